This is an optimization exercise on Yosys and OpenROAD, whose aim is small area, a short achievable clock period and few clock cycles, not a production implementation.
At most, simulation tests tie the RTL to the original design; equivalence was not proved.
Order is by start time. A run may have started before the one above it ended, and the first run may already hold edits.
The series may have gaps, and a smaller design here may also do less where the tests do not look.
No functional check of the RTL was part of runs 2 to 10 and 19.
Power is estimated from default activity; no workload was simulated.

### flow/run.sh
#!/bin/bash
# synth_recipe.tcl (not shown) runs the flow's synth.tcl, then flattens the netlist and writes it again
# the make line also repeats each setting of config.mk as NAME=value (left out here)
make -C /OpenROAD-flow-scripts/flow DESIGN_CONFIG=/design/flow/config.mk WORK_HOME=/design/flow/orfs CLKGATE_MAP_FILE= SYNTH_SCRIPT=/design/flow/synth_recipe.tcl finish
### flow/constraint.sdc
create_clock -name core_clock -period 9.0 [get_ports {clk}]
set_input_delay 1.8000 -clock core_clock [delete_from_list [all_inputs] [get_ports {clk}]]
set_output_delay 1.8000 -clock core_clock [all_outputs]
set_load 0.01 [all_outputs]
### flow/design.v
module huffman(clk, reset, gray_data, gray_valid, CNT_valid, CNT1, CNT2, CNT3, CNT4, CNT5, CNT6,
    code_valid, HC1, HC2, HC3, HC4, HC5, HC6, M1, M2, M3, M4, M5, M6);
input clk;
input reset;
input gray_valid;
input [2:0] gray_data;
output reg CNT_valid;
output reg [7:0] CNT1, CNT2, CNT3, CNT4, CNT5, CNT6;
output reg code_valid;
output reg [7:0] HC1, HC2, HC3, HC4, HC5, HC6;
output reg [7:0] M1, M2, M3, M4, M5, M6;
parameter idle           = 3'd0;    
parameter rec            = 3'd1;    
parameter CNT_OUT        = 3'd2;    
parameter merge          = 3'd3;    
parameter split_1        = 3'd4;    
parameter code_valid_OUT = 3'd5;    
reg [2:0] cs, ns;
reg [6:0] node_cnt [1:6];
reg [5:0] node_idx [1:6];
reg [2:0] merge_count;
function smaller;
	input [6:0] cnt_a;
	input [5:0] idx_a;
	input [6:0] cnt_b;
	input [5:0] idx_b;
	begin
		if (idx_b == 6'd0)
			smaller = 1'b1;
		else if (idx_a == 6'd0)
			smaller = 1'b0;
		else if (cnt_a != cnt_b)
			smaller = (cnt_a < cnt_b);
		else
			smaller = (idx_a > idx_b);
	end
endfunction
reg [2:0] rank [1:6];
reg [5:0] first_sel, second_sel;    
reg [6:0] first_cnt, second_cnt;
reg [5:0] first_idx, second_idx;
integer i, j;
always @(*) begin
	for (i = 1; i <= 6; i = i + 1) begin
		rank[i] = 3'd0;
		for (j = 1; j <= 6; j = j + 1)
			if (j != i && smaller(node_cnt[j], node_idx[j], node_cnt[i], node_idx[i]))
				rank[i] = rank[i] + 3'd1;
	end
	first_cnt  = 7'd0;
	first_idx  = 6'd0;
	second_cnt = 7'd0;
	second_idx = 6'd0;
	for (i = 1; i <= 6; i = i + 1) begin
		first_sel[i-1]  = (rank[i] == 3'd0);
		second_sel[i-1] = (rank[i] == 3'd1);
		if (rank[i] == 3'd0) begin
			first_cnt = first_cnt | node_cnt[i];
			first_idx = first_idx | node_idx[i];
		end
		if (rank[i] == 3'd1) begin
			second_cnt = second_cnt | node_cnt[i];
			second_idx = second_idx | node_idx[i];
		end
	end
end
wire [6:0] merge_cnt   = first_cnt + second_cnt;
wire [5:0] merge_index = first_idx | second_idx;
wire split_finish = M1[0] & M2[0] & M3[0] & M4[0] & M5[0] & M6[0];
always @(*) begin
	case (cs)
		idle :
			if (gray_valid)
				ns = rec;
			else
				ns = idle;
		rec :
			if (!gray_valid)
				ns = CNT_OUT;
			else
				ns = rec;
		CNT_OUT :
			ns = merge;
		merge :
			if (merge_count == 3'd4)
				ns = split_1;
			else
				ns = merge;
		split_1 :
			if (split_finish)
				ns = code_valid_OUT;
			else
				ns = split_1;
		code_valid_OUT :
			ns = code_valid_OUT;
		default :
			ns = idle;
	endcase
end
always @(posedge clk) begin
	if (reset) cs <= idle;
	else cs <= ns;
end
always @(*) begin
	CNT_valid = (cs == CNT_OUT);
end
always @(posedge clk) begin
	if (reset) begin
		CNT1 <= 8'd0;
		CNT2 <= 8'd0;
		CNT3 <= 8'd0;
		CNT4 <= 8'd0;
		CNT5 <= 8'd0;
		CNT6 <= 8'd0;
	end
	else if (gray_valid && (cs == idle || cs == rec)) begin
		case (gray_data)
			3'd1 : CNT1 <= CNT1 + 8'd1;
			3'd2 : CNT2 <= CNT2 + 8'd1;
			3'd3 : CNT3 <= CNT3 + 8'd1;
			3'd4 : CNT4 <= CNT4 + 8'd1;
			3'd5 : CNT5 <= CNT5 + 8'd1;
			3'd6 : CNT6 <= CNT6 + 8'd1;
			default : ;
		endcase
	end
end
always @(posedge clk) begin
	if (reset) begin
		for (i = 1; i <= 6; i = i + 1) begin
			node_cnt[i] <= 7'd0;
			node_idx[i] <= 6'd0;
		end
		merge_count <= 3'd0;
	end
	else if (cs == CNT_OUT) begin
		node_cnt[1] <= CNT1[6:0];
		node_cnt[2] <= CNT2[6:0];
		node_cnt[3] <= CNT3[6:0];
		node_cnt[4] <= CNT4[6:0];
		node_cnt[5] <= CNT5[6:0];
		node_cnt[6] <= CNT6[6:0];
		for (i = 1; i <= 6; i = i + 1)
			node_idx[i] <= 6'd1 << (i - 1);
		merge_count <= 3'd0;
	end
	else if (cs == merge) begin
		for (i = 1; i <= 6; i = i + 1) begin
			if (second_sel[i-1]) begin
				node_cnt[i] <= merge_cnt;
				node_idx[i] <= merge_index;
			end
			else if (first_sel[i-1]) begin
				node_cnt[i] <= 7'd0;
				node_idx[i] <= 6'd0;
			end
		end
		merge_count <= merge_count + 3'd1;
	end
end
always @(posedge clk) begin
	if (reset)
		code_valid <= 1'b0;
	else if (cs == split_1 && split_finish)
		code_valid <= 1'b1;
end
always @(posedge clk) begin
	if (reset) begin
		HC1 <= 8'd0;  M1 <= 8'd0;
		HC2 <= 8'd0;  M2 <= 8'd0;
		HC3 <= 8'd0;  M3 <= 8'd0;
		HC4 <= 8'd0;  M4 <= 8'd0;
		HC5 <= 8'd0;  M5 <= 8'd0;
		HC6 <= 8'd0;  M6 <= 8'd0;
	end
	else if (cs == merge) begin
		if (merge_index[0]) begin HC1 <= {first_idx[0], HC1[7:1]}; M1 <= {1'b1, M1[7:1]}; end
		if (merge_index[1]) begin HC2 <= {first_idx[1], HC2[7:1]}; M2 <= {1'b1, M2[7:1]}; end
		if (merge_index[2]) begin HC3 <= {first_idx[2], HC3[7:1]}; M3 <= {1'b1, M3[7:1]}; end
		if (merge_index[3]) begin HC4 <= {first_idx[3], HC4[7:1]}; M4 <= {1'b1, M4[7:1]}; end
		if (merge_index[4]) begin HC5 <= {first_idx[4], HC5[7:1]}; M5 <= {1'b1, M5[7:1]}; end
		if (merge_index[5]) begin HC6 <= {first_idx[5], HC6[7:1]}; M6 <= {1'b1, M6[7:1]}; end
	end
	else if (cs == split_1) begin
		if (!M1[0]) begin HC1 <= {1'b0, HC1[7:1]}; M1 <= {1'b0, M1[7:1]}; end
		if (!M2[0]) begin HC2 <= {1'b0, HC2[7:1]}; M2 <= {1'b0, M2[7:1]}; end
		if (!M3[0]) begin HC3 <= {1'b0, HC3[7:1]}; M3 <= {1'b0, M3[7:1]}; end
		if (!M4[0]) begin HC4 <= {1'b0, HC4[7:1]}; M4 <= {1'b0, M4[7:1]}; end
		if (!M5[0]) begin HC5 <= {1'b0, HC5[7:1]}; M5 <= {1'b0, M5[7:1]}; end
		if (!M6[0]) begin HC6 <= {1'b0, HC6[7:1]}; M6 <= {1'b0, M6[7:1]}; end
	end
end
endmodule
### flow/config.mk
export PLATFORM = sky130hd
export DESIGN_NAME = huffman
export DESIGN_NICKNAME = huffman
export VERILOG_FILES = /design/flow/design.v
export SDC_FILE = /design/flow/constraint.sdc
export NUM_CORES = 4
export LEC_CHECK = 0
export CAP_MARGIN = 20
export CORE_MARGIN = 2
export CORE_UTILIZATION = 40
export SLEW_MARGIN = 20
==> results of run 1 <==
==> placed cells by master, fill, tap and decap left out, types with 47 or more instances in the layout <==
cell type | netlist | routed
nand2_1 | 241 | 240
ha_1 | 235 | 235
dfxtp_1 | 229 | 229
nor2_1 | 192 | 190
clkdlybuf4s50_1 | 0 | 150
o21ai_0 | 108 | 108
a21oi_1 | 108 | 108
inv_1 | 103 | 103
nand3_1 | 88 | 88
mux2i_1 | 53 | 53
nor3_1 | 48 | 48
nand4_1 | 47 | 47
==> worst paths after layout <==
| path | startpoint | end | slack [ns] |
|---|---|---|---|
| worst min register to register | HC2[0]$_SDFFE_PP0P_ | HC2[0]$_SDFFE_PP0P_ | 0.47 |
| worst max register to register | node_cnt[3][1]$_SDFFE_PP0P_ | node_cnt[6][6]$_SDFFE_PP0P_ | 1.17 |
| worst max-delay path | node_cnt[3][1]$_SDFFE_PP0P_ | node_cnt[6][6]$_SDFFE_PP0P_ | 1.17 |
| worst min-delay path | HC2[0]$_SDFFE_PP0P_ | HC2[0]$_SDFFE_PP0P_ | 0.47 |
==> metrics by stage <==
stage,setup slack (ns),cells,instance area (sq um)
final,1.17,2846,20300
after global placement,1.37,2799,19400
after detailed placement,1.23,2801,19400
after floorplan,2.47,2149,17400
after CTS,1.21,2844,20300
after global routing,0.587,2846,20300
==> power breakdown <==
part / total (mW) / switching (mW) / internal, mW
logic: 0.747 / 0.505 / 0.242
clock network: 1.11 / 0.438 / 0.670
registers: 1.05 / 0.0299 / 1.02
==> layout make-up <==
| class | instances | area (sq um) |
|---|---|---|
| clock buffer | 33 | 716 |
| clock inverter | 10 | 159 |
| fill | 4203 | 22800 |
| inverter | 105 | 397 |
| multi-input combinational | 1711 | 12000 |
| sequential | 229 | 4580 |
| tap | 585 | 732 |
| timing repair buffer | 173 | 1700 |
==> logic make-up (layout without fill, tap and decap cells) <==
family | after synthesis | count (layout) | synth area share
buffers and inverters | 209 | 321 | 0.0480
XOR/XNOR | 74 | 74 | 0.0425
AND/OR/NAND/NOR | 810 | 810 | 0.229
multiplexers | 63 | 63 | 0.0369
adder cells (fa/ha/maj) | 236 | 236 | 0.170
flip-flops | 229 | 229 | 0.263
AO/OA/AOI/OAI | 528 | 528 | 0.210
==> worst max-delay path: cells and delay by family, from the launching register on <==
family	cells	cell delay (ns)
XOR/XNOR	1	0.21
AND/OR/NAND/NOR	7	1.14
buffers and inverters	2	0.21
multiplexers	1	0.40
adder cells (fa/ha/maj)	6	1.93
AO/OA/AOI/OAI	18	3.29
flip-flops	1	0.53
==> routing by layer <==
metal / routed length [um] / vias up / part of all wire / GRT usage
met5: 0 / - / 0 / 0
met4: 2520 / 0 / 0.040 / 0.107
met3: 5080 / 147 / 0.080 / 0.0403
li1: - / 8164 / - / -
met2: 28000 / 786 / 0.44 / 0.441
met1: 27700 / 8334 / 0.44 / 0.374
==> run_results.csv, run 1 <==
group,metric,value,unit
finish,final_util,0.472,
finish,diodes,0,
setup_path,cp_slowest_stage_delay,0.53,ns
detailed_routing,detail-route-antenna-nets,0,
finish,area_growth_syn_to_layout,16.6,%
pwr,leakagePower,8.20,nW
finish,layout-drive-gt1-share,0.0522,
clock_network,cts_resized,0,
clock_network,cts-root-buf,"clkbuf_16",
detailed_routing,drt_iter0_drc,1760,
clock_network,htree_levels,1,
sta,fmax,128,MHz
hold_path,holdPathStages,2,
setup_path,critical_path_class,"reg -> reg",
place,dp_hpwl,47.3,mm
detailed_routing,drc_errors,0,
grt,grt_pass1_wl,97.2,mm
place,io_buffers,151,
floorplanning,die_y,213,um
floorplanning,core,43100,sq um
floorplanning,die_width,213,um
finish,largest_register,"node_cnt",
setup_path,worst-path-max-fanout,12,
sta,drv_slew,0,
job,maxCapViolCount,0,
run_status,status,"timing/DRC/antenna clean",
clock_network,cts-hold-fix-buffers,0,
sta,hold_viol_final,0,
sta,fin_worst_skew,0.0158,ns
clock_network,path_clk_slew,0.06,ns
logic_synthesis,synth_common_cells,"241 x nand2_1, 235 x ha_1, 229 x dfxtp_1",
sta,setup_tns,0,ns
grt,grtUsageTotal,0.275,
sta,period_needed,7.83,ns
logic_synthesis,synthFlopType,"dfxtp_1",
grt,grt_max_degree,98,
setup_path,crit_path_end_kind,"flip-flop",
detailed_routing,dr_total_vias,17431,
logic_synthesis,yosys.area.top_type,"dfxtp_1",
logic_synthesis,synth_most_common_cell,"nand2_1",
sta,post-route-period-util,0.869,
detailed_routing,drt-wirelength-per-cell,22.2,um
detailed_routing,first_pass_iters,10,
grt,grt_overflow,0,
sta,tightest_slew,1.13,ns
detailed_routing,wl,63.3,mm
sta,rsz0062_at_grt,"false",
hold_path,min_path_type,"reg -> reg",
logic_synthesis,synth_edf_count,0,
grt,grt_pass1_vias,16696,
clock_network,cts_setup_buffers,0,
clock_network,insertion_delay,0.54,ns
place,gp_congestion,0.968,
setup_path,cp_slowest_cell,"dfxtp_1",
finish,top_regs,"node_cnt x42, node_idx x36",
logic_synthesis,async_reset_ff_frac,0,
grt,antenna_found_initial,0,
floorplanning,boundaryPins,152,
clock_network,numCtsBuffers,24,
pwr,power,2.91,mW
logic_synthesis,synth_top_area_frac,0.263,
logic_synthesis,synth_cells,2149,
logic_synthesis,seq_area_frac_synth,0.263,
logic_synthesis,synth_seq_cells,229,
finish,largest_reg_flops,42,
logic_synthesis,syn_avg_cell_area,8.11,sq um
setup_path,crit_required,9.45,ns
detailed_routing,vias_per_cell,6.12,
clock_network,clkSinkCount,229,
setup_path,arrival,8.27,ns
finish,nets,2486,
pwr,p_per_area,143,nW/um^2
sta,hold_ws,0.474,ns
logic_synthesis,synth_cell_types,89,
setup_path,r2r_cells,35,
logic_synthesis,synth.cell_area,17400,sq um
floorplanning,die_area,45300,sq um
pwr,vdd_drop_max,159,uV
floorplanning,row_count,76,
clock_network,cts_tree,"yes",
sta,slew_headroom,0.237,
clock_network,clockBufferDepth,3,
logic_synthesis,synthTopCellsByArea,"dfxtp_1 26%, ha_1 17%, nand2_1 5.2%, nor2_1 4.1%, a21oi_1 3.1%",
setup_path,cp-start-kind,"flip-flop",
sta,finalSetupViolations,0,
floorplanning,start_util,0.405,
logic_synthesis,ys_warn_count,4,
Testbench counts, summed over its fixed seeds: cycles 28,006.
==> run 2, diff against run 1 <==
==> flow/design.v (replaced) <==
module huffman(clk, reset, gray_data, gray_valid, CNT_valid, CNT1, CNT2, CNT3, CNT4, CNT5, CNT6,
    code_valid, HC1, HC2, HC3, HC4, HC5, HC6, M1, M2, M3, M4, M5, M6);
input clk;
input reset;
input gray_valid;
input [2:0] gray_data;
output CNT_valid;
output [7:0] CNT1, CNT2, CNT3, CNT4, CNT5, CNT6;
output code_valid;
output [7:0] HC1, HC2, HC3, HC4, HC5, HC6;
output [7:0] M1, M2, M3, M4, M5, M6;
reg        seen;                 
reg [6:0]  w   [1:6];            
reg [6:1]  v;                    
reg [6:1]  mem [1:6];            
reg [4:0]  hc  [1:6];            
reg [4:0]  m   [1:6];            
integer i, j;
reg [6:1] sm [1:6];
always @(*) begin
	for (i = 1; i <= 6; i = i + 1)
		for (j = 1; j <= 6; j = j + 1)
			if (j == i)
				sm[i][j] = 1'b0;
			else if (i < j)
				sm[i][j] = !(v[i] && (!v[j] || w[i] < w[j]));
			else
				sm[i][j] = v[j] && (!v[i] || w[j] < w[i]);
end
reg [6:1] sel_a, sel_ab, sel_b;
always @(*) begin
	for (i = 1; i <= 6; i = i + 1) begin
		sel_a[i]  = (sm[i] == 6'd0);
		sel_ab[i] = ((sm[i] & (sm[i] - 6'd1)) == 6'd0);    
	end
	sel_b = sel_ab & ~sel_a;
end
reg [6:0] wa, wb;
reg [6:1] in_a, in_ab;
always @(*) begin
	wa = 7'd0;
	wb = 7'd0;
	for (i = 1; i <= 6; i = i + 1) begin
		if (sel_a[i]) wa = wa | w[i];
		if (sel_b[i]) wb = wb | w[i];
	end
	for (j = 1; j <= 6; j = j + 1) begin
		in_a[j]  = sel_a[j];
		in_ab[j] = sel_ab[j];
		for (i = j + 1; i <= 6; i = i + 1) begin
			in_a[j]  = in_a[j]  | (sel_a[i]  & mem[i][j]);
			in_ab[j] = in_ab[j] | (sel_ab[i] & mem[i][j]);
		end
	end
end
wire [6:0] wsum = wa + wb;
wire done = (v[5:1] == 5'd0);
wire merge = seen && !gray_valid && !done;
assign CNT_valid = seen && !gray_valid && (v == 6'b111111);
assign code_valid = done;
assign CNT1 = {1'b0, w[1]};
assign CNT2 = {1'b0, w[2]};
assign CNT3 = {1'b0, w[3]};
assign CNT4 = {1'b0, w[4]};
assign CNT5 = {1'b0, w[5]};
assign CNT6 = {1'b0, w[6]};
assign HC1 = {3'd0, hc[1]};
assign HC2 = {3'd0, hc[2]};
assign HC3 = {3'd0, hc[3]};
assign HC4 = {3'd0, hc[4]};
assign HC5 = {3'd0, hc[5]};
assign HC6 = {3'd0, hc[6]};
assign M1 = {3'd0, m[1]};
assign M2 = {3'd0, m[2]};
assign M3 = {3'd0, m[3]};
assign M4 = {3'd0, m[4]};
assign M5 = {3'd0, m[5]};
assign M6 = {3'd0, m[6]};
always @(posedge clk) begin
	if (reset)
		seen <= 1'b0;
	else if (gray_valid)
		seen <= 1'b1;
end
always @(posedge clk) begin
	for (i = 1; i <= 6; i = i + 1) begin
		if (reset) begin
			w[i]   <= 7'd0;
			v[i]   <= 1'b1;
			mem[i] <= 6'd0;
			hc[i]  <= 5'd0;
			m[i]   <= 5'd0;
		end else if (merge) begin
			if (sel_ab[i]) w[i] <= wsum;
			for (j = i + 1; j <= 6; j = j + 1)
				if (sel_ab[i] && sel_ab[j]) v[i] <= 1'b0;
			if (sel_ab[i]) mem[i] <= mem[i] | in_ab;
			if (in_ab[i]) begin
				m[i]  <= {m[i][3:0], 1'b1};
				hc[i] <= hc[i] | ({5{in_a[i]}} & ~m[i] & {m[i][3:0], 1'b1});
			end
		end else if (gray_valid && gray_data == i)
			w[i] <= w[i] + 7'd1;
	end
end
endmodule
==> run 2 against run 1 <==
Net effect: still clean; global-route usage fell by 1.1 points; sequential cell count fell by 106; non-clock buffer count fell by 57; register-to-register slack improved by 2.2 ns; final cell count fell by 44%; wire length fell by 48%; cell area fell by 45%; critical path depth fell by 13; via count fell by 46%; synthesized area fell by 46%; combinational power rose by 54%; synthesized cell count fell by 45%; critical endpoint is now w[6][6]$_SDFFE_PP0P_; largest power group is now combinational logic.
==> run_results.csv, run 2 <==
group,metric,value,unit
detailed_routing,vias_per_cell,5.84,
place,dp_hpwl,23.9,mm
sta,slew_headroom,0.277,
clock_network,htree_levels,4,
logic_synthesis,synth_cells,1176,
clock_network,cts-hold-fix-buffers,0,
place,gp_congestion,0.928,
clock_network,cts_resized,0,
finish,final_common_cell,"dfxtp_1",
pwr,power,2.49,mW
place,io_buffers,109,
logic_synthesis,syn_avg_cell_area,8.07,sq um
detailed_routing,dr_total_vias,9335,
floorplanning,die_width,158,um
finish,final_cell_mix,"123 x dfxtp_1, 116 x nand2_1, 113 x nor2_1, 111 x a21oi_1, 108 x clkdlybuf4s50_1",
logic_synthesis,synth_edf_count,0,
logic_synthesis,synth_cell_types,94,
pwr,leakagePower,4.54,nW
sta,drv_slew,0,
logic_synthesis,async_reset_ff_frac,0,
detailed_routing,first_pass_iters,9,
finish,nets,1375,
finish,largest_reg_flops,42,
finish,top_regs,"w x42, hc x30, m x30",
logic_synthesis,synth_top_area_frac,0.259,
detailed_routing,drt-wirelength-per-cell,20.5,um
finish,diodes,0,
sta,finalSetupViolations,0,
floorplanning,start_util,0.406,
sta,fin_worst_skew,0.0135,ns
clock_network,cts_tree,"yes",
pwr,vdd_drop_max,128,uV
grt,antenna_found_initial,0,
logic_synthesis,synthFlopType,"dfxtp_1",
clock_network,cts_setup_buffers,0,
clock_network,cts-root-buf,"clkbuf_16",
floorplanning,die_area,25000,sq um
detailed_routing,drt_iter0_drc,1033,
finish,largest_register,"w",
sta,tightest_slew,1.08,ns
floorplanning,core,23400,sq um
finish,final_cells,1598,
job,maxCapViolCount,0,
logic_synthesis,synth_most_common_cell,"dfxtp_1",
clock_network,numCtsBuffers,17,
grt,grt_max_degree,65,
logic_synthesis,synth_seq_cells,123,
grt,grtUsageTotal,0.265,
sta,setup_tns,0,ns
finish,layout-drive-gt1-share,0.0758,
clock_network,insertion_delay,0.44,ns
detailed_routing,drc_errors,0,
clock_network,clockBufferDepth,2,
finish,multi_input_area,6430,sq um
grt,grt_pass1_vias,8776,
finish,fill_cells,2307,
clock_network,clkSinkCount,123,
logic_synthesis,yosys.area.top_type,"dfxtp_1",
floorplanning,row_count,56,
logic_synthesis,ys_warn_count,6,
setup_path,cp-start-kind,"flip-flop",
setup_path,arrival,5.94,ns
run_status,status,"timing/DRC/antenna clean",
grt,grt_pass1_wl,50.6,mm
floorplanning,boundaryPins,152,
hold_path,min_path_type,"reg -> reg",
sta,hold_viol_final,0,
pwr,p_per_area,221,nW/um^2
clock_network,path_clk_slew,0.07,ns
logic_synthesis,synth_common_cells,"123 x dfxtp_1, 116 x nand2_1, 114 x nor2_1",
setup_path,crit_required,9.35,ns
setup_path,crit_path_end_kind,"flip-flop",
logic_synthesis,synthTopCellsByArea,"dfxtp_1 26%, ha_1 13%, a21oi_1 5.9%, nand2_1 4.6%, nor2_1 4.5%",
sta,post-route-period-util,0.620,
place,dp.cells,1566,
sta,fmax,179,MHz
finish,area_growth_syn_to_layout,18.7,%
detailed_routing,wl,32.7,mm
floorplanning,die_y,158,um
setup_path,critical_path_class,"reg -> reg",
detailed_routing,detail-route-antenna-nets,0,
sta,rsz0062_at_grt,"false",
setup_path,worst-path-max-fanout,12,
logic_synthesis,synth.cell_area,9490,sq um
sta,period_needed,5.58,ns
grt,grt_overflow,0,
finish,regArea,2460,sq um
logic_synthesis,seq_area_frac_synth,0.259,
-- run 2: cell types whose count changed in the layout (fill, tap and decap cells not counted), sizes merged, moves of 37 or more --
cell,change
clkdlybuf4s50,-42
conb,+42
dfxtp,-106
ha,-133
nand2,-122
nand4,-37
nor2,-78
nor3,-37
o21ai,-62
xor2,-44
-- run 2: through the flow --
stage	hold WS (ns)	setup WS, ns	util	area (sq um)
after floorplan	0.438	4.39	-	9650
after global placement	0.445	3.62	0.456	10700
after detailed placement	0.446	3.55	0.456	10700
after CTS	0.468	3.53	0.482	11300
after global routing	0.474	3.05	0.482	11300
final	0.464	3.42	0.482	11300
-- run 2: critical path, cell delays in order, from the launching register on --
cell	delay (ns)
dfxtp_1	0.53
inv_1	0.19
ha_1	0.37
and3_1	0.18
nand3_1	0.14
o221a_2	0.39
nor3_2	0.24
and2_1	0.59
nor2b_1	0.28
a222oi_1	0.42
nand2_1	0.10
ha_1	0.21
inv_1	0.07
fa_1	0.20
inv_1	0.05
a21oi_1	0.16
o21bai_1	0.12
a21o_1	0.19
a21o_1	0.21
or3b_4	0.28
nand2_4	0.09
or4_1	0.41
o211ai_1	0.08
-- run 2: kinds of logic (layout without fill, tap and decap cells) --
group | count (synthesis) | in the layout | share of synthesized area
AO/OA/AOI/OAI | 370 | 370 | 0.287
multiplexers | 22 | 22 | 0.0232
XOR/XNOR | 10 | 10 | 0.00923
adder cells (fa/ha/maj) | 107 | 107 | 0.141
AND/OR/NAND/NOR | 393 | 393 | 0.200
buffers and inverters | 150 | 212 | 0.0799
flip-flops | 123 | 123 | 0.259
other | 1 | 42 | 0.000395
-- run 2: final timing paths --
path	start	endpoint	slack [ns]	cells after the start
min	hc[4][3]$_SDFFE_PP0P_	hc[4][3]$_SDFFE_PP0P_	0.46	1
max reg2reg	w[5][6]$_SDFFE_PP0P_	w[6][6]$_SDFFE_PP0P_	3.42	22
max	w[5][6]$_SDFFE_PP0P_	w[6][6]$_SDFFE_PP0P_	3.42	22
min reg2reg	hc[4][3]$_SDFFE_PP0P_	hc[4][3]$_SDFFE_PP0P_	0.46	1
-- run 2: where the power goes --
part           internal (mW)  leakage [nW]  switching [mW]  total, mW
clock network          0.395         0.286           0.315      0.710
logic                  0.390          3.26           0.757       1.15
registers              0.570         0.993          0.0615      0.631
total                   1.36          4.54            1.13       2.49
-- run 2: routing by layer --
layer	share of wire	track usage	vias to the layer above
met5	0	0	-
met4	0.042	0.123	0
met3	0.088	0.0610	90
met2	0.44	0.411	452
met1	0.43	0.348	4362
li1	-	-	4431
-- run 2: final cells by class --
type | instances | area share
Multi-Input combinational cell | 944 | 0.571
Clock buffer | 17 | 0.0378
Timing Repair Buffer | 116 | 0.101
Tap cell | 319 | 0.0354
Sequential cell | 123 | 0.219
Inverter | 64 | 0.0213
Clock inverter | 15 | 0.0149
==> run 3, diff against run 2 <==
==> flow/design.v (replaced) <==
module huffman(clk, reset, gray_data, gray_valid, CNT_valid, CNT1, CNT2, CNT3, CNT4, CNT5, CNT6,
    code_valid, HC1, HC2, HC3, HC4, HC5, HC6, M1, M2, M3, M4, M5, M6);
input clk;
input reset;
input gray_valid;
input [2:0] gray_data;
output CNT_valid;
output [7:0] CNT1, CNT2, CNT3, CNT4, CNT5, CNT6;
output code_valid;
output [7:0] HC1, HC2, HC3, HC4, HC5, HC6;
output [7:0] M1, M2, M3, M4, M5, M6;
reg        mg;                   
reg        ph;                   
reg [6:1]  sa, sb;               
reg [6:0]  w   [1:6];            
reg [6:1]  v;                    
reg [6:1]  mem [1:6];            
reg [4:0]  hc  [1:6];            
reg [4:1]  m   [1:6];            
reg [6:1]  m0;                   
integer i, j;
function lt7;
	input [6:0] a, b;
	integer n;
	reg br;
	begin
		br = 1'b0;
		for (n = 0; n < 7; n = n + 1)
			br = (~a[n] & b[n]) | (~a[n] & br) | (b[n] & br);
		lt7 = br;
	end
endfunction
reg [6:1] sm [1:6];
always @(*) begin
	for (i = 1; i <= 6; i = i + 1)
		sm[i][i] = 1'b0;
	for (i = 1; i <= 6; i = i + 1)
		for (j = i + 1; j <= 6; j = j + 1) begin
			sm[j][i] = v[i] && (!v[j] || lt7(w[i], w[j]));
			sm[i][j] = !sm[j][i];
		end
end
reg [6:1] r0, r1, dec;
always @(*) begin
	for (i = 1; i <= 6; i = i + 1) begin
		r0[i] = (sm[i] == 6'd0);
		r1[i] = (sm[i] != 6'd0) && ((sm[i] & (sm[i] - 6'd1)) == 6'd0);
		dec[i] = gray_valid && !reset && (gray_data == i);
	end
end
reg [6:0] wa, wb;
reg [6:1] sab, lo, in_a, in_ab;
always @(*) begin
	wa = 7'd0;
	wb = 7'd0;
	sab = sa | sb;
	for (i = 1; i <= 6; i = i + 1) begin
		if (sa[i]) wa = wa | w[i];
		if (sb[i]) wb = wb | w[i];
		lo[i] = 1'b0;
		for (j = i + 1; j <= 6; j = j + 1)
			lo[i] = lo[i] | (sab[i] & sab[j]);
	end
	for (j = 1; j <= 6; j = j + 1) begin
		in_a[j]  = sa[j];
		in_ab[j] = sab[j];
		for (i = j + 1; i <= 6; i = i + 1) begin
			in_a[j]  = in_a[j]  | (sa[i]  & mem[i][j]);
			in_ab[j] = in_ab[j] | (sab[i] & mem[i][j]);
		end
	end
	for (i = 1; i <= 6; i = i + 1)
		m0[i] = !v[i] || (mem[i] != 6'd0);
end
wire [6:0] wsum = wa + wb + {6'd0, !mg};
wire wen = !mg || ph;
wire done = (v[5:1] == 5'd0);
assign CNT_valid = ph && (v == 6'b111111);
assign code_valid = done;
assign CNT1 = {1'b0, w[1]};
assign CNT2 = {1'b0, w[2]};
assign CNT3 = {1'b0, w[3]};
assign CNT4 = {1'b0, w[4]};
assign CNT5 = {1'b0, w[5]};
assign CNT6 = {1'b0, w[6]};
assign HC1 = {3'd0, hc[1]};
assign HC2 = {3'd0, hc[2]};
assign HC3 = {3'd0, hc[3]};
assign HC4 = {3'd0, hc[4]};
assign HC5 = {3'd0, hc[5]};
assign HC6 = {3'd0, hc[6]};
assign M1 = {3'd0, m[1], m0[1]};
assign M2 = {3'd0, m[2], m0[2]};
assign M3 = {3'd0, m[3], m0[3]};
assign M4 = {3'd0, m[4], m0[4]};
assign M5 = {3'd0, m[5], m0[5]};
assign M6 = {3'd0, m[6], m0[6]};
always @(posedge clk) begin
	if (reset) begin
		mg <= 1'b0;
		ph <= 1'b0;
	end else begin
		mg <= mg || (!gray_valid && sa != 6'd0);
		ph <= mg && !ph && !done;
	end
	sa <= (mg && !reset) ? r0 : dec;
	sb <= (mg && !reset) ? r1 : 6'd0;
end
always @(posedge clk) begin
	for (i = 1; i <= 6; i = i + 1) begin
		if (reset) begin
			w[i]   <= 7'd0;
			v[i]   <= 1'b1;
			mem[i] <= 6'd0;
		end else begin
			if (wen && sab[i]) w[i] <= wsum;
			if (ph && lo[i]) v[i] <= 1'b0;
			if (ph && sab[i]) mem[i] <= mem[i] | in_ab;
		end
		if (ph && in_ab[i]) begin
			m[i]  <= {m[i][3:1] & {3{m0[i]}}, m0[i]};
			hc[i] <= m0[i] ? hc[i] | ({5{in_a[i]}} & {m[i][3:1], 2'b11} & ~{m[i], 1'b1})
			               : {4'd0, in_a[i]};
		end
	end
end
endmodule
==> run 3 against run 2 <==
Net effect: die area fell by 8.6%; count of clock-buffer cells in the layout stayed put; first-iteration DRC count decreased by 18%; sequential power is 16% higher; critical path type is now reg -> out; largest power group is now sequential cells.
==> run_results.csv, run 3 <==
group,metric,value,unit
run_status,status,"timing/DRC/antenna clean",
sta,finalSetupViolations,0,
logic_synthesis,synth_top_area_frac,0.224,
detailed_routing,drc_errors,0,
clock_network,numCtsBuffers,17,
logic_synthesis,synth_cells,1013,
logic_synthesis,ys_warn_count,6,
pwr,pwr-share-comb,0.120,
finish,final_cell_mix,"153 x nor2_1, 108 x clkdlybuf4s50_1, 97 x dfxtp_1, 55 x inv_1, 54 x edfxtp_1",
logic_synthesis,async_reset_ff_frac,0,
hold_path,min_path_type,"reg -> reg",
grt,grt_pass1_vias,7334,
finish,multi_input_area,4470,sq um
logic_synthesis,yosys.area.top_type,"dfxtp_1",
hold_path,holdPathEnd,"mem[4][6]$_SDFFE_PP0P_",
detailed_routing,dr_total_vias,7894,
setup_path,worst-path-max-fanout,13,
grt,grtUsageTotal,0.239,
hold_path,holdPathStages,2,
finish,diodes,0,
finish,largest_reg_flops,42,
clock_network,path_clk_slew,0.06,ns
sta,post-route-period-util,0.469,
clock_network,cts_tree,"yes",
pwr,swShare,0.286,
pwr,clockPowerShare,0.421,
logic_synthesis,synth_most_common_cell,"nor2_1",
pwr,vdd_drop_max,122,uV
logic_synthesis,synthTopCellsByArea,"dfxtp_1 22%, edfxtp_1 19%, nor2_1 6.8%, a22oi_1 4.6%, buf_4 3.6%",
pwr,leakagePower,3.75,nW
floorplanning,die_y,151,um
setup_path,r2r-start,"sa[1]$_DFF_P_",
logic_synthesis,syn_avg_cell_area,8.55,sq um
clock_network,cts-hold-fix-buffers,0,
finish,postLayoutCellArea,10300,sq um
finish,layout-drive-gt1-share,0.0503,
pwr,p_per_area,155,nW/um^2
pwr,pwr-share-seq,0.459,
detailed_routing,first_pass_iters,5,
sta,hold_ws,0.469,ns
pwr,switching_power,0.457,mW
logic_synthesis,synth_cell_types,69,
place,gp_congestion,0.907,
job,maxCapViolCount,0,
clock_network,insertion_delay,0.43,ns
sta,tightest_slew,1.12,ns
setup_path,crit_required,7.20,ns
setup_path,timing.rr.end,"w[5][6]$_SDFFE_PP0P_",
logic_synthesis,synth_edf_count,54,
logic_synthesis,synth_common_cells,"156 x nor2_1, 97 x dfxtp_1, 61 x clkbuf_1",
detailed_routing,vias_per_cell,5.77,
sta,drv_slew,0,
sta,fin_worst_skew,0.00621,ns
setup_path,arrival,2.42,ns
finish,nets,1094,
sta,slew_headroom,0.244,
detailed_routing,drt-wirelength-per-cell,19.9,um
floorplanning,start_util,0.409,
clock_network,htree_levels,4,
finish,regArea,3560,sq um
hold_path,min-delay-start,"mem[4][6]$_SDFFE_PP0P_",
pwr,internal_power,1.14,mW
grt,grt_overflow,0,
detailed_routing,drt_iter0_drc,848,
detailed_routing,detail-route-antenna-nets,0,
sta,fmax,237,MHz
floorplanning,die_width,151,um
clock_network,cts-root-buf,"clkbuf_16",
place,dp_hpwl,18.9,mm
logic_synthesis,synth.cell_area,8660,sq um
finish,final_common_cell,"nor2_1",
finish,fill_cells,2073,
sta,period_needed,4.22,ns
grt,grt_pass1_wl,41.3,mm
setup_path,r2r_slack,5.65,ns
logic_synthesis,synthFlopType,"dfxtp_1",
floorplanning,boundaryPins,152,
finish,area_growth_syn_to_layout,18.8,%
finish,top_regs,"w x42, mem x36, hc x30",
clock_network,cts_resized,0,
clock_network,cts_setup_buffers,0,
sta,hold_viol_final,0,
setup_path,critical_path_class,"reg -> out",
floorplanning,core,21200,sq um
grt,antenna_found_initial,0,
setup_path,r2r_cells,12,
floorplanning,die_area,22800,sq um
floorplanning,row_count,53,
clock_network,clockBufferDepth,2,
detailed_routing,wl,27.3,mm
sta,rsz0062_at_grt,"false",
sta,setup_tns,0,ns
place,io_buffers,109,
logic_synthesis,synth_seq_cells,151,
setup_path,crit_path_end_kind,"output port",
grt,grt_max_degree,88,
finish,largest_register,"w",
clock_network,clkSinkCount,151,
logic_synthesis,seq_area_frac_synth,0.412,
setup_path,cp-start-kind,"flip-flop",
place,placed_area,9730,sq um
[run 3: changes by cell type after synthesis, moves of 14 or more]
cell | before | now
nor2b_1 | 11 | 36
a22oi_1 | 15 | 53
a21oi_1 | 111 | 50
dfxtp_1 | 123 | 97
edfxtp_1 | 0 | 54
o2bb2ai_1 | 18 | 0
ha_1 | 102 | 5
nand2b_1 | 17 | 31
nand2_1 | 116 | 43
nor2_1 | 114 | 156
maj3_1 | 1 | 17
nand3_1 | 52 | 21
and3_1 | 18 | 4
clkbuf_1 | 27 | 61
[run 3: kinds of logic after synthesis]
group           count (synthesis)  share of synthesized area
simple gates                  376                      0.215
flops                         151                      0.412
fa+ha+maj                      27                     0.0354
xor+xnor                       10                     0.0101
mux                            25                     0.0289
buf+inv                       166                     0.0905
other cells                     1                   0.000433
compound gates                257                      0.208
[run 3: worst max-delay path, stage by stage (launching register included)]
cell and delay [ns]:
dfxtp_1 0.71, nor4b_1 0.43, nand2_1 0.30, clkdlybuf4s50_1 0.55
[run 3: how the worst max path moves through the flow]
| stage | cells after the start | slack [ns] | end | from |
|---|---|---|---|---|
| 2_1_floorplan | 6 | 5.83 | M5[0] | v[4]$_SDFFE_PP1P_ |
| 3_3_place_gp | 7 | 5.27 | sb[4]$_SDFF_PN0_ | reset |
| 3_5_place_dp | 7 | 5.23 | sb[4]$_SDFF_PN0_ | reset |
| 4_1_cts | 4 | 4.82 | M1[0] | v[0]$_SDFFE_PP1P_ |
| 5_1_grt | 3 | 4.69 | M3[0] | v[2]$_SDFFE_PP1P_ |
| 6_report | 3 | 4.78 | M3[0] | v[2]$_SDFFE_PP1P_ |
[run 3: final cells by class]
cell class | instances | share of cell area
multi-input combinational | 737 | 0.435
clock inverter | 15 | 0.0117
timing repair buffer | 117 | 0.112
clock buffer | 17 | 0.0413
tap | 275 | 0.0334
inverter | 57 | 0.0208
sequential | 151 | 0.346
[run 3: power groups by stage]
stage / sequential (mW) / combinational [mW] / clock, mW
after floorplan: 0.734 / 0.152 / 0
after global placement: 0.748 / 0.189 / 0
after detailed placement: 0.748 / 0.189 / 0
after CTS: 0.732 / 0.189 / 0.684
after global routing: 0.734 / 0.208 / 0.713
final: 0.734 / 0.192 / 0.674
[run 3: per-layer routing]
| metal | track usage | vias up | part of all wire |
|---|---|---|---|
| met5 | 0 | - | 0 |
| met4 | 0.0902 | 0 | 0.035 |
| met3 | 0.0485 | 66 | 0.073 |
| met2 | 0.393 | 380 | 0.47 |
| met1 | 0.310 | 3746 | 0.42 |
| li1 | - | 3702 | - |
[run 3: through the flow]
step | util | std cells | total power, mW | setup WS, ns
finish | 0.486 | 1369 | 1.60 | 4.78
global route | 0.486 | 1369 | 1.65 | 4.69
CTS | 0.486 | 1368 | 1.61 | 4.82
detailed placement | 0.460 | 1336 | 0.936 | 5.23
global placement | 0.460 | 1336 | 0.937 | 5.27
floorplan | - | 1054 | 0.886 | 5.83
==> run 4, diff against run 3 <==
--- a/flow/config.mk
+++ b/flow/config.mk
@@ -5,7 +5,9 @@
 export SDC_FILE = /design/flow/constraint.sdc
 export NUM_CORES = 4
 export LEC_CHECK = 0
+export ABC_CLOCK_PERIOD_IN_PS = 2800
 export CAP_MARGIN = 20
 export CORE_MARGIN = 2
 export CORE_UTILIZATION = 40
+export SETUP_SLACK_MARGIN = 5.0
 export SLEW_MARGIN = 20
==> run 4 against run 3 <==
Net effect: synthesized area unchanged; final cell count hardly changed; clock skew increased by 0.0012 ns; worst hold slack barely moved; sequential share of layout area fell by 0.068 points; non-clock buffer count up 1; still clean; count of clock-buffer cells in the layout stayed put; via count decreased by 0.13%; fmax grew 7.9%; largest power group unchanged.
==> run_results.csv, run 4 <==
group,metric,value,unit
logic_synthesis,synth_cells,1013,
grt,grt_max_degree,88,
logic_synthesis,synth_xor_area_frac,0.0101,
detailed_routing,first_pass_iters,6,
grt,grt_pass1_vias,7350,
logic_synthesis,synth.cell_area,8660,sq um
sta,drv_slew,0,
sta,tightest_slew,1.09,ns
logic_synthesis,syn_avg_cell_area,8.55,sq um
job,maxCapViolCount,0,
run_status,status,"timing/DRC/antenna clean",
detailed_routing,vias_per_cell,5.75,
finish,largest_register,"w",
grt,antenna_found_initial,0,
setup_path,worst-path-max-fanout,10,
detailed_routing,wl,27.4,mm
floorplanning,die_y,151,um
place,io_buffers,109,
logic_synthesis,synth_most_common_cell,"nor2_1",
pwr,switching_power,0.455,mW
pwr,internal_power,1.14,mW
detailed_routing,drc_errors,0,
floorplanning,core,21200,sq um
sta,slew_headroom,0.265,
finish,final_cell_mix,"153 x nor2_1, 107 x clkdlybuf4s50_1, 94 x dfxtp_1, 55 x inv_1, 54 x edfxtp_1",
finish,area_growth_syn_to_layout,19.2,%
clock_network,clkSinkCount,151,
pwr,leakagePower,3.78,nW
setup_path,crit_required,7.20,ns
setup_path,startpoint,"v[0]$_SDFFE_PP1P_",
clock_network,htree_levels,4,
floorplanning,start_util,0.409,
clock_network,cts_tree,"yes",
pwr,vdd_drop_max,122,uV
floorplanning,die_width,151,um
clock_network,cts-hold-fix-buffers,0,
setup_path,timing.rr.end,"w[5][6]$_SDFFE_PP0P_",
pwr,swShare,0.285,
logic_synthesis,yosys.area.top_type,"dfxtp_1",
grt,grt_pass1_wl,41.5,mm
clock_network,insertion_delay,0.43,ns
hold_path,min_path_type,"reg -> reg",
grt,grtUsageTotal,0.240,
setup_path,arrival,2.11,ns
logic_synthesis,synth_edf_count,54,
pwr,pwr-share-comb,0.120,
finish,nets,1095,
logic_synthesis,yosys.area_share.simple,0.215,
sta,fin_worst_skew,0.00744,ns
sta,post-route-period-util,0.435,
grt,grt_overflow,0,
place,dp_hpwl,18.9,mm
clock_network,path_clk_slew,0.06,ns
setup_path,cp_slowest_stage_delay,0.53,ns
floorplanning,boundaryPins,152,
finish,top_regs,"w x42, mem x36, hc x30",
pwr,clockPowerShare,0.421,
logic_synthesis,synthAdderAreaFrac,0.0354,
floorplanning,die_area,22800,sq um
detailed_routing,drt_iter0_drc,880,
pwr,p_per_area,155,nW/um^2
detailed_routing,detail-route-antenna-nets,0,
finish,largest_reg_flops,42,
pwr,power,1.60,mW
logic_synthesis,synth_top_area_frac,0.224,
finish,regArea,3570,sq um
logic_synthesis,synthTopCellsByArea,"dfxtp_1 22%, edfxtp_1 19%, nor2_1 6.8%, a22oi_1 4.6%, buf_4 3.6%",
detailed_routing,drt-wirelength-per-cell,20.0,um
sta,finalSetupViolations,0,
setup_path,cp-start-kind,"flip-flop",
sta,setup_tns,0,ns
finish,fill_cells,2072,
logic_synthesis,muxShareOfSynthArea,0.0289,
logic_synthesis,synth_compound_area_frac,0.208,
detailed_routing,dr_total_vias,7884,
logic_synthesis,synthFlopType,"dfxtp_1",
sta,period_needed,3.91,ns
finish,layout-drive-gt1-share,0.0584,
setup_path,cp_slowest_cell,"clkdlybuf4s50_1",
logic_synthesis,seq_area_frac_synth,0.412,
clock_network,numCtsBuffers,17,
logic_synthesis,ys_warn_count,6,
pwr,pwr-share-seq,0.459,
logic_synthesis,synth_seq_cells,151,
logic_synthesis,synth_cell_types,69,
finish,final_common_cell,"nor2_1",
setup_path,critical_path_class,"reg -> out",
place,gp_congestion,0.907,
finish,multi_input_area,4490,sq um
setup_path,timing.critical_path.to,"M1[0]",
clock_network,clockBufferDepth,2,
logic_synthesis,synth_top_family_by_area,"simple AND/OR/NAND/NOR gates",
logic_synthesis,synth_common_cells,"156 x nor2_1, 97 x dfxtp_1, 61 x clkbuf_1",
finish,diodes,0,
setup_path,r2r_slack,5.67,ns
sta,fmax,255,MHz
setup_path,crit_path_end_kind,"output port",
setup_path,r2r-start,"sa[1]$_DFF_P_",
sta,hold_viol_final,0,
sta,rsz0062_at_grt,"true",
setup_path,r2r_cells,12,
logic_synthesis,async_reset_ff_frac,0,
setup_path,path_cells,"inv_1 -> nor4_2 -> nand2_2 -> clkdlybuf4s50_1",
floorplanning,row_count,53,
clock_network,cts-root-buf,"clkbuf_16",
hold_path,holdPathStages,2,
==> run 4: cell counts after synthesis <==
Identical to the previous run, type by type.
==> run 4: per-layer routing <==
metal  track usage  up-vias  routed length [um]
li1              -     3698                   -
met1         0.310     3726               11500
met2         0.395      392               13000
met3        0.0485       68                1970
met4        0.0897        0                 955
met5             0        -                   0
==> run 4: cell type report <==
type                            instances  area share
Multi-Input combinational cell        737       0.435
Timing Repair Buffer                  118       0.112
Clock buffer                           17      0.0412
Tap cell                              275      0.0333
Inverter                               57      0.0207
Sequential cell                       151       0.346
Clock inverter                         15      0.0116
==> run 4: how the worst min path moves through the flow <==
stage,startpoint,end,slack [ns]
6_report,mem[4][6]$_SDFFE_PP0P_,mem[4][6]$_SDFFE_PP0P_,0.47
5_1_grt,mem[2][6]$_SDFFE_PP0P_,mem[2][6]$_SDFFE_PP0P_,0.49
4_1_cts,mem[1][3]$_SDFFE_PP0P_,mem[1][3]$_SDFFE_PP0P_,0.47
3_5_place_dp,mem[1][3]$_SDFFE_PP0P_,mem[1][3]$_SDFFE_PP0P_,0.46
3_3_place_gp,mem[1][3]$_SDFFE_PP0P_,mem[1][3]$_SDFFE_PP0P_,0.45
2_1_floorplan,sa[6]$_DFF_P_,hc[6][0]$_DFFE_PP_,0.41
==> run 4: per-stage QoR <==
step	util	area, sq um	std cells	worst slack, ns	hold slack, ns
floorplan	-	8810	1054	5.83	0.406
global placement	0.460	9730	1336	5.27	0.449
CTS	0.486	10300	1369	4.98	0.472
finish	0.488	10300	1370	5.09	0.469
global route	0.488	10300	1370	4.90	0.493
detailed placement	0.460	9730	1336	5.23	0.455
==> run 4: cell families after synthesis <==
| logic type | Yosys count |
|---|---|
| buffers and inverters | 166 |
| flip-flops | 151 |
| AO/OA/AOI/OAI | 257 |
| adder cells (fa/ha/maj) | 27 |
| other | 1 |
| AND/OR/NAND/NOR | 376 |
| XOR/XNOR | 10 |
| multiplexers | 25 |
==> run 4: timing repair <==
item,CTS,global route
setup endpoints to repair,5,5
resized for setup,4,5
gates cloned,0,0
pin swaps,1,0
setup buffers,1,0
==> run 4: worst max-delay path, delay by kind of cell, from the launching register on <==
| family | cells | cell delay (ns) |
|---|---|---|
| flip-flops | 1 | 0.42 |
| AND/OR/NAND/NOR | 2 | 0.56 |
| buffers and inverters | 2 | 0.71 |
==> run 4: power by group through the flow <==
| stage | registers (mW) | logic (mW) | clock network [mW] |
|---|---|---|---|
| floorplan | 0.734 | 0.152 | 0 |
| global placement | 0.748 | 0.189 | 0 |
| detailed placement | 0.748 | 0.189 | 0 |
| CTS | 0.732 | 0.189 | 0.684 |
| global route | 0.734 | 0.208 | 0.713 |
| finish | 0.733 | 0.191 | 0.672 |
==> run 5, diff against run 4 <==
--- a/flow/design.v
+++ b/flow/design.v
@@ -4,9 +4,9 @@
 input reset;
 input gray_valid;
 input [2:0] gray_data;
-output CNT_valid;
+output reg CNT_valid;
 output [7:0] CNT1, CNT2, CNT3, CNT4, CNT5, CNT6;
-output code_valid;
+output reg code_valid;
 output [7:0] HC1, HC2, HC3, HC4, HC5, HC6;
 output [7:0] M1, M2, M3, M4, M5, M6;
 reg        mg;                   
@@ -75,8 +75,6 @@
 wire [6:0] wsum = wa + wb + {6'd0, !mg};
 wire wen = !mg || ph;
 wire done = (v[5:1] == 5'd0);
-assign CNT_valid = ph && (v == 6'b111111);
-assign code_valid = done;
 assign CNT1 = {1'b0, w[1]};
 assign CNT2 = {1'b0, w[2]};
 assign CNT3 = {1'b0, w[3]};
@@ -89,12 +87,12 @@
 assign HC4 = {3'd0, hc[4]};
 assign HC5 = {3'd0, hc[5]};
 assign HC6 = {3'd0, hc[6]};
-assign M1 = {3'd0, m[1], m0[1]};
-assign M2 = {3'd0, m[2], m0[2]};
-assign M3 = {3'd0, m[3], m0[3]};
-assign M4 = {3'd0, m[4], m0[4]};
-assign M5 = {3'd0, m[5], m0[5]};
-assign M6 = {3'd0, m[6], m0[6]};
+assign M1 = {3'd0, m[1], 1'b1};    
+assign M2 = {3'd0, m[2], 1'b1};    
+assign M3 = {3'd0, m[3], 1'b1};    
+assign M4 = {3'd0, m[4], 1'b1};    
+assign M5 = {3'd0, m[5], 1'b1};    
+assign M6 = {3'd0, m[6], 1'b1};    
 always @(posedge clk) begin
 	if (reset) begin
 		mg <= 1'b0;
@@ -103,6 +101,8 @@
 		mg <= mg || (!gray_valid && sa != 6'd0);
 		ph <= mg && !ph && !done;
 	end
+	CNT_valid <= !reset && !mg && !gray_valid && sa != 6'd0;
+	code_valid <= !reset && mg && (done || (ph && v[5:1] == lo[5:1]));
 	sa <= (mg && !reset) ? r0 : dec;
 	sb <= (mg && !reset) ? r1 : 6'd0;
 end
@@ -115,7 +115,7 @@
 		end else begin
 			if (wen && sab[i]) w[i] <= wsum;
 			if (ph && lo[i]) v[i] <= 1'b0;
-			if (ph && sab[i]) mem[i] <= mem[i] | in_ab;
+			if (ph && sab[i]) mem[i] <= (mem[i] | in_ab) & ((6'd1 << (i - 1)) - 6'd1);
 		end
 		if (ph && in_ab[i]) begin
 			m[i]  <= {m[i][3:1] & {3{m0[i]}}, m0[i]};
==> run 5 against run 4 <==
Net effect: critical path type unchanged; critical path depth down 3; worst setup slack improved by 0.30 ns; wire length is 3.0% lower; largest power group is now clock; highest routed layer unchanged; sequential share of layout area decreased by 2.1 points; combinational power up 17%; final cell count is 1.4% lower.
==> run_results.csv, run 5 <==
group,metric,value,unit
logic_synthesis,synth.cell_area,8240,sq um
clock_network,cts_setup_buffers,0,
sta,slew_headroom,0.290,
finish,nets,1081,
logic_synthesis,ys_warn_count,6,
clock_network,cts-root-buf,"clkbuf_16",
grt,antenna_found_initial,0,
job,maxCapViolCount,0,
logic_synthesis,synth_common_cells,"107 x nand2_1, 101 x nor2_1, 78 x dfxtp_1",
sta,finalSetupViolations,0,
logic_synthesis,synth_cell_types,71,
floorplanning,row_count,52,
setup_path,cp_slowest_cell,"dfxtp_1",
sta,fin_worst_skew,0.00728,ns
setup_path,r2r_slack,5.83,ns
detailed_routing,wl,26.6,mm
finish,regArea,3180,sq um
setup_path,critical_path_class,"reg -> out",
sta,fmax,277,MHz
place,dp_hpwl,18.4,mm
finish,diodes,0,
detailed_routing,vias_per_cell,5.68,
clock_network,insertion_delay,0.42,ns
setup_path,cp.buffers_inverters,1,
place,placed_area,9220,sq um
finish,top_regs,"w x42, hc x30, m x24",
pwr,power,1.57,mW
clock_network,htree_levels,4,
clock_network,cts_tree,"yes",
logic_synthesis,synth_top_area_frac,0.197,
sta,hold_viol_final,0,
grt,grt_overflow,0,
sta,period_needed,3.61,ns
finish,final_common_cell,"nand2_1",
floorplanning,boundaryPins,152,
clock_network,numCtsBuffers,17,
logic_synthesis,yosys.area.top_type,"edfxtp_1",
logic_synthesis,synthFlopType,"dfxtp_1",
finish,largest_reg_flops,42,
detailed_routing,first_pass_iters,5,
finish,multi_input_area,4330,sq um
finish,final_util,0.485,
setup_path,arrival,1.81,ns
setup_path,crit_required,7.20,ns
finish,largest_register,"w",
sta,rsz0062_at_grt,"false",
floorplanning,die_width,148,um
finish,layout-drive-gt1-share,0.0500,
logic_synthesis,synth_cells,1007,
detailed_routing,drt-wirelength-per-cell,19.7,um
setup_path,cp_slowest_stage_delay,0.73,ns
place,dp.cells,1319,
logic_synthesis,syn_avg_cell_area,8.19,sq um
floorplanning,die_y,148,um
grt,grt_pass1_vias,7058,
clock_network,path_clk_slew,0.06,ns
logic_synthesis,synth_edf_count,54,
clock_network,cts-hold-fix-buffers,0,
setup_path,path_cells,"clkdlybuf4s50_1",
clock_network,cts_resized,0,
place,io_buffers,103,
clock_network,clockBufferDepth,2,
setup_path,crit_path_end_kind,"output port",
finish,final_cells,1351,
sta,tightest_slew,1.06,ns
grt,grt_pass1_wl,41.3,mm
sta,setup_tns,0,ns
logic_synthesis,async_reset_ff_frac,0,
finish,fill_cells,1962,
logic_synthesis,synthTopCellsByArea,"edfxtp_1 20%, dfxtp_1 19%, nand2_1 4.9%, a22oi_1 4.6%, nor2_1 4.6%",
finish,postLayoutCellArea,9800,sq um
pwr,vdd_drop_max,128,uV
floorplanning,start_util,0.407,
finish,final_cell_mix,"107 x nand2_1, 102 x clkdlybuf4s50_1, 101 x nor2_1, 78 x dfxtp_1, 73 x inv_1",
hold_path,min_path_type,"reg -> reg",
detailed_routing,detail-route-antenna-nets,0,
pwr,leakagePower,3.66,nW
pwr,p_per_area,160,nW/um^2
logic_synthesis,seq_area_frac_synth,0.386,
place,gp_congestion,0.949,
run_status,status,"timing/DRC/antenna clean",
detailed_routing,drc_errors,0,
sta,drv_slew,0,
logic_synthesis,synth_most_common_cell,"nand2_1",
grt,grt_max_degree,64,
setup_path,crit_family,"flip-flops",
floorplanning,core,20200,sq um
setup_path,cp-start-kind,"flip-flop",
clock_network,clkSinkCount,132,
setup_path,worst-path-max-fanout,13,
detailed_routing,dr_total_vias,7677,
finish,area_growth_syn_to_layout,18.9,%
floorplanning,die_area,21800,sq um
grt,grtUsageTotal,0.243,
sta,post-route-period-util,0.401,
logic_synthesis,synth_seq_cells,132,
detailed_routing,drt_iter0_drc,692,
## run 5: cell count changes after synthesis, sizes merged, moves of 18 or more
cell   delta
a21oi    +20
dfxtp    -19
inv      +18
mux2i    -25
nand2    +64
nor2     -55
## run 5: final cells by class
type                            count  area share
Multi-Input combinational cell    731       0.442
Sequential cell                   132       0.325
Timing Repair Buffer              111       0.111
Clock buffer                       21      0.0459
Tap cell                          270      0.0345
Inverter                           75      0.0287
Clock inverter                     11      0.0137
## run 5: where the power goes
group          switching [mW]  internal [mW]
logic                   0.140         0.0836
clock network           0.253          0.439
registers              0.0237          0.627
## run 5: final timing paths
check	startpoint	to	depth (start not counted)
max	w[6][4]$_SDFFE_PP0P_	CNT6[4]	1
min	mg$_SDFF_PP0_	CNT_valid$_DFF_P_	1
max reg2reg	sa[3]$_DFF_P_	w[3][6]$_SDFFE_PP0P_	12
min reg2reg	mg$_SDFF_PP0_	CNT_valid$_DFF_P_	1
## run 5: kinds of logic (layout without fill, tap and decap cells)
logic type      after synthesis  in the layout  synth area share
simple gates                359            359             0.210
compound gates              271            271             0.227
buf+inv                     190            218             0.109
flops                       132            132             0.386
fa+ha+maj                    37             37            0.0495
xor+xnor                     15             15            0.0159
other cells                   2             48          0.000911
mux                           1              1           0.00137
## run 5: metrics by stage
stage	worst slack [ns]	hold WS [ns]
final	5.39	0.512
after global routing	5.38	0.531
after CTS	5.42	0.504
after detailed placement	5.60	0.489
after global placement	5.60	0.472
after floorplan	6.15	0.406
## run 5: layer usage
metal / vias to the layer above / track usage / part of all wire
met5: - / 0 / 0
met4: 0 / 0.0620 / 0.019
met3: 42 / 0.0565 / 0.098
met2: 406 / 0.360 / 0.44
met1: 3612 / 0.355 / 0.45
li1: 3617 / - / -
==> run 6, diff against run 5 <==
==> flow/flow/run.sh (new file) <==
#!/bin/bash
# The standard layout, with each port buffered by a plain buffer (buf_2) instead of the
# delay-cell buffer buffer_ports picks by default. Full make output goes to flow.log here;
# each ORFS step's log is under orfs/logs/.
set -euo pipefail
export BUFFER_PORTS_ARGS="-buffer_cell sky130_fd_sc_hd__buf_2"
bash standard.sh > flow.log 2>&1
==> flow/standard.sh (new file) <==
#!/bin/bash
# synth_recipe.tcl (not shown) runs the flow's synth.tcl, then flattens the netlist and writes it again
# the make line also repeats each setting of config.mk as NAME=value (left out here)
make -C /OpenROAD-flow-scripts/flow DESIGN_CONFIG=/design/flow/config.mk WORK_HOME=/design/flow/orfs CLKGATE_MAP_FILE= SYNTH_SCRIPT=/design/flow/synth_recipe.tcl "${@:-finish}"
removed: flow/run.sh
==> run 6 against run 5 <==
Net effect: synthesized cell count did not move; die area stayed put; sequential share of layout area increased by 1.6 points; clock power grew 14%; via count shrank 0.20%; register-to-register slack about the same.
==> run_results.csv, run 6 <==
group,metric,value,unit
detailed_routing,vias_per_cell,5.68,
floorplanning,die_y,148,um
grt,grt_pass1_vias,6899,
floorplanning,die_width,148,um
floorplanning,die_area,21800,sq um
logic_synthesis,async_reset_ff_frac,0,
grt,grt_max_degree,64,
sta,setup_tns,0,ns
detailed_routing,wl,26.1,mm
clock_network,numCtsBuffers,17,
setup_path,r2r-start,"sa[5]$_DFF_P_",
setup_path,crit_path_end_kind,"output port",
hold_path,min-delay-start,"mg$_SDFF_PP0_",
finish,final_cell_mix,"107 x nand2_1, 103 x buf_2, 101 x nor2_1, 78 x dfxtp_1, 73 x inv_1",
logic_synthesis,yosys.area.top_type,"edfxtp_1",
setup_path,r2r_slack,5.82,ns
place,gp_congestion,0.922,
logic_synthesis,synthFlopType,"dfxtp_1",
sta,post-route-period-util,0.358,
setup_path,cp_slowest_stage_delay,0.75,ns
place,io_buffers,103,
job,maxCapViolCount,0,
logic_synthesis,synth_cell_types,71,
grt,grt_pass1_wl,40.7,mm
clock_network,cts-root-buf,"clkbuf_16",
clock_network,htree_levels,4,
clock_network,cts-hold-fix-buffers,0,
setup_path,path_cells,"buf_2",
sta,drv_slew,0,
finish,largest_register,"w",
clock_network,clockBufferDepth,2,
sta,fmax,310,MHz
floorplanning,core,20200,sq um
floorplanning,row_count,52,
setup_path,crit_required,7.20,ns
place,post-place-ws,5.56,ns
sta,fin_worst_skew,0.00904,ns
pwr,p_per_area,177,nW/um^2
logic_synthesis,synth.cell_area,8240,sq um
grt,grtUsageTotal,0.239,
sta,period_needed,3.22,ns
sta,hold_viol_final,0,
sta,rsz0062_at_grt,"false",
logic_synthesis,seq_area_frac_synth,0.386,
detailed_routing,dr_total_vias,7662,
detailed_routing,drc_errors,0,
clock_network,cts_tree,"yes",
pwr,power,1.65,mW
sta,hold_ws,0.522,ns
floorplanning,boundaryPins,152,
finish,area_growth_syn_to_layout,13.5,%
clock_network,cts_setup_buffers,0,
hold_path,min_path_type,"reg -> reg",
sta,finalSetupViolations,0,
clock_network,path_clk_slew,0.06,ns
setup_path,cp_slowest_cell,"dfxtp_1",
detailed_routing,drt-wirelength-per-cell,19.4,um
sta,slew_headroom,0.342,
run_status,status,"timing/DRC/antenna clean",
logic_synthesis,syn_avg_cell_area,8.19,sq um
finish,largest_reg_flops,42,
place,dp_hpwl,18.3,mm
grt,grt_overflow,0,
setup_path,critical_path_class,"reg -> out",
setup_path,crit_family,"flip-flops",
finish,layout-drive-gt1-share,0.145,
setup_path,cp-start-kind,"flip-flop",
finish,final_common_cell,"nand2_1",
logic_synthesis,synth_seq_cells,132,
clock_network,insertion_delay,0.43,ns
floorplanning,start_util,0.407,
logic_synthesis,ys_warn_count,6,
pwr,leakagePower,3.77,nW
grt,antenna_found_initial,0,
detailed_routing,first_pass_iters,7,
logic_synthesis,synthTopCellsByArea,"edfxtp_1 20%, dfxtp_1 19%, nand2_1 4.9%, a22oi_1 4.6%, nor2_1 4.6%",
setup_path,worst-path-max-fanout,13,
clock_network,clkSinkCount,132,
logic_synthesis,synth_cells,1007,
sta,fin_ws,5.78,ns
pwr,vdd_drop_max,140,uV
finish,nets,1079,
setup_path,startpoint,"w[2][4]$_SDFFE_PP0P_",
setup_path,arrival,1.42,ns
logic_synthesis,synth_most_common_cell,"nand2_1",
logic_synthesis,synth_common_cells,"107 x nand2_1, 101 x nor2_1, 78 x dfxtp_1",
finish,top_regs,"w x42, hc x30, m x24",
logic_synthesis,synth_top_area_frac,0.197,
detailed_routing,drt_iter0_drc,882,
detailed_routing,detail-route-antenna-nets,0,
finish,diodes,0,
logic_synthesis,synth_edf_count,54,
clock_network,cts_resized,0,
setup_path,cp.buffers_inverters,1,
sta,tightest_slew,0.984,ns
run 6: cell counts after synthesis:
Identical to the previous run, type by type.
run 6: final timing paths:
check	to	cells after the start
setup reg to reg	w[3][6]$_SDFFE_PP0P_	12
hold reg to reg	CNT_valid$_DFF_P_	1
hold / removal	CNT_valid$_DFF_P_	1
setup / recovery	CNT2[4]	1
run 6: where the power goes:
| group | internal, mW | switching [mW] | leakage (nW) |
|---|---|---|---|
| sequential | 0.627 | 0.0253 | 1.13 |
| combinational | 0.0771 | 0.137 | 2.32 |
| clock | 0.519 | 0.266 | 0.319 |
run 6: cell type report:
| type | instances | area, sq um |
|---|---|---|
| Clock buffer | 19 | 433 |
| Clock inverter | 13 | 228 |
| Fill cell | 2036 | 10900 |
| Inverter | 75 | 282 |
| Multi-Input combinational cell | 731 | 4330 |
| Sequential cell | 132 | 3180 |
| Tap cell | 270 | 338 |
| Timing Repair Buffer | 109 | 561 |
run 6: logic make-up after synthesis:
family,after synthesis,share of synthesized area
buffers and inverters,190,0.109
other,2,0.000911
AND/OR/NAND/NOR,359,0.210
adder cells (fa/ha/maj),37,0.0495
AO/OA/AOI/OAI,271,0.227
flip-flops,132,0.386
XOR/XNOR,15,0.0159
multiplexers,1,0.00137
run 6: metrics by stage:
stage                     utilization  cells  area [sq um]
after floorplan                     -   1053          8420
after global placement          0.430   1317          8690
after detailed placement        0.430   1317          8690
after CTS                       0.462   1349          9360
after global routing            0.462   1349          9360
final                           0.462   1349          9360
run 6: routing by layer:
metal	global-route usage	vias up	part of all wire
met3	0.0660	59	0.098
met2	0.349	407	0.43
met4	0.0769	0	0.025
met1	0.341	3583	0.45
met5	0	-	0
li1	-	3613	-
==> run 7, diff against run 6 <==
--- a/flow/design.v
+++ b/flow/design.v
@@ -9,16 +9,23 @@
 output reg code_valid;
 output [7:0] HC1, HC2, HC3, HC4, HC5, HC6;
 output [7:0] M1, M2, M3, M4, M5, M6;
+reg        rq;                   
 reg        mg;                   
 reg        ph;                   
 reg [6:1]  sa, sb;               
 reg [6:0]  w   [1:6];            
-reg [6:1]  v;                    
-reg [6:1]  mem [1:6];            
+reg [5:1]  vr;                   
+reg [5:1]  mem [2:6];            
 reg [4:0]  hc  [1:6];            
 reg [4:1]  m   [1:6];            
-reg [6:1]  m0;                   
 integer i, j;
+wire [6:1] v = {1'b1, vr};
+function inset;
+	input integer i, s;
+	begin
+		inset = (s < i) ? mem[i][s] : 1'b0;
+	end
+endfunction
 function lt7;
 	input [6:0] a, b;
 	integer n;
@@ -49,7 +56,7 @@
 	end
 end
 reg [6:0] wa, wb;
-reg [6:1] sab, lo, in_a, in_ab;
+reg [6:1] sab, lo, in_a, in_ab, m0;
 always @(*) begin
 	wa = 7'd0;
 	wb = 7'd0;
@@ -65,16 +72,19 @@
 		in_a[j]  = sa[j];
 		in_ab[j] = sab[j];
 		for (i = j + 1; i <= 6; i = i + 1) begin
-			in_a[j]  = in_a[j]  | (sa[i]  & mem[i][j]);
-			in_ab[j] = in_ab[j] | (sab[i] & mem[i][j]);
+			in_a[j]  = in_a[j]  | (sa[i]  & inset(i, j));
+			in_ab[j] = in_ab[j] | (sab[i] & inset(i, j));
 		end
 	end
-	for (i = 1; i <= 6; i = i + 1)
-		m0[i] = !v[i] || (mem[i] != 6'd0);
+	for (i = 1; i <= 6; i = i + 1) begin
+		m0[i] = !v[i];
+		for (j = 1; j < i; j = j + 1)
+			m0[i] = m0[i] | inset(i, j);
+	end
 end
 wire [6:0] wsum = wa + wb + {6'd0, !mg};
 wire wen = !mg || ph;
-wire done = (v[5:1] == 5'd0);
+wire done = (vr == 5'd0);
 assign CNT1 = {1'b0, w[1]};
 assign CNT2 = {1'b0, w[2]};
 assign CNT3 = {1'b0, w[3]};
@@ -87,13 +97,14 @@
 assign HC4 = {3'd0, hc[4]};
 assign HC5 = {3'd0, hc[5]};
 assign HC6 = {3'd0, hc[6]};
-assign M1 = {3'd0, m[1], 1'b1};    
-assign M2 = {3'd0, m[2], 1'b1};    
-assign M3 = {3'd0, m[3], 1'b1};    
-assign M4 = {3'd0, m[4], 1'b1};    
-assign M5 = {3'd0, m[5], 1'b1};    
-assign M6 = {3'd0, m[6], 1'b1};    
+assign M1 = {3'd0, m[1], 1'b1};
+assign M2 = {3'd0, m[2], 1'b1};
+assign M3 = {3'd0, m[3], 1'b1};
+assign M4 = {3'd0, m[4], 1'b1};
+assign M5 = {3'd0, m[5], 1'b1};
+assign M6 = {3'd0, m[6], 1'b1};
 always @(posedge clk) begin
+	rq <= reset;
 	if (reset) begin
 		mg <= 1'b0;
 		ph <= 1'b0;
@@ -102,25 +113,33 @@
 		ph <= mg && !ph && !done;
 	end
 	CNT_valid <= !reset && !mg && !gray_valid && sa != 6'd0;
-	code_valid <= !reset && mg && (done || (ph && v[5:1] == lo[5:1]));
+	code_valid <= !reset && mg && (done || (ph && vr == lo[5:1]));
 	sa <= (mg && !reset) ? r0 : dec;
 	sb <= (mg && !reset) ? r1 : 6'd0;
 end
 always @(posedge clk) begin
 	for (i = 1; i <= 6; i = i + 1) begin
-		if (reset) begin
-			w[i]   <= 7'd0;
-			v[i]   <= 1'b1;
-			mem[i] <= 6'd0;
-		end else begin
-			if (wen && sab[i]) w[i] <= wsum;
-			if (ph && lo[i]) v[i] <= 1'b0;
-			if (ph && sab[i]) mem[i] <= (mem[i] | in_ab) & ((6'd1 << (i - 1)) - 6'd1);
+		if (rq)
+			w[i] <= 7'd0;
+		else if (wen && sab[i])
+			w[i] <= wsum;
+		if (i <= 5) begin
+			if (rq)
+				vr[i] <= 1'b1;
+			else if (ph && lo[i])
+				vr[i] <= 1'b0;
 		end
-		if (ph && in_ab[i]) begin
-			m[i]  <= {m[i][3:1] & {3{m0[i]}}, m0[i]};
-			hc[i] <= m0[i] ? hc[i] | ({5{in_a[i]}} & {m[i][3:1], 2'b11} & ~{m[i], 1'b1})
-			               : {4'd0, in_a[i]};
+		for (j = 1; j < i; j = j + 1)
+			if (rq)
+				mem[i][j] <= 1'b0;
+			else if (ph && sab[i] && in_ab[j])
+				mem[i][j] <= 1'b1;
+		if (rq) begin
+			m[i]  <= 4'd0;
+			hc[i] <= 5'd0;
+		end else if (ph && in_ab[i]) begin
+			m[i]  <= m[i] | {m[i][3:1], m0[i]};
+			hc[i] <= hc[i] | ({5{in_a[i]}} & {m[i][3:1], m0[i], 1'b1} & ~{m[i], m0[i]});
 		end
 	end
 end
==> flow/flow/run.sh (replaced) <==
#!/bin/bash
# The standard layout, with each port buffered by a plain buffer (buf_2) instead of the
# delay-cell buffer buffer_ports picks by default, and timing repair aimed at a 4 ns period.
# Full make output goes to flow.log here; each ORFS step's log is under orfs/logs/.
set -euo pipefail
export BUFFER_PORTS_ARGS="-buffer_cell sky130_fd_sc_hd__buf_2"
bash standard.sh SETUP_SLACK_MARGIN=5.0 finish > flow.log 2>&1
--- a/flow/config.mk
+++ b/flow/config.mk
@@ -9,5 +9,4 @@
 export CAP_MARGIN = 20
 export CORE_MARGIN = 2
 export CORE_UTILIZATION = 40
-export SETUP_SLACK_MARGIN = 5.0
 export SLEW_MARGIN = 20
==> run 7 against run 6 <==
Net effect: cell area down 6.5%; die area down 5.8%; register-to-register slack worse by 0.06 ns; combinational power down 4%; utilization up 0.057 points; wire length down 5.1%; worst hold slack worse by 0.056 ns; synthesized cell count down 0.20%.
==> run_results.csv, run 7 <==
group,metric,value,unit
run_status,status,"timing/DRC/antenna clean",
sta,finalSetupViolations,0,
setup_path,startpoint,"w[1][6]$_SDFFE_PP0P_",
finish,area_growth_syn_to_layout,12.8,%
pwr,clockPowerShare,0.449,
finish,nets,1073,
grt,grt_pass1_wl,38.3,mm
sta,rsz0062_at_grt,"false",
pwr,pwr-share-seq,0.415,
logic_synthesis,synth.cell_area,7750,sq um
logic_synthesis,synth_cells,1005,
logic_synthesis,synth_seq_cells,133,
setup_path,cp_slowest_cell,"dfxtp_1",
sta,drv_slew,0,
setup_path,crit_path_end_kind,"output port",
floorplanning,die_width,143,um
finish,final_cell_mix,"164 x nor2_1, 132 x dfxtp_1, 103 x buf_2, 67 x a21oi_1, 55 x inv_1",
setup_path,timing.critical_path.to,"CNT1[6]",
sta,fmax,307,MHz
detailed_routing,wl,24.8,mm
clock_network,clockBufferDepth,2,
setup_path,cp-start-kind,"flip-flop",
detailed_routing,drt-wirelength-per-cell,18.6,um
setup_path,worst-path-max-fanout,15,
setup_path,cp.buffers_inverters,1,
logic_synthesis,ys_warn_count,6,
clock_network,cts-hold-fix-buffers,0,
finish,layout-drive-gt1-share,0.140,
finish,diodes,0,
finish,final_cells,1333,
grt,grt_pass1_vias,6718,
detailed_routing,drt_iter0_drc,785,
place,dp.cells,1301,
floorplanning,row_count,50,
setup_path,critical_path_class,"reg -> out",
detailed_routing,vias_per_cell,5.63,
setup_path,crit_required,7.20,ns
pwr,internal_power,1.09,mW
sta,tightest_slew,1.12,ns
finish,final_common_cell,"nor2_1",
logic_synthesis,seq_area_frac_synth,0.343,
logic_synthesis,syn_avg_cell_area,7.72,sq um
logic_synthesis,synth_top_area_frac,0.343,
sta,period_needed,3.26,ns
clock_network,path_clk_slew,0.06,ns
clock_network,cts-root-buf,"clkbuf_16",
place,dp_hpwl,17.7,mm
clock_network,clkSinkCount,133,
setup_path,arrival,1.46,ns
finish,largest_reg_flops,42,
setup_path,path_cells,"buf_2",
clock_network,cts_resized,0,
grt,grtUsageTotal,0.240,
clock_network,htree_levels,4,
sta,setup_tns,0,ns
pwr,switching_power,0.413,mW
setup_path,crit_family,"flip-flops",
floorplanning,start_util,0.410,
sta,hold_viol_final,0,
sta,fin_worst_skew,0.0115,ns
detailed_routing,dr_total_vias,7505,
floorplanning,core,18900,sq um
pwr,power,1.51,mW
floorplanning,die_y,143,um
logic_synthesis,synth_common_cells,"164 x nor2_1, 133 x dfxtp_1, 67 x a21oi_1",
logic_synthesis,yosys.area.top_type,"dfxtp_1",
grt,grt_max_degree,87,
place,io_buffers,103,
clock_network,cts_tree,"yes",
logic_synthesis,synth_cell_types,67,
logic_synthesis,synth_edf_count,0,
setup_path,r2r_slack,5.76,ns
hold_path,holdPathStages,2,
clock_network,numCtsBuffers,17,
pwr,swShare,0.275,
setup_path,cp_slowest_stage_delay,0.78,ns
detailed_routing,detail-route-antenna-nets,0,
pwr,pwr-share-comb,0.136,
sta,slew_headroom,0.247,
floorplanning,die_area,20500,sq um
setup_path,timing.rr.end,"w[6][6]$_SDFFE_PP0P_",
pwr,vdd_drop_max,92.9,uV
logic_synthesis,synthTopCellsByArea,"dfxtp_1 34%, nor2_1 7.9%, a22oi_1 4.8%, buf_4 4.6%, a21oi_1 4.3%",
detailed_routing,drc_errors,0,
grt,antenna_found_initial,0,
hold_path,min_path_type,"reg -> reg",
floorplanning,boundaryPins,152,
logic_synthesis,synth_most_common_cell,"nor2_1",
finish,largest_register,"w",
logic_synthesis,synthFlopType,"dfxtp_1",
finish,fill_cells,1894,
grt,grt_overflow,0,
sta,post-route-period-util,0.362,
clock_network,cts_setup_buffers,0,
detailed_routing,first_pass_iters,7,
setup_path,r2r-start,"sa[6]$_DFF_P_",
clock_network,insertion_delay,0.41,ns
place,gp_congestion,0.929,
setup_path,worst-path-stages,1,
pwr,leakagePower,3.51,nW
logic_synthesis,async_reset_ff_frac,0,
setup_path,r2r_cells,12,
finish,top_regs,"w x42, hc x30, m x24",
pwr,p_per_area,172,nW/um^2
job,maxCapViolCount,0,
finish,final_util,0.463,
## run 7: cell types whose count changed in the layout (fill, tap and decap cells not counted), moves of 7 or more
cell	delta
a31oi_1	+7
mux2i_1	+26
a211oi_1	+7
nand2_1	-58
nor2_1	+63
nor2b_1	+10
edfxtp_1	-54
dfxtp_1	+54
and2_1	-10
inv_1	-18
## run 7: kinds of logic after synthesis
family / synth area share
AND/OR/NAND/NOR: 0.206
AO/OA/AOI/OAI: 0.250
multiplexers: 0.0336
flip-flops: 0.343
XOR/XNOR: 0.0136
adder cells (fa/ha/maj): 0.0460
other: 0.000968
buffers and inverters: 0.107
## run 7: layout make-up
class / instances / area, sq um / share of cell area
multi-input cells: 747 / 4440 / 0.507
flip-flops and latches: 133 / 2670 / 0.305
repair buffers: 105 / 531 / 0.0607
clock buffers: 21 / 450 / 0.0515
well taps: 260 / 325 / 0.0372
inverters: 56 / 210 / 0.0240
clock inverters: 11 / 128 / 0.0146
## run 7: stage by stage
step / hold WS [ns] / cell area [sq um] / setup WS, ns
2_1_floorplan: 0.469 / 7930 / 6.18
3_3_place_gp: 0.445 / 8170 / 5.86
3_5_place_dp: 0.453 / 8170 / 5.81
4_1_cts: 0.468 / 8750 / 5.76
5_1_grt: 0.480 / 8750 / 5.49
6_report: 0.465 / 8750 / 5.74
## run 7: layer usage
layer  vias to the layer above  global-route usage  wire length (um)
met5                         -                   0                 0
met4                         0              0.0918               671
met3                        46              0.0526              2050
met2                       339               0.344             10500
met1                      3548               0.348             11500
li1                       3572                   -                 -
## run 7: worst min-delay path by stage
stage	startpoint	slack [ns]	to
final	hc[4][2]$_SDFFE_PP0P_	0.47	hc[4][2]$_SDFFE_PP0P_
after CTS	hc[4][2]$_SDFFE_PP0P_	0.47	hc[4][2]$_SDFFE_PP0P_
after detailed placement	hc[6][3]$_SDFFE_PP0P_	0.45	hc[6][3]$_SDFFE_PP0P_
after global placement	hc[4][4]$_SDFFE_PP0P_	0.44	hc[4][4]$_SDFFE_PP0P_
after floorplan	mg$_SDFF_PP0_	0.47	CNT_valid$_DFF_P_
after global routing	hc[4][2]$_SDFFE_PP0P_	0.48	hc[4][2]$_SDFFE_PP0P_
## run 7: power by group through the flow
stage / Clock, mW / Sequential [mW] / Combinational [mW]
final: 0.676 / 0.625 / 0.205
after global routing: 0.713 / 0.627 / 0.226
after CTS: 0.689 / 0.624 / 0.202
after detailed placement: 0 / 0.637 / 0.201
after global placement: 0 / 0.636 / 0.201
after floorplan: 0 / 0.619 / 0.184
==> run 8, diff against run 7 <==
==> flow/flow/run.sh (replaced) <==
#!/bin/bash
# The standard layout, with each port buffered by a plain buffer (buf_2) instead of the
# delay-cell buffer buffer_ports picks by default, and timing repair aimed at a 2.8 ns period.
# Full make output goes to flow.log here; each ORFS step's log is under orfs/logs/.
set -euo pipefail
export BUFFER_PORTS_ARGS="-buffer_cell sky130_fd_sc_hd__buf_2"
bash standard.sh SETUP_SLACK_MARGIN=6.2 finish > flow.log 2>&1
==> run 8 against run 7 <==
Net effect: clock skew up 0.0049 ns; global-route usage is 1.8 points higher; sequential share of layout area up 0.33 points; count of clock-buffer cells in the layout up 3; register-to-register slack better by 0.47 ns; critical path depth stayed put; utilization grew 3.2 points; fmax increased by 17%.
==> run_results.csv, run 8 <==
group,metric,value,unit
run_status,status,"timing/DRC/antenna clean",
floorplanning,core,18900,sq um
logic_synthesis,synthFlopType,"dfxtp_1",
clock_network,numCtsBuffers,17,
place,gp_congestion,0.961,
setup_path,critical_path_class,"reg -> out",
grt,grt_pass1_wl,40.4,mm
logic_synthesis,async_reset_ff_frac,0,
detailed_routing,wl,26.6,mm
logic_synthesis,synthTopCellsByArea,"dfxtp_1 34%, nor2_1 7.9%, a22oi_1 4.8%, buf_4 4.6%, a21oi_1 4.3%",
hold_path,holdPathStages,2,
setup_path,cp_slowest_cell,"dfxtp_4",
finish,top_regs,"w x42, hc x30, m x24",
setup_path,cp.buffers_inverters,1,
sta,rsz0062_at_grt,"true",
pwr,pwr-share-comb,0.147,
finish,largest_reg_flops,42,
pwr,leakagePower,3.81,nW
detailed_routing,dr_total_vias,7767,
floorplanning,row_count,50,
pwr,vdd_drop_max,124,uV
sta,tightest_slew,1.08,ns
finish,diodes,0,
sta,setup_tns,0,ns
pwr,clockPowerShare,0.457,
logic_synthesis,yosys.area.top_type,"dfxtp_1",
floorplanning,start_util,0.410,
finish,final_common_cell,"nor2_1",
floorplanning,die_y,143,um
logic_synthesis,synth_top_area_frac,0.343,
finish,regArea,2880,sq um
floorplanning,die_area,20500,sq um
sta,slew_headroom,0.274,
clock_network,clkSinkCount,133,
grt,antenna_found_initial,1,
hold_path,holdPathEnd,"hc[4][4]$_SDFFE_PP0P_",
pwr,swShare,0.267,
sta,drv_slew,0,
floorplanning,die_width,143,um
grt,grt_pass1_vias,6969,
finish,largest_register,"w",
setup_path,worst-path-max-fanout,7,
clock_network,htree_levels,4,
finish,fill_cells,1891,
finish,final_cells,1372,
sta,fin_ws,6.21,ns
finish,layout-drive-gt1-share,0.239,
sta,hold_viol_final,0,
logic_synthesis,ys_warn_count,6,
setup_path,cp-start-kind,"flip-flop",
setup_path,arrival,0.99,ns
setup_path,crit_required,7.20,ns
sta,hold_ws,0.461,ns
detailed_routing,drc_errors,0,
place,io_buffers,103,
setup_path,r2r_cells,12,
job,maxCapViolCount,0,
finish,nets,1112,
detailed_routing,drt_iter0_drc,872,
logic_synthesis,synth_edf_count,0,
detailed_routing,first_pass_iters,8,
pwr,internal_power,1.12,mW
grt,grtUsageTotal,0.258,
floorplanning,boundaryPins,152,
sta,fin_worst_skew,0.0164,ns
hold_path,min_path_type,"reg -> reg",
hold_path,min-delay-start,"hc[4][4]$_SDFFE_PP0P_",
finish,multi_input_area,4480,sq um
sta,fmax,358,MHz
logic_synthesis,seq_area_frac_synth,0.343,
clock_network,clockBufferDepth,2,
logic_synthesis,syn_avg_cell_area,7.72,sq um
setup_path,cp_slowest_stage_delay,0.42,ns
logic_synthesis,synth_seq_cells,133,
detailed_routing,drt-wirelength-per-cell,19.4,um
detailed_routing,detail-route-antenna-nets,0,
setup_path,r2r-start,"sa[4]$_DFF_P_",
place,post-place-ws,6.00,ns
pwr,p_per_area,164,nW/um^2
place,dp.cells,1302,
sta,period_needed,2.79,ns
sta,post-route-period-util,0.310,
grt,grt_overflow,0,
setup_path,worst-path-stages,1,
pwr,pwr-share-seq,0.396,
clock_network,cts_tree,"yes",
pwr,power,1.53,mW
setup_path,path_cells,"buf_2",
clock_network,path_clk_slew,0.05,ns
logic_synthesis,synth_cells,1005,
detailed_routing,vias_per_cell,5.66,
finish,area_growth_syn_to_layout,20.5,%
finish,final_cell_mix,"164 x nor2_1, 101 x buf_2, 65 x a21oi_1, 61 x dfxtp_1, 55 x inv_1",
setup_path,r2r_slack,6.23,ns
place,dp_hpwl,17.5,mm
sta,finalSetupViolations,0,
logic_synthesis,synth_common_cells,"164 x nor2_1, 133 x dfxtp_1, 67 x a21oi_1",
pwr,switching_power,0.408,mW
logic_synthesis,synth_cell_types,67,
logic_synthesis,synth.cell_area,7750,sq um
logic_synthesis,synth_most_common_cell,"nor2_1",
clock_network,cts-hold-fix-buffers,0,
clock_network,insertion_delay,0.42,ns
clock_network,cts-root-buf,"clkbuf_16",
grt,grt_max_degree,108,
setup_path,timing.rr.end,"w[4][6]$_SDFFE_PP0P_",
setup_path,crit_path_end_kind,"output port",
setup_path,crit_family,"flip-flops",
[run 8: cell counts after synthesis]
No cell type changed its count.
[run 8: kinds of logic after synthesis]
| group | after synthesis | share of synthesized area |
|---|---|---|
| buffers and inverters | 171 | 0.107 |
| other | 2 | 0.000968 |
| DFF | 133 | 0.343 |
| xor gates and xnor gates | 12 | 0.0136 |
| AOI/OAI and AO/OA | 286 | 0.250 |
| and+or+nand+nor | 343 | 0.206 |
| adders and majority gates | 32 | 0.0460 |
| muxes | 26 | 0.0336 |
[run 8: area by class of cell]
class,instances,area share
Clock buffer,24,0.0505
Multi-Input combinational cell,747,0.479
Inverter,56,0.0225
Tap cell,260,0.0348
Timing Repair Buffer,144,0.0916
Clock inverter,8,0.0134
Sequential cell,133,0.308
[run 8: stage by stage]
step | util | cell area, sq um
2_1_floorplan | - | 7940
3_3_place_gp | 0.433 | 8180
3_5_place_dp | 0.433 | 8180
4_1_cts | 0.485 | 9170
5_1_grt | 0.495 | 9350
6_report | 0.495 | 9350
[run 8: power groups by stage]
| stage | logic [mW] | clock network, mW | registers [mW] |
|---|---|---|---|
| CTS | 0.217 | 0.710 | 0.607 |
| floorplan | 0.184 | 0 | 0.619 |
| detailed placement | 0.203 | 0 | 0.634 |
| global placement | 0.202 | 0 | 0.634 |
| finish | 0.226 | 0.699 | 0.606 |
| global route | 0.247 | 0.738 | 0.606 |
[run 8: what timing repair did]
item,CTS,global route
buffers inserted,28,10
pin swaps,0,2
gates resized for setup,97,35
gates cloned,0,0
setup endpoints to repair,63,45
[run 8: per-layer routing]
| metal | wire, um | track usage | vias up |
|---|---|---|---|
| li1 | - | - | 3656 |
| met1 | 11700 | 0.366 | 3630 |
| met2 | 11200 | 0.363 | 408 |
| met3 | 2930 | 0.0795 | 73 |
| met4 | 866 | 0.0991 | 0 |
| met5 | 0 | 0 | - |
[run 8: how the worst max path moves through the flow]
stage,startpoint,endpoint
detailed placement,sa[6]$_DFF_P_,w[2][6]$_SDFFE_PP0P_
finish,w[4][2]$_SDFFE_PP0P_,CNT4[2]
global route,sb[1]$_SDFF_PN0_,w[4][6]$_SDFFE_PP0P_
floorplan,sa[6]$_DFF_P_,w[1][6]$_SDFFE_PP0P_
CTS,w[2][5]$_SDFFE_PP0P_,CNT2[5]
global placement,sa[6]$_DFF_P_,w[4][6]$_SDFFE_PP0P_
==> run 9, diff against run 8 <==
==> flow/flow/run.sh (replaced) <==
#!/bin/bash
# The standard layout, with each port buffered by a plain buffer (buf_2) instead of the
# delay-cell buffer buffer_ports picks by default, a clock tree of fewer, larger clusters
# without dummy loads, and timing repair aimed at a 2.8 ns period.
# Full make output goes to flow.log here; each ORFS step's log is under orfs/logs/.
set -euo pipefail
export BUFFER_PORTS_ARGS="-buffer_cell sky130_fd_sc_hd__buf_2"
export CTS_ARGS="-sink_clustering_enable -repair_clock_nets -sink_clustering_size 30 -sink_clustering_max_diameter 100 -buf_list sky130_fd_sc_hd__clkbuf_8 -dont_use_dummy_load"
bash standard.sh SETUP_SLACK_MARGIN=6.2 finish > flow.log 2>&1
==> run 9 against run 8 <==
Net effect: synthesized cell count is the same; clock skew grew 0.0079 ns; count of clock-buffer cells in the layout fell by 7; cell area shrank 2.4%; register-to-register slack gained 0.07 ns; clock power fell by 48%; utilization shrank 1.2 points; critical path type unchanged.
==> run_results.csv, run 9 <==
group,metric,value,unit
logic_synthesis,synth_cells,1005,
run_status,status,"timing/DRC/antenna clean",
sta,drv_slew,0,
grt,antenna_found_initial,3,
pwr,pwr-share-comb,0.198,
sta,setup_tns,0,ns
setup_path,critical_path_class,"reg -> out",
detailed_routing,vias_per_cell,5.71,
clock_network,cts_tree,"yes",
place,gp_congestion,0.961,
logic_synthesis,syn_avg_cell_area,7.72,sq um
floorplanning,row_count,50,
detailed_routing,detail-route-antenna-nets,0,
floorplanning,core,18900,sq um
place,post-place-ws,6.00,ns
sta,fin_ws,6.21,ns
pwr,leakagePower,3.72,nW
finish,largest_register,"w",
hold_path,min_path_type,"reg -> reg",
finish,layout-drive-gt1-share,0.250,
finish,final_cell_mix,"164 x nor2_1, 97 x buf_2, 64 x a21oi_1, 57 x dfxtp_1, 55 x inv_1",
clock_network,htree_levels,4,
logic_synthesis,synthTopCellsByArea,"dfxtp_1 34%, nor2_1 7.9%, a22oi_1 4.8%, buf_4 4.6%, a21oi_1 4.3%",
logic_synthesis,synth_edf_count,0,
setup_path,worst-path-max-fanout,2,
logic_synthesis,yosys.area.top_type,"dfxtp_1",
pwr,p_per_area,132,nW/um^2
logic_synthesis,ys_warn_count,6,
logic_synthesis,synth.cell_area,7750,sq um
setup_path,crit_required,7.20,ns
sta,tightest_slew,1.09,ns
finish,final_common_cell,"nor2_1",
pwr,vdd_drop_max,98.6,uV
logic_synthesis,synth_top_area_frac,0.343,
detailed_routing,drt-wirelength-per-cell,19.6,um
pwr,pwr-share-seq,0.502,
clock_network,insertion_delay,0.45,ns
place,dp_hpwl,17.5,mm
floorplanning,boundaryPins,152,
pwr,switching_power,0.356,mW
floorplanning,die_width,143,um
setup_path,arrival,0.99,ns
finish,largest_reg_flops,42,
sta,rsz0062_at_grt,"true",
job,maxCapViolCount,0,
finish,final_cells,1369,
logic_synthesis,seq_area_frac_synth,0.343,
floorplanning,die_area,20500,sq um
floorplanning,start_util,0.410,
finish,area_growth_syn_to_layout,17.7,%
sta,fmax,358,MHz
clock_network,numCtsBuffers,17,
setup_path,cp-start-kind,"flip-flop",
logic_synthesis,synth_common_cells,"164 x nor2_1, 133 x dfxtp_1, 67 x a21oi_1",
grt,grt_max_degree,108,
setup_path,crit_path_end_kind,"output port",
logic_synthesis,synth_seq_cells,133,
clock_network,clkSinkCount,133,
logic_synthesis,synthFlopType,"dfxtp_1",
place,dp.cells,1302,
clock_network,path_clk_slew,0.07,ns
sta,post-route-period-util,0.310,
grt,grt_overflow,0,
logic_synthesis,synth_cell_types,67,
pwr,internal_power,0.844,mW
logic_synthesis,synth_most_common_cell,"nor2_1",
sta,period_needed,2.79,ns
grt,grt_pass1_wl,40.8,mm
detailed_routing,wl,26.8,mm
pwr,clockPowerShare,0.300,
grt,grt_pass1_vias,7031,
finish,nets,1123,
detailed_routing,drc_errors,0,
detailed_routing,drt_iter0_drc,1005,
sta,fin_worst_skew,0.0243,ns
clock_network,cts-root-buf,"clkbuf_8",
sta,slew_headroom,0.272,
place,io_buffers,103,
pwr,swShare,0.297,
clock_network,clockBufferDepth,2,
finish,top_regs,"w x42, hc x30, m x24",
floorplanning,die_y,143,um
pwr,power,1.20,mW
sta,hold_viol_final,0,
grt,grtUsageTotal,0.262,
detailed_routing,first_pass_iters,6,
detailed_routing,dr_total_vias,7822,
logic_synthesis,async_reset_ff_frac,0,
sta,finalSetupViolations,0,
==> run 9: final cells by class <==
class	count	area, sq um
multi-input combinational	747	4510
clock buffer	17	234
tap	260	325
inverter	56	210
antenna	1	2.50
fill	1935	9770
timing repair buffer	155	960
sequential	133	2890
==> run 9: worst max-delay path, stage by stage, from the launching register on <==
cell and delay [ns]:
dfxtp_2 0.32, buf_6 0.13, buf_6 0.11
==> run 9: cells by family after synthesis <==
family,Yosys count,synth area share
AND/OR/NAND/NOR,343,0.206
AO/OA/AOI/OAI,286,0.250
buffers and inverters,171,0.107
flip-flops,133,0.343
adder cells (fa/ha/maj),32,0.0460
multiplexers,26,0.0336
XOR/XNOR,12,0.0136
other,2,0.000968
==> run 9: what timing repair did <==
item                                    in CTS  in global routing
pin swaps                                    0                  4
setup buffers                               45                  4
hold buffers                                 0                  0
endpoints found under the setup margin      79                 43
resized for setup                          115                 32
==> run 9: power groups by stage <==
stage / Sequential [mW] / Clock [mW] / Combinational, mW
floorplan: 0.619 / 0 / 0.184
finish: 0.602 / 0.361 / 0.238
detailed placement: 0.634 / 0 / 0.203
global route: 0.603 / 0.392 / 0.259
global placement: 0.634 / 0 / 0.202
CTS: 0.603 / 0.373 / 0.226
==> run 9: final timing paths <==
| check | depth (start not counted) | slack, ns | startpoint | endpoint |
|---|---|---|---|---|
| setup / recovery | 2 | 6.21 | w[6][3]$_SDFFE_PP0P_ | CNT6[3] |
| hold / removal | 2 | 0.46 | hc[4][4]$_SDFFE_PP0P_ | hc[4][4]$_SDFFE_PP0P_ |
| setup reg to reg | 9 | 6.30 | w[4][0]$_SDFFE_PP0P_ | sb[6]$_SDFF_PN0_ |
| hold reg to reg | 2 | 0.46 | hc[4][4]$_SDFFE_PP0P_ | hc[4][4]$_SDFFE_PP0P_ |
==> run 9: metal layers <==
layer,track usage,vias up,part of all wire
li1,-,3671,-
met1,0.363,3675,0.43
met2,0.362,402,0.42
met3,0.0902,74,0.11
met4,0.119,0,0.035
met5,0,-,0
==> run 9: metrics by stage <==
stage | area [sq um] | hold WS, ns | util
floorplan | 7940 | 0.469 | -
global placement | 8180 | 0.445 | 0.433
detailed placement | 8180 | 0.449 | 0.433
CTS | 8970 | 0.468 | 0.475
global route | 9120 | 0.492 | 0.483
finish | 9130 | 0.464 | 0.483
==> run 10, diff against run 9 <==
--- a/flow/flow/run.sh
+++ b/flow/flow/run.sh
@@ -5,5 +5,5 @@
 # Full make output goes to flow.log here; each ORFS step's log is under orfs/logs/.
 set -euo pipefail
 export BUFFER_PORTS_ARGS="-buffer_cell sky130_fd_sc_hd__buf_2"
-export CTS_ARGS="-sink_clustering_enable -repair_clock_nets -sink_clustering_size 30 -sink_clustering_max_diameter 100 -buf_list sky130_fd_sc_hd__clkbuf_8 -dont_use_dummy_load"
+export CTS_ARGS="-sink_clustering_enable -repair_clock_nets -sink_clustering_size 40 -sink_clustering_max_diameter 150 -buf_list sky130_fd_sc_hd__clkbuf_16 -dont_use_dummy_load"
 bash standard.sh SETUP_SLACK_MARGIN=6.2 finish > flow.log 2>&1
==> run 10 against run 9 <==
Net effect: worst setup slack gained 0.020 ns; worst hold slack lost 0.0034 ns; global-route usage shrank 0.67 points; via count shrank 0.59%; synthesized area is the same; utilization grew 0.38 points; largest power group unchanged; sequential power grew 0.8%; synthesized cell count is the same; first-iteration DRC count shrank 11%; final cell count shrank 0.73%.
==> run_results.csv, run 10 <==
group,metric,value,unit
place,io_buffers,103,
place,gp_congestion,0.961,
sta,drv_slew,0,
finish,layout-drive-gt1-share,0.235,
place,post-place-ws,6.00,ns
logic_synthesis,syn_avg_cell_area,7.72,sq um
setup_path,path_cells,"buf_2",
logic_synthesis,synth_edf_count,0,
sta,finalSetupViolations,0,
grt,grtUsageTotal,0.255,
floorplanning,core,18900,sq um
finish,final_cells,1359,
finish,nets,1113,
logic_synthesis,synthTopCellsByArea,"dfxtp_1 34%, nor2_1 7.9%, a22oi_1 4.8%, buf_4 4.6%, a21oi_1 4.3%",
logic_synthesis,async_reset_ff_frac,0,
sta,setup_tns,0,ns
finish,largest_register,"w",
floorplanning,boundaryPins,152,
floorplanning,row_count,50,
finish,regArea,2880,sq um
place,dp_hpwl,17.5,mm
finish,area_growth_syn_to_layout,18.6,%
sta,rsz0062_at_grt,"false",
pwr,leakagePower,3.74,nW
floorplanning,die_area,20500,sq um
detailed_routing,dr_total_vias,7776,
floorplanning,start_util,0.410,
job,maxCapViolCount,0,
logic_synthesis,synth_top_area_frac,0.343,
sta,period_needed,2.77,ns
finish,largest_reg_flops,42,
logic_synthesis,synth_seq_cells,133,
sta,fin_ws,6.23,ns
clock_network,path_clk_slew,0.05,ns
setup_path,crit_family,"flip-flops",
logic_synthesis,synth_most_common_cell,"nor2_1",
setup_path,worst-path-stages,1,
floorplanning,die_width,143,um
setup_path,timing.critical_path.to,"CNT4[2]",
grt,antenna_found_initial,2,
finish,top_regs,"w x42, hc x30, m x24",
clock_network,clkSinkCount,133,
grt,grt_pass1_vias,6945,
detailed_routing,drt_iter0_drc,893,
detailed_routing,detail-route-antenna-nets,0,
clock_network,clockBufferDepth,2,
setup_path,cp_slowest_stage_delay,0.42,ns
grt,grt_overflow,0,
setup_path,cp_slowest_cell,"dfxtp_4",
setup_path,critical_path_class,"reg -> out",
setup_path,worst-path-max-fanout,7,
detailed_routing,drt-wirelength-per-cell,19.3,um
sta,slew_headroom,0.285,
place,dp.cells,1302,
setup_path,cp-start-kind,"flip-flop",
sta,hold_viol_final,0,
detailed_routing,vias_per_cell,5.72,
logic_synthesis,yosys.area.top_type,"dfxtp_1",
setup_path,crit_required,7.20,ns
floorplanning,die_y,143,um
grt,grt_max_degree,108,
detailed_routing,drc_errors,0,
logic_synthesis,synth_common_cells,"164 x nor2_1, 133 x dfxtp_1, 67 x a21oi_1",
logic_synthesis,synthFlopType,"dfxtp_1",
clock_network,insertion_delay,0.42,ns
grt,grt_pass1_wl,40.1,mm
finish,final_cell_mix,"164 x nor2_1, 100 x buf_2, 64 x a21oi_1, 61 x dfxtp_1, 55 x inv_1",
pwr,vdd_drop_max,124,uV
finish,multi_input_area,4500,sq um
hold_path,min_path_type,"reg -> reg",
setup_path,timing.rr.end,"w[2][6]$_SDFFE_PP0P_",
clock_network,cts-root-buf,"clkbuf_16",
setup_path,crit_path_end_kind,"output port",
clock_network,cts_tree,"yes",
logic_synthesis,ys_warn_count,6,
finish,final_common_cell,"nor2_1",
setup_path,r2r_slack,6.27,ns
setup_path,cp.buffers_inverters,1,
setup_path,r2r-start,"sa[5]$_DFF_P_",
clock_network,numCtsBuffers,17,
detailed_routing,first_pass_iters,6,
logic_synthesis,synth_cell_types,67,
finish,fill_cells,1908,
detailed_routing,wl,26.3,mm
setup_path,r2r_cells,10,
setup_path,arrival,0.97,ns
logic_synthesis,synth.cell_area,7750,sq um
setup_path,startpoint,"w[4][2]$_SDFFE_PP0P_",
sta,fmax,361,MHz
sta,tightest_slew,1.07,ns
sta,post-route-period-util,0.308,
finish,final_util,0.487,
pwr,p_per_area,149,nW/um^2
run_status,status,"timing/DRC/antenna clean",
logic_synthesis,seq_area_frac_synth,0.343,
clock_network,cts-hold-fix-buffers,0,
logic_synthesis,synth_cells,1005,
sta,fin_worst_skew,0.0277,ns
clock_network,htree_levels,4,
run 10: cell count changes in the layout (fill, tap and decap cells not counted), sizes merged:
cell,delta
buf,-10
run 10: repair_timing:
action	in CTS	in global routing
resized for setup	94	41
endpoints found under the setup margin	61	51
pin swaps	0	2
setup buffers	25	14
run 10: layout make-up:
type	instances	share of cell area
inverter	56	0.0229
antenna	1	0.000272
tap	260	0.0354
multi-input combinational	747	0.489
timing repair buffer	145	0.0932
clock buffer	17	0.0462
sequential	133	0.313
run 10: cells by family (layout without fill, tap and decap cells):
family,Yosys count,in the layout,synth area share
buf+inv,171,218,0.107
mux,26,26,0.0336
fa+ha+maj,32,32,0.0460
other cells,2,49,0.000968
xor+xnor,12,12,0.0136
simple gates,343,343,0.206
flops,133,133,0.343
compound gates,286,286,0.250
run 10: worst min-delay path by stage:
stage / startpoint / end / slack [ns] / cells after the start
after floorplan: mg$_SDFF_PP0_ / CNT_valid$_DFF_P_ / 0.47 / 1
after global placement: hc[4][4]$_SDFFE_PP0P_ / hc[4][4]$_SDFFE_PP0P_ / 0.44 / 2
after detailed placement: hc[6][3]$_SDFFE_PP0P_ / hc[6][3]$_SDFFE_PP0P_ / 0.45 / 2
after CTS: hc[4][4]$_SDFFE_PP0P_ / hc[4][4]$_SDFFE_PP0P_ / 0.46 / 2
after global routing: hc[4][4]$_SDFFE_PP0P_ / hc[4][4]$_SDFFE_PP0P_ / 0.49 / 2
final: hc[4][4]$_SDFFE_PP0P_ / hc[4][4]$_SDFFE_PP0P_ / 0.46 / 2
run 10: through the flow:
stage | hold WS, ns | power, mW | area, sq um
after floorplan | 0.469 | 0.803 | 7940
after global placement | 0.445 | 0.836 | 8180
after detailed placement | 0.449 | 0.837 | 8180
after CTS | 0.464 | 1.38 | 8970
after global routing | 0.487 | 1.43 | 9200
final | 0.461 | 1.37 | 9200
run 10: routing by layer:
layer / track usage / wire length (um) / share of wire / up-vias
met1: 0.363 / 11600 / 0.44 / 3621
met3: 0.0724 / 2730 / 0.10 / 78
li1: - / - / - / 3646
met2: 0.359 / 11000 / 0.42 / 431
met4: 0.103 / 957 / 0.036 / 0
met5: 0 / 0 / 0 / -
run 10: power breakdown:
group	switching, mW	internal, mW	total, mW
logic	0.139	0.0862	0.225
clock network	0.217	0.325	0.542
registers	0.0193	0.587	0.607
run 10: worst min-delay path, delay by kind of cell (launching register included):
kind	cells	cell delay, ns
AOI/OAI and AO/OA	1	0.04
DFF	1	0.32
and+or+nand+nor	1	0.07
==> run 11, diff against run 10 <==
--- a/flow/design.v
+++ b/flow/design.v
@@ -14,12 +14,19 @@
 reg        ph;                   
 reg [6:1]  sa, sb;               
 reg [6:0]  w   [1:6];            
-reg [5:1]  vr;                   
 reg [5:1]  mem [2:6];            
 reg [4:0]  hc  [1:6];            
 reg [4:1]  m   [1:6];            
 integer i, j;
-wire [6:1] v = {1'b1, vr};
+reg  [6:1] v;                    
+always @(*) begin
+	v[6] = 1'b1;
+	for (i = 1; i <= 5; i = i + 1) begin
+		v[i] = 1'b1;
+		for (j = i + 1; j <= 6; j = j + 1)
+			v[i] = v[i] & !mem[j][i];
+	end
+end
 function inset;
 	input integer i, s;
 	begin
@@ -84,7 +91,7 @@
 end
 wire [6:0] wsum = wa + wb + {6'd0, !mg};
 wire wen = !mg || ph;
-wire done = (vr == 5'd0);
+wire done = (v[5:1] == 5'd0);
 assign CNT1 = {1'b0, w[1]};
 assign CNT2 = {1'b0, w[2]};
 assign CNT3 = {1'b0, w[3]};
@@ -113,7 +120,7 @@
 		ph <= mg && !ph && !done;
 	end
 	CNT_valid <= !reset && !mg && !gray_valid && sa != 6'd0;
-	code_valid <= !reset && mg && (done || (ph && vr == lo[5:1]));
+	code_valid <= !reset && mg && (done || (ph && v[5:1] == lo[5:1]));
 	sa <= (mg && !reset) ? r0 : dec;
 	sb <= (mg && !reset) ? r1 : 6'd0;
 end
@@ -123,12 +130,6 @@
 			w[i] <= 7'd0;
 		else if (wen && sab[i])
 			w[i] <= wsum;
-		if (i <= 5) begin
-			if (rq)
-				vr[i] <= 1'b1;
-			else if (ph && lo[i])
-				vr[i] <= 1'b0;
-		end
 		for (j = 1; j < i; j = j + 1)
 			if (rq)
 				mem[i][j] <= 1'b0;
--- a/flow/flow/run.sh
+++ b/flow/flow/run.sh
@@ -5,5 +5,5 @@
 # Full make output goes to flow.log here; each ORFS step's log is under orfs/logs/.
 set -euo pipefail
 export BUFFER_PORTS_ARGS="-buffer_cell sky130_fd_sc_hd__buf_2"
-export CTS_ARGS="-sink_clustering_enable -repair_clock_nets -sink_clustering_size 40 -sink_clustering_max_diameter 150 -buf_list sky130_fd_sc_hd__clkbuf_16 -dont_use_dummy_load"
+export CTS_ARGS="-sink_clustering_enable -repair_clock_nets -sink_clustering_size 30 -sink_clustering_max_diameter 100 -buf_list sky130_fd_sc_hd__clkbuf_8 -dont_use_dummy_load"
 bash standard.sh SETUP_SLACK_MARGIN=6.2 finish > flow.log 2>&1
==> run 11 against run 10 <==
Net effect: still clean; sequential power decreased by 4.6%; fmax about the same; critical path depth unchanged; clock power decreased by 34%; via count increased by 1.2%; sequential cell count decreased by 5; utilization increased by 0.054 points; cell area decreased by 0.88%; first-iteration DRC count decreased by 10%; worst setup slack improved by 0.00093 ns; global-route usage increased by 0.44 points; largest power group unchanged.
==> run_results.csv, run 11 <==
group,metric,value,unit
run_status,status,"timing/DRC/antenna clean",
pwr,p_per_area,130,nW/um^2
place,dp.cells,1268,
logic_synthesis,synth_top_family_by_area,"compound AO/OA/AOI/OAI gates",
detailed_routing,vias_per_cell,5.81,
sta,drv_slew,0,
grt,grt_overflow,0,
finish,nets,1134,
setup_path,cp-start-kind,"flip-flop",
clock_network,clkSinkCount,128,
finish,final_cells,1353,
clock_network,cts-hold-fix-buffers,0,
floorplanning,start_util,0.407,
logic_synthesis,synth_cells,997,
clock_network,htree_levels,4,
logic_synthesis,ys_warn_count,6,
logic_synthesis,syn_avg_cell_area,7.64,sq um
job,maxCapViolCount,0,
setup_path,crit_family,"flip-flops",
logic_synthesis,muxShareOfSynthArea,0.0276,
sta,rsz0062_at_grt,"true",
place,placed_area,8020,sq um
floorplanning,die_area,20200,sq um
detailed_routing,first_pass_iters,5,
pwr,leakagePower,3.79,nW
logic_synthesis,synthAdderAreaFrac,0.0560,
grt,antenna_found_initial,0,
finish,area_growth_syn_to_layout,19.7,%
pwr,vdd_drop_max,85.6,uV
clock_network,insertion_delay,0.45,ns
setup_path,arrival,0.97,ns
logic_synthesis,synth_seq_cells,128,
finish,layout-drive-gt1-share,0.270,
detailed_routing,drt_iter0_drc,802,
logic_synthesis,synth_common_cells,"151 x nor2_1, 128 x dfxtp_1, 74 x a21oi_1",
logic_synthesis,synthTopCellsByArea,"dfxtp_1 34%, nor2_1 7.4%, a21oi_1 4.9%, buf_4 4.7%, a22oi_1 4.3%",
hold_path,min_path_type,"reg -> reg",
floorplanning,die_width,142,um
sta,slew_headroom,0.226,
place,io_buffers,103,
finish,top_regs,"w x42, hc x30, m x24",
setup_path,crit_required,7.20,ns
grt,grt_pass1_vias,7352,
floorplanning,die_y,142,um
sta,fin_worst_skew,0.0255,ns
finish,final_common_cell,"nor2_1",
sta,fmax,361,MHz
clock_network,cts-root-buf,"clkbuf_8",
detailed_routing,dr_total_vias,7867,
logic_synthesis,synth_most_common_cell,"nor2_1",
sta,post-route-period-util,0.308,
grt,grt_max_degree,79,
logic_synthesis,synthFlopType,"dfxtp_1",
logic_synthesis,synth.cell_area,7620,sq um
clock_network,clockBufferDepth,2,
logic_synthesis,async_reset_ff_frac,0,
setup_path,cp.buffers_inverters,1,
finish,diodes,0,
logic_synthesis,synth_edf_count,0,
logic_synthesis,yosys.area_share.simple,0.211,
place,dp_hpwl,17.1,mm
detailed_routing,drc_errors,0,
clock_network,cts_tree,"yes",
setup_path,cp_slowest_stage_delay,0.39,ns
logic_synthesis,synth_xor_area_frac,0.0149,
finish,postLayoutCellArea,9120,sq um
clock_network,path_clk_slew,0.07,ns
detailed_routing,drt-wirelength-per-cell,19.4,um
clock_network,numCtsBuffers,17,
finish,largest_register,"w",
grt,grtUsageTotal,0.259,
floorplanning,core,18700,sq um
setup_path,r2r_slack,6.31,ns
logic_synthesis,synth_top_area_frac,0.336,
place,gp_congestion,0.926,
finish,largest_reg_flops,42,
logic_synthesis,yosys.area.top_type,"dfxtp_1",
detailed_routing,detail-route-antenna-nets,0,
floorplanning,boundaryPins,152,
sta,period_needed,2.77,ns
setup_path,critical_path_class,"reg -> out",
floorplanning,row_count,50,
setup_path,crit_path_end_kind,"output port",
setup_path,path_cells,"buf_2",
sta,hold_viol_final,0,
sta,hold_ws,0.467,ns
setup_path,worst-path-max-fanout,9,
logic_synthesis,seq_area_frac_synth,0.336,
sta,tightest_slew,1.16,ns
detailed_routing,wl,26.3,mm
setup_path,cp_slowest_cell,"dfxtp_4",
sta,finalSetupViolations,0,
finish,final_cell_mix,"151 x nor2_1, 100 x buf_2, 71 x a21oi_1, 70 x buf_4, 67 x dfxtp_4",
logic_synthesis,synth_cell_types,68,
sta,setup_tns,0,ns
grt,grt_pass1_wl,40.8,mm
logic_synthesis,synth_compound_area_frac,0.244,
[run 11: cell types whose count changed in the layout (fill, tap and decap cells not counted), sizes merged, moves of 6 or more]
cell and change:
nor2b -7, maj3 +6, a21oi +8, nor3 +15
nor2 -13, o221ai -6, buf +27, a22oi -6
[run 11: kinds of logic after synthesis]
| logic type | after synthesis |
|---|---|
| xor+xnor | 13 |
| other cells | 2 |
| compound gates | 276 |
| flops | 128 |
| buf+inv | 174 |
| fa+ha+maj | 38 |
| mux | 21 |
| simple gates | 345 |
[run 11: routing by layer]
layer	global-route usage	wire length, um	vias up
met3	0.0555	2340	60
met4	0.113	744	0
met1	0.352	11500	3730
met5	0	0	-
li1	-	-	3663
met2	0.397	11700	414
[run 11: power by group]
group	total [mW]	internal, mW	switching [mW]
Clock	0.360	0.165	0.195
Sequential	0.579	0.560	0.0194
Combinational	0.245	0.0975	0.148
[run 11: worst register-to-register path, stage by stage, from the launching register on]
cell,delay [ns]
dfxtp_4,0.38
nor2b_1,0.14
maj3_1,0.40
maj3_2,0.33
maj3_1,0.39
o221ai_2,0.20
o311a_1,0.34
nand3_1,0.13
o32ai_1,0.27
[run 11: metrics by stage]
step	total power, mW	util	setup WS (ns)
floorplan	0.778	-	6.24
global placement	0.824	0.429	5.89
detailed placement	0.821	0.429	5.84
CTS	1.18	0.469	6.10
global route	1.23	0.487	6.13
finish	1.18	0.487	6.23
[run 11: worst paths after layout]
kind                          from                     to  cells after the start
min          hc[1][3]$_SDFFE_PP0P_  hc[1][3]$_SDFFE_PP0P_                      2
min reg2reg  hc[1][3]$_SDFFE_PP0P_  hc[1][3]$_SDFFE_PP0P_                      2
max reg2reg   w[5][0]$_SDFFE_PP0P_          sa[5]$_DFF_P_                      8
max           w[1][0]$_SDFFE_PP0P_                CNT1[0]                      1
[run 11: area by class of cell]
cell class	count	area (sq um)
Multi-Input combinational cell	741	4490
Tap cell	234	293
Timing Repair Buffer	173	1050
Clock buffer	17	234
Sequential cell	128	2830
Fill cell	1893	9590
Inverter	60	225
[run 11: repair_timing]
action                     in CTS  in global routing
pin swaps                       1                  7
setup endpoints to repair      90                 57
resized for setup             124                 37
setup buffers                  40                 28
Testbench counts for the RTL of run 11, summed over its fixed seeds: cycles 27,112.
==> run 12, diff against run 11 <==
--- a/flow/flow/run.sh
+++ b/flow/flow/run.sh
@@ -5,5 +5,5 @@
 # Full make output goes to flow.log here; each ORFS step's log is under orfs/logs/.
 set -euo pipefail
 export BUFFER_PORTS_ARGS="-buffer_cell sky130_fd_sc_hd__buf_2"
-export CTS_ARGS="-sink_clustering_enable -repair_clock_nets -sink_clustering_size 30 -sink_clustering_max_diameter 100 -buf_list sky130_fd_sc_hd__clkbuf_8 -dont_use_dummy_load"
+export CTS_ARGS="-sink_clustering_enable -repair_clock_nets -sink_clustering_size 30 -sink_clustering_max_diameter 100 -root_buf sky130_fd_sc_hd__clkbuf_16 -buf_list sky130_fd_sc_hd__clkbuf_4 -dont_use_dummy_load"
 bash standard.sh SETUP_SLACK_MARGIN=6.2 finish > flow.log 2>&1
==> run 12 against run 11 <==
Net effect: combinational power fell by 8.2%; synthesized area did not move; worst hold slack better by 0.0091 ns; total power shrank 7.1%; clock power decreased by 21%; clock skew rose by 0.012 ns; first-iteration DRC count down 21%; die area unchanged; wire length is 3.7% lower; via count down 3.2%; fmax down 0.14%; utilization fell by 2.4 points; critical path type unchanged; largest cell class unchanged; largest power group unchanged.
==> run_results.csv, run 12 <==
group,metric,value,unit
setup_path,cp.buffers_inverters,1,
setup_path,crit_required,7.20,ns
setup_path,crit_family,"flip-flops",
setup_path,worst-path-stages,1,
place,io_buffers,103,
grt,antenna_found_initial,0,
job,maxCapViolCount,0,
place,gp_congestion,0.926,
logic_synthesis,synth_cell_types,68,
setup_path,critical_path_class,"reg -> out",
floorplanning,start_util,0.407,
pwr,leakagePower,3.54,nW
clock_network,clkSinkCount,128,
logic_synthesis,synthTopCellsByArea,"dfxtp_1 34%, nor2_1 7.4%, a21oi_1 4.9%, buf_4 4.7%, a22oi_1 4.3%",
detailed_routing,detail-route-antenna-nets,0,
sta,hold_viol_final,0,
sta,post-route-period-util,0.308,
floorplanning,row_count,50,
clock_network,htree_levels,4,
setup_path,cp_slowest_stage_delay,0.45,ns
grt,grt_pass1_wl,39.6,mm
sta,setup_tns,0,ns
clock_network,path_clk_slew,0.11,ns
grt,grt_max_degree,79,
clock_network,clockBufferDepth,2,
floorplanning,die_y,142,um
finish,largest_register,"w",
logic_synthesis,synth_most_common_cell,"nor2_1",
clock_network,numCtsBuffers,17,
grt,use_met3,0.0582,
finish,nets,1097,
setup_path,cp_slowest_cell,"dfxtp_4",
clock_network,cts-root-buf,"clkbuf_16",
floorplanning,die_area,20200,sq um
logic_synthesis,seq_area_frac_synth,0.336,
finish,area_growth_syn_to_layout,13.7,%
finish,largest_reg_flops,42,
pwr,vdd_drop_max,83.3,uV
floorplanning,die_width,142,um
logic_synthesis,synth_seq_cells,128,
logic_synthesis,ys_warn_count,6,
setup_path,path_cells,"buf_2",
logic_synthesis,synth_cells,997,
setup_path,r2r_slack,6.29,ns
place,post-place-ws,5.84,ns
clock_network,cts-hold-fix-buffers,0,
setup_path,crit_path_end_kind,"output port",
logic_synthesis,yosys.area.top_type,"dfxtp_1",
detailed_routing,dr_total_vias,7614,
logic_synthesis,synth_common_cells,"151 x nor2_1, 128 x dfxtp_1, 74 x a21oi_1",
hold_path,min_path_type,"reg -> reg",
logic_synthesis,syn_avg_cell_area,7.64,sq um
setup_path,arrival,0.97,ns
logic_synthesis,synth_edf_count,0,
setup_path,r2r_cells,8,
grt,grt.busiest_layer,"met2",
floorplanning,boundaryPins,152,
finish,final_cell_mix,"151 x nor2_1, 103 x buf_2, 72 x a21oi_1, 60 x dfxtp_1, 59 x inv_1",
sta,rsz0062_at_grt,"true",
grt,globalRouteMet2Util,0.390,
grt,grtUsageTotal,0.250,
detailed_routing,drt-wirelength-per-cell,19.2,um
finish,final_common_cell,"nor2_1",
finish,diodes,0,
setup_path,worst-path-max-fanout,13,
detailed_routing,wl,25.3,mm
finish,layout-drive-gt1-share,0.237,
finish,top_regs,"w x42, hc x30, m x24",
logic_synthesis,async_reset_ff_frac,0,
grt,use_met1,0.333,
sta,fin_worst_skew,0.0378,ns
logic_synthesis,synth_top_area_frac,0.336,
detailed_routing,first_pass_iters,6,
pwr,power,1.10,mW
sta,drv_slew,0,
sta,fmax,361,MHz
sta,tightest_slew,1.10,ns
sta,hold_ws,0.476,ns
setup_path,cp-start-kind,"flip-flop",
grt,grt_pass1_vias,7090,
detailed_routing,drc_errors,0,
sta,period_needed,2.77,ns
floorplanning,core,18700,sq um
logic_synthesis,synth.cell_area,7620,sq um
detailed_routing,drt_iter0_drc,632,
place,dp_hpwl,17.1,mm
sta,fin_ws,6.23,ns
hold_path,holdPathStages,2,
clock_network,insertion_delay,0.37,ns
detailed_routing,vias_per_cell,5.79,
sta,slew_headroom,0.266,
run_status,status,"timing/DRC/antenna clean",
pwr,p_per_area,127,nW/um^2
grt,grt_overflow,0,
logic_synthesis,synthFlopType,"dfxtp_1",
clock_network,cts_tree,"yes",
sta,finalSetupViolations,0,
finish,final_util,0.463,
## run 12: cell counts after synthesis
No cell type changed its count.
## run 12: cell type report
type                    count  area, sq um
clock buffers              17          145
fillers                  1934        10000
inverters                  60          225
multi-input cells         741         4480
flip-flops and latches    128         2760
well taps                 234          293
repair buffers            136          763
## run 12: final timing paths
kind	from	to
worst max-delay path	w[2][6]$_SDFFE_PP0P_	CNT2[6]
worst max register to register	w[5][0]$_SDFFE_PP0P_	sa[5]$_DFF_P_
worst min register to register	hc[1][3]$_SDFFE_PP0P_	hc[1][3]$_SDFFE_PP0P_
worst min-delay path	hc[1][3]$_SDFFE_PP0P_	hc[1][3]$_SDFFE_PP0P_
## run 12: metrics by stage
step           instances  instance area, sq um
4_1_cts             1296                  8410
5_1_grt             1316                  8660
3_3_place_gp        1268                  8020
3_5_place_dp        1268                  8020
2_1_floorplan       1043                  7800
6_report            1316                  8660
## run 12: report_power, final
group          internal, mW  leakage, nW  switching, mW  total, mW
clock network         0.103       0.0859          0.180      0.283
registers             0.565         1.08         0.0267      0.592
logic                0.0891         2.37          0.136      0.225
total                 0.757         3.54          0.343       1.10
## run 12: cell families (layout without fill, tap and decap cells)
kind of cell / count (synthesis) / count (layout) / share of synthesized area
and+or+nand+nor: 345 / 345 / 0.211
AOI/OAI and AO/OA: 276 / 276 / 0.244
buffers and inverters: 174 / 213 / 0.110
DFF: 128 / 128 / 0.336
adders and majority gates: 38 / 38 / 0.0560
muxes: 21 / 21 / 0.0276
xor gates and xnor gates: 13 / 13 / 0.0149
other: 2 / 48 / 0.000986
## run 12: routing by layer
metal  routed length (um)  up-vias
li1                     -     3599
met1                10800     3543
met2                11600      425
met3                 2330       47
met4                  625        0
met5                    0        -
## run 12: repair_timing
item / 4_1_cts / 5_1_grt
pin swaps: 2 / 7
gates resized for setup: 90 / 37
endpoints found under the setup margin: 72 / 52
setup buffers: 11 / 20
==> run 13, diff against run 12 <==
==> flow/flow/run.sh (replaced) <==
#!/bin/bash
# The standard layout, with each port buffered by a plain buffer (buf_2) instead of the
# delay-cell buffer buffer_ports picks by default, a clock tree of fewer, larger clusters
# without dummy loads, and timing repair aimed at a 2.8 ns period.
# Full make output goes to flow.log here; each ORFS step's log is under orfs/logs/.
set -euo pipefail
export BUFFER_PORTS_ARGS="-buffer_cell sky130_fd_sc_hd__buf_2"
export CTS_ARGS="-sink_clustering_enable -repair_clock_nets -sink_clustering_size 30 -sink_clustering_max_diameter 100 -root_buf sky130_fd_sc_hd__clkbuf_16 -buf_list {sky130_fd_sc_hd__clkbuf_4 sky130_fd_sc_hd__clkbuf_8} -dont_use_dummy_load"
bash standard.sh SETUP_SLACK_MARGIN=6.2 finish > flow.log 2>&1
--- a/flow/config.mk
+++ b/flow/config.mk
@@ -8,5 +8,5 @@
 export ABC_CLOCK_PERIOD_IN_PS = 2800
 export CAP_MARGIN = 20
 export CORE_MARGIN = 2
-export CORE_UTILIZATION = 40
+export CORE_UTILIZATION = 65
 export SLEW_MARGIN = 20
==> run 13 against run 12 <==
Net effect: synthesized cell count unchanged; first-iteration DRC count increased by 59%; die area decreased by 38%; final cell count decreased by 8.7%; sequential power is essentially flat; utilization up 28 points; non-clock buffer count is 24 lower; cell area shrank 2.6%; total power increased by 7.8%; critical path depth did not move; critical path type unchanged; highest routed layer unchanged.
==> run_results.csv, run 13 <==
group,metric,value,unit
floorplanning,die_width,112,um
finish,area_growth_syn_to_layout,10.7,%
setup_path,cp-start-kind,"flip-flop",
logic_synthesis,ys_warn_count,6,
logic_synthesis,seq_area_frac_synth,0.336,
logic_synthesis,async_reset_ff_frac,0,
setup_path,path_cells,"buf_2",
clock_network,cts_tree,"yes",
setup_path,cp_slowest_cell,"dfxtp_2",
hold_path,min_path_type,"reg -> reg",
detailed_routing,first_pass_iters,6,
detailed_routing,dr_total_vias,7555,
detailed_routing,detail-route-antenna-nets,0,
setup_path,critical_path_class,"reg -> out",
logic_synthesis,synthFlopType,"dfxtp_1",
logic_synthesis,synth_most_common_cell,"nor2_1",
detailed_routing,drt_iter0_drc,1007,
setup_path,cp.buffers_inverters,1,
clock_network,cts-root-buf,"clkbuf_16",
place,gp_congestion,1.06,
grt,antenna_found_initial,0,
logic_synthesis,synthTopCellsByArea,"dfxtp_1 34%, nor2_1 7.4%, a21oi_1 4.9%, buf_4 4.7%, a22oi_1 4.3%",
clock_network,htree_levels,4,
sta,drv_slew,0,
finish,final_cell_mix,"151 x nor2_1, 103 x buf_2, 73 x dfxtp_1, 72 x a21oi_1, 59 x inv_1",
sta,setup_tns,0,ns
setup_path,r2r_slack,6.32,ns
floorplanning,die_y,112,um
finish,nets,1073,
setup_path,worst-path-stages,1,
clock_network,clkSinkCount,128,
setup_path,crit_family,"flip-flops",
sta,slew_headroom,0.243,
clock_network,insertion_delay,0.38,ns
finish,largest_reg_flops,42,
sta,post-route-period-util,0.312,
pwr,leakagePower,3.45,nW
grt,grt_overflow,0,
sta,hold_viol_final,0,
sta,fmax,356,MHz
clock_network,numCtsBuffers,17,
floorplanning,boundaryPins,152,
finish,top_regs,"w x42, hc x30, m x24",
clock_network,cts-hold-fix-buffers,0,
setup_path,crit_required,7.20,ns
floorplanning,core,11400,sq um
grt,grt_max_degree,99,
logic_synthesis,synth_common_cells,"151 x nor2_1, 128 x dfxtp_1, 74 x a21oi_1",
grt,grtUsageTotal,0.356,
setup_path,worst-path-max-fanout,9,
finish,final_common_cell,"nor2_1",
setup_path,timing.critical_path.to,"CNT6[3]",
floorplanning,die_area,12600,sq um
pwr,vdd_drop_max,147,uV
grt,grt_pass1_wl,35.8,mm
setup_path,r2r-start,"w[1][1]$_SDFFE_PP0P_",
finish,layout-drive-gt1-share,0.209,
sta,tightest_slew,1.13,ns
pwr,p_per_area,141,nW/um^2
logic_synthesis,yosys.area.top_type,"dfxtp_1",
sta,rsz0062_at_grt,"true",
logic_synthesis,synth_seq_cells,128,
setup_path,crit_path_end_kind,"output port",
grt,grt_pass1_vias,6682,
setup_path,r2r_cells,9,
finish,largest_register,"w",
place,dp_hpwl,15.7,mm
floorplanning,start_util,0.667,
setup_path,arrival,1.01,ns
detailed_routing,drc_errors,0,
place,io_buffers,103,
setup_path,timing.rr.end,"sb[3]$_SDFF_PN0_",
logic_synthesis,syn_avg_cell_area,7.64,sq um
finish,diodes,0,
logic_synthesis,synth_cells,997,
detailed_routing,drt-wirelength-per-cell,19.0,um
logic_synthesis,synth_edf_count,0,
logic_synthesis,synth_top_area_frac,0.336,
clock_network,path_clk_slew,0.07,ns
sta,period_needed,2.81,ns
setup_path,startpoint,"w[6][3]$_SDFFE_PP0P_",
detailed_routing,wl,22.8,mm
sta,fin_worst_skew,0.0268,ns
logic_synthesis,synth_cell_types,68,
sta,finalSetupViolations,0,
job,maxCapViolCount,0,
clock_network,clockBufferDepth,2,
floorplanning,row_count,39,
pwr,power,1.19,mW
logic_synthesis,synth.cell_area,7620,sq um
run_status,status,"timing/DRC/antenna clean",
setup_path,cp_slowest_stage_delay,0.46,ns
detailed_routing,vias_per_cell,6.29,
run 13: worst min-delay path by stage:
stage / start / end / slack, ns / cells past startpoint
floorplan: mg$_SDFF_PP0_ / CNT_valid$_DFF_P_ / 0.46 / 1
global placement: hc[5][2]$_SDFFE_PP0P_ / hc[5][2]$_SDFFE_PP0P_ / 0.44 / 2
detailed placement: hc[5][2]$_SDFFE_PP0P_ / hc[5][2]$_SDFFE_PP0P_ / 0.45 / 2
CTS: hc[1][3]$_SDFFE_PP0P_ / hc[1][3]$_SDFFE_PP0P_ / 0.47 / 2
global route: hc[5][2]$_SDFFE_PP0P_ / hc[5][2]$_SDFFE_PP0P_ / 0.48 / 2
finish: hc[1][4]$_SDFFE_PP0P_ / hc[1][4]$_SDFFE_PP0P_ / 0.46 / 2
run 13: timing repair:
action | in CTS | in global routing
setup endpoints to repair | 58 | 35
pin swaps | 1 | 5
gates resized for setup | 79 | 26
buffers inserted | 1 | 6
run 13: power breakdown:
part	internal, mW	total [mW]	switching, mW
clock	0.177	0.372	0.195
sequential	0.568	0.593	0.0251
combinational	0.0869	0.220	0.133
total	0.832	1.19	0.353
run 13: final cells by class:
class | count | area [sq um]
fill | 988 | 2980
multi-input combinational | 741 | 4490
timing repair buffer | 112 | 583
clock buffer | 17 | 245
sequential | 128 | 2720
tap | 143 | 179
inverter | 60 | 225
run 13: through the flow:
step	std cells	setup slack, ns	hold slack (ns)	util	area [sq um]
6_report	1201	6.19	0.463	0.739	8440
5_1_grt	1201	6.16	0.478	0.739	8440
4_1_cts	1195	6.20	0.467	0.726	8290
2_1_floorplan	1043	6.24	0.465	-	7800
3_5_place_dp	1177	5.88	0.452	0.692	7900
3_3_place_gp	1177	5.95	0.440	0.692	7900
run 13: cells by family after synthesis:
logic type / Yosys count / share of synthesized area
muxes: 21 / 0.0276
and+or+nand+nor: 345 / 0.211
adders and majority gates: 38 / 0.0560
DFF: 128 / 0.336
AOI/OAI and AO/OA: 276 / 0.244
other: 2 / 0.000986
xor gates and xnor gates: 13 / 0.0149
buffers and inverters: 174 / 0.110
run 13: worst register-to-register path, delay by kind of cell (launching register included):
family	cells	cell delay, ns
compound gates	4	0.70
simple gates	1	0.21
fa+ha+maj	3	1.16
buf+inv	1	0.10
flops	1	0.42
run 13: routing by layer:
layer | track usage | wire length [um] | vias to the layer above
met1 | 0.506 | 9570 | 3457
met4 | 0.144 | 718 | 0
met3 | 0.0761 | 2660 | 74
met5 | 0 | 0 | -
li1 | - | - | 3531
met2 | 0.530 | 9840 | 493
==> run 14, diff against run 13 <==
--- a/flow/design.v
+++ b/flow/design.v
@@ -59,7 +59,7 @@
 	for (i = 1; i <= 6; i = i + 1) begin
 		r0[i] = (sm[i] == 6'd0);
 		r1[i] = (sm[i] != 6'd0) && ((sm[i] & (sm[i] - 6'd1)) == 6'd0);
-		dec[i] = gray_valid && !reset && (gray_data == i);
+		dec[i] = gray_valid && (gray_data == i);
 	end
 end
 reg [6:0] wa, wb;
@@ -116,13 +116,13 @@
 		mg <= 1'b0;
 		ph <= 1'b0;
 	end else begin
-		mg <= mg || (!gray_valid && sa != 6'd0);
+		mg <= mg || (!rq && !gray_valid && sa != 6'd0);
 		ph <= mg && !ph && !done;
 	end
-	CNT_valid <= !reset && !mg && !gray_valid && sa != 6'd0;
+	CNT_valid <= !reset && !rq && !mg && !gray_valid && sa != 6'd0;
 	code_valid <= !reset && mg && (done || (ph && v[5:1] == lo[5:1]));
-	sa <= (mg && !reset) ? r0 : dec;
-	sb <= (mg && !reset) ? r1 : 6'd0;
+	sa <= mg ? r0 : dec;
+	sb <= mg ? r1 : 6'd0;
 end
 always @(posedge clk) begin
 	for (i = 1; i <= 6; i = i + 1) begin
==> flow/flow/run.sh (replaced) <==
#!/bin/bash
# The standard layout, with each port buffered by a plain buffer (buf_2) instead of the
# delay-cell buffer buffer_ports picks by default, a clock tree of fewer, larger clusters
# without dummy loads, one tie cell per constant instead of one per port, and timing repair aimed at a 2.8 ns period.
# Full make output goes to flow.log here; each ORFS step's log is under orfs/logs/.
set -euo pipefail
export BUFFER_PORTS_ARGS="-buffer_cell sky130_fd_sc_hd__buf_2"
export CTS_ARGS="-sink_clustering_enable -repair_clock_nets -sink_clustering_size 30 -sink_clustering_max_diameter 100 -root_buf sky130_fd_sc_hd__clkbuf_16 -buf_list {sky130_fd_sc_hd__clkbuf_4 sky130_fd_sc_hd__clkbuf_8} -dont_use_dummy_load"
bash standard.sh SETUP_SLACK_MARGIN=6.2 SKIP_REPAIR_TIE_FANOUT=1 finish > flow.log 2>&1
==> run 14 against run 13 <==
Net effect: clock skew shrank 0.0048 ns; fmax is 0.10% lower; non-clock buffer count is 3 higher; count of clock-buffer cells in the layout is the same; synthesized cell count up 0.40%; first-iteration DRC count grew 22%; register-to-register slack worse by 0.07 ns; clock power up 2%; final cell count down 2.9%; still clean on timing, DRC and antenna; wire length increased by 10%.
==> run_results.csv, run 14 <==
group,metric,value,unit
run_status,status,"timing/DRC/antenna clean",
logic_synthesis,syn_avg_cell_area,7.58,sq um
finish,top_regs,"w x42, hc x30, m x24",
grt,grtUsageTotal,0.384,
job,maxCapViolCount,0,
logic_synthesis,seq_area_frac_synth,0.338,
place,dp.cells,1137,
finish,diodes,0,
logic_synthesis,synth_seq_cells,128,
sta,fin_worst_skew,0.0220,ns
sta,hold_viol_final,0,
setup_path,worst-path-max-fanout,8,
sta,tightest_slew,1.21,ns
logic_synthesis,synthTopCellsByArea,"dfxtp_1 34%, nor2_1 8.3%, a21oi_1 5.9%, buf_4 4.7%, a22oi_1 4.3%",
finish,fill_cells,870,
setup_path,crit_required,7.20,ns
finish,multi_input_area,4340,sq um
clock_network,clkSinkCount,128,
pwr,leakagePower,3.35,nW
setup_path,r2r_cells,12,
sta,fmax,356,MHz
floorplanning,die_y,112,um
hold_path,min_path_type,"reg -> reg",
logic_synthesis,synth.cell_area,7590,sq um
logic_synthesis,synth_common_cells,"168 x nor2_1, 128 x dfxtp_1, 89 x a21oi_1",
sta,rsz0062_at_grt,"true",
setup_path,path_cells,"buf_2",
floorplanning,die_width,112,um
sta,drv_slew,0,
grt,grt_overflow,0,
pwr,vdd_drop_max,168,uV
setup_path,cp_slowest_cell,"dfxtp_2",
place,gp_congestion,0.990,
setup_path,cp.buffers_inverters,1,
setup_path,cp_slowest_stage_delay,0.47,ns
finish,area_growth_syn_to_layout,10.0,%
clock_network,path_clk_slew,0.07,ns
finish,final_cell_mix,"168 x nor2_1, 103 x buf_2, 87 x a21oi_1, 71 x dfxtp_1, 61 x inv_1",
place,dp_hpwl,16.9,mm
finish,layout-drive-gt1-share,0.238,
logic_synthesis,synth_edf_count,0,
finish,regArea,2730,sq um
sta,post-route-period-util,0.312,
logic_synthesis,synthFlopType,"dfxtp_1",
setup_path,crit_path_end_kind,"output port",
detailed_routing,wl,25.1,mm
detailed_routing,detail-route-antenna-nets,0,
clock_network,cts-hold-fix-buffers,0,
finish,largest_register,"w",
setup_path,critical_path_class,"reg -> out",
logic_synthesis,synth_cells,1001,
place,io_buffers,103,
logic_synthesis,synth_top_area_frac,0.338,
sta,finalSetupViolations,0,
floorplanning,row_count,39,
sta,setup_tns,0,ns
grt,grt_pass1_wl,38.5,mm
clock_network,cts-root-buf,"clkbuf_16",
logic_synthesis,yosys.area.top_type,"dfxtp_1",
floorplanning,start_util,0.665,
setup_path,arrival,1.01,ns
detailed_routing,drt_iter0_drc,1229,
finish,final_common_cell,"nor2_1",
floorplanning,die_area,12600,sq um
clock_network,clockBufferDepth,2,
grt,grt_max_degree,113,
detailed_routing,drc_errors,0,
clock_network,numCtsBuffers,17,
setup_path,r2r_slack,6.25,ns
floorplanning,boundaryPins,152,
clock_network,htree_levels,4,
finish,final_cells,1166,
grt,antenna_found_initial,0,
floorplanning,core,11400,sq um
clock_network,cts_tree,"yes",
finish,largest_reg_flops,42,
clock_network,insertion_delay,0.38,ns
sta,period_needed,2.81,ns
setup_path,crit_family,"flip-flops",
logic_synthesis,synth_cell_types,76,
logic_synthesis,synth_most_common_cell,"nor2_1",
sta,slew_headroom,0.191,
pwr,p_per_area,179,nW/um^2
detailed_routing,vias_per_cell,6.82,
detailed_routing,first_pass_iters,9,
logic_synthesis,ys_warn_count,6,
detailed_routing,drt-wirelength-per-cell,21.5,um
detailed_routing,dr_total_vias,7950,
logic_synthesis,async_reset_ff_frac,0,
grt,grt_pass1_vias,7312,
setup_path,worst-path-stages,1,
setup_path,cp-start-kind,"flip-flop",
finish,nets,1038,
hold_path,holdPathStages,2,
==> run 14: final cells by class <==
| cell class | instances | area share |
|---|---|---|
| timing repair buffer | 115 | 0.0749 |
| multi-input combinational | 700 | 0.519 |
| tap | 143 | 0.0214 |
| clock buffer | 17 | 0.0294 |
| sequential | 128 | 0.327 |
| inverter | 63 | 0.0283 |
==> run 14: what timing repair did <==
item	in CTS	in global routing
endpoints found under the hold margin	0	0
pin swaps	0	9
setup buffers	0	9
resized for setup	67	54
gates cloned	0	0
endpoints found under the setup margin	77	45
==> run 14: layer usage <==
layer / global-route usage / up-vias / routed length, um / part of all wire
li1: - / 3544 / - / -
met1: 0.489 / 3671 / 9580 / 0.38
met2: 0.611 / 573 / 11200 / 0.45
met3: 0.110 / 162 / 3000 / 0.12
met4: 0.174 / 0 / 1290 / 0.052
met5: 0 / - / 0 / 0
==> run 14: power breakdown <==
group	leakage [nW]	switching [mW]	internal, mW
Combinational	2.15	0.280	0.188
Clock	0.127	0.202	0.178
Sequential	1.07	0.0621	0.584
==> run 14: final timing paths <==
| kind | from | endpoint |
|---|---|---|
| max | w[6][5]$_SDFFE_PP0P_ | CNT6[5] |
| min | hc[2][4]$_SDFFE_PP0P_ | hc[2][4]$_SDFFE_PP0P_ |
| max reg2reg | sb[2]$_SDFF_PN0_ | w[4][6]$_SDFFE_PP0P_ |
| min reg2reg | hc[2][4]$_SDFFE_PP0P_ | hc[2][4]$_SDFFE_PP0P_ |
==> run 14: cell families after synthesis <==
group / synth area share
simple gates: 0.215
flops: 0.338
xor+xnor: 0.0150
other cells: 0.000989
fa+ha+maj: 0.0560
mux: 0.00676
compound gates: 0.260
buf+inv: 0.109
==> run 14: per-stage QoR <==
step / worst slack [ns] / total power [mW] / utilization / instance area (sq um) / hold slack [ns]
4_1_cts: 6.17 / 1.43 / 0.705 / 8060 / 0.466
3_5_place_dp: 5.82 / 1.07 / 0.674 / 7700 / 0.449
2_1_floorplan: 6.26 / 0.968 / - / 7590 / 0.494
3_3_place_gp: 5.90 / 1.06 / 0.674 / 7700 / 0.441
5_1_grt: 6.15 / 1.55 / 0.732 / 8350 / 0.490
6_report: 6.19 / 1.49 / 0.732 / 8350 / 0.466
Testbench counts for the RTL of run 14, summed over its fixed seeds: cycles 27,112.
==> run 15, diff against run 14 <==
==> flow/flow/run.sh (replaced) <==
#!/bin/bash
# The standard layout, with each port buffered by a plain buffer (buf_2) instead of the
# delay-cell buffer buffer_ports picks by default, a clock tree of fewer, larger clusters
# without dummy loads, one tie cell per constant instead of one per port, and timing repair aimed at a 3.0 ns period.
# Full make output goes to flow.log here; each ORFS step's log is under orfs/logs/.
set -euo pipefail
export BUFFER_PORTS_ARGS="-buffer_cell sky130_fd_sc_hd__buf_2"
export CTS_ARGS="-sink_clustering_enable -repair_clock_nets -sink_clustering_size 30 -sink_clustering_max_diameter 100 -root_buf sky130_fd_sc_hd__clkbuf_16 -buf_list {sky130_fd_sc_hd__clkbuf_4 sky130_fd_sc_hd__clkbuf_8} -dont_use_dummy_load"
bash standard.sh SETUP_SLACK_MARGIN=6.0 SKIP_REPAIR_TIE_FANOUT=1 finish > flow.log 2>&1
==> run 15 against run 14 <==
Net effect: still clean on timing, DRC and antenna; register-to-register slack worse by 0.27 ns; synthesized area unchanged; synthesized cell count did not move; critical endpoint is now w[4][6]$_SDFFE_PP0P_.
==> run_results.csv, run 15 <==
group,metric,value,unit
finish,diodes,0,
finish,area_growth_syn_to_layout,6.03,%
setup_path,cp_slowest_cell,"dfxtp_1",
setup_path,critical_path_class,"reg -> reg",
sta,drv_slew,0,
setup_path,cp_slowest_stage_delay,0.63,ns
clock_network,htree_levels,4,
place,dp.cells,1137,
floorplanning,start_util,0.665,
logic_synthesis,synthTopCellsByArea,"dfxtp_1 34%, nor2_1 8.3%, a21oi_1 5.9%, buf_4 4.7%, a22oi_1 4.3%",
sta,fin_worst_skew,0.0243,ns
finish,final_cells,1157,
clock_network,cts-hold-fix-buffers,0,
pwr,leakagePower,3.24,nW
clock_network,path_clk_slew,0.07,ns
finish,final_cell_mix,"168 x nor2_1, 106 x dfxtp_1, 103 x buf_2, 89 x a21oi_1, 61 x inv_1",
clock_network,cts-root-buf,"clkbuf_16",
grt,grt_pass1_wl,38.0,mm
detailed_routing,drt-wirelength-per-cell,21.0,um
detailed_routing,drc_errors,0,
run_status,status,"timing/DRC/antenna clean",
clock_network,insertion_delay,0.38,ns
logic_synthesis,synth_cells,1001,
setup_path,crit_path_end_kind,"flip-flop",
sta,hold_viol_final,0,
detailed_routing,wl,24.3,mm
detailed_routing,vias_per_cell,6.76,
floorplanning,die_y,112,um
finish,final_util,0.705,
logic_synthesis,synth_common_cells,"168 x nor2_1, 128 x dfxtp_1, 89 x a21oi_1",
grt,grt_pass1_vias,7200,
setup_path,arrival,3.22,ns
finish,largest_register,"w",
logic_synthesis,async_reset_ff_frac,0,
sta,finalSetupViolations,0,
sta,tightest_slew,1.11,ns
logic_synthesis,yosys.area.top_type,"dfxtp_1",
sta,fmax,332,MHz
setup_path,worst-path-max-fanout,8,
hold_path,min_path_type,"reg -> reg",
place,io_buffers,103,
floorplanning,boundaryPins,152,
grt,antenna_found_initial,0,
setup_path,startpoint,"sb[1]$_SDFF_PN0_",
setup_path,path_cells,"a22oi_1 -> nand2_1 -> a221oi_1 -> fa_1 -> fa_1 -> nor2b_1 -> o21ai_0 -> nand2b_1 -> a21o_1 -> a21oi_1 -> xnor2_2 -> a211oi_1",
logic_synthesis,synth_cell_types,76,
clock_network,numCtsBuffers,17,
setup_path,path_common_cell,"fa_1",
floorplanning,core,11400,sq um
detailed_routing,detail-route-antenna-nets,0,
job,maxCapViolCount,0,
floorplanning,die_area,12600,sq um
pwr,p_per_area,181,nW/um^2
grt,grtUsageTotal,0.381,
finish,final_common_cell,"nor2_1",
logic_synthesis,synth_most_common_cell,"nor2_1",
logic_synthesis,syn_avg_cell_area,7.58,sq um
logic_synthesis,synthFlopType,"dfxtp_1",
clock_network,cts_tree,"yes",
logic_synthesis,synth_edf_count,0,
finish,largest_reg_flops,42,
floorplanning,row_count,39,
detailed_routing,first_pass_iters,6,
grt,grt_overflow,0,
finish,top_regs,"w x42, hc x30, m x24",
clock_network,cts_resized,11,
setup_path,crit_required,9.20,ns
pwr,vdd_drop_max,168,uV
sta,rsz0062_at_grt,"true",
clock_network,clockBufferDepth,2,
logic_synthesis,seq_area_frac_synth,0.338,
sta,post-route-period-util,0.335,
place,dp_hpwl,16.9,mm
finish,layout-drive-gt1-share,0.182,
floorplanning,die_width,112,um
logic_synthesis,synth_top_area_frac,0.338,
logic_synthesis,synth.cell_area,7590,sq um
setup_path,cp-start-kind,"flip-flop",
sta,setup_tns,0,ns
detailed_routing,dr_total_vias,7826,
detailed_routing,drt_iter0_drc,971,
sta,slew_headroom,0.255,
clock_network,cts_setup_buffers,0,
clock_network,clkSinkCount,128,
grt,grt_max_degree,113,
logic_synthesis,ys_warn_count,6,
finish,nets,1029,
setup_path,r2r-start,"sb[1]$_SDFF_PN0_",
sta,period_needed,3.02,ns
hold_path,min-delay-start,"hc[2][4]$_SDFFE_PP0P_",
place,gp_congestion,0.990,
logic_synthesis,synth_seq_cells,128,
[run 15: cell count changes in the layout (fill, tap and decap cells not counted), moves of 3 or more]
cell	before	now
dfxtp_1	71	106
dfxtp_4	39	1
a221oi_1	4	7
maj3_1	18	21
maj3_2	13	10
buf_4	11	2
dfxtp_2	18	21
[run 15: worst paths after layout]
path                           endpoint  slack, ns  cells after the start
hold reg to reg   hc[2][4]$_SDFFE_PP0P_       0.47                      2
hold / removal    hc[2][4]$_SDFFE_PP0P_       0.47                      2
setup / recovery   w[4][6]$_SDFFE_PP0P_       5.98                     12
setup reg to reg   w[4][6]$_SDFFE_PP0P_       5.98                     12
[run 15: area by class of cell]
class	count	area (sq um)
Clock buffer	17	245
Fill cell	915	3370
Inverter	63	236
Multi-Input combinational cell	700	4240
Sequential cell	128	2590
Tap cell	143	179
Timing Repair Buffer	106	558
[run 15: critical path, delay by kind of cell (launching register included)]
kind	cells	cell delay [ns]
fa+ha+maj	2	0.90
compound gates	6	0.67
flops	1	0.63
simple gates	3	0.38
xor+xnor	1	0.27
[run 15: kinds of logic after synthesis]
| logic type | share of synthesized area |
|---|---|
| flip-flops | 0.338 |
| adder cells (fa/ha/maj) | 0.0560 |
| other | 0.000989 |
| buffers and inverters | 0.109 |
| XOR/XNOR | 0.0150 |
| AND/OR/NAND/NOR | 0.215 |
| multiplexers | 0.00676 |
| AO/OA/AOI/OAI | 0.260 |
[run 15: power by group]
group,leakage (nW),switching [mW],internal [mW]
clock,0.127,0.198,0.177
sequential,1.04,0.0626,0.585
combinational,2.06,0.264,0.172
[run 15: per-layer routing]
layer,vias up,global-route usage,wire [um]
met5,-,0,0
met4,0,0.164,1140
li1,3511,-,-
met3,130,0.102,2900
met2,579,0.606,10900
met1,3606,0.491,9410
[run 15: metrics by stage]
stage | hold WS (ns) | instance area [sq um] | worst slack, ns | total power, mW
final | 0.466 | 8050 | 5.98 | 1.46
after global placement | 0.441 | 7700 | 5.90 | 1.06
after global routing | 0.490 | 8050 | 5.89 | 1.52
after floorplan | 0.494 | 7590 | 6.26 | 0.968
after CTS | 0.466 | 7960 | 6.00 | 1.43
after detailed placement | 0.449 | 7700 | 5.82 | 1.07
==> run 16, diff against run 15 <==
==> flow/flow/run.sh (replaced) <==
#!/bin/bash
# The standard layout, with each port buffered by a plain buffer (buf_2) instead of the
# delay-cell buffer buffer_ports picks by default, a clock tree of fewer, larger clusters
# without dummy loads, one tie cell per constant instead of one per port, and timing repair aimed at a 2.9 ns period.
# Full make output goes to flow.log here; each ORFS step's log is under orfs/logs/.
set -euo pipefail
export BUFFER_PORTS_ARGS="-buffer_cell sky130_fd_sc_hd__buf_2"
export CTS_ARGS="-sink_clustering_enable -repair_clock_nets -sink_clustering_size 30 -sink_clustering_max_diameter 100 -root_buf sky130_fd_sc_hd__clkbuf_16 -buf_list {sky130_fd_sc_hd__clkbuf_4 sky130_fd_sc_hd__clkbuf_8} -dont_use_dummy_load"
bash standard.sh SETUP_SLACK_MARGIN=6.1 SKIP_REPAIR_TIE_FANOUT=1 finish > flow.log 2>&1
==> run 16 against run 15 <==
Net effect: still clean on timing, DRC and antenna; cell area up 0.87%; synthesized cell count is the same; first-iteration DRC count up 9.0%; final cell count hardly changed; sequential cell count is the same; wire length grew 1.6%; combinational power increased by 0.9%; clock power increased by 1%; worst hold slack barely moved; worst setup slack better by 0.14 ns; clock skew fell by 0.00091 ns; largest power group unchanged; highest routed layer unchanged.
==> run_results.csv, run 16 <==
group,metric,value,unit
finish,area_growth_syn_to_layout,6.95,%
sta,tightest_slew,1.16,ns
setup_path,crit_path_end_kind,"output port",
detailed_routing,drt-wirelength-per-cell,21.4,um
sta,fmax,347,MHz
grt,grtUsageTotal,0.381,
clock_network,clkSinkCount,128,
floorplanning,boundaryPins,152,
sta,slew_headroom,0.221,
hold_path,min_path_type,"reg -> reg",
sta,hold_viol_final,0,
setup_path,critical_path_class,"reg -> out",
sta,post-route-period-util,0.320,
logic_synthesis,synth_compound_area_frac,0.260,
sta,setup_tns,0,ns
floorplanning,die_width,112,um
logic_synthesis,syn_avg_cell_area,7.58,sq um
clock_network,cts-root-buf,"clkbuf_16",
finish,final_common_cell,"nor2_1",
finish,postLayoutCellArea,8120,sq um
finish,top_regs,"w x42, hc x30, m x24",
setup_path,path_cells,"buf_2",
logic_synthesis,seq_area_frac_synth,0.338,
finish,layout-drive-gt1-share,0.218,
logic_synthesis,synth_most_common_cell,"nor2_1",
clock_network,clockBufferDepth,2,
setup_path,crit_required,7.20,ns
place,dp.cells,1137,
clock_network,insertion_delay,0.38,ns
place,io_buffers,103,
place,dp_hpwl,16.9,mm
detailed_routing,detail-route-antenna-nets,0,
pwr,vdd_drop_max,160,uV
finish,largest_reg_flops,42,
sta,rsz0062_at_grt,"true",
floorplanning,start_util,0.665,
logic_synthesis,synth_top_area_frac,0.338,
sta,fin_worst_skew,0.0234,ns
logic_synthesis,synth.cell_area,7590,sq um
finish,final_cells,1156,
logic_synthesis,synth_cell_types,76,
setup_path,crit_family,"flip-flops",
detailed_routing,wl,24.7,mm
logic_synthesis,synthAdderAreaFrac,0.0560,
detailed_routing,drc_errors,0,
logic_synthesis,muxShareOfSynthArea,0.00676,
clock_network,cts_tree,"yes",
logic_synthesis,synth_common_cells,"168 x nor2_1, 128 x dfxtp_1, 89 x a21oi_1",
grt,grt_max_degree,113,
logic_synthesis,synthTopCellsByArea,"dfxtp_1 34%, nor2_1 8.3%, a21oi_1 5.9%, buf_4 4.7%, a22oi_1 4.3%",
detailed_routing,dr_total_vias,7821,
clock_network,path_clk_slew,0.07,ns
grt,grt_pass1_vias,7243,
floorplanning,row_count,39,
sta,fin_ws,6.12,ns
clock_network,cts-hold-fix-buffers,0,
grt,grt_pass1_wl,38.1,mm
pwr,p_per_area,181,nW/um^2
setup_path,arrival,1.08,ns
sta,finalSetupViolations,0,
floorplanning,die_y,112,um
finish,diodes,0,
detailed_routing,first_pass_iters,9,
floorplanning,die_area,12600,sq um
logic_synthesis,synth_top_family_by_area,"compound AO/OA/AOI/OAI gates",
place,placed_area,7700,sq um
logic_synthesis,yosys.area_share.simple,0.215,
grt,grt_overflow,0,
finish,final_cell_mix,"167 x nor2_1, 103 x buf_2, 89 x a21oi_1, 75 x dfxtp_1, 61 x inv_1",
floorplanning,core,11400,sq um
detailed_routing,drt_iter0_drc,1058,
finish,largest_register,"w",
logic_synthesis,synthFlopType,"dfxtp_1",
setup_path,cp_slowest_stage_delay,0.51,ns
clock_network,cts_setup_buffers,0,
finish,nets,1028,
logic_synthesis,synth_edf_count,0,
setup_path,cp-start-kind,"flip-flop",
logic_synthesis,yosys.area.top_type,"dfxtp_1",
pwr,leakagePower,3.25,nW
setup_path,cp.buffers_inverters,1,
setup_path,worst-path-max-fanout,14,
sta,drv_slew,0,
place,gp_congestion,0.990,
grt,antenna_found_initial,0,
job,maxCapViolCount,0,
place,post-place-ws,5.82,ns
sta,period_needed,2.88,ns
logic_synthesis,synth_cells,1001,
run_status,status,"timing/DRC/antenna clean",
clock_network,htree_levels,4,
clock_network,numCtsBuffers,17,
logic_synthesis,synth_seq_cells,128,
logic_synthesis,async_reset_ff_frac,0,
detailed_routing,vias_per_cell,6.77,
setup_path,cp_slowest_cell,"dfxtp_2",
logic_synthesis,synth_xor_area_frac,0.0150,
sta,hold_ws,0.466,ns
logic_synthesis,ys_warn_count,6,
## run 16: cell counts after synthesis
No cell type changed its count.
## run 16: routing by layer
metal,vias to the layer above,share of wire,global-route usage
li1,3506,-,-
met1,3605,0.38,0.489
met2,586,0.45,0.607
met3,124,0.12,0.106
met4,0,0.045,0.167
met5,-,0,0
## run 16: through the flow
stage / power (mW) / util
floorplan: 0.968 / -
global placement: 1.06 / 0.674
detailed placement: 1.07 / 0.674
CTS: 1.43 / 0.699
global route: 1.53 / 0.711
finish: 1.47 / 0.711
## run 16: worst reg2reg max path, cell delays in order, from the launching register on
cell      delay (ns)
dfxtp_2         0.45
a22oi_1         0.21
and3_1          0.23
inv_1           0.07
ha_1            0.31
nor2b_1         0.15
o21ai_0         0.18
nand2b_1        0.12
a21o_1          0.20
a21oi_1         0.27
xnor2_2         0.21
nand2_1         0.10
a21oi_1         0.20
## run 16: timing repair
item,4_1_cts,5_1_grt
setup endpoints to repair,40,41
pin swaps,0,2
resized for setup,34,34
## run 16: report_power, final
part           switching (mW)  internal (mW)
registers              0.0641          0.587
clock network           0.201          0.178
logic                   0.266          0.174
total                   0.531          0.939
## run 16: final timing paths
path | to | slack [ns] | depth (start not counted) | startpoint
max | CNT1[6] | 6.12 | 1 | w[1][6]$_SDFFE_PP0P_
min | hc[2][4]$_SDFFE_PP0P_ | 0.47 | 2 | hc[2][4]$_SDFFE_PP0P_
max reg2reg | w[6][5]$_SDFFE_PP0P_ | 6.18 | 12 | sa[5]$_DFF_P_
min reg2reg | hc[2][4]$_SDFFE_PP0P_ | 0.47 | 2 | hc[2][4]$_SDFFE_PP0P_
## run 16: kinds of logic (layout without fill, tap and decap cells)
group,count (synthesis),after routing
XOR/XNOR,13,13
flip-flops,128,128
buffers and inverters,173,185
AND/OR/NAND/NOR,347,347
other,2,2
adder cells (fa/ha/maj),38,38
AO/OA/AOI/OAI,295,295
multiplexers,5,5
## run 16: layout make-up
cell class | count | area, sq um
sequential | 128 | 2640
clock buffer | 17 | 245
timing repair buffer | 105 | 551
multi-input combinational | 700 | 4270
tap | 143 | 179
inverter | 63 | 236
fill | 899 | 3300
==> run 17, diff against run 16 <==
==> flow/flow/run.sh (replaced) <==
#!/bin/bash
# The standard layout, with each port buffered by a plain buffer (buf_2) instead of the
# delay-cell buffer buffer_ports picks by default, a clock tree of fewer, larger clusters
# without dummy loads, one tie cell per constant instead of one per port, and timing repair aimed at a 2.8 ns period.
# Full make output goes to flow.log here; each ORFS step's log is under orfs/logs/.
set -euo pipefail
export BUFFER_PORTS_ARGS="-buffer_cell sky130_fd_sc_hd__buf_2"
export CTS_ARGS="-sink_clustering_enable -repair_clock_nets -sink_clustering_size 30 -sink_clustering_max_diameter 100 -root_buf sky130_fd_sc_hd__clkbuf_16 -buf_list {sky130_fd_sc_hd__clkbuf_4 sky130_fd_sc_hd__clkbuf_8} -dont_use_dummy_load"
bash standard.sh SETUP_SLACK_MARGIN=6.2 SKIP_REPAIR_TIE_FANOUT=1 finish > flow.log 2>&1
--- a/flow/config.mk
+++ b/flow/config.mk
@@ -9,4 +9,5 @@
 export CAP_MARGIN = 20
 export CORE_MARGIN = 2
 export CORE_UTILIZATION = 65
+export PLACE_DENSITY = 0.8
 export SLEW_MARGIN = 20
==> run 17 against run 16 <==
Net effect: still clean; sequential share of layout area increased by 0.24 points; final cell count is 0.69% higher; sequential cell count unchanged; register-to-register slack improved by 0.05 ns; sequential power shrank 1%; total power is essentially flat; worst setup slack improved by 0.062 ns; wire length fell by 8.7%; utilization up 1.5 points; via count fell by 3.0%.
==> run_results.csv, run 17 <==
group,metric,value,unit
logic_synthesis,synth_seq_cells,128,
floorplanning,start_util,0.665,
grt,grt_max_degree,113,
sta,fin_worst_skew,0.0288,ns
detailed_routing,drt_iter0_drc,874,
finish,final_util,0.726,
finish,regArea,2720,sq um
setup_path,arrival,1.02,ns
finish,final_common_cell,"nor2_1",
sta,drv_slew,0,
setup_path,crit_required,7.20,ns
clock_network,clockBufferDepth,2,
detailed_routing,vias_per_cell,6.52,
setup_path,crit_path_end_kind,"output port",
clock_network,cts_tree,"yes",
detailed_routing,first_pass_iters,6,
sta,slew_headroom,0.218,
floorplanning,core,11400,sq um
floorplanning,boundaryPins,152,
clock_network,path_clk_slew,0.08,ns
floorplanning,die_width,112,um
logic_synthesis,synth_top_area_frac,0.338,
clock_network,insertion_delay,0.37,ns
hold_path,min_path_type,"reg -> reg",
detailed_routing,wl,22.6,mm
logic_synthesis,syn_avg_cell_area,7.58,sq um
setup_path,cp-start-kind,"flip-flop",
finish,diodes,0,
place,gp_congestion,1.02,
setup_path,critical_path_class,"reg -> out",
logic_synthesis,synth_most_common_cell,"nor2_1",
place,io_buffers,103,
detailed_routing,detail-route-antenna-nets,0,
finish,largest_reg_flops,42,
pwr,vdd_drop_max,173,uV
pwr,power,1.47,mW
finish,nets,1036,
run_status,status,"timing/DRC/antenna clean",
floorplanning,die_y,112,um
grt,grtUsageTotal,0.353,
sta,setup_tns,0,ns
logic_synthesis,synth.cell_area,7590,sq um
job,maxCapViolCount,0,
floorplanning,row_count,39,
clock_network,clkSinkCount,128,
finish,top_regs,"w x42, hc x30, m x24",
logic_synthesis,synth_cell_types,76,
pwr,p_per_area,177,nW/um^2
logic_synthesis,yosys.area.top_type,"dfxtp_1",
finish,fill_cells,916,
sta,hold_viol_final,0,
clock_network,cts-root-buf,"clkbuf_16",
clock_network,numCtsBuffers,17,
logic_synthesis,synth_cells,1001,
logic_synthesis,async_reset_ff_frac,0,
grt,grt_overflow,0,
place,dp_hpwl,15.4,mm
finish,final_cell_mix,"166 x nor2_1, 103 x buf_2, 88 x a21oi_1, 74 x dfxtp_1, 61 x inv_1",
finish,multi_input_area,4320,sq um
finish,area_growth_syn_to_layout,9.15,%
clock_network,htree_levels,4,
logic_synthesis,synth_edf_count,0,
logic_synthesis,seq_area_frac_synth,0.338,
logic_synthesis,synthTopCellsByArea,"dfxtp_1 34%, nor2_1 8.3%, a21oi_1 5.9%, buf_4 4.7%, a22oi_1 4.3%",
logic_synthesis,ys_warn_count,6,
sta,rsz0062_at_grt,"true",
sta,tightest_slew,1.17,ns
finish,layout-drive-gt1-share,0.234,
detailed_routing,drc_errors,0,
detailed_routing,drt-wirelength-per-cell,19.4,um
setup_path,worst-path-max-fanout,9,
detailed_routing,dr_total_vias,7590,
grt,grt_pass1_vias,6672,
floorplanning,die_area,12600,sq um
pwr,leakagePower,3.31,nW
grt,antenna_found_initial,0,
grt,grt_pass1_wl,35.5,mm
logic_synthesis,synthFlopType,"dfxtp_1",
sta,post-route-period-util,0.313,
sta,fmax,355,MHz
finish,largest_register,"w",
sta,period_needed,2.82,ns
sta,finalSetupViolations,0,
logic_synthesis,synth_common_cells,"168 x nor2_1, 128 x dfxtp_1, 89 x a21oi_1",
run 17: cell counts after synthesis:
Identical to the previous run, type by type.
run 17: logic make-up (layout without fill, tap and decap cells):
| logic type | count (synthesis) | count (layout) | synth area share |
|---|---|---|---|
| AO/OA/AOI/OAI | 295 | 295 | 0.260 |
| XOR/XNOR | 13 | 13 | 0.0150 |
| adder cells (fa/ha/maj) | 38 | 38 | 0.0560 |
| buffers and inverters | 173 | 193 | 0.109 |
| flip-flops | 128 | 128 | 0.338 |
| multiplexers | 5 | 5 | 0.00676 |
| other | 2 | 2 | 0.000989 |
| AND/OR/NAND/NOR | 347 | 347 | 0.215 |
run 17: final timing paths:
path | cells past startpoint | startpoint | to | slack (ns)
max | 2 | w[1][0]$_SDFFE_PP0P_ | CNT1[0] | 6.18
min | 2 | hc[5][3]$_SDFFE_PP0P_ | hc[5][3]$_SDFFE_PP0P_ | 0.46
max reg2reg | 9 | w[1][0]$_SDFFE_PP0P_ | sb[2]$_SDFF_PN0_ | 6.23
min reg2reg | 2 | hc[5][3]$_SDFFE_PP0P_ | hc[5][3]$_SDFFE_PP0P_ | 0.46
run 17: where the power goes:
group	switching (mW)	total (mW)	internal, mW
Clock	0.189	0.366	0.177
Sequential	0.0597	0.644	0.584
Combinational	0.274	0.460	0.186
run 17: what timing repair did:
| item | CTS | global route |
|---|---|---|
| hold buffers | 0 | 0 |
| resized for setup | 65 | 45 |
| setup buffers | 0 | 7 |
| pin swaps | 2 | 14 |
| endpoints found under the setup margin | 64 | 41 |
run 17: critical path, stage by stage (launching register included):
cell     delay [ns]
dfxtp_4        0.38
buf_4          0.14
buf_2          0.13
run 17: metal layers:
layer / up-vias / GRT usage / routed length [um]
met2: 489 / 0.535 / 9810
met5: - / 0 / 0
met3: 80 / 0.101 / 2700
met1: 3501 / 0.499 / 9350
met4: 0 / 0.0927 / 707
li1: 3520 / - / -
run 17: area by class of cell:
| class | instances | area share |
|---|---|---|
| sequential | 128 | 0.328 |
| clock buffer | 17 | 0.0296 |
| timing repair buffer | 113 | 0.0717 |
| tap | 143 | 0.0216 |
| inverter | 63 | 0.0285 |
| multi-input combinational | 700 | 0.521 |
run 17: metrics by stage:
stage	cells	instance area (sq um)	setup slack, ns	hold slack (ns)
2_1_floorplan	1001	7590	6.26	0.494
3_3_place_gp	1140	7720	5.96	0.442
3_5_place_dp	1140	7720	5.85	0.451
4_1_cts	1157	8070	6.17	0.467
5_1_grt	1164	8290	6.12	0.487
6_report	1164	8290	6.18	0.464
==> run 18, diff against run 17 <==
==> flow/flow/run.sh (replaced) <==
#!/bin/bash
# The standard layout, with each port buffered by a plain buffer (buf_1) instead of the
# delay-cell buffer buffer_ports picks by default, a clock tree of fewer, larger clusters
# without dummy loads, one tie cell per constant instead of one per port, and timing repair aimed at a 2.8 ns period.
# Full make output goes to flow.log here; each ORFS step's log is under orfs/logs/.
set -euo pipefail
export BUFFER_PORTS_ARGS="-buffer_cell sky130_fd_sc_hd__buf_1"
export CTS_ARGS="-sink_clustering_enable -repair_clock_nets -sink_clustering_size 30 -sink_clustering_max_diameter 100 -root_buf sky130_fd_sc_hd__clkbuf_16 -buf_list {sky130_fd_sc_hd__clkbuf_4 sky130_fd_sc_hd__clkbuf_8} -dont_use_dummy_load"
bash standard.sh SETUP_SLACK_MARGIN=6.2 SKIP_REPAIR_TIE_FANOUT=1 finish > flow.log 2>&1
==> run 18 against run 17 <==
Net effect: still clean on timing, DRC and antenna; wire length shrank 0.40%; utilization shrank 0.19 points; critical path depth shrank 1; count of clock-buffer cells in the layout is the same; sequential power shrank 0.6%; total power grew 1.8%; final cell count grew 0.95%; cell area shrank 0.26%; combinational power grew 7.0%; clock skew is essentially flat; critical path type unchanged; largest power group unchanged.
==> run_results.csv, run 18 <==
group,metric,value,unit
run_status,status,"timing/DRC/antenna clean",
pwr,internal_power,0.966,mW
floorplanning,row_count,39,
detailed_routing,detail-route-antenna-nets,0,
place,post-place-ws,5.91,ns
grt,grt_pass1_vias,6886,
finish,largest_reg_flops,42,
setup_path,crit_path_end_kind,"output port",
pwr,pwr-share-comb,0.329,
setup_path,r2r_cells,9,
detailed_routing,routed-wl-met2,9.78,mm
setup_path,path_cells,"buf_1",
floorplanning,die_width,112,um
sta,post-route-period-util,0.310,
detailed_routing,drt-wirelength-per-cell,19.1,um
finish,final_util,0.724,
job,maxCapViolCount,0,
floorplanning,start_util,0.665,
logic_synthesis,synth_edf_count,0,
sta,fin_ws,6.21,ns
sta,fin_worst_skew,0.0287,ns
detailed_routing,vias_per_cell,6.47,
pwr,switching_power,0.532,mW
clock_network,cts-root-buf,"clkbuf_16",
logic_synthesis,synthFlopType,"dfxtp_1",
detailed_routing,dr_total_vias,7605,
logic_synthesis,yosys.area.top_type,"dfxtp_1",
setup_path,r2r-start,"w[4][0]$_SDFFE_PP0P_",
setup_path,cp.buffers_inverters,1,
sta,fmax,358,MHz
sta,slew_headroom,0.231,
pwr,leakagePower,2.94,nW
clock_network,clockBufferDepth,2,
logic_synthesis,synth_cell_types,76,
finish,area_growth_syn_to_layout,8.87,%
finish,final_common_cell,"nor2_1",
clock_network,htree_levels,4,
setup_path,cp_slowest_cell,"dfxtp_2",
hold_path,holdPathEnd,"hc[1][2]$_SDFFE_PP0P_",
setup_path,timing.rr.end,"sa[6]$_DFF_P_",
logic_synthesis,synth_seq_cells,128,
logic_synthesis,ys_warn_count,6,
floorplanning,core,11400,sq um
sta,hold_viol_final,0,
detailed_routing,drt_iter0_drc,1131,
sta,period_needed,2.79,ns
grt,antenna_found_initial,0,
grt,grt_max_degree,96,
sta,drv_slew,0,
pwr,p_per_area,181,nW/um^2
place,dp_hpwl,15.3,mm
detailed_routing,wl,22.5,mm
grt,grt_overflow,0,
sta,finalSetupViolations,0,
setup_path,arrival,0.99,ns
place,io_buffers,103,
detailed_routing,drc_errors,0,
sta,tightest_slew,1.15,ns
logic_synthesis,synth.cell_area,7590,sq um
detailed_routing,met1Wirelength,9.39,mm
logic_synthesis,seq_area_frac_synth,0.338,
pwr,clockPowerShare,0.244,
setup_path,worst-path-max-fanout,9,
logic_synthesis,synthTopCellsByArea,"dfxtp_1 34%, nor2_1 8.3%, a21oi_1 5.9%, buf_4 4.7%, a22oi_1 4.3%",
finish,largest_register,"w",
clock_network,numCtsBuffers,17,
clock_network,cts_tree,"yes",
finish,final_cell_mix,"168 x nor2_1, 98 x buf_1, 88 x a21oi_1, 71 x dfxtp_1, 61 x inv_1",
detailed_routing,first_pass_iters,8,
grt,grt_pass1_wl,36.1,mm
logic_synthesis,synth_most_common_cell,"nor2_1",
sta,setup_tns,0,ns
floorplanning,die_y,112,um
finish,top_regs,"w x42, hc x30, m x24",
pwr,vdd_drop_max,195,uV
logic_synthesis,synth_cells,1001,
detailed_routing,top_layer,"met4",
setup_path,crit_required,7.20,ns
detailed_routing,routed-wl-met3,2.56,mm
logic_synthesis,synth_common_cells,"168 x nor2_1, 128 x dfxtp_1, 89 x a21oi_1",
finish,fill_cells,955,
finish,layout-drive-gt1-share,0.147,
logic_synthesis,syn_avg_cell_area,7.58,sq um
clock_network,insertion_delay,0.37,ns
pwr,power,1.50,mW
pwr,pwr-share-seq,0.427,
setup_path,crit_family,"flip-flops",
finish,diodes,0,
pwr,swShare,0.355,
clock_network,clkSinkCount,128,
floorplanning,die_area,12600,sq um
setup_path,cp-start-kind,"flip-flop",
setup_path,cp_slowest_stage_delay,0.46,ns
clock_network,path_clk_slew,0.06,ns
hold_path,holdPathStages,2,
setup_path,critical_path_class,"reg -> out",
setup_path,startpoint,"w[2][6]$_SDFFE_PP0P_",
clock_network,cts-hold-fix-buffers,0,
floorplanning,boundaryPins,152,
logic_synthesis,async_reset_ff_frac,0,
hold_path,min-delay-start,"hc[1][2]$_SDFFE_PP0P_",
place,gp_congestion,0.947,
sta,rsz0062_at_grt,"true",
logic_synthesis,synth_top_area_frac,0.338,
hold_path,min_path_type,"reg -> reg",
setup_path,r2r_slack,6.24,ns
grt,grtUsageTotal,0.357,
finish,nets,1047,
-- run 18: cells by family after synthesis --
| logic type | after synthesis | share of synthesized area |
|---|---|---|
| buffers and inverters | 173 | 0.109 |
| AND/OR/NAND/NOR | 347 | 0.215 |
| multiplexers | 5 | 0.00676 |
| adder cells (fa/ha/maj) | 38 | 0.0560 |
| flip-flops | 128 | 0.338 |
| XOR/XNOR | 13 | 0.0150 |
| AO/OA/AOI/OAI | 295 | 0.260 |
| other | 2 | 0.000989 |
-- run 18: timing repair --
action,CTS,global route
setup buffers,1,18
endpoints found under the setup margin,60,63
pin swaps,2,15
resized for setup,65,61
-- run 18: how the worst max path moves through the flow --
stage,end,slack [ns],depth (start not counted)
after detailed placement,w[6][6]$_SDFFE_PP0P_,5.91,12
final,CNT2[6],6.21,1
after global routing,sa[6]$_DFF_P_,6.11,9
after floorplan,w[1][6]$_SDFFE_PP0P_,6.26,13
after global placement,w[6][6]$_SDFFE_PP0P_,5.95,12
after CTS,w[6][6]$_SDFFE_PP0P_,6.16,12
-- run 18: metrics by stage --
stage / instances / instance area (sq um) / hold slack, ns
after floorplan: 1001 / 7590 / 0.494
after global placement: 1138 / 7580 / 0.447
after detailed placement: 1138 / 7580 / 0.456
after CTS: 1156 / 7940 / 0.472
after global routing: 1175 / 8270 / 0.483
final: 1175 / 8270 / 0.466
-- run 18: power by group through the flow --
stage / combinational [mW] / clock, mW / sequential, mW
3_5_place_dp: 0.409 / 0 / 0.651
5_1_grt: 0.533 / 0.393 / 0.640
3_3_place_gp: 0.408 / 0 / 0.651
6_report: 0.492 / 0.365 / 0.640
4_1_cts: 0.424 / 0.369 / 0.641
2_1_floorplan: 0.352 / 0 / 0.617
-- run 18: worst reg2reg max path: stages, from the launching register on --
cell and delay, ns:
dfxtp_2 0.42, and2b_2 0.24, maj3_1 0.41, o31ai_1 0.33
a2111oi_1 0.11, nor2_1 0.28, nor2_1 0.15, or2_2 0.34
nor4_1 0.22, a21o_1 0.16
-- run 18: area by class of cell --
type,instances,area [sq um],share of cell area
Timing Repair Buffer,124,551,0.0666
Clock buffer,17,245,0.0297
Inverter,63,236,0.0286
Tap cell,143,179,0.0216
Sequential cell,128,2730,0.330
Multi-Input combinational cell,700,4320,0.523
-- run 18: metal layers --
metal	vias to the layer above	global-route usage
met5	-	0
met4	0	0.162
met3	70	0.100
met2	468	0.524
met1	3514	0.491
li1	3553	-
==> run 19, diff against run 18 <==
--- a/flow/design.v
+++ b/flow/design.v
@@ -39,9 +39,9 @@
 	reg br;
 	begin
 		br = 1'b0;
-		for (n = 0; n < 7; n = n + 1)
+		for (n = 0; n < 6; n = n + 1)
 			br = (~a[n] & b[n]) | (~a[n] & br) | (b[n] & br);
-		lt7 = br;
+		lt7 = ~a[6] & (b[6] | br);
 	end
 endfunction
 reg [6:1] sm [1:6];
==> flow/flow/run.sh (replaced) <==
#!/bin/bash
# The standard layout, with each port buffered by a plain buffer (buf_2) instead of the
# delay-cell buffer buffer_ports picks by default, a clock tree of fewer, larger clusters
# without dummy loads, one tie cell per constant instead of one per port, and timing repair aimed at a 2.8 ns period.
# Full make output goes to flow.log here; each ORFS step's log is under orfs/logs/.
set -euo pipefail
export BUFFER_PORTS_ARGS="-buffer_cell sky130_fd_sc_hd__buf_2"
export CTS_ARGS="-sink_clustering_enable -repair_clock_nets -sink_clustering_size 30 -sink_clustering_max_diameter 100 -root_buf sky130_fd_sc_hd__clkbuf_16 -buf_list {sky130_fd_sc_hd__clkbuf_4 sky130_fd_sc_hd__clkbuf_8} -dont_use_dummy_load"
bash standard.sh SETUP_SLACK_MARGIN=6.2 SKIP_REPAIR_TIE_FANOUT=1 finish > flow.log 2>&1
==> run 19 against run 18 <==
Net effect: fmax barely moved; sequential power fell by 2%; sequential cell count did not move; synthesized area fell by 1.1%; via count fell by 0.88%; register-to-register slack improved by 0.06 ns; critical path type unchanged; largest cell class unchanged.
==> run_results.csv, run 19 <==
group,metric,value,unit
run_status,status,"timing/DRC/antenna clean",
sta,fmax,358,MHz
logic_synthesis,yosys.area.top_type,"dfxtp_1",
detailed_routing,wl,24.2,mm
sta,finalSetupViolations,0,
setup_path,crit_required,7.20,ns
grt,grt_pass1_vias,6606,
clock_network,cts-hold-fix-buffers,0,
clock_network,htree_levels,4,
sta,period_needed,2.80,ns
setup_path,r2r_cells,8,
grt,grtUsageTotal,0.381,
logic_synthesis,synthTopCellsByArea,"dfxtp_1 34%, nor2_1 8.5%, a21oi_1 5.1%, buf_4 4.8%, a22oi_1 4.6%",
logic_synthesis,synth_cells,971,
sta,fin_worst_skew,0.0187,ns
logic_synthesis,synth_top_family_by_area,"compound AO/OA/AOI/OAI gates",
setup_path,path_cells,"buf_2",
floorplanning,die_y,111,um
pwr,p_per_area,168,nW/um^2
finish,diodes,0,
sta,rsz0062_at_grt,"false",
sta,tightest_slew,1.16,ns
place,placed_area,7600,sq um
detailed_routing,drt-wirelength-per-cell,21.4,um
logic_synthesis,async_reset_ff_frac,0,
grt,grt_pass1_wl,37.4,mm
place,io_buffers,103,
finish,area_growth_syn_to_layout,8.58,%
hold_path,holdPathStages,2,
floorplanning,boundaryPins,152,
clock_network,numCtsBuffers,17,
detailed_routing,first_pass_iters,9,
clock_network,insertion_delay,0.37,ns
setup_path,cp_slowest_cell,"dfxtp_2",
clock_network,cts-root-buf,"clkbuf_16",
floorplanning,die_width,111,um
logic_synthesis,synth_common_cells,"170 x nor2_1, 128 x dfxtp_1, 77 x a21oi_1",
clock_network,path_clk_slew,0.06,ns
sta,hold_viol_final,0,
logic_synthesis,synth.cell_area,7510,sq um
grt,grt_overflow,0,
detailed_routing,drt_iter0_drc,1290,
finish,final_common_cell,"nor2_1",
logic_synthesis,yosys.area_share.simple,0.205,
pwr,vdd_drop_max,139,uV
clock_network,clockBufferDepth,2,
finish,final_cells,1132,
detailed_routing,dr_total_vias,7538,
grt,antenna_found_initial,0,
sta,fin_ws,6.20,ns
setup_path,cp-start-kind,"flip-flop",
hold_path,holdPathEnd,"hc[6][1]$_SDFFE_PP0P_",
finish,top_regs,"w x42, hc x30, m x24",
clock_network,clkSinkCount,128,
logic_synthesis,seq_area_frac_synth,0.341,
sta,post-route-period-util,0.311,
logic_synthesis,synthAdderAreaFrac,0.0585,
setup_path,worst-path-max-fanout,6,
finish,largest_reg_flops,42,
floorplanning,die_area,12400,sq um
finish,final_cell_mix,"166 x nor2_1, 103 x buf_2, 75 x a21oi_1, 73 x dfxtp_1, 60 x inv_1",
logic_synthesis,synth_cell_types,74,
hold_path,min_path_type,"reg -> reg",
hold_path,min-delay-start,"hc[6][1]$_SDFFE_PP0P_",
place,dp_hpwl,16.8,mm
setup_path,arrival,1.00,ns
detailed_routing,vias_per_cell,6.66,
grt,grt_max_degree,83,
sta,slew_headroom,0.223,
logic_synthesis,synth_seq_cells,128,
setup_path,timing.rr.end,"sb[5]$_SDFF_PN0_",
logic_synthesis,synth_compound_area_frac,0.241,
logic_synthesis,synth_most_common_cell,"nor2_1",
place,gp_congestion,1.03,
setup_path,cp_slowest_stage_delay,0.46,ns
sta,drv_slew,0,
detailed_routing,detail-route-antenna-nets,0,
logic_synthesis,synthFlopType,"dfxtp_1",
logic_synthesis,syn_avg_cell_area,7.73,sq um
setup_path,r2r_slack,6.30,ns
finish,layout-drive-gt1-share,0.221,
floorplanning,core,11300,sq um
logic_synthesis,synth_xor_area_frac,0.0140,
job,maxCapViolCount,0,
finish,postLayoutCellArea,8150,sq um
finish,largest_register,"w",
sta,setup_tns,0,ns
setup_path,cp.buffers_inverters,1,
setup_path,critical_path_class,"reg -> out",
setup_path,crit_path_end_kind,"output port",
place,post-place-ws,5.90,ns
pwr,leakagePower,3.29,nW
clock_network,cts_tree,"yes",
logic_synthesis,muxShareOfSynthArea,0.0267,
logic_synthesis,synth_edf_count,0,
logic_synthesis,synth_top_area_frac,0.341,
setup_path,crit_family,"flip-flops",
floorplanning,start_util,0.663,
place,dp.cells,1105,
finish,nets,1004,
logic_synthesis,ys_warn_count,6,
floorplanning,row_count,39,
setup_path,r2r-start,"w[5][1]$_SDFFE_PP0P_",
detailed_routing,drc_errors,0,
## run 19: area by class of cell
cell class | count | area [sq um]
Fill cell | 966 | 3170
Sequential cell | 128 | 2730
Inverter | 63 | 236
Timing Repair Buffer | 114 | 598
Tap cell | 143 | 179
Multi-Input combinational cell | 667 | 4170
Clock buffer | 17 | 245
## run 19: worst max path at each step
stage / start / endpoint / slack [ns] / cells after the start
floorplan: sa[4]$_DFF_P_ / w[5][6]$_SDFFE_PP0P_ / 6.22 / 13
global placement: sa[4]$_DFF_P_ / w[4][6]$_SDFFE_PP0P_ / 5.98 / 12
detailed placement: sa[4]$_DFF_P_ / w[6][6]$_SDFFE_PP0P_ / 5.90 / 12
CTS: sb[3]$_SDFF_PN0_ / w[4][6]$_SDFFE_PP0P_ / 6.21 / 10
global route: sa[2]$_DFF_P_ / w[5][6]$_SDFFE_PP0P_ / 6.19 / 12
finish: w[5][3]$_SDFFE_PP0P_ / CNT5[3] / 6.20 / 1
## run 19: tightest hold or removal path: stages, from the launching register on
cell	delay, ns
dfxtp_1	0.32
a31oi_1	0.04
nor2_1	0.07
## run 19: metrics by stage
stage / hold slack (ns) / utilization / total power [mW]
floorplan: 0.495 / - / 0.902
global placement: 0.442 / 0.672 / 0.984
detailed placement: 0.455 / 0.672 / 0.985
CTS: 0.468 / 0.706 / 1.35
global route: 0.488 / 0.720 / 1.43
finish: 0.468 / 0.720 / 1.37
## run 19: per-layer routing
layer	up-vias	global-route usage	share of wire
li1	3408	-	-
met1	3490	0.538	0.41
met2	540	0.542	0.42
met3	100	0.108	0.13
met4	0	0.174	0.046
met5	-	0	0
## run 19: timing repair
action	CTS	global route
buffers inserted	1	9
gates resized for setup	77	25
pin swaps	1	5
endpoints found under the setup margin	55	30
## run 19: cells by family (layout without fill, tap and decap cells)
| logic type | count (synthesis) | count (layout) |
|---|---|---|
| flip-flops | 128 | 128 |
| buffers and inverters | 176 | 194 |
| XOR/XNOR | 12 | 12 |
| other | 2 | 2 |
| adder cells (fa/ha/maj) | 40 | 40 |
| AO/OA/AOI/OAI | 264 | 264 |
| AND/OR/NAND/NOR | 329 | 329 |
| multiplexers | 20 | 20 |
## run 19: power breakdown
part	switching [mW]	internal [mW]
registers	0.0494	0.578
clock network	0.192	0.178
logic	0.228	0.144
==> run 20, diff against run 19 <==
--- a/flow/design.v
+++ b/flow/design.v
@@ -89,7 +89,8 @@
 			m0[i] = m0[i] | inset(i, j);
 	end
 end
-wire [6:0] wsum = wa + wb + {6'd0, !mg};
+wire [6:0] wlo = wa[5:0] + wb[5:0] + {5'd0, !mg};
+wire [6:0] wsum = {wa[6] | wb[6] | wlo[6], wlo[5:0]};
 wire wen = !mg || ph;
 wire done = (v[5:1] == 5'd0);
 assign CNT1 = {1'b0, w[1]};
==> flow/flow/run.sh (replaced) <==
#!/bin/bash
# The standard layout, with each port buffered by a plain buffer (buf_1) instead of the
# delay-cell buffer buffer_ports picks by default, a clock tree of fewer, larger clusters
# without dummy loads, one tie cell per constant instead of one per port, and timing repair aimed at a 2.7 ns period.
# Full make output goes to flow.log here; each ORFS step's log is under orfs/logs/.
set -euo pipefail
export BUFFER_PORTS_ARGS="-buffer_cell sky130_fd_sc_hd__buf_1"
export CTS_ARGS="-sink_clustering_enable -repair_clock_nets -sink_clustering_size 30 -sink_clustering_max_diameter 100 -root_buf sky130_fd_sc_hd__clkbuf_16 -buf_list {sky130_fd_sc_hd__clkbuf_4 sky130_fd_sc_hd__clkbuf_8} -dont_use_dummy_load"
bash standard.sh SETUP_SLACK_MARGIN=6.3 SKIP_REPAIR_TIE_FANOUT=1 finish > flow.log 2>&1
==> run 20 against run 19 <==
Net effect: fmax rose by 3.1%; sequential power fell by 3%; total power grew 0.10%; critical endpoint is now CNT1[0].
==> run_results.csv, run 20 <==
group,metric,value,unit
run_status,status,"timing/DRC/antenna clean",
logic_synthesis,ys_warn_count,6,
place,dp.cells,1095,
logic_synthesis,synth_top_area_frac,0.351,
sta,fin_ws,6.29,ns
setup_path,critical_path_class,"reg -> out",
pwr,vdd_drop_max,149,uV
setup_path,crit_required,7.20,ns
floorplanning,die_area,12100,sq um
clock_network,cts-root-buf,"clkbuf_16",
sta,drv_slew,0,
setup_path,r2r-start,"sb[3]$_SDFF_PN0_",
sta,hold_viol_final,0,
logic_synthesis,synth_edf_count,0,
detailed_routing,first_pass_iters,8,
logic_synthesis,synth_common_cells,"171 x nor2_1, 128 x dfxtp_1, 94 x a21oi_1",
logic_synthesis,seq_area_frac_synth,0.351,
floorplanning,row_count,38,
logic_synthesis,syn_avg_cell_area,7.60,sq um
detailed_routing,vias_per_cell,6.65,
logic_synthesis,async_reset_ff_frac,0,
floorplanning,core,10900,sq um
logic_synthesis,yosys.area.top_type,"dfxtp_1",
finish,fill_cells,785,
logic_synthesis,synthFlopType,"dfxtp_1",
sta,rsz0062_at_grt,"true",
job,maxCapViolCount,0,
finish,multi_input_area,4070,sq um
logic_synthesis,synth_most_common_cell,"nor2_1",
grt,grt_pass1_vias,6689,
floorplanning,die_width,110,um
grt,grt_max_degree,107,
finish,regArea,2800,sq um
clock_network,htree_levels,4,
finish,largest_reg_flops,42,
clock_network,clkSinkCount,128,
pwr,p_per_area,162,nW/um^2
clock_network,path_clk_slew,0.07,ns
pwr,power,1.37,mW
logic_synthesis,synth_cells,961,
sta,setup_tns,0,ns
setup_path,crit_path_end_kind,"output port",
clock_network,cts_tree,"yes",
setup_path,cp_slowest_cell,"dfxtp_4",
logic_synthesis,synth_cell_types,70,
finish,diodes,0,
logic_synthesis,synth_seq_cells,128,
sta,post-route-period-util,0.301,
sta,finalSetupViolations,0,
detailed_routing,drt-wirelength-per-cell,20.3,um
place,gp_congestion,0.983,
setup_path,arrival,0.91,ns
place,io_buffers,103,
finish,final_cells,1166,
floorplanning,start_util,0.671,
place,dp_hpwl,15.0,mm
logic_synthesis,synthTopCellsByArea,"dfxtp_1 35%, nor2_1 8.8%, a21oi_1 6.4%, buf_4 4.9%, a22oi_1 4.0%",
sta,hold_ws,0.463,ns
sta,period_needed,2.71,ns
setup_path,startpoint,"w[1][0]$_SDFFE_PP0P_",
clock_network,cts-hold-fix-buffers,0,
finish,final_cell_mix,"168 x nor2_1, 88 x a21oi_1, 60 x inv_1, 56 x dfxtp_4, 55 x buf_4",
setup_path,cp.buffers_inverters,1,
finish,area_growth_syn_to_layout,15.9,%
grt,grt_pass1_wl,35.1,mm
place,post-place-ws,6.09,ns
detailed_routing,detail-route-antenna-nets,0,
pwr,leakagePower,3.31,nW
grt,grtUsageTotal,0.381,
clock_network,clockBufferDepth,2,
sta,slew_headroom,0.198,
finish,top_regs,"w x42, hc x30, m x24",
detailed_routing,wl,23.6,mm
sta,fmax,369,MHz
grt,antenna_found_initial,0,
setup_path,path_cells,"buf_2",
finish,layout-drive-gt1-share,0.258,
floorplanning,boundaryPins,152,
finish,final_common_cell,"nor2_1",
detailed_routing,dr_total_vias,7759,
detailed_routing,drt_iter0_drc,1470,
sta,tightest_slew,1.20,ns
finish,nets,1041,
hold_path,min_path_type,"reg -> reg",
clock_network,numCtsBuffers,17,
setup_path,crit_family,"flip-flops",
floorplanning,die_y,110,um
logic_synthesis,synth.cell_area,7300,sq um
finish,largest_register,"w",
setup_path,cp_slowest_stage_delay,0.40,ns
setup_path,worst-path-max-fanout,9,
detailed_routing,drc_errors,0,
setup_path,cp-start-kind,"flip-flop",
hold_path,min-delay-start,"rq$_DFF_P_",
clock_network,insertion_delay,0.36,ns
sta,fin_worst_skew,0.0282,ns
grt,grt_overflow,0,
[run 20: changes by cell type after synthesis, moves of 8 or more]
cell	delta
mux2i_1	-8
nand2b_1	-12
o22ai_1	+8
nor2b_1	-14
nand2_1	+12
o21ai_0	+17
a21oi_1	+17
[run 20: per-stage QoR]
stage	utilization	instance area, sq um
after floorplan	-	7300
after global placement	0.668	7280
after detailed placement	0.668	7280
after CTS	0.738	8040
after global routing	0.777	8460
final	0.777	8460
[run 20: worst paths after layout]
path	endpoint	slack (ns)	cells after the start
hold / removal	m[4][2]$_SDFFE_PP0P_	0.46	1
setup reg to reg	w[5][2]$_SDFFE_PP0P_	6.35	6
hold reg to reg	m[4][2]$_SDFFE_PP0P_	0.46	1
setup / recovery	CNT1[0]	6.29	1
[run 20: timing repair]
item / in CTS / in global routing
setup buffers: 32 / 22
pin swaps: 2 / 14
resized for setup: 156 / 85
endpoints found under the setup margin: 89 / 92
cloned: 0 / 0
endpoints found under the hold margin: 0 / 0
[run 20: logic make-up (layout without fill, tap and decap cells)]
group                    after synthesis  in the layout  share of synthesized area
XOR/XNOR                              12             12                     0.0144
AND/OR/NAND/NOR                      309            309                      0.190
buffers and inverters                171            236                      0.113
flip-flops                           128            128                      0.351
AO/OA/AOI/OAI                        292            292                      0.261
other                                  2              2                    0.00103
adder cells (fa/ha/maj)               34             34                     0.0521
multiplexers                          13             13                     0.0180
[run 20: power breakdown]
group          switching (mW)  total (mW)  internal (mW)  leakage [nW]
Clock                   0.193       0.371          0.178         0.127
Combinational           0.224       0.391          0.167          2.10
Sequential             0.0366       0.609          0.572          1.09
[run 20: worst reg2reg max path: stages, from the launching register on]
cell and delay (ns):
dfxtp_1 0.61, a221oi_2 0.15, fa_2 0.40, fa_1 0.47, xnor2_1 0.61, mux2i_1 0.21
nor2_1 0.14
[run 20: area by class of cell]
class,count,area share
clock buffer,17,0.0290
sequential,128,0.331
multi-input combinational,662,0.480
tap,140,0.0207
inverter,61,0.0271
timing repair buffer,158,0.112
[run 20: routing by layer]
layer,global-route usage,up-vias,wire length (um)
met3,0.118,141,3120
met5,0,-,0
met4,0.155,0,1110
met2,0.553,600,10000
met1,0.525,3552,9360
li1,-,3466,-
Testbench counts for the RTL of run 20, summed over its fixed seeds: cycles 27,112.
==> run 21, diff against run 20 <==
==> flow/flow/run.sh (replaced) <==
#!/bin/bash
# The standard layout, with each port buffered by a plain buffer (buf_1) instead of the
# delay-cell buffer buffer_ports picks by default, a clock tree of fewer, larger clusters
# without dummy loads, one tie cell per constant instead of one per port, and timing repair aimed at a 2.8 ns period.
# Full make output goes to flow.log here; each ORFS step's log is under orfs/logs/.
set -euo pipefail
export BUFFER_PORTS_ARGS="-buffer_cell sky130_fd_sc_hd__buf_1"
export CTS_ARGS="-sink_clustering_enable -repair_clock_nets -sink_clustering_size 30 -sink_clustering_max_diameter 100 -root_buf sky130_fd_sc_hd__clkbuf_16 -buf_list {sky130_fd_sc_hd__clkbuf_4 sky130_fd_sc_hd__clkbuf_8} -dont_use_dummy_load"
bash standard.sh SETUP_SLACK_MARGIN=6.2 SKIP_REPAIR_TIE_FANOUT=1 finish > flow.log 2>&1
==> run 21 against run 20 <==
Net effect: wire length down 8.1%; via count down 5.3%; cell area down 7.9%; sequential cell count unchanged; worst setup slack got worse by 0.10 ns; die area did not move; synthesized area is the same; fmax down 3.6%; critical endpoint is now CNT4[6].
==> run_results.csv, run 21 <==
group,metric,value,unit
sta,slew_headroom,0.234,
clock_network,cts-root-buf,"clkbuf_16",
finish,final_util,0.716,
logic_synthesis,synth_top_family_by_area,"compound AO/OA/AOI/OAI gates",
finish,top_regs,"w x42, hc x30, m x24",
detailed_routing,dr_total_vias,7344,
grt,grtUsageTotal,0.361,
clock_network,cts_tree,"yes",
detailed_routing,drt_iter0_drc,1041,
clock_network,cts-hold-fix-buffers,0,
finish,fill_cells,912,
setup_path,crit_family,"flip-flops",
sta,fin_ws,6.19,ns
setup_path,cp-start-kind,"flip-flop",
grt,grt_overflow,0,
setup_path,path_cells,"buf_1",
setup_path,cp_slowest_cell,"dfxtp_1",
logic_synthesis,synthFlopType,"dfxtp_1",
finish,largest_reg_flops,42,
logic_synthesis,synth_edf_count,0,
finish,area_growth_syn_to_layout,6.70,%
place,dp.cells,1095,
floorplanning,die_width,110,um
setup_path,cp_slowest_stage_delay,0.47,ns
sta,finalSetupViolations,0,
finish,diodes,0,
finish,largest_register,"w",
pwr,vdd_drop_max,148,uV
sta,tightest_slew,1.14,ns
detailed_routing,vias_per_cell,6.55,
logic_synthesis,yosys.area.top_type,"dfxtp_1",
grt,grt_max_degree,107,
logic_synthesis,ys_warn_count,6,
pwr,leakagePower,2.77,nW
floorplanning,die_area,12100,sq um
sta,post-route-period-util,0.313,
sta,rsz0062_at_grt,"true",
floorplanning,row_count,38,
setup_path,r2r_slack,6.27,ns
logic_synthesis,synth_common_cells,"171 x nor2_1, 128 x dfxtp_1, 94 x a21oi_1",
logic_synthesis,synthTopCellsByArea,"dfxtp_1 35%, nor2_1 8.8%, a21oi_1 6.4%, buf_4 4.9%, a22oi_1 4.0%",
detailed_routing,wl,21.7,mm
detailed_routing,drt-wirelength-per-cell,19.4,um
place,io_buffers,103,
sta,setup_tns,0,ns
grt,grt_pass1_vias,6322,
setup_path,arrival,1.01,ns
floorplanning,die_y,110,um
finish,final_cell_mix,"170 x nor2_1, 97 x buf_1, 91 x a21oi_1, 73 x dfxtp_1, 60 x inv_1",
pwr,power,1.33,mW
logic_synthesis,synth_cell_types,70,
clock_network,insertion_delay,0.37,ns
grt,grt_pass1_wl,33.3,mm
logic_synthesis,synth_seq_cells,128,
logic_synthesis,seq_area_frac_synth,0.351,
clock_network,clkSinkCount,128,
hold_path,min_path_type,"reg -> reg",
clock_network,clockBufferDepth,2,
floorplanning,start_util,0.671,
logic_synthesis,synth_most_common_cell,"nor2_1",
setup_path,crit_path_end_kind,"output port",
pwr,p_per_area,170,nW/um^2
logic_synthesis,synth_cells,961,
logic_synthesis,yosys.area_share.simple,0.190,
logic_synthesis,syn_avg_cell_area,7.60,sq um
finish,postLayoutCellArea,7790,sq um
finish,final_common_cell,"nor2_1",
detailed_routing,detail-route-antenna-nets,0,
sta,hold_viol_final,0,
place,post-place-ws,6.09,ns
setup_path,worst-path-max-fanout,4,
sta,period_needed,2.81,ns
setup_path,critical_path_class,"reg -> out",
logic_synthesis,synth_xor_area_frac,0.0144,
place,placed_area,7280,sq um
floorplanning,core,10900,sq um
sta,fmax,355,MHz
floorplanning,boundaryPins,152,
finish,final_cells,1121,
sta,hold_ws,0.469,ns
clock_network,numCtsBuffers,17,
sta,drv_slew,0,
logic_synthesis,async_reset_ff_frac,0,
place,gp_congestion,0.983,
logic_synthesis,synthAdderAreaFrac,0.0521,
finish,layout-drive-gt1-share,0.122,
setup_path,crit_required,7.20,ns
detailed_routing,drc_errors,0,
clock_network,path_clk_slew,0.07,ns
setup_path,cp.buffers_inverters,1,
logic_synthesis,synth_top_area_frac,0.351,
logic_synthesis,synth.cell_area,7300,sq um
job,maxCapViolCount,0,
run_status,status,"timing/DRC/antenna clean",
logic_synthesis,synth_compound_area_frac,0.261,
grt,antenna_found_initial,0,
sta,fin_worst_skew,0.0283,ns
clock_network,htree_levels,4,
place,dp_hpwl,15.0,mm
finish,nets,996,
detailed_routing,first_pass_iters,9,
logic_synthesis,muxShareOfSynthArea,0.0180,
[run 21: cell count changes in the layout (fill, tap and decap cells not counted), sizes merged]
cell    delta
buf       -30
clkbuf    -15
[run 21: logic make-up (layout without fill, tap and decap cells)]
group                    Yosys count  after routing
AO/OA/AOI/OAI                    292            292
other                              2              2
multiplexers                      13             13
adder cells (fa/ha/maj)           34             34
AND/OR/NAND/NOR                  309            309
flip-flops                       128            128
buffers and inverters            171            191
XOR/XNOR                          12             12
[run 21: routing by layer]
layer | part of all wire | GRT usage | wire [um]
met1 | 0.41 | 0.501 | 8950
met2 | 0.42 | 0.521 | 9160
met3 | 0.13 | 0.111 | 2770
met4 | 0.039 | 0.144 | 841
met5 | 0 | 0 | 0
[run 21: path summary, 6_finish.rpt]
| kind | from | to | depth (start not counted) |
|---|---|---|---|
| worst min register to register | hc[3][0]$_SDFFE_PP0P_ | hc[3][0]$_SDFFE_PP0P_ | 2 |
| worst min-delay path | hc[3][0]$_SDFFE_PP0P_ | hc[3][0]$_SDFFE_PP0P_ | 2 |
| worst max-delay path | w[4][6]$_SDFFE_PP0P_ | CNT4[6] | 1 |
| worst max register to register | w[2][0]$_SDFFE_PP0P_ | sb[2]$_SDFF_PN0_ | 9 |
[run 21: timing repair]
action / in CTS / in global routing
gates cloned: 0 / 0
endpoints found under the setup margin: 63 / 57
pin swaps: 1 / 3
gates resized for setup: 56 / 42
setup buffers: 0 / 9
[run 21: layout make-up]
class	instances	area, sq um	share of cell area
Clock buffer	17	245	0.0315
Inverter	61	229	0.0294
Multi-Input combinational cell	662	3970	0.510
Timing Repair Buffer	113	469	0.0602
Sequential cell	128	2700	0.347
Tap cell	140	175	0.0225
[run 21: where the power goes]
part,total [mW],switching (mW),internal [mW]
clock network,0.370,0.193,0.178
registers,0.621,0.0438,0.577
logic,0.335,0.200,0.135
==> run 22, diff against run 21 <==
==> flow/flow/run.sh (replaced) <==
#!/bin/bash
# The standard layout, with each port buffered by a plain buffer (buf_1) instead of the
# delay-cell buffer buffer_ports picks by default, a clock tree of fewer, larger clusters
# without dummy loads, one tie cell per constant instead of one per port, and timing repair aimed at a 3.1 ns period.
# Full make output goes to flow.log here; each ORFS step's log is under orfs/logs/.
set -euo pipefail
export BUFFER_PORTS_ARGS="-buffer_cell sky130_fd_sc_hd__buf_1"
export CTS_ARGS="-sink_clustering_enable -repair_clock_nets -sink_clustering_size 30 -sink_clustering_max_diameter 100 -root_buf sky130_fd_sc_hd__clkbuf_16 -buf_list {sky130_fd_sc_hd__clkbuf_4 sky130_fd_sc_hd__clkbuf_8} -dont_use_dummy_load"
bash standard.sh SETUP_SLACK_MARGIN=5.9 SKIP_REPAIR_TIE_FANOUT=1 finish > flow.log 2>&1
==> run 22 against run 21 <==
Net effect: synthesized cell count is the same; via count shrank 1.4%; critical path depth is the same; count of clock-buffer cells in the layout unchanged; final cell count decreased by 0.80%; worst hold slack hardly changed; largest cell class unchanged; still clean on timing, DRC and antenna.
==> run_results.csv, run 22 <==
group,metric,value,unit
run_status,status,"timing/DRC/antenna clean",
place,placed_area,7280,sq um
detailed_routing,detail-route-antenna-nets,0,
finish,final_cells,1112,
logic_synthesis,synth_xor_area_frac,0.0144,
setup_path,cp_slowest_stage_delay,0.69,ns
grt,antenna_found_initial,0,
pwr,vdd_drop_max,148,uV
sta,drv_slew,0,
grt,grt_pass1_wl,33.0,mm
logic_synthesis,synthAdderAreaFrac,0.0521,
sta,slew_headroom,0.248,
logic_synthesis,synth.cell_area,7300,sq um
floorplanning,die_area,12100,sq um
setup_path,worst-path-max-fanout,9,
logic_synthesis,synth_common_cells,"171 x nor2_1, 128 x dfxtp_1, 94 x a21oi_1",
finish,diodes,0,
sta,fin_worst_skew,0.0265,ns
clock_network,htree_levels,4,
pwr,p_per_area,175,nW/um^2
sta,fin_ws,5.95,ns
detailed_routing,wl,21.3,mm
finish,nets,987,
logic_synthesis,synth_top_family_by_area,"compound AO/OA/AOI/OAI gates",
clock_network,cts-root-buf,"clkbuf_16",
finish,area_growth_syn_to_layout,3.12,%
detailed_routing,drt-wirelength-per-cell,19.1,um
finish,largest_reg_flops,42,
sta,tightest_slew,1.12,ns
finish,top_regs,"w x42, hc x30, m x24",
sta,rsz0062_at_grt,"true",
logic_synthesis,synthFlopType,"dfxtp_1",
hold_path,min_path_type,"reg -> reg",
pwr,leakagePower,2.64,nW
place,dp.cells,1095,
finish,largest_register,"w",
logic_synthesis,ys_warn_count,6,
sta,hold_viol_final,0,
logic_synthesis,synth_compound_area_frac,0.261,
setup_path,path_cells,"buf_1",
sta,hold_ws,0.469,ns
finish,final_util,0.692,
setup_path,cp.buffers_inverters,1,
place,dp_hpwl,15.0,mm
grt,grt_pass1_vias,6271,
clock_network,clkSinkCount,128,
logic_synthesis,seq_area_frac_synth,0.351,
floorplanning,core,10900,sq um
place,gp_congestion,0.983,
detailed_routing,dr_total_vias,7239,
setup_path,critical_path_class,"reg -> out",
floorplanning,die_width,110,um
sta,post-route-period-util,0.338,
logic_synthesis,synthTopCellsByArea,"dfxtp_1 35%, nor2_1 8.8%, a21oi_1 6.4%, buf_4 4.9%, a22oi_1 4.0%",
setup_path,crit_required,7.20,ns
floorplanning,start_util,0.671,
clock_network,cts_tree,"yes",
logic_synthesis,muxShareOfSynthArea,0.0180,
logic_synthesis,synth_top_area_frac,0.351,
grt,grtUsageTotal,0.357,
detailed_routing,vias_per_cell,6.51,
logic_synthesis,yosys.area_share.simple,0.190,
clock_network,insertion_delay,0.36,ns
setup_path,arrival,1.25,ns
setup_path,cp-start-kind,"flip-flop",
logic_synthesis,syn_avg_cell_area,7.60,sq um
floorplanning,die_y,110,um
clock_network,cts-hold-fix-buffers,0,
logic_synthesis,synth_cells,961,
pwr,power,1.32,mW
finish,final_common_cell,"nor2_1",
logic_synthesis,synth_seq_cells,128,
sta,fmax,328,MHz
detailed_routing,drc_errors,0,
job,maxCapViolCount,0,
finish,final_cell_mix,"171 x nor2_1, 125 x dfxtp_1, 103 x buf_1, 93 x a21oi_1, 60 x inv_1",
logic_synthesis,synth_most_common_cell,"nor2_1",
detailed_routing,first_pass_iters,9,
logic_synthesis,synth_edf_count,0,
setup_path,cp_slowest_cell,"dfxtp_1",
clock_network,numCtsBuffers,17,
grt,grt_overflow,0,
detailed_routing,drt_iter0_drc,1156,
floorplanning,boundaryPins,152,
floorplanning,row_count,38,
logic_synthesis,async_reset_ff_frac,0,
setup_path,crit_family,"flip-flops",
clock_network,clockBufferDepth,2,
logic_synthesis,synth_cell_types,70,
sta,setup_tns,0,ns
sta,finalSetupViolations,0,
place,io_buffers,103,
grt,grt_max_degree,107,
clock_network,path_clk_slew,0.07,ns
sta,period_needed,3.05,ns
logic_synthesis,yosys.area.top_type,"dfxtp_1",
finish,postLayoutCellArea,7530,sq um
finish,layout-drive-gt1-share,0.0473,
setup_path,crit_path_end_kind,"output port",
place,post-place-ws,6.09,ns
==> run 22: area by class of cell <==
class	count	area, sq um
Fill cell	972	3360
Clock buffer	17	245
Tap cell	140	175
Sequential cell	128	2570
Multi-Input combinational cell	662	3920
Timing Repair Buffer	104	394
Inverter	61	229
==> run 22: worst register-to-register path: stages (launching register included) <==
cell      delay, ns
dfxtp_1        0.54
inv_1          0.11
maj3_1         0.35
maj3_1         0.37
a211oi_1       0.34
o21ai_0        0.28
nor3_2         0.36
mux2_2         0.21
nand3b_1       0.08
a31oi_1        0.18
==> run 22: path summary, 6_finish.rpt <==
kind	start	to	slack [ns]	cells after the start
worst max-delay path	w[6][6]$_SDFFE_PP0P_	CNT6[6]	5.95	1
worst max register to register	w[3][1]$_SDFFE_PP0P_	sb[2]$_SDFF_PN0_	6.08	9
worst min register to register	hc[3][0]$_SDFFE_PP0P_	hc[3][0]$_SDFFE_PP0P_	0.47	2
worst min-delay path	hc[3][0]$_SDFFE_PP0P_	hc[3][0]$_SDFFE_PP0P_	0.47	2
==> run 22: power by group <==
part / switching [mW] / total, mW / internal, mW / leakage [nW]
clock network: 0.192 / 0.369 / 0.178 / 0.127
registers: 0.0435 / 0.624 / 0.580 / 1.03
logic: 0.195 / 0.323 / 0.128 / 1.47
==> run 22: cells by family (layout without fill, tap and decap cells) <==
| family | count (synthesis) | after routing |
|---|---|---|
| AO/OA/AOI/OAI | 292 | 292 |
| XOR/XNOR | 12 | 12 |
| adder cells (fa/ha/maj) | 34 | 34 |
| buffers and inverters | 171 | 182 |
| flip-flops | 128 | 128 |
| multiplexers | 13 | 13 |
| other | 2 | 2 |
| AND/OR/NAND/NOR | 309 | 309 |
==> run 22: repair_timing <==
item,4_1_cts,5_1_grt
gates resized for setup,0,3
buffers inserted,0,0
setup endpoints to repair,0,13
hold endpoints to repair,0,0
==> run 22: metal layers <==
| metal | global-route usage | vias up | wire (um) |
|---|---|---|---|
| met5 | 0 | - | 0 |
| met1 | 0.498 | 3341 | 9030 |
| met3 | 0.111 | 70 | 2680 |
| met4 | 0.135 | 0 | 618 |
| li1 | - | 3351 | - |
| met2 | 0.514 | 477 | 8960 |
==> run 23, diff against run 22 <==
==> flow/flow/run.sh (replaced) <==
#!/bin/bash
# The standard layout, with each port buffered by a plain buffer (buf_1) instead of the
# delay-cell buffer buffer_ports picks by default, a clock tree of fewer, larger clusters
# without dummy loads, one tie cell per constant instead of one per port, and timing repair aimed at a 2.9 ns period.
# Full make output goes to flow.log here; each ORFS step's log is under orfs/logs/.
set -euo pipefail
export BUFFER_PORTS_ARGS="-buffer_cell sky130_fd_sc_hd__buf_1"
export CTS_ARGS="-sink_clustering_enable -repair_clock_nets -sink_clustering_size 30 -sink_clustering_max_diameter 100 -root_buf sky130_fd_sc_hd__clkbuf_16 -buf_list {sky130_fd_sc_hd__clkbuf_4 sky130_fd_sc_hd__clkbuf_8} -dont_use_dummy_load"
bash standard.sh SETUP_SLACK_MARGIN=6.1 SKIP_REPAIR_TIE_FANOUT=1 finish > flow.log 2>&1
==> run 23 against run 22 <==
Net effect: die area did not move; still clean on timing, DRC and antenna; sequential share of layout area rose by 0.25 points; wire length increased by 0.40%; fmax up 5.6%; critical path depth stayed put; sequential cell count unchanged; synthesized cell count is the same; largest power group unchanged; combinational power is 2% higher; synthesized area is the same; global-route usage about the same; largest cell class unchanged.
==> run_results.csv, run 23 <==
group,metric,value,unit
logic_synthesis,synthTopCellsByArea,"dfxtp_1 35%, nor2_1 8.8%, a21oi_1 6.4%, buf_4 4.9%, a22oi_1 4.0%",
pwr,p_per_area,174,nW/um^2
place,post-place-ws,6.09,ns
floorplanning,die_width,110,um
hold_path,holdPathEnd,"hc[3][0]$_SDFFE_PP0P_",
grt,grt.busiest_layer,"met2",
grt,antenna_found_initial,0,
detailed_routing,detail-route-antenna-nets,0,
pwr,swShare,0.327,
hold_path,holdPathStages,2,
logic_synthesis,synth_top_area_frac,0.351,
job,maxCapViolCount,0,
sta,setup_tns,0,ns
grt,grtUsageTotal,0.357,
setup_path,r2r_slack,6.19,ns
sta,fmax,347,MHz
finish,final_cells,1115,
detailed_routing,dr_total_vias,7183,
logic_synthesis,synth.cell_area,7300,sq um
finish,final_util,0.701,
place,dp_hpwl,15.0,mm
clock_network,clockBufferDepth,2,
clock_network,numCtsBuffers,17,
setup_path,crit_family,"flip-flops",
detailed_routing,drt_iter0_drc,1065,
logic_synthesis,synth_seq_cells,128,
finish,top_regs,"w x42, hc x30, m x24",
detailed_routing,wl,21.4,mm
floorplanning,die_area,12100,sq um
sta,period_needed,2.88,ns
clock_network,htree_levels,4,
logic_synthesis,yosys.area.top_type,"dfxtp_1",
place,gp_congestion,0.983,
setup_path,cp.buffers_inverters,1,
logic_synthesis,synth_cell_types,70,
clock_network,cts-root-buf,"clkbuf_16",
sta,tightest_slew,1.13,ns
setup_path,r2r_cells,9,
hold_path,min-delay-start,"hc[3][0]$_SDFFE_PP0P_",
clock_network,path_clk_slew,0.07,ns
detailed_routing,vias_per_cell,6.44,
floorplanning,core,10900,sq um
pwr,vdd_drop_max,147,uV
pwr,pwr-share-comb,0.249,
sta,hold_viol_final,0,
pwr,clockPowerShare,0.280,
run_status,status,"timing/DRC/antenna clean",
logic_synthesis,synth_most_common_cell,"nor2_1",
finish,final_cell_mix,"171 x nor2_1, 103 x buf_1, 91 x a21oi_1, 86 x dfxtp_1, 60 x inv_1",
pwr,internal_power,0.892,mW
logic_synthesis,synthFlopType,"dfxtp_1",
setup_path,crit_required,7.20,ns
hold_path,min_path_type,"reg -> reg",
detailed_routing,drt-wirelength-per-cell,19.2,um
floorplanning,start_util,0.671,
setup_path,r2r-start,"w[3][0]$_SDFFE_PP0P_",
grt,use_met1,0.501,
setup_path,cp_slowest_cell,"dfxtp_1",
finish,largest_register,"w",
logic_synthesis,async_reset_ff_frac,0,
setup_path,cp-start-kind,"flip-flop",
grt,grt_pass1_vias,6278,
sta,rsz0062_at_grt,"false",
place,dp.cells,1095,
setup_path,arrival,1.08,ns
grt,grt_overflow,0,
finish,diodes,0,
finish,largest_reg_flops,42,
pwr,leakagePower,2.69,nW
place,io_buffers,103,
setup_path,critical_path_class,"reg -> out",
setup_path,cp_slowest_stage_delay,0.53,ns
finish,final_common_cell,"nor2_1",
floorplanning,row_count,38,
grt,globalRouteMet2Util,0.514,
grt,use_met3,0.109,
pwr,switching_power,0.433,mW
logic_synthesis,synth_cells,961,
logic_synthesis,ys_warn_count,6,
detailed_routing,drc_errors,0,
logic_synthesis,syn_avg_cell_area,7.60,sq um
clock_network,clkSinkCount,128,
finish,layout-drive-gt1-share,0.0954,
floorplanning,die_y,110,um
sta,post-route-period-util,0.321,
finish,area_growth_syn_to_layout,4.51,%
sta,drv_slew,0,
grt,grt_max_degree,107,
grt,grt_pass1_wl,33.0,mm
setup_path,path_cells,"buf_1",
sta,slew_headroom,0.241,
floorplanning,boundaryPins,152,
pwr,pwr-share-seq,0.472,
setup_path,worst-path-max-fanout,9,
detailed_routing,first_pass_iters,9,
clock_network,cts_tree,"yes",
sta,fin_ws,6.12,ns
finish,nets,990,
setup_path,timing.rr.end,"sb[2]$_SDFF_PN0_",
setup_path,crit_path_end_kind,"output port",
logic_synthesis,seq_area_frac_synth,0.351,
sta,finalSetupViolations,0,
logic_synthesis,synth_edf_count,0,
logic_synthesis,synth_common_cells,"171 x nor2_1, 128 x dfxtp_1, 94 x a21oi_1",
sta,fin_worst_skew,0.0292,ns
clock_network,insertion_delay,0.37,ns
## run 23: logic make-up (layout without fill, tap and decap cells)
| logic type | after synthesis | in the layout | share of synthesized area |
|---|---|---|---|
| muxes | 13 | 13 | 0.0180 |
| and+or+nand+nor | 309 | 309 | 0.190 |
| other | 2 | 2 | 0.00103 |
| AOI/OAI and AO/OA | 292 | 292 | 0.261 |
| xor gates and xnor gates | 12 | 12 | 0.0144 |
| buffers and inverters | 171 | 185 | 0.113 |
| DFF | 128 | 128 | 0.351 |
| adders and majority gates | 34 | 34 | 0.0521 |
## run 23: routing by layer
metal / wire, um / vias to the layer above
li1: - / 3349
met1: 9050 / 3316
met2: 9080 / 449
met3: 2640 / 69
met4: 608 / 0
met5: 0 / -
## run 23: how the worst max path moves through the flow
stage | endpoint | cells past startpoint | from
after floorplan | w[5][4]$_SDFFE_PP0P_ | 12 | sa[6]$_DFF_P_
after global placement | w[4][4]$_SDFFE_PP0P_ | 11 | sa[6]$_DFF_P_
after detailed placement | w[4][4]$_SDFFE_PP0P_ | 11 | sa[6]$_DFF_P_
after CTS | CNT4[4] | 1 | w[4][4]$_SDFFE_PP0P_
after global routing | sa[1]$_DFF_P_ | 9 | w[2][2]$_SDFFE_PP0P_
final | CNT3[0] | 1 | w[3][0]$_SDFFE_PP0P_
## run 23: what timing repair did
item,in CTS,in global routing
endpoints found under the hold margin,0,0
hold buffers,0,0
endpoints found under the setup margin,25,45
buffers inserted,0,3
gates cloned,0,0
pin swaps,0,3
gates resized for setup,18,31
## run 23: through the flow
step	area [sq um]	power [mW]	hold slack [ns]
after CTS	7550	1.31	0.468
final	7630	1.33	0.469
after global routing	7630	1.39	0.490
after floorplan	7300	0.890	0.490
after global placement	7280	0.944	0.445
after detailed placement	7280	0.948	0.457
## run 23: final cells by class
class | instances | area (sq um)
repair buffers | 107 | 417
fillers | 942 | 3260
clock buffers | 17 | 245
inverters | 61 | 229
well taps | 140 | 175
multi-input cells | 662 | 3940
flip-flops and latches | 128 | 2620
## run 23: power by group through the flow
stage	Sequential (mW)	Clock [mW]	Combinational (mW)
final	0.625	0.370	0.329
after global routing	0.626	0.399	0.361
after CTS	0.620	0.372	0.318
after detailed placement	0.632	0	0.316
after global placement	0.632	0	0.313
after floorplan	0.609	0	0.281
==> run 24, diff against run 23 <==
==> flow/flow/run.sh (replaced) <==
#!/bin/bash
# The standard layout, with each port buffered by a plain buffer (buf_1) instead of the
# delay-cell buffer buffer_ports picks by default, a clock tree of fewer, larger clusters
# without dummy loads, one tie cell per constant instead of one per port, and timing repair aimed at a 2.8 ns period.
# Full make output goes to flow.log here; each ORFS step's log is under orfs/logs/.
set -euo pipefail
export BUFFER_PORTS_ARGS="-buffer_cell sky130_fd_sc_hd__buf_1"
export CTS_ARGS="-sink_clustering_enable -repair_clock_nets -sink_clustering_size 30 -sink_clustering_max_diameter 100 -root_buf sky130_fd_sc_hd__clkbuf_16 -buf_list {sky130_fd_sc_hd__clkbuf_4 sky130_fd_sc_hd__clkbuf_8} -dont_use_dummy_load"
bash standard.sh SETUP_SLACK_MARGIN=6.2 SKIP_REPAIR_TIE_FANOUT=1 finish > flow.log 2>&1
--- a/flow/config.mk
+++ b/flow/config.mk
@@ -11,3 +11,4 @@
 export CORE_UTILIZATION = 65
 export PLACE_DENSITY = 0.8
 export SLEW_MARGIN = 20
+export TNS_END_PERCENT = 30
==> run 24 against run 23 <==
Net effect: wire length up 0.11%; register-to-register slack better by 0.03 ns; count of clock-buffer cells in the layout unchanged; largest power group unchanged; clock power about the same; utilization up 0.56 points; synthesized cell count unchanged; critical endpoint is now CNT5[5]; synthesized area unchanged; non-clock buffer count unchanged; total power down 0.21%; largest cell class unchanged.
==> run_results.csv, run 24 <==
group,metric,value,unit
finish,largest_register,"w",
run_status,status,"timing/DRC/antenna clean",
logic_synthesis,synth.cell_area,7300,sq um
logic_synthesis,yosys.area.top_type,"dfxtp_1",
detailed_routing,dr_total_vias,7254,
finish,final_common_cell,"nor2_1",
place,dp_hpwl,15.0,mm
clock_network,clkSinkCount,128,
grt,antenna_found_initial,0,
sta,drv_slew,0,
clock_network,cts-hold-fix-buffers,0,
setup_path,cp_slowest_cell,"dfxtp_1",
sta,fin_worst_skew,0.0281,ns
hold_path,holdPathStages,2,
setup_path,r2r_slack,6.22,ns
pwr,p_per_area,172,nW/um^2
clock_network,path_clk_slew,0.07,ns
logic_synthesis,synth_seq_cells,128,
logic_synthesis,synth_common_cells,"171 x nor2_1, 128 x dfxtp_1, 94 x a21oi_1",
logic_synthesis,async_reset_ff_frac,0,
logic_synthesis,synthFlopType,"dfxtp_1",
pwr,internal_power,0.890,mW
hold_path,holdPathEnd,"hc[3][0]$_SDFFE_PP0P_",
finish,area_growth_syn_to_layout,5.35,%
finish,nets,990,
finish,diodes,0,
setup_path,cp.buffers_inverters,1,
sta,finalSetupViolations,0,
setup_path,critical_path_class,"reg -> out",
detailed_routing,drc_errors,0,
pwr,pwr-share-seq,0.470,
clock_network,cts-root-buf,"clkbuf_16",
setup_path,timing.rr.end,"w[1][2]$_SDFFE_PP0P_",
detailed_routing,vias_per_cell,6.51,
clock_network,numCtsBuffers,17,
logic_synthesis,synth_most_common_cell,"nor2_1",
pwr,swShare,0.327,
clock_network,cts_tree,"yes",
place,post-place-ws,6.09,ns
logic_synthesis,synth_top_area_frac,0.351,
hold_path,min-delay-start,"hc[3][0]$_SDFFE_PP0P_",
floorplanning,die_y,110,um
sta,rsz0062_at_grt,"true",
grt,grt_overflow,0,
hold_path,min_path_type,"reg -> reg",
floorplanning,boundaryPins,152,
place,gp_congestion,0.983,
pwr,leakagePower,2.71,nW
logic_synthesis,synth_cell_types,70,
sta,post-route-period-util,0.320,
finish,final_cell_mix,"171 x nor2_1, 102 x buf_1, 90 x a21oi_1, 88 x dfxtp_1, 60 x inv_1",
detailed_routing,wl,21.4,mm
finish,layout-drive-gt1-share,0.0954,
place,io_buffers,103,
grt,grt_max_degree,107,
setup_path,path_cells,"buf_1",
sta,fmax,348,MHz
logic_synthesis,syn_avg_cell_area,7.60,sq um
setup_path,arrival,1.08,ns
finish,largest_reg_flops,42,
logic_synthesis,seq_area_frac_synth,0.351,
pwr,power,1.32,mW
setup_path,crit_required,7.20,ns
logic_synthesis,synthTopCellsByArea,"dfxtp_1 35%, nor2_1 8.8%, a21oi_1 6.4%, buf_4 4.9%, a22oi_1 4.0%",
pwr,pwr-share-comb,0.252,
floorplanning,row_count,38,
clock_network,htree_levels,4,
detailed_routing,first_pass_iters,6,
sta,fin_ws,6.12,ns
pwr,switching_power,0.433,mW
setup_path,crit_family,"flip-flops",
setup_path,cp_slowest_stage_delay,0.51,ns
detailed_routing,drt_iter0_drc,1081,
sta,tightest_slew,1.13,ns
sta,setup_tns,0,ns
pwr,vdd_drop_max,147,uV
detailed_routing,detail-route-antenna-nets,0,
grt,grt_pass1_wl,33.3,mm
floorplanning,die_width,110,um
sta,period_needed,2.88,ns
finish,top_regs,"w x42, hc x30, m x24",
finish,fill_cells,933,
logic_synthesis,synth_edf_count,0,
floorplanning,core,10900,sq um
setup_path,cp-start-kind,"flip-flop",
setup_path,r2r_cells,6,
floorplanning,die_area,12100,sq um
detailed_routing,drt-wirelength-per-cell,19.2,um
logic_synthesis,ys_warn_count,6,
finish,final_util,0.707,
setup_path,worst-path-stages,1,
setup_path,worst-path-max-fanout,9,
sta,hold_viol_final,0,
logic_synthesis,synth_cells,961,
clock_network,clockBufferDepth,2,
setup_path,r2r-start,"sa[3]$_DFF_P_",
clock_network,insertion_delay,0.36,ns
job,maxCapViolCount,0,
pwr,clockPowerShare,0.278,
setup_path,startpoint,"w[5][5]$_SDFFE_PP0P_",
grt,grtUsageTotal,0.360,
setup_path,crit_path_end_kind,"output port",
grt,grt_pass1_vias,6298,
floorplanning,start_util,0.671,
sta,slew_headroom,0.243,
## run 24: kinds of logic after synthesis
group                    Yosys count  synth area share
flip-flops                       128             0.351
multiplexers                      13            0.0180
adder cells (fa/ha/maj)           34            0.0521
XOR/XNOR                          12            0.0144
AO/OA/AOI/OAI                    292             0.261
buffers and inverters            171             0.113
AND/OR/NAND/NOR                  309             0.190
other                              2           0.00103
## run 24: worst max-delay path by stage
stage                            to  slack, ns
2_1_floorplan  w[5][4]$_SDFFE_PP0P_       6.41
6_report                    CNT5[5]       6.12
4_1_cts                     CNT6[2]       6.08
3_5_place_dp   w[4][4]$_SDFFE_PP0P_       6.09
5_1_grt                     CNT5[5]       6.09
3_3_place_gp   w[4][4]$_SDFFE_PP0P_       6.10
## run 24: area by class of cell
class | count | area (sq um) | area share
inverter | 61 | 229 | 0.0298
clock buffer | 17 | 245 | 0.0319
timing repair buffer | 107 | 418 | 0.0543
multi-input combinational | 662 | 3970 | 0.515
sequential | 128 | 2660 | 0.346
tap | 140 | 175 | 0.0228
## run 24: metal layers
layer	vias to the layer above	GRT usage	part of all wire
li1	3356	-	-
met1	3333	0.500	0.42
met2	484	0.523	0.42
met3	81	0.112	0.13
met4	0	0.137	0.034
met5	-	0	0
## run 24: per-stage QoR
step	hold slack [ns]	instances	area [sq um]
final	0.469	1115	7690
after floorplan	0.490	961	7300
after global routing	0.490	1115	7690
after detailed placement	0.457	1095	7280
after CTS	0.468	1112	7580
after global placement	0.445	1095	7280
## run 24: power by group through the flow
stage / Clock, mW / Sequential (mW) / Combinational, mW
floorplan: 0 / 0.609 / 0.281
global placement: 0 / 0.632 / 0.313
detailed placement: 0 / 0.632 / 0.316
CTS: 0.372 / 0.617 / 0.318
global route: 0.399 / 0.622 / 0.365
finish: 0.368 / 0.622 / 0.333
## run 24: timing repair
item	4_1_cts	5_1_grt
pin swaps	0	3
gates resized for setup	29	39
setup buffers	0	3
endpoints found under the setup margin	63	73
==> run 25, diff against run 24 <==
--- a/flow/config.mk
+++ b/flow/config.mk
@@ -11,4 +11,4 @@
 export CORE_UTILIZATION = 65
 export PLACE_DENSITY = 0.8
 export SLEW_MARGIN = 20
-export TNS_END_PERCENT = 30
+export TNS_END_PERCENT = 10
==> run 25 against run 24 <==
Net effect: via count down 0.73%; fmax down 0.11%; total power up 0.11%; wire length down 0.29%; die area unchanged; count of clock-buffer cells in the layout unchanged; non-clock buffer count unchanged; sequential share of layout area down 0.081 points; worst hold slack about the same; critical path depth unchanged; cell area down 0.52%; highest routed layer unchanged.
==> run_results.csv, run 25 <==
group,metric,value,unit
run_status,status,"timing/DRC/antenna clean",
hold_path,min-delay-start,"hc[3][0]$_SDFFE_PP0P_",
setup_path,critical_path_class,"reg -> out",
place,io_buffers,103,
setup_path,cp.buffers_inverters,1,
setup_path,cp_slowest_cell,"dfxtp_1",
clock_network,insertion_delay,0.36,ns
sta,rsz0062_at_grt,"true",
setup_path,crit_family,"flip-flops",
logic_synthesis,synth_most_common_cell,"nor2_1",
finish,largest_reg_flops,42,
hold_path,holdPathEnd,"hc[3][0]$_SDFFE_PP0P_",
finish,top_regs,"w x42, hc x30, m x24",
floorplanning,row_count,38,
finish,largest_register,"w",
clock_network,clockBufferDepth,2,
setup_path,path_cells,"buf_1",
finish,final_common_cell,"nor2_1",
sta,drv_slew,0,
finish,postLayoutCellArea,7650,sq um
sta,fmax,347,MHz
clock_network,clkSinkCount,128,
detailed_routing,drt_iter0_drc,1034,
clock_network,cts-root-buf,"clkbuf_16",
clock_network,path_clk_slew,0.07,ns
detailed_routing,wl,21.3,mm
place,placed_area,7280,sq um
logic_synthesis,seq_area_frac_synth,0.351,
logic_synthesis,synthFlopType,"dfxtp_1",
sta,period_needed,2.88,ns
detailed_routing,detail-route-antenna-nets,0,
pwr,vdd_drop_max,147,uV
hold_path,holdPathStages,2,
clock_network,cts-hold-fix-buffers,0,
logic_synthesis,ys_warn_count,6,
hold_path,min_path_type,"reg -> reg",
detailed_routing,vias_per_cell,6.46,
logic_synthesis,synth_edf_count,0,
finish,nets,990,
clock_network,numCtsBuffers,17,
sta,hold_viol_final,0,
setup_path,arrival,1.08,ns
logic_synthesis,synthTopCellsByArea,"dfxtp_1 35%, nor2_1 8.8%, a21oi_1 6.4%, buf_4 4.9%, a22oi_1 4.0%",
sta,slew_headroom,0.256,
pwr,p_per_area,173,nW/um^2
logic_synthesis,synth_cell_types,70,
clock_network,cts_tree,"yes",
grt,grt_overflow,0,
logic_synthesis,async_reset_ff_frac,0,
finish,diodes,0,
pwr,leakagePower,2.70,nW
detailed_routing,drc_errors,0,
logic_synthesis,syn_avg_cell_area,7.60,sq um
place,dp_hpwl,15.0,mm
sta,finalSetupViolations,0,
floorplanning,boundaryPins,152,
logic_synthesis,synth_cells,961,
floorplanning,start_util,0.671,
grt,grt_pass1_vias,6295,
setup_path,crit_path_end_kind,"output port",
finish,area_growth_syn_to_layout,4.80,%
clock_network,htree_levels,4,
logic_synthesis,synth.cell_area,7300,sq um
setup_path,r2r-start,"w[3][0]$_SDFFE_PP0P_",
logic_synthesis,synth_top_area_frac,0.351,
logic_synthesis,synth_common_cells,"171 x nor2_1, 128 x dfxtp_1, 94 x a21oi_1",
setup_path,crit_required,7.20,ns
sta,tightest_slew,1.11,ns
grt,grt_max_degree,107,
job,maxCapViolCount,0,
finish,fill_cells,934,
setup_path,cp-start-kind,"flip-flop",
grt,antenna_found_initial,0,
grt,grt_pass1_wl,33.1,mm
floorplanning,die_area,12100,sq um
detailed_routing,dr_total_vias,7201,
setup_path,timing.rr.end,"sb[2]$_SDFF_PN0_",
finish,layout-drive-gt1-share,0.0954,
logic_synthesis,synth_seq_cells,128,
sta,post-route-period-util,0.320,
floorplanning,die_width,110,um
detailed_routing,first_pass_iters,9,
floorplanning,die_y,110,um
finish,final_cell_mix,"171 x nor2_1, 103 x buf_1, 91 x a21oi_1, 86 x dfxtp_1, 60 x inv_1",
floorplanning,core,10900,sq um
setup_path,r2r_cells,9,
sta,setup_tns,0,ns
detailed_routing,drt-wirelength-per-cell,19.1,um
setup_path,worst-path-max-fanout,9,
setup_path,cp_slowest_stage_delay,0.53,ns
logic_synthesis,yosys.area.top_type,"dfxtp_1",
setup_path,r2r_slack,6.17,ns
grt,grtUsageTotal,0.358,
sta,fin_worst_skew,0.0286,ns
place,gp_congestion,0.983,
-- run 25: area by class of cell --
type                       count  area (sq um)  share of cell area
clock buffer                  17           245              0.0320
inverter                      61           229              0.0299
timing repair buffer         107           417              0.0544
multi-input combinational    662          3950               0.516
tap                          140           175              0.0229
sequential                   128          2640               0.345
-- run 25: report_power, final --
part           internal [mW]  total, mW  switching [mW]
clock                  0.178      0.371           0.193
sequential             0.581      0.624          0.0435
combinational          0.132      0.329           0.196
-- run 25: timing repair --
| item | 4_1_cts | 5_1_grt |
|---|---|---|
| setup endpoints to repair | 63 | 77 |
| pin swaps | 0 | 3 |
| resized for setup | 19 | 37 |
| setup buffers | 0 | 3 |
-- run 25: cells by family after synthesis --
group                      count (synthesis)  synth area share
adders and majority gates                 34            0.0521
xor gates and xnor gates                  12            0.0144
other                                      2           0.00103
muxes                                     13            0.0180
AOI/OAI and AO/OA                        292             0.261
and+or+nand+nor                          309             0.190
DFF                                      128             0.351
buffers and inverters                    171             0.113
-- run 25: layer usage --
metal  track usage  vias up  wire length, um
li1              -     3353                -
met1         0.501     3287             9050
met2         0.520      473             8900
met3         0.105       88             2680
met4         0.135        0              709
met5             0        -                0
-- run 25: how the worst max path moves through the flow --
stage	end	slack (ns)	start	cells past startpoint
after floorplan	w[5][4]$_SDFFE_PP0P_	6.41	sa[6]$_DFF_P_	12
after global placement	w[4][4]$_SDFFE_PP0P_	6.10	sa[6]$_DFF_P_	11
after detailed placement	w[4][4]$_SDFFE_PP0P_	6.09	sa[6]$_DFF_P_	11
after CTS	CNT4[3]	6.07	w[4][3]$_SDFFE_PP0P_	1
after global routing	CNT5[5]	6.09	w[5][5]$_SDFFE_PP0P_	1
final	CNT3[0]	6.12	w[3][0]$_SDFFE_PP0P_	1
-- run 25: per-stage QoR --
step	std cells	hold WS, ns	utilization	setup WS, ns	power (mW)
final	1115	0.469	0.703	6.12	1.32
after detailed placement	1095	0.457	0.668	6.09	0.948
after CTS	1112	0.468	0.694	6.07	1.31
after global routing	1115	0.490	0.703	6.09	1.38
after floorplan	961	0.490	-	6.41	0.890
after global placement	1095	0.445	0.668	6.10	0.944
==> run 26, diff against run 25 <==
--- a/flow/config.mk
+++ b/flow/config.mk
@@ -8,7 +8,6 @@
 export ABC_CLOCK_PERIOD_IN_PS = 2800
 export CAP_MARGIN = 20
 export CORE_MARGIN = 2
-export CORE_UTILIZATION = 65
-export PLACE_DENSITY = 0.8
+export CORE_UTILIZATION = 70
+export PLACE_DENSITY = 0.85
 export SLEW_MARGIN = 20
-export TNS_END_PERCENT = 10
==> run 26 against run 25 <==
Net effect: wire length is 0.11% lower; sequential share of layout area hardly changed; die area shrank 6.9%; synthesized cell count is the same; count of clock-buffer cells in the layout is the same; sequential power is essentially flat; global-route usage increased by 2.3 points; sequential cell count did not move; utilization grew 5.4 points; worst setup slack gained 0.11 ns.
==> run_results.csv, run 26 <==
group,metric,value,unit
clock_network,numCtsBuffers,17,
detailed_routing,met1Wirelength,8.24,mm
job,maxCapViolCount,0,
place,dp.cells,1092,
detailed_routing,vias_per_cell,6.62,
logic_synthesis,synth_top_family_by_area,"compound AO/OA/AOI/OAI gates",
finish,nets,993,
logic_synthesis,synth_seq_cells,128,
sta,post-route-period-util,0.308,
logic_synthesis,async_reset_ff_frac,0,
place,io_buffers,103,
clock_network,cts-hold-fix-buffers,0,
logic_synthesis,yosys.area_share.simple,0.190,
logic_synthesis,synth_cells,961,
finish,layout-drive-gt1-share,0.113,
place,gp_congestion,1.02,
floorplanning,start_util,0.714,
sta,drv_slew,0,
detailed_routing,first_pass_iters,7,
floorplanning,die_width,106,um
sta,hold_viol_final,0,
detailed_routing,drt_iter0_drc,1052,
finish,final_cells,1114,
sta,fin_worst_skew,0.0251,ns
floorplanning,row_count,37,
finish,postLayoutCellArea,7740,sq um
setup_path,cp.buffers_inverters,1,
sta,period_needed,2.77,ns
clock_network,htree_levels,4,
setup_path,crit_required,7.20,ns
floorplanning,core,10200,sq um
setup_path,r2r-start,"sb[1]$_SDFF_PN0_",
pwr,p_per_area,171,nW/um^2
logic_synthesis,syn_avg_cell_area,7.60,sq um
logic_synthesis,muxShareOfSynthArea,0.0180,
place,dp_hpwl,14.8,mm
grt,grt_max_degree,113,
place,placed_area,7280,sq um
setup_path,timing.rr.end,"w[3][6]$_SDFFE_PP0P_",
place,post-place-ws,6.06,ns
grt,grt_pass1_wl,34.0,mm
setup_path,critical_path_class,"reg -> out",
setup_path,worst-path-stages,1,
finish,regArea,2670,sq um
logic_synthesis,synth_xor_area_frac,0.0144,
hold_path,min-delay-start,"hc[2][1]$_SDFFE_PP0P_",
sta,rsz0062_at_grt,"true",
setup_path,crit_family,"flip-flops",
finish,final_cell_mix,"170 x nor2_1, 101 x buf_1, 91 x a21oi_1, 78 x dfxtp_1, 60 x inv_1",
finish,largest_register,"w",
logic_synthesis,synthFlopType,"dfxtp_1",
setup_path,path_cells,"buf_1",
clock_network,insertion_delay,0.36,ns
sta,setup_tns,0,ns
setup_path,worst-path-max-fanout,9,
detailed_routing,dr_total_vias,7371,
finish,fill_cells,803,
logic_synthesis,synth_edf_count,0,
finish,diodes,0,
logic_synthesis,synthTopCellsByArea,"dfxtp_1 35%, nor2_1 8.8%, a21oi_1 6.4%, buf_4 4.9%, a22oi_1 4.0%",
logic_synthesis,synth_most_common_cell,"nor2_1",
detailed_routing,drc_errors,0,
setup_path,r2r_slack,6.27,ns
floorplanning,die_area,11300,sq um
grt,grt_pass1_vias,6716,
detailed_routing,routed-wl-met3,2.60,mm
pwr,leakagePower,2.75,nW
setup_path,cp_slowest_cell,"dfxtp_4",
logic_synthesis,ys_warn_count,6,
run_status,status,"timing/DRC/antenna clean",
floorplanning,die_y,106,um
setup_path,cp_slowest_stage_delay,0.45,ns
hold_path,holdPathStages,2,
setup_path,crit_path_end_kind,"output port",
finish,final_util,0.757,
logic_synthesis,synthAdderAreaFrac,0.0521,
logic_synthesis,synth_top_area_frac,0.351,
grt,antenna_found_initial,0,
finish,top_regs,"w x42, hc x30, m x24",
logic_synthesis,synth_cell_types,70,
pwr,vdd_drop_max,106,uV
sta,slew_headroom,0.245,
logic_synthesis,synth_compound_area_frac,0.261,
clock_network,clockBufferDepth,2,
setup_path,r2r_cells,11,
logic_synthesis,synth_common_cells,"171 x nor2_1, 128 x dfxtp_1, 94 x a21oi_1",
detailed_routing,routed-wl-met2,9.31,mm
grt,grt_overflow,0,
finish,multi_input_area,3980,sq um
floorplanning,boundaryPins,152,
clock_network,cts-root-buf,"clkbuf_16",
setup_path,cp-start-kind,"flip-flop",
hold_path,holdPathEnd,"hc[2][1]$_SDFFE_PP0P_",
clock_network,path_clk_slew,0.07,ns
finish,area_growth_syn_to_layout,6.03,%
sta,fmax,360,MHz
logic_synthesis,synth.cell_area,7300,sq um
setup_path,arrival,0.97,ns
logic_synthesis,yosys.area.top_type,"dfxtp_1",
clock_network,cts_tree,"yes",
detailed_routing,drt-wirelength-per-cell,19.1,um
finish,final_common_cell,"nor2_1",
logic_synthesis,seq_area_frac_synth,0.351,
finish,largest_reg_flops,42,
sta,fin_ws,6.23,ns
detailed_routing,top_layer,"met4",
detailed_routing,detail-route-antenna-nets,0,
clock_network,clkSinkCount,128,
detailed_routing,wl,21.3,mm
sta,finalSetupViolations,0,
hold_path,min_path_type,"reg -> reg",
grt,grtUsageTotal,0.381,
sta,tightest_slew,1.13,ns
[run 26: cell counts after synthesis]
No cell type changed its count.
[run 26: kinds of logic (layout without fill, tap and decap cells)]
kind of cell	Yosys count	after routing
buffers and inverters	171	188
DFF	128	128
other	2	2
muxes	13	13
AOI/OAI and AO/OA	292	292
adders and majority gates	34	34
xor gates and xnor gates	12	12
and+or+nand+nor	309	309
[run 26: final cells by class]
cell class | count | share of cell area
Sequential cell | 128 | 0.345
Tap cell | 136 | 0.0220
Multi-Input combinational cell | 662 | 0.514
Clock buffer | 17 | 0.0317
Inverter | 61 | 0.0296
Timing Repair Buffer | 110 | 0.0575
[run 26: how the worst max path moves through the flow]
| stage | startpoint | to | slack (ns) |
|---|---|---|---|
| floorplan | sa[6]$_DFF_P_ | w[5][4]$_SDFFE_PP0P_ | 6.41 |
| global placement | sa[5]$_DFF_P_ | w[1][4]$_SDFFE_PP0P_ | 6.13 |
| detailed placement | sa[6]$_DFF_P_ | w[6][4]$_SDFFE_PP0P_ | 6.06 |
| CTS | w[1][2]$_SDFFE_PP0P_ | CNT1[2] | 6.15 |
| global route | sa[5]$_DFF_P_ | w[1][5]$_SDFFE_PP0P_ | 6.16 |
| finish | w[6][6]$_SDFFE_PP0P_ | CNT6[6] | 6.23 |
[run 26: report_power, final]
| part | switching, mW | internal, mW | leakage [nW] |
|---|---|---|---|
| clock | 0.184 | 0.177 | 0.127 |
| combinational | 0.203 | 0.132 | 1.56 |
| sequential | 0.0438 | 0.579 | 1.06 |
| total | 0.431 | 0.889 | 2.75 |
[run 26: repair_timing]
item | in CTS | in global routing
gates cloned | 0 | 0
resized for setup | 53 | 28
endpoints found under the setup margin | 63 | 44
endpoints found under the hold margin | 0 | 0
setup buffers | 0 | 5
pin swaps | 0 | 3
[run 26: routing by layer]
| layer | global-route usage | up-vias |
|---|---|---|
| met5 | 0 | - |
| met2 | 0.591 | 519 |
| met1 | 0.495 | 3369 |
| met4 | 0.188 | 0 |
| met3 | 0.0932 | 122 |
| li1 | - | 3361 |
[run 26: through the flow]
stage | hold WS [ns] | power [mW]
floorplan | 0.490 | 0.890
global placement | 0.446 | 0.946
detailed placement | 0.452 | 0.951
CTS | 0.466 | 1.31
global route | 0.489 | 1.38
finish | 0.463 | 1.32
==> run 27, diff against run 26 <==
--- a/flow/config.mk
+++ b/flow/config.mk
@@ -6,8 +6,8 @@
 export NUM_CORES = 4
 export LEC_CHECK = 0
 export ABC_CLOCK_PERIOD_IN_PS = 2800
-export CAP_MARGIN = 20
+export CAP_MARGIN = 5
 export CORE_MARGIN = 2
 export CORE_UTILIZATION = 70
 export PLACE_DENSITY = 0.85
-export SLEW_MARGIN = 20
+export SLEW_MARGIN = 5
==> run 27 against run 26 <==
Net effect: register-to-register slack barely moved; fmax fell by 0.47%; sequential cell count did not move; final cell count did not move; critical endpoint is now CNT5[6]; synthesized cell count did not move; largest cell class unchanged; sequential power barely moved; first-iteration DRC count rose by 3.4%; total power rose by 0.15%; worst setup slack got worse by 0.013 ns.
==> run_results.csv, run 27 <==
group,metric,value,unit
detailed_routing,first_pass_iters,7,
setup_path,cp.buffers_inverters,1,
floorplanning,die_y,106,um
clock_network,cts-root-buf,"clkbuf_16",
pwr,power,1.32,mW
grt,grt_pass1_vias,6716,
place,dp_hpwl,14.8,mm
setup_path,cp_slowest_cell,"dfxtp_1",
logic_synthesis,synth.cell_area,7300,sq um
logic_synthesis,yosys.area.top_type,"dfxtp_1",
place,dp.cells,1092,
setup_path,crit_family,"flip-flops",
floorplanning,die_area,11300,sq um
pwr,p_per_area,171,nW/um^2
setup_path,worst-path-max-fanout,5,
detailed_routing,drt_iter0_drc,1088,
detailed_routing,wl,21.5,mm
clock_network,clkSinkCount,128,
detailed_routing,vias_per_cell,6.63,
grt,grt_overflow,0,
place,post-place-ws,6.06,ns
finish,final_cell_mix,"170 x nor2_1, 101 x buf_1, 90 x a21oi_1, 79 x dfxtp_1, 60 x inv_1",
pwr,vdd_drop_max,106,uV
grt,use_met3,0.0932,
floorplanning,die_width,106,um
clock_network,clockBufferDepth,2,
hold_path,min_path_type,"reg -> reg",
detailed_routing,dr_total_vias,7383,
floorplanning,start_util,0.714,
finish,area_growth_syn_to_layout,6.12,%
floorplanning,row_count,37,
detailed_routing,detail-route-antenna-nets,0,
sta,slew_headroom,0.249,
setup_path,cp-start-kind,"flip-flop",
setup_path,arrival,0.99,ns
pwr,leakagePower,2.75,nW
finish,nets,993,
setup_path,cp_slowest_stage_delay,0.46,ns
sta,post-route-period-util,0.310,
logic_synthesis,synthTopCellsByArea,"dfxtp_1 35%, nor2_1 8.8%, a21oi_1 6.4%, buf_4 4.9%, a22oi_1 4.0%",
finish,diodes,0,
sta,period_needed,2.79,ns
sta,finalSetupViolations,0,
finish,top_regs,"w x42, hc x30, m x24",
finish,postLayoutCellArea,7750,sq um
grt,grtUsageTotal,0.381,
grt,grt_pass1_wl,34.0,mm
sta,hold_viol_final,0,
logic_synthesis,synth_common_cells,"171 x nor2_1, 128 x dfxtp_1, 94 x a21oi_1",
clock_network,path_clk_slew,0.07,ns
clock_network,numCtsBuffers,17,
finish,final_common_cell,"nor2_1",
logic_synthesis,synth_most_common_cell,"nor2_1",
grt,antenna_found_initial,0,
logic_synthesis,syn_avg_cell_area,7.60,sq um
finish,final_cells,1114,
sta,fmax,359,MHz
clock_network,htree_levels,4,
detailed_routing,drt-wirelength-per-cell,19.3,um
grt,globalRouteMet2Util,0.591,
place,gp_congestion,1.02,
setup_path,path_cells,"buf_1",
place,placed_area,7280,sq um
sta,drv_slew,0,
floorplanning,core,10200,sq um
place,io_buffers,103,
setup_path,crit_required,7.20,ns
sta,setup_tns,0,ns
logic_synthesis,synth_seq_cells,128,
sta,tightest_slew,1.13,ns
setup_path,crit_path_end_kind,"output port",
job,maxCapViolCount,0,
setup_path,critical_path_class,"reg -> out",
finish,largest_reg_flops,42,
logic_synthesis,synth_cell_types,70,
logic_synthesis,async_reset_ff_frac,0,
detailed_routing,drc_errors,0,
sta,fin_ws,6.21,ns
hold_path,min-delay-start,"hc[2][1]$_SDFFE_PP0P_",
logic_synthesis,synth_top_area_frac,0.351,
grt,use_met1,0.495,
grt,grt.busiest_layer,"met2",
finish,largest_register,"w",
run_status,status,"timing/DRC/antenna clean",
finish,layout-drive-gt1-share,0.113,
logic_synthesis,synthFlopType,"dfxtp_1",
setup_path,r2r-start,"sb[1]$_SDFF_PN0_",
clock_network,cts_tree,"yes",
grt,grt_max_degree,113,
logic_synthesis,synth_cells,961,
setup_path,startpoint,"w[5][6]$_SDFFE_PP0P_",
floorplanning,boundaryPins,152,
sta,fin_worst_skew,0.0249,ns
clock_network,insertion_delay,0.37,ns
logic_synthesis,ys_warn_count,6,
logic_synthesis,synth_edf_count,0,
sta,rsz0062_at_grt,"true",
logic_synthesis,seq_area_frac_synth,0.351,
run 27: cell counts after synthesis:
Identical to the previous run, type by type.
run 27: logic make-up (layout without fill, tap and decap cells):
family          Yosys count  in the layout  share of synthesized area
buf+inv                 171            188                      0.113
simple gates            309            309                      0.190
fa+ha+maj                34             34                     0.0521
compound gates          292            292                      0.261
mux                      13             13                     0.0180
xor+xnor                 12             12                     0.0144
other cells               2              2                    0.00103
flops                   128            128                      0.351
run 27: stage by stage:
step | hold slack, ns | util
floorplan | 0.490 | -
global placement | 0.446 | 0.712
detailed placement | 0.452 | 0.712
CTS | 0.466 | 0.744
global route | 0.489 | 0.757
finish | 0.463 | 0.757
run 27: area by class of cell:
| cell class | instances | area [sq um] |
|---|---|---|
| clock buffers | 17 | 245 |
| inverters | 61 | 229 |
| multi-input cells | 662 | 3990 |
| fillers | 801 | 2480 |
| well taps | 136 | 170 |
| flip-flops and latches | 128 | 2670 |
| repair buffers | 110 | 442 |
run 27: worst reg2reg max path, cell delays in order (launching register included):
cell and delay [ns]:
dfxtp_1 0.58, a22oi_1 0.19, nand2_1 0.11, a221oi_2 0.04
fa_2 0.40, fa_1 0.49, inv_1 0.08, a21o_1 0.15
a21oi_4 0.08, o21bai_1 0.16, a21oi_2 0.13, a211oi_1 0.22
run 27: where the power goes:
part / internal [mW] / leakage, nW / total [mW] / switching, mW
clock network: 0.177 / 0.127 / 0.363 / 0.186
registers: 0.579 / 1.06 / 0.623 / 0.0441
logic: 0.132 / 1.56 / 0.336 / 0.203
total: 0.889 / 2.75 / 1.32 / 0.434
run 27: routing by layer:
| layer | up-vias | wire length (um) |
|---|---|---|
| li1 | 3353 | - |
| met1 | 3359 | 8210 |
| met2 | 532 | 9390 |
| met3 | 137 | 2630 |
| met4 | 2 | 1220 |
| met5 | - | 16 |
run 27: timing repair:
item,in CTS,in global routing
pin swaps,0,3
buffers inserted,0,5
gates resized for setup,53,29
setup endpoints to repair,63,44
hold buffers,0,0
run 27: path summary, 6_finish.rpt:
path                            to  slack, ns  cells after the start
max reg2reg   w[2][6]$_SDFFE_PP0P_       6.27                     11
max                        CNT5[6]       6.21                      1
min          hc[2][1]$_SDFFE_PP0P_       0.46                      2
min reg2reg  hc[2][1]$_SDFFE_PP0P_       0.46                      2
==> run 28, diff against run 27 <==
--- a/flow/config.mk
+++ b/flow/config.mk
@@ -6,8 +6,9 @@
 export NUM_CORES = 4
 export LEC_CHECK = 0
 export ABC_CLOCK_PERIOD_IN_PS = 2800
-export CAP_MARGIN = 5
+export CAP_MARGIN = 20
 export CORE_MARGIN = 2
 export CORE_UTILIZATION = 70
+export GPL_ROUTABILITY_DRIVEN = 0
 export PLACE_DENSITY = 0.85
-export SLEW_MARGIN = 5
+export SLEW_MARGIN = 20
==> run 28 against run 27 <==
Net effect: combinational power decreased by 1%; critical path depth unchanged; sequential share of layout area increased by 0.39 points; worst setup slack got worse by 0.019 ns; clock power increased by 2%; cell area about the same; wire length increased by 0.16%; non-clock buffer count decreased by 5; total power increased by 0.16%; sequential cell count unchanged; largest power group unchanged; sequential power about the same.
==> run_results.csv, run 28 <==
group,metric,value,unit
logic_synthesis,async_reset_ff_frac,0,
logic_synthesis,ys_warn_count,6,
clock_network,insertion_delay,0.38,ns
logic_synthesis,synthFlopType,"dfxtp_1",
sta,hold_viol_final,0,
clock_network,clkSinkCount,128,
logic_synthesis,synth_common_cells,"171 x nor2_1, 128 x dfxtp_1, 94 x a21oi_1",
clock_network,cts-hold-fix-buffers,0,
finish,top_regs,"w x42, hc x30, m x24",
clock_network,cts_tree,"yes",
floorplanning,die_width,106,um
floorplanning,row_count,37,
sta,drv_slew,0,
sta,fin_ws,6.19,ns
setup_path,arrival,1.01,ns
clock_network,clockBufferDepth,2,
setup_path,crit_family,"flip-flops",
floorplanning,boundaryPins,152,
setup_path,cp.buffers_inverters,1,
sta,fin_worst_skew,0.0254,ns
pwr,vdd_drop_max,130,uV
logic_synthesis,synth_cell_types,70,
sta,tightest_slew,1.09,ns
detailed_routing,drc_errors,0,
place,io_buffers,103,
sta,slew_headroom,0.271,
sta,rsz0062_at_grt,"false",
setup_path,cp_slowest_cell,"dfxtp_1",
place,post-place-ws,6.06,ns
detailed_routing,vias_per_cell,6.68,
logic_synthesis,synthTopCellsByArea,"dfxtp_1 35%, nor2_1 8.8%, a21oi_1 6.4%, buf_4 4.9%, a22oi_1 4.0%",
logic_synthesis,seq_area_frac_synth,0.351,
finish,layout-drive-gt1-share,0.117,
finish,largest_reg_flops,42,
sta,setup_tns,0,ns
detailed_routing,detail-route-antenna-nets,0,
floorplanning,die_y,106,um
pwr,power,1.32,mW
clock_network,path_clk_slew,0.06,ns
hold_path,min_path_type,"reg -> reg",
setup_path,crit_required,7.20,ns
grt,grt_max_degree,113,
setup_path,critical_path_class,"reg -> out",
pwr,leakagePower,2.73,nW
detailed_routing,drt-wirelength-per-cell,19.4,um
sta,post-route-period-util,0.312,
finish,area_growth_syn_to_layout,6.01,%
logic_synthesis,synth_edf_count,0,
logic_synthesis,synth_most_common_cell,"nor2_1",
finish,final_util,0.757,
place,dp_hpwl,14.6,mm
clock_network,numCtsBuffers,17,
logic_synthesis,synth_top_area_frac,0.351,
grt,grt_pass1_wl,34.1,mm
floorplanning,core,10200,sq um
job,maxCapViolCount,0,
grt,grtUsageTotal,0.384,
detailed_routing,wl,21.5,mm
setup_path,path_cells,"buf_1",
clock_network,cts-root-buf,"clkbuf_16",
finish,fill_cells,785,
detailed_routing,drt_iter0_drc,1002,
logic_synthesis,synth.cell_area,7300,sq um
setup_path,cp-start-kind,"flip-flop",
floorplanning,start_util,0.714,
finish,largest_register,"w",
grt,grt_pass1_vias,6663,
logic_synthesis,synth_seq_cells,128,
finish,final_common_cell,"nor2_1",
finish,diodes,0,
run_status,status,"timing/DRC/antenna clean",
logic_synthesis,synth_cells,961,
grt,grt_overflow,0,
finish,final_cell_mix,"171 x nor2_1, 98 x buf_1, 92 x a21oi_1, 71 x dfxtp_1, 60 x inv_1",
finish,regArea,2700,sq um
clock_network,htree_levels,4,
sta,finalSetupViolations,0,
sta,period_needed,2.81,ns
detailed_routing,dr_total_vias,7406,
logic_synthesis,yosys.area.top_type,"dfxtp_1",
setup_path,cp_slowest_stage_delay,0.44,ns
grt,antenna_found_initial,0,
detailed_routing,first_pass_iters,6,
pwr,p_per_area,171,nW/um^2
setup_path,worst-path-max-fanout,4,
floorplanning,die_area,11300,sq um
setup_path,crit_path_end_kind,"output port",
sta,fmax,356,MHz
logic_synthesis,syn_avg_cell_area,7.60,sq um
finish,multi_input_area,3970,sq um
finish,nets,988,
run 28: cell counts after synthesis:
No cell type changed its count.
run 28: final cells by class:
class,instances,share of cell area
clock buffer,17,0.0317
tap,136,0.0220
sequential,128,0.349
inverter,61,0.0296
timing repair buffer,105,0.0553
multi-input combinational,662,0.513
run 28: stage by stage:
step           hold slack [ns]  cells  cell area, sq um
2_1_floorplan            0.490    961              7300
3_3_place_gp             0.445   1090              7270
3_5_place_dp             0.455   1090              7270
4_1_cts                  0.471   1107              7610
5_1_grt                  0.486   1109              7740
6_report                 0.466   1109              7740
run 28: path summary, 6_finish.rpt:
check,slack (ns),cells past startpoint,endpoint,start
setup / recovery,6.19,1,CNT4[6],w[4][6]$_SDFFE_PP0P_
hold / removal,0.47,2,hc[3][2]$_SDFFE_PP0P_,hc[3][2]$_SDFFE_PP0P_
setup reg to reg,6.31,11,w[4][4]$_SDFFE_PP0P_,sa[6]$_DFF_P_
hold reg to reg,0.47,2,hc[3][2]$_SDFFE_PP0P_,hc[3][2]$_SDFFE_PP0P_
run 28: routing by layer:
layer	GRT usage	vias up	share of wire
met1	0.505	3349	0.38
met2	0.590	559	0.44
met5	0	-	0
met3	0.104	135	0.13
li1	-	3363	-
met4	0.173	0	0.049
run 28: worst min-delay path: cells and delay by family, from the launching register on:
family | cells | cell delay [ns]
AND/OR/NAND/NOR | 1 | 0.07
AO/OA/AOI/OAI | 1 | 0.04
flip-flops | 1 | 0.32
run 28: kinds of logic (layout without fill, tap and decap cells):
| logic type | count (synthesis) | in the layout | share of synthesized area |
|---|---|---|---|
| adder cells (fa/ha/maj) | 34 | 34 | 0.0521 |
| AND/OR/NAND/NOR | 309 | 309 | 0.190 |
| buffers and inverters | 171 | 183 | 0.113 |
| multiplexers | 13 | 13 | 0.0180 |
| AO/OA/AOI/OAI | 292 | 292 | 0.261 |
| flip-flops | 128 | 128 | 0.351 |
| XOR/XNOR | 12 | 12 | 0.0144 |
| other | 2 | 2 | 0.00103 |
run 28: repair_timing:
action                     4_1_cts  5_1_grt
pin swaps                        0        0
gates cloned                     0        0
setup buffers                    0        1
setup endpoints to repair       53       54
resized for setup               59       38
run 28: report_power, final:
group | internal, mW | switching [mW]
Clock | 0.177 | 0.193
Combinational | 0.133 | 0.199
Sequential | 0.578 | 0.0445

==> port drivers added, routing unchanged <==
The results above use ideal ports. As a check the final layouts listed here were re-extracted and re-timed, cells and wires unchanged. Step 1, drivers: a clkbuf_16 drives clk and a buf_2 each remaining input, both assumed. Step 2, shift: input delay + t, output delay - t, t = (earliest + latest rising clock arrival at the registers) / 2. This alone moves slack from input paths to output paths. Three values: ideal ports, drivers, drivers and shift; two values: the first two.
run	shift t [ns]	setup WS [ns]	slew at the worst register clock pin (ns)	worst data-port slew with drivers (ns)	cell pins on the clock port's net
run 1	0.587	1.175 / 1.175 / 1.175	0.07 / 0.07	0.05	1
run 2	0.480	3.416 / 3.416 / 3.416	0.07 / 0.07	0.05	1
run 3	0.472	4.776 / 4.729 / 5.200	0.07 / 0.07	0.05	1
run 4	0.470	5.086 / 5.038 / 5.294	0.07 / 0.07	0.05	1
run 5	0.458	5.389 / 5.345 / 5.562	0.06 / 0.06	0.04	1
run 6	0.463	5.776 / 5.737 / 5.571	0.06 / 0.06	0.06	1
run 7	0.448	5.745 / 5.705 / 5.763	0.06 / 0.06	0.04	1
run 8	0.463	6.210 / 6.164 / 5.904	0.06 / 0.06	0.04	1
run 9	0.476	6.210 / 6.170 / 5.949	0.07 / 0.07	0.04	1
run 10	0.454	6.230 / 6.186 / 5.951	0.06 / 0.06	0.04	1
run 11	0.474	6.231 / 6.197 / 5.965	0.08 / 0.08	0.04	1
run 12	0.394	6.227 / 6.184 / 5.969	0.12 / 0.12	0.04	1
run 13	0.405	6.193 / 6.150 / 5.961	0.07 / 0.07	0.03	1
run 14	0.406	6.190 / 6.148 / 6.249	0.08 / 0.08	0.03	1
run 15	0.408	5.985 / 5.945 / 5.985	0.08 / 0.08	0.03	1
run 16	0.408	6.122 / 6.078 / 6.180	0.08 / 0.08	0.03	1
run 17	0.401	6.184 / 6.142 / 6.227	0.08 / 0.08	0.04	1
run 18	0.399	6.206 / 6.165 / 6.245	0.08 / 0.08	0.03	1
run 19	0.402	6.204 / 6.160 / 6.279	0.07 / 0.07	0.03	1
run 20	0.394	6.288 / 6.246 / 6.355	0.08 / 0.08	0.04	1
run 21	0.396	6.187 / 6.145 / 6.275	0.08 / 0.08	0.04	1
run 22	0.391	5.955 / 5.914 / 6.078	0.08 / 0.08	0.04	1
run 23	0.394	6.115 / 6.075 / 6.190	0.08 / 0.08	0.04	1
run 24	0.391	6.124 / 6.084 / 6.224	0.08 / 0.08	0.04	1
run 25	0.392	6.120 / 6.080 / 6.170	0.08 / 0.08	0.04	1
run 26	0.388	6.226 / 6.185 / 6.273	0.08 / 0.08	0.03	1
run 27	0.392	6.212 / 6.172 / 6.267	0.08 / 0.08	0.03	1
run 28	0.411	6.193 / 6.153 / 6.309	0.08 / 0.08	0.03	1
After both steps every run listed still meets setup and hold. The setup slack of run 8, which loses most, moves by -0.046 ns with the drivers and by -0.306 ns with both steps.
